From an optimization exercise on the open Yosys and OpenROAD flow, aimed at small area and a short achievable clock period; shortcuts taken in it are not production practice. Where RTL was checked, it was by simulation tests only, not by an equivalence proof against the original. Runs are listed by start time; runs that overlapped did not see each other's results, and the first one shown may already differ from the original design. Some runs may be left out. An edit can pass the tests and still lose a function that they never use. The RTL of runs 1 to 3 and 6 to 11 was laid out without a check of its function. No activity file was given, so power comes from the tool's default toggle rates.

## design/flow/run.sh

```bash
#!/bin/bash
# synth_recipe.tcl (not shown) runs the flow's synth.tcl, then flattens the netlist and writes it again
# the make line also repeats each setting of config.mk as NAME=value (left out here)
make -C /OpenROAD-flow-scripts/flow DESIGN_CONFIG=/design/flow/config.mk WORK_HOME=/design/flow/orfs CLKGATE_MAP_FILE= SYNTH_SCRIPT=/design/flow/synth_recipe.tcl finish
```

## design/flow/config.mk

```make
export PLATFORM = sky130hd
export DESIGN_NAME = uw_phase_resolver
export DESIGN_NICKNAME = uw_phase_resolver
export VERILOG_FILES = /design/flow/design.v
export SDC_FILE = /design/flow/constraint.sdc
export NUM_CORES = 4
export LEC_CHECK = 0
export CAP_MARGIN = 20
export CORE_MARGIN = 2
export CORE_UTILIZATION = 40
export PLACE_DENSITY = 0.6
export SLEW_MARGIN = 20
```

## design/flow/constraint.sdc

```tcl
create_clock -name core_clock -period 28.0 [get_ports {clk}]
set_input_delay 5.6000 -clock core_clock [delete_from_list [all_inputs] [get_ports {clk}]]
set_output_delay 5.6000 -clock core_clock [all_outputs]
set_load 0.01 [all_outputs]
```

## design/flow/design.v

```verilog
`timescale 1ns / 1ps
module window_buffer (
    input clk,
    input rst,
    input in_en,
    input signed [15:0] in_i,
    input signed [15:0] in_q,
    output reg signed [15:0] out_i0, output reg signed [15:0] out_q0,
    output reg signed [15:0] out_i1, output reg signed [15:0] out_q1,
    output reg signed [15:0] out_i2, output reg signed [15:0] out_q2,
    output reg signed [15:0] out_i3, output reg signed [15:0] out_q3,
    output reg signed [15:0] out_i4, output reg signed [15:0] out_q4,
    output reg signed [15:0] out_i5, output reg signed [15:0] out_q5,
    output reg signed [15:0] out_i6, output reg signed [15:0] out_q6,
    output reg signed [15:0] out_i7, output reg signed [15:0] out_q7,
    output reg signed [15:0] out_i8, output reg signed [15:0] out_q8,
    output reg signed [15:0] out_i9, output reg signed [15:0] out_q9,
    output reg signed [15:0] out_i10, output reg signed [15:0] out_q10,
    output reg signed [15:0] out_i11, output reg signed [15:0] out_q11,
    output reg signed [15:0] out_i12, output reg signed [15:0] out_q12,
    output reg signed [15:0] out_i13, output reg signed [15:0] out_q13,
    output reg signed [15:0] out_i14, output reg signed [15:0] out_q14,
    output reg signed [15:0] out_i15, output reg signed [15:0] out_q15
);
    always @(posedge clk) begin
        if (rst) begin
            out_i0 <= 0;  out_q0 <= 0;
            out_i1 <= 0;  out_q1 <= 0;
            out_i2 <= 0;  out_q2 <= 0;
            out_i3 <= 0;  out_q3 <= 0;
            out_i4 <= 0;  out_q4 <= 0;
            out_i5 <= 0;  out_q5 <= 0;
            out_i6 <= 0;  out_q6 <= 0;
            out_i7 <= 0;  out_q7 <= 0;
            out_i8 <= 0;  out_q8 <= 0;
            out_i9 <= 0;  out_q9 <= 0;
            out_i10 <= 0; out_q10 <= 0;
            out_i11 <= 0; out_q11 <= 0;
            out_i12 <= 0; out_q12 <= 0;
            out_i13 <= 0; out_q13 <= 0;
            out_i14 <= 0; out_q14 <= 0;
            out_i15 <= 0; out_q15 <= 0;
        end else if (in_en) begin
            out_i0  <= out_i1;   out_q0  <= out_q1;
            out_i1  <= out_i2;   out_q1  <= out_q2;
            out_i2  <= out_i3;   out_q2  <= out_q3;
            out_i3  <= out_i4;   out_q3  <= out_q4;
            out_i4  <= out_i5;   out_q4  <= out_q5;
            out_i5  <= out_i6;   out_q5  <= out_q6;
            out_i6  <= out_i7;   out_q6  <= out_q7;
            out_i7  <= out_i8;   out_q7  <= out_q8;
            out_i8  <= out_i9;   out_q8  <= out_q9;
            out_i9  <= out_i10;  out_q9  <= out_q10;
            out_i10 <= out_i11;  out_q10 <= out_q11;
            out_i11 <= out_i12;  out_q11 <= out_q12;
            out_i12 <= out_i13;  out_q12 <= out_q13;
            out_i13 <= out_i14;  out_q13 <= out_q14;
            out_i14 <= out_i15;  out_q14 <= out_q15;
            out_i15 <= in_i;     out_q15 <= in_q;    
        end
    end
endmodule
`timescale 1ns / 1ps
module uw_match_score (
    input clk,
    input rst,
    input in_en,
    input [31:0] uw_pattern,   
    input signed [15:0] i0, input signed [15:0] q0,
    input signed [15:0] i1, input signed [15:0] q1,
    input signed [15:0] i2, input signed [15:0] q2,
    input signed [15:0] i3, input signed [15:0] q3,
    input signed [15:0] i4, input signed [15:0] q4,
    input signed [15:0] i5, input signed [15:0] q5,
    input signed [15:0] i6, input signed [15:0] q6,
    input signed [15:0] i7, input signed [15:0] q7,
    input signed [15:0] i8, input signed [15:0] q8,
    input signed [15:0] i9, input signed [15:0] q9,
    input signed [15:0] i10, input signed [15:0] q10,
    input signed [15:0] i11, input signed [15:0] q11,
    input signed [15:0] i12, input signed [15:0] q12,
    input signed [15:0] i13, input signed [15:0] q13,
    input signed [15:0] i14, input signed [15:0] q14,
    input signed [15:0] i15, input signed [15:0] q15,
    output reg [1:0] best_rot,
    output reg [5:0] score   
);
    reg [31:0] rot_sym[0:3];      
    reg [5:0]  rot_score[0:3];    
    reg signed [15:0] i_tmp, q_tmp;
    reg [1:0] sym;
    reg i_sign, q_sign;
    integer i, j;
    always @(posedge clk) begin
        if (rst) begin
            best_rot <= 2'd0;
            score    <= 5'd0;
        end else if (in_en) begin
            for (j = 0; j < 4; j = j + 1)
                rot_sym[j] = 32'd0;
            for (i = 0; i < 16; i = i + 1) begin
                case (i)
                    0:  begin i_tmp = i0;  q_tmp = q0;  end
                    1:  begin i_tmp = i1;  q_tmp = q1;  end
                    2:  begin i_tmp = i2;  q_tmp = q2;  end
                    3:  begin i_tmp = i3;  q_tmp = q3;  end
                    4:  begin i_tmp = i4;  q_tmp = q4;  end
                    5:  begin i_tmp = i5;  q_tmp = q5;  end
                    6:  begin i_tmp = i6;  q_tmp = q6;  end
                    7:  begin i_tmp = i7;  q_tmp = q7;  end
                    8:  begin i_tmp = i8;  q_tmp = q8;  end
                    9:  begin i_tmp = i9;  q_tmp = q9;  end
                    10: begin i_tmp = i10; q_tmp = q10; end
                    11: begin i_tmp = i11; q_tmp = q11; end
                    12: begin i_tmp = i12; q_tmp = q12; end
                    13: begin i_tmp = i13; q_tmp = q13; end
                    14: begin i_tmp = i14; q_tmp = q14; end
                    15: begin i_tmp = i15; q_tmp = q15; end
                endcase
                i_sign = ~i_tmp[15];
                q_sign = ~q_tmp[15];
                sym = {q_sign, i_sign};
                rot_sym[0][(31 - 2*i) -: 2] = sym;
                sym = {i_sign, ~q_sign};
                rot_sym[1][(31 - 2*i) -: 2] = sym;
                sym = {~q_sign, ~i_sign};
                rot_sym[2][(31 - 2*i) -: 2] = sym;
                sym = {~i_sign, q_sign};
                rot_sym[3][(31 - 2*i) -: 2] = sym;
            end
            for (j = 0; j < 4; j = j + 1) begin
                rot_score[j] = 0;
                for (i = 0; i < 32; i = i + 1)
                    if (rot_sym[j][i] == uw_pattern[i])
                        rot_score[j] = rot_score[j] + 1;
            end
            if (rot_score[0] >= rot_score[1] &&
                rot_score[0] >= rot_score[2] &&
                rot_score[0] >= rot_score[3]) begin
                best_rot <= 2'd0;
                score    <= rot_score[0];
            end else if (rot_score[1] >= rot_score[2] &&
                         rot_score[1] >= rot_score[3]) begin
                best_rot <= 2'd1;
                score    <= rot_score[1];
            end else if (rot_score[2] >= rot_score[3]) begin
                best_rot <= 2'd2;
                score    <= rot_score[2];
            end else begin
                best_rot <= 2'd3;
                score    <= rot_score[3];
            end
        end
    end
endmodule
`timescale 1ns / 1ps
module phase_corrector (
    input wire [1:0] best_rot,            
    input wire signed [15:0] i_in,        
    input wire signed [15:0] q_in,        
    output reg signed [15:0] i_out,       
    output reg signed [15:0] q_out        
);
    always @(*) begin
        case (best_rot)
            2'b00: begin
                i_out = i_in;
                q_out = q_in;
            end
            2'b01: begin
                i_out = -q_in;
                q_out = i_in;
            end
            2'b10: begin
                i_out = -i_in;
                q_out = -q_in;
            end
            2'b11: begin
                i_out = q_in;
                q_out = -i_in;
            end
            default: begin
                i_out = i_in;
                q_out = q_in;
            end
        endcase
    end
endmodule
`timescale 1ns / 1ps
module uw_phase_resolver (
    input clk,
    input rst,
    input [31:0] uw_pattern,                 
    output [13:0] mem_addr,                  
    input signed [15:0] rd_i,                
    input signed [15:0] rd_q,                
    output wr_en,
    output [13:0] wr_addr,
    output signed [15:0] wr_i,
    output signed [15:0] wr_q,
    output reg [1:0] best_rot,               
    output reg [13:0] match_index,           
    output reg valid                         
);
    parameter TOTAL_SAMPLES = 16384;
    parameter UW_LEN = 16;
    reg [1:0] state;
    localparam SCAN_UW = 2'd0,
               HOLD    = 2'd1,
               ROTATE  = 2'd2,
               DONE    = 2'd3;
    reg [14:0] bram_addr;
    wire signed [15:0] i_data = rd_i;
    wire signed [15:0] q_data = rd_q;
    reg window_en;
    reg rot_en;
    reg [5:0] max_score;
    reg [13:0] best_index;
    wire signed [15:0] i_rot, q_rot;
    assign mem_addr = bram_addr[13:0];
    assign wr_en    = rot_en;
    assign wr_addr  = bram_addr[13:0] - 14'd1;    
    assign wr_i     = i_rot;
    assign wr_q     = q_rot;
    wire signed [15:0] i_sym0, i_sym1, i_sym2, i_sym3;
    wire signed [15:0] i_sym4, i_sym5, i_sym6, i_sym7;
    wire signed [15:0] i_sym8, i_sym9, i_sym10, i_sym11;
    wire signed [15:0] i_sym12, i_sym13, i_sym14, i_sym15;
    wire signed [15:0] q_sym0, q_sym1, q_sym2, q_sym3;
    wire signed [15:0] q_sym4, q_sym5, q_sym6, q_sym7;
    wire signed [15:0] q_sym8, q_sym9, q_sym10, q_sym11;
    wire signed [15:0] q_sym12, q_sym13, q_sym14, q_sym15;
    window_buffer buffer_inst (
        .clk(clk),
        .rst(rst),
        .in_en(window_en),
        .in_i(i_data),
        .in_q(q_data),
        .out_i0(i_sym0), .out_q0(q_sym0),
        .out_i1(i_sym1), .out_q1(q_sym1),
        .out_i2(i_sym2), .out_q2(q_sym2),
        .out_i3(i_sym3), .out_q3(q_sym3),
        .out_i4(i_sym4), .out_q4(q_sym4),
        .out_i5(i_sym5), .out_q5(q_sym5),
        .out_i6(i_sym6), .out_q6(q_sym6),
        .out_i7(i_sym7), .out_q7(q_sym7),
        .out_i8(i_sym8), .out_q8(q_sym8),
        .out_i9(i_sym9), .out_q9(q_sym9),
        .out_i10(i_sym10), .out_q10(q_sym10),
        .out_i11(i_sym11), .out_q11(q_sym11),
        .out_i12(i_sym12), .out_q12(q_sym12),
        .out_i13(i_sym13), .out_q13(q_sym13),
        .out_i14(i_sym14), .out_q14(q_sym14),
        .out_i15(i_sym15), .out_q15(q_sym15)
    );
    wire [1:0] match_rot;
    wire [5:0] match_score;
    uw_match_score scorer (
        .clk(clk),
        .rst(rst),
        .in_en(window_en),
        .uw_pattern(uw_pattern),
        .i0(i_sym0),   .q0(q_sym0),
        .i1(i_sym1),   .q1(q_sym1),
        .i2(i_sym2),   .q2(q_sym2),
        .i3(i_sym3),   .q3(q_sym3),
        .i4(i_sym4),   .q4(q_sym4),
        .i5(i_sym5),   .q5(q_sym5),
        .i6(i_sym6),   .q6(q_sym6),
        .i7(i_sym7),   .q7(q_sym7),
        .i8(i_sym8),   .q8(q_sym8),
        .i9(i_sym9),   .q9(q_sym9),
        .i10(i_sym10), .q10(q_sym10),
        .i11(i_sym11), .q11(q_sym11),
        .i12(i_sym12), .q12(q_sym12),
        .i13(i_sym13), .q13(q_sym13),
        .i14(i_sym14), .q14(q_sym14),
        .i15(i_sym15), .q15(q_sym15),
        .best_rot(match_rot),
        .score(match_score)
    );
    phase_corrector pc_inst (
        .best_rot(best_rot),
        .i_in(i_data),
        .q_in(q_data),
        .i_out(i_rot),
        .q_out(q_rot)
    );
    always @(posedge clk) begin
        if (rst) begin
            state       <= SCAN_UW;
            bram_addr   <= 0;
            window_en   <= 0;
            rot_en      <= 0;
            valid       <= 0;
            best_rot    <= 0;
            max_score   <= 0;
            match_index <= 0;
            best_index  <= 0;
        end else begin
            case (state)
                SCAN_UW: begin
                    window_en <= 1;
                    if (bram_addr < TOTAL_SAMPLES) begin
                        bram_addr <= bram_addr + 1;
                        if (match_score > max_score) begin
                            max_score   <= match_score;
                            best_index  <= bram_addr - UW_LEN - 2;
                            best_rot    <= match_rot;
                        end
                    end else begin
                        window_en   <= 0;
                        match_index <= best_index;
                        valid       <= 1;
                        bram_addr   <= 0;
                        state       <= ROTATE;
                    end
                end
                ROTATE: begin
                    rot_en <= 1;
                    if (bram_addr < TOTAL_SAMPLES) begin
                        bram_addr <= bram_addr + 1;
                    end else begin
                        rot_en <= 0;
                        state  <= DONE;
                    end
                end
                DONE: begin
                    rot_en <= 0;
                end
            endcase
        end
    end
endmodule
```

==> results of run 1 <==
[worst max-delay path by stage]
stage / startpoint / end
final: uw_pattern[2] / scorer.score[2]$_SDFFE_PP0P_
after global routing: uw_pattern[2] / scorer.score[2]$_SDFFE_PP0P_
after CTS: uw_pattern[2] / scorer.score[2]$_SDFFE_PP0P_
after detailed placement: uw_pattern[2] / scorer.score[2]$_SDFFE_PP0P_
after global placement: uw_pattern[2] / scorer.score[2]$_SDFFE_PP0P_
after floorplan: uw_pattern[0] / scorer.score[2]$_SDFFE_PP0P_
[flip-flops by register name (all words and copies together), names as in the netlist, 2 cells and up]
register / flops
best_rot: 2
match_index: 14
best_index: 14
state: 2
max_score: 6
scorer.best_rot: 2
bram_addr: 15
scorer.score: 6
[critical path, delay by kind of cell]
kind / cells / cell delay, ns
muxes: 5 / 0.91
xor gates and xnor gates: 11 / 3.14
and+or+nand+nor: 30 / 5.04
AOI/OAI and AO/OA: 25 / 6.43
adders and majority gates: 14 / 4.20
buffers and inverters: 4 / 1.09
[layout make-up]
cell class / instances / share of cell area
multi-input combinational: 3383 / 0.8103
clock inverter: 6 / 0.002498
antenna: 2 / 0.0001665
timing repair buffer: 199 / 0.06154
inverter: 136 / 0.01699
tap: 882 / 0.03672
sequential: 96 / 0.06416
clock buffer: 10 / 0.007620
[cells by family after synthesis]
logic type,Yosys count
buf+inv,315
xor+xnor,705
mux,145
fa+ha+maj,174
flops,96
compound gates,914
simple gates,1445
[per-layer routing]
metal  share of wire  global-route usage
met1            0.48              0.2956
met2            0.47              0.3718
met3           0.035             0.01725
met4           0.016             0.04145
met5               0                   0
[stage by stage]
stage / cells / hold slack [ns] / util / worst slack (ns) / cell area, µm²
after global routing: 4712 / 0.4766 / 0.4396 / 0.04504 / 30050
after CTS: 4712 / 0.4542 / 0.4395 / 2.123 / 30040
final: 4714 / 0.4513 / 0.4397 / 1.830 / 30050
after detailed placement: 4696 / 0.4440 / 0.4350 / 1.812 / 29730
after global placement: 4696 / 0.4401 / 0.4350 / 2.247 / 29730
after floorplan: 3794 / 0.4312 / - / 4.972 / 27560
[layout by cell type (no fill, tap or decap), drive strengths merged, types with 34 or more instances in the layout]
cell,n
nand2,447
nand4,34
o21ai,177
or3,43
nand3,113
buf,57
mux2i,118
inv,140
clkdlybuf4s50,142
a211oi,67
ha,171
o211ai,46
nor2,445
xnor2,447
and2,39
xor2,188
a31oi,63
a21oi,238
dfxtp,96
nor3,131
xnor3,62
==> impl_metrics.json, run 1 <==
{
  "status": "timing/DRC/antenna clean",
  "hpwl_um": 63600,
  "tns_ns": 0,
  "synth_area_leaders": "xnor2_1, ha_1, dfxtp_1",
  "n_fill_cell": 7090,
  "routed_wl_um": 78920,
  "antenna_found_initial": 2,
  "cts_sinks": 96,
  "yosysSeqAreaShare": 0.06975,
  "drcViolationCount": 0,
  "slowest_stage": "xnor2_1",
  "wl_per_cell_um": 16.74,
  "synth_top_area_cell": "xnor2_1",
  "htree_levels": 3,
  "synthAdderAreaFrac": 0.07874,
  "overflow": 0,
  "postCtsSetupBuffers": 0,
  "synth-edff-count": 0,
  "fin_crit_ns": 26.17,
  "yosys_warnings": 6,
  "drive_gt1_frac": 0.06005,
  "required_ns": 28.27,
  "synth_common_cells": "nand2_1, nor2_1, xnor2_1",
  "finalHoldViolCount": 0,
  "hold_path_depth": 2,
  "rows": 96,
  "fin_nets": 4062,
  "cap_violations": 0,
  "io_pins": 144,
  "cts_tree": "done",
  "timing.final.setup_violations": 0,
  "hold_path_class": "reg -> reg",
  "cts.clk_slew.worst_paths_ns": 0.08,
  "critPathLaunchType": "input pin",
  "post_cts_resized": 0,
  "fmax_ghz": 0.03821,
  "yosysUniqueCellTypes": 111,
  "grt_max_degree": 100,
  "clk_path_buf_depth": 2,
  "rrSetupSlack_ns": 7.15,
  "drt_first_pass_iters": 6,
  "yosysMostFrequentCell": "nand2_1",
  "slew_viol_final": 0,
  "worstMarginPinSlew_ns": 1.039,
  "multi_input_area_mm2": 0.02435,
  "ys.flop_type": "dfxtp_1",
  "initial_core_util": 0.4032,
  "cts_hold_buf": 0,
  "port_buffers": 143,
  "cpPeakStageDelay_ns": 0.86,
  "rsz0062_at_grt": "false",
  "cts_buffers": 9,
  "synthesis.area_mm2": 0.02756,
  "clock_latency_ns": 0.38,
  "yosysTopAreaCellShare": 0.1294,
  "fin_crit_sh": 0.9347,
  "vias_per_cell": 5.694,
  "syn_area_per_cell_um2": 7.263,
  "setup.worst_path.end_class": "register",
  "timing.rr.start": "buffer_inst.out_q15[15]$_SDFFE_PP0P_",
  "grt_pass1_wl_um": 128200,
  "min_to": "match_index[6]$_SDFFE_PP0P_",
  "seqCellArea_mm2": 0.001928,
  "die_w_um": 266.5,
  "globalRouteTotalUtil": 0.2161,
  "root_buffer": "clkbuf_16",
  "drtAntennaViolNets": 0,
  "synthMuxAreaShare": 0.05798,
  "min_from": "best_index[6]$_SDFFE_PP0P_",
  "drt-initial-drc-count": 1974,
  "fin_skew_ns": 0.01311,
  "ff2ff_path_depth": 90,
  "async_reset_ff_frac": 0,
  "area_delta_synth_final_pct": 9.054,
  "synth_compound_area_frac": 0.2215,
  "synth_top_family_by_area": "XOR/XNOR gates",
  "path_class": "in -> reg",
  "syn_nets": 4031,
  "grt_pass1_vias": 24381,
  "coreArea_mm2": 0.06835,
  "arrival_ns": 26.44,
  "gp_congestion": 0.8977,
  "die_h_um": 266.5,
  "yosys.area_share.simple": 0.2430,
  "num_vias": 26842,
  "critPathMaxFanout": 12,
  "ys_seq_elements": 96,
  "worst_path_most_repeated_cell": "ha_1",
  "max_slew_margin": 0.3034,
  "syn_inst": 3794,
  "die_area_mm2": 0.07100,
  "rr_endpoint": "scorer.score[2]$_SDFFE_PP0P_",
  "synth-xor-area-share": 0.2815
}
Power of run 1 is not shown: default switching activity piles up to over one toggle a cycle in this logic, so the estimate is an artifact.
==> inputs of run 2 (changes only) <==
==> design/flow/design.v (replaced) <==
`timescale 1ns / 1ps
module window_buffer (
    input clk,
    input rst,
    input in_in,             
    input in_qn,             
    output [31:0] win
);
    reg [33:0] sr;
    always @(posedge clk) begin
        if (rst)
            sr <= 34'd0;
        else
            sr <= {sr[31:0], in_qn, in_in};
    end
    genvar k;
    generate
        for (k = 0; k < 16; k = k + 1) begin : g_win
            assign win[2*k+1] = sr[33-2*k];
            assign win[2*k]   = sr[32-2*k];
        end
    endgenerate
endmodule
`timescale 1ns / 1ps
module uw_match_score (
    input  [31:0] uw_pattern,
    input  [31:0] win,           
    output [1:0]  best_rot,
    output [4:0]  level          
);
    wire [15:0] alpha, beta;
    genvar k;
    generate
        for (k = 0; k < 16; k = k + 1) begin : g_sym
            wire in = win[2*k];
            wire qn = win[2*k+1];
            wire uq = uw_pattern[31-2*k];
            wire ui = uw_pattern[30-2*k];
            wire e  = ~(uq ^ ui);
            assign alpha[k] = (e ? in : qn) ^ uq;
            assign beta[k]  = (e ? qn : in) ^ ui;
        end
    endgenerate
    function [1:0] fa(input x, input y, input z);
        fa = {(x & y) | (x & z) | (y & z), x ^ y ^ z};
    endfunction
    function [1:0] ha(input x, input y);
        ha = {x & y, x ^ y};
    endfunction
    function [4:0] pop16(input [15:0] x);
        reg [1:0] a1, a2, a3, a4, a5, b1, b2, b3, c1, c2, c3, d1, d2, e1, e2, e3;
        begin
            a1 = fa(x[0], x[1], x[2]);
            a2 = fa(x[3], x[4], x[5]);
            a3 = fa(x[6], x[7], x[8]);
            a4 = fa(x[9], x[10], x[11]);
            a5 = fa(x[12], x[13], x[14]);
            b1 = fa(a1[0], a2[0], a3[0]);
            b2 = fa(a4[0], a5[0], x[15]);
            b3 = ha(b1[0], b2[0]);
            c1 = fa(a1[1], a2[1], a3[1]);
            c2 = fa(a4[1], a5[1], b1[1]);
            c3 = fa(c1[0], c2[0], b2[1]);
            d1 = ha(c3[0], b3[1]);
            e1 = fa(c1[1], c2[1], c3[1]);
            e2 = ha(e1[0], d1[1]);
            e3 = ha(e1[1], e2[1]);
            pop16 = {e3[1], e3[0], e2[0], d1[0], b3[0]};
        end
    endfunction
    wire [4:0] a = pop16(alpha);
    wire [4:0] b = pop16(beta);
    wire a_lo = ~(a[4] | a[3]);                  
    wire b_lo = ~(b[4] | b[3]);                  
    wire b_hi = b[4] | (b[3] & (|b[2:0]));        
    wire [4:0] a_mag = a_lo ? (5'd8 - a) : (a - 5'd8);
    wire [4:0] b_mag = b_lo ? (5'd8 - b) : (b - 5'd8);
    assign level    = a_mag + b_mag + 5'd1;
    assign best_rot = {a_lo, a_lo ? b_hi : b_lo};
endmodule
`timescale 1ns / 1ps
module phase_corrector (
    input  [1:0] best_rot,
    input  signed [15:0] i_in,
    input  signed [15:0] q_in,
    output signed [15:0] i_out,
    output signed [15:0] q_out
);
    wire swap  = best_rot[0];
    wire neg_i = best_rot[0] ^ best_rot[1];
    wire neg_q = best_rot[1];
    wire [15:0] a = swap ? q_in : i_in;
    wire [15:0] b = swap ? i_in : q_in;
    wire [15:0] a_low, b_low;    
    assign a_low[0] = 1'b0;
    assign b_low[0] = 1'b0;
    genvar k;
    generate
        for (k = 1; k < 16; k = k + 1) begin : g_or
            assign a_low[k] = |a[k-1:0];
            assign b_low[k] = |b[k-1:0];
        end
    endgenerate
    assign i_out = a ^ (a_low & {16{neg_i}});
    assign q_out = b ^ (b_low & {16{neg_q}});
endmodule
`timescale 1ns / 1ps
module uw_phase_resolver (
    input clk,
    input rst,
    input [31:0] uw_pattern,                 
    output [13:0] mem_addr,                  
    input signed [15:0] rd_i,                
    input signed [15:0] rd_q,                
    output reg wr_en,
    output [13:0] wr_addr,
    output signed [15:0] wr_i,
    output signed [15:0] wr_q,
    output reg [1:0] best_rot,               
    output [13:0] match_index,               
    output reg valid                         
);
    reg [13:0] pos;
    reg        started;
    reg [4:0]  max_level;
    reg [13:0] best_index;
    wire [14:0] next  = {1'b0, pos} + 15'd1;
    wire        last  = next[14];                
    wire        count = ~last | (~started & ~wr_en);
    assign mem_addr    = next[13:0];
    assign wr_addr     = pos;
    assign match_index = valid ? best_index : 14'd0;
    wire judge = started & ~valid & ~last & (|pos);
    wire [31:0] win;
    window_buffer buffer_inst (
        .clk(clk),
        .rst(rst),
        .in_in(rd_i[15] & started),              
        .in_qn(rd_q[15] & started),
        .win(win)
    );
    wire [1:0] match_rot;
    wire [4:0] match_level;
    uw_match_score scorer (
        .uw_pattern(uw_pattern),
        .win(win),
        .best_rot(match_rot),
        .level(match_level)
    );
    phase_corrector pc_inst (
        .best_rot(best_rot),
        .i_in(rd_i),
        .q_in(rd_q),
        .i_out(wr_i),
        .q_out(wr_q)
    );
    always @(posedge clk) begin
        if (rst) begin
            pos     <= 14'h3fff;
            started <= 1'b0;
            valid   <= 1'b0;
            wr_en   <= 1'b0;
        end else begin
            if (count)
                pos <= next[13:0];
            if (last) begin
                started <= ~(started ^ valid) | wr_en;
                valid   <= valid | started;
                wr_en   <= ~started & valid & ~wr_en;
            end
        end
    end
    wire better = judge && match_level > max_level;
    always @(posedge clk) begin
        if (rst) begin
            max_level <= 5'd0;
            best_rot  <= 2'd0;
        end else if (better) begin
            max_level <= match_level;
            best_rot  <= match_rot;
        end
    end
    always @(posedge clk) begin
        if (better)
            best_index <= pos - 14'd17;
    end
endmodule
==> impl_metrics.json, run 2 <==
{
  "p_clk_frac": 0.148,
  "yosysUniqueCellTypes": 65,
  "worstMarginPinSlew_ns": 0.9101,
  "synth_common_cells": "nand2_1, o21ai_0, dfxtp_1",
  "critPathLaunchType": "input pin",
  "initial_core_util": 0.4072,
  "synthAdderAreaFrac": 0.1319,
  "vdd_drop_max_v": 0.00009488,
  "synthesis.area_mm2": 0.006145,
  "drtAntennaViolNets": 0,
  "die_area_mm2": 0.01637,
  "antenna_found_initial": 0,
  "fin_crit_ns": 14.13,
  "combinationalPowerShare": 0.676,
  "drt-initial-drc-count": 244,
  "rr_endpoint": "max_level[0]$_SDFFE_PP0P_",
  "rsz0062_at_grt": "false",
  "io_pins": 144,
  "worst_path_most_repeated_cell": "clkdlybuf4s50_1",
  "fin_skew_ns": 0.006465,
  "globalRouteTotalUtil": 0.1868,
  "largest_reg_flops": 34,
  "synthMuxAreaShare": 0.07005,
  "overflow": 0,
  "synth-xor-area-share": 0.07127,
  "routed_wl_um": 15150,
  "synth_top_family_by_area": "simple AND/OR/NAND/NOR gates",
  "top_register": "buffer_inst.sr",
  "setup.worst_path.end_class": "primary output",
  "drt_first_pass_iters": 4,
  "reg.largest.list": "buffer_inst.sr (34), best_index (14), pos (14)",
  "power_switching_uw": 377.3,
  "cts_tree": "done",
  "drcViolationCount": 0,
  "finalHoldViolCount": 0,
  "fin_nets": 981,
  "syn_area_per_cell_um2": 8.337,
  "syn_nets": 854,
  "cts_sinks": 72,
  "status": "timing/DRC/antenna clean",
  "max_slew_margin": 0.3933,
  "cts_hold_buf": 0,
  "ys.flop_type": "dfxtp_1",
  "fmax_ghz": 0.07076,
  "yosysMostFrequentCell": "nand2_1",
  "cpPeakStageDelay_ns": 0.69,
  "post_cts_resized": 0,
  "die_w_um": 127.9,
  "grt_pass1_wl_um": 25130,
  "clock_latency_ns": 0.34,
  "multi_input_area_mm2": 0.004200,
  "coreArea_mm2": 0.01509,
  "p_sw_frac": 0.4165,
  "die_h_um": 127.9,
  "timing.rr.start": "buffer_inst.sr[32]$_SDFF_PP0_",
  "path_cells": "clkdlybuf4s50_1 -> nor3b_1 -> o211ai_1 -> or4b_1 -> o41ai_1 -> xor2_1 -> clkdlybuf4s50_1",
  "ys_seq_elements": 72,
  "drive_gt1_frac": 0.04488,
  "grt_max_degree": 98,
  "cp_top_family": "buffers and inverters",
  "yosysTopAreaCellShare": 0.1890,
  "gp_congestion": 0.8114,
  "async_reset_ff_frac": 0,
  "root_buffer": "clkbuf_16",
  "htree_levels": 3,
  "num_vias": 5567,
  "antenna_cells": 0,
  "layout_common_cells": "clkdlybuf4s50_1, nand2_1, o21ai_0",
  "vias_per_cell": 5.267,
  "port_buffers": 143,
  "power.leakage_nw": 2.957,
  "hold_path_class": "reg -> reg",
  "cap_violations": 0,
  "path_buf_inv": 2,
  "yosysSeqAreaShare": 0.2574,
  "area_delta_synth_final_pct": 30.73,
  "seqCellArea_mm2": 0.001584,
  "fin_crit_sh": 0.5047,
  "hold_path_depth": 1,
  "postCtsSetupBuffers": 0,
  "min_to": "buffer_inst.sr[2]$_SDFF_PP0_",
  "min_from": "buffer_inst.sr[0]$_SDFF_PP0_",
  "yosys_warnings": 3,
  "tns_ns": 0,
  "syn_inst": 737,
  "hpwl_um": 11580,
  "slew_viol_final": 0,
  "path_class": "in -> out",
  "synth_compound_area_frac": 0.1725,
  "cts.clk_slew.worst_paths_ns": 0.06,
  "pwr_density_cell_mw_per_mm2": 112.8,
  "grt_pass1_vias": 5376,
  "wl_per_cell_um": 14.33,
  "synth_top_area_cell": "dfxtp_1",
  "arrival_ns": 8.53,
  "synth-edff-count": 14,
  "pwr-share-seq": 0.177,
  "critPathMaxFanout": 8,
  "yosys.area_share.simple": 0.2378,
  "rrSetupSlack_ns": 20.80,
  "synth_area_leaders": "dfxtp_1, fa_1, edfxtp_1",
  "timing.final.setup_violations": 0,
  "design_area_mm2": 0.008033,
  "slowest_stage": "or4b_1",
  "clk_path_buf_depth": 2,
  "n_fill_cell": 1425,
  "final_common_cell": "clkdlybuf4s50_1",
  "cts_buffers": 9,
  "post_dp_cell_area_mm2": 0.007686,
  "rows": 45,
  "p_int_uw": 528.5,
  "required_ns": 22.40,
  "ff2ff_path_depth": 26
}
[run 2: changes by cell type in the layout (fill, tap and decap cells not counted), sizes merged, moves of 86 or more]
cell	before	now
xnor2	447	26
a21oi	238	31
xor2	188	24
nor3	131	15
nand3	113	20
o21ai	177	61
nand2	447	66
ha	171	28
nor2	445	28
inv	140	54
[run 2: logic make-up after synthesis]
kind of cell / count (synthesis)
AO/OA/AOI/OAI: 169
XOR/XNOR: 50
adder cells (fa/ha/maj): 51
buffers and inverters: 86
flip-flops: 72
multiplexers: 42
AND/OR/NAND/NOR: 267
[run 2: cell type report]
| type | instances | area share |
|---|---|---|
| multi-input cells | 579 | 0.5229 |
| flip-flops and latches | 72 | 0.1972 |
| repair buffers | 147 | 0.1819 |
| clock buffers | 10 | 0.02975 |
| well taps | 188 | 0.02928 |
| inverters | 55 | 0.02570 |
| clock inverters | 6 | 0.01324 |
[run 2: per-stage QoR]
| step | utilization | instances | setup slack, ns | hold WS (ns) | power [mW] |
|---|---|---|---|---|---|
| 2_1_floorplan | - | 737 | 15.08 | 0.4138 | 0.5636 |
| 3_3_place_gp | 0.5094 | 1041 | 13.91 | 0.4396 | 0.7511 |
| 3_5_place_dp | 0.5094 | 1041 | 13.90 | 0.4392 | 0.7699 |
| 4_1_cts | 0.5323 | 1057 | 13.86 | 0.4636 | 0.9110 |
| 5_1_grt | 0.5323 | 1057 | 13.69 | 0.4746 | 0.9901 |
| 6_report | 0.5323 | 1057 | 13.87 | 0.4600 | 0.9057 |
[run 2: how the worst max path moves through the flow]
| stage | cells past startpoint | end | from | slack [ns] |
|---|---|---|---|---|
| finish | 7 | wr_q[15] | rd_i[0] | 13.87 |
| global route | 7 | wr_q[15] | rd_i[0] | 13.69 |
| CTS | 7 | wr_q[15] | rd_i[0] | 13.86 |
| detailed placement | 7 | wr_q[15] | rd_i[0] | 13.90 |
| global placement | 7 | wr_q[15] | rd_i[0] | 13.91 |
| floorplan | 6 | wr_i[15] | rd_q[0] | 15.08 |
[run 2: power by group through the flow]
stage	Clock, mW	Combinational (mW)	Sequential [mW]
global route	0.140	0.686	0.164
detailed placement	0	0.608	0.162
floorplan	0	0.413	0.151
global placement	0	0.590	0.161
finish	0.134	0.612	0.160
CTS	0.136	0.615	0.160
[run 2: layer usage]
metal	GRT usage	routed length [µm]	vias up
li1	-	-	2842
met4	0.05495	218	0
met2	0.3177	7178	126
met5	0	0	-
met3	0.03339	656	19
met1	0.2430	7099	2580
==> inputs of run 3 (changes only) <==
==> design/flow/flow/run.sh (new file) <==
#!/bin/bash
# Own layout flow: the standard ORFS layout, with the port buffers that
# buffer_ports inserts on every input and output made of the smallest plain
# buffer (sky130_fd_sc_hd__buf_1) instead of ORFS's default choice.
set -euo pipefail
export BUFFER_PORTS_ARGS="-buffer_cell sky130_fd_sc_hd__buf_1"
bash standard.sh finish > standard_flow.log 2>&1
==> design/flow/standard.sh (new file) <==
#!/bin/bash
# synth_recipe.tcl (not shown) runs the flow's synth.tcl, then flattens the netlist and writes it again
# the make line also repeats each setting of config.mk as NAME=value (left out here)
make -C /OpenROAD-flow-scripts/flow DESIGN_CONFIG=/design/flow/config.mk WORK_HOME=/design/flow/orfs CLKGATE_MAP_FILE= SYNTH_SCRIPT=/design/flow/synth_recipe.tcl "${@:-finish}"
removed: design/flow/run.sh
==> impl_metrics.json, run 3 <==
{
  "status": "timing/DRC/antenna clean",
  "num_vias": 5409,
  "syn_inst": 737,
  "critPathMaxFanout": 8,
  "drtAntennaViolNets": 0,
  "finalHoldViolCount": 0,
  "final_core_util": 0.4716,
  "hold_path_class": "reg -> reg",
  "die_w_um": 127.9,
  "rr_endpoint": "max_level[0]$_SDFFE_PP0P_",
  "fin_crit_sh": 0.4771,
  "yosysTopAreaCellShare": 0.1890,
  "arrival_ns": 7.76,
  "min_to": "buffer_inst.sr[2]$_SDFF_PP0_",
  "top_register": "buffer_inst.sr",
  "fmax_ghz": 0.07485,
  "drcViolationCount": 0,
  "hold_path_depth": 1,
  "post_cts_resized": 0,
  "critPathLaunchType": "input pin",
  "synth_top_family_by_area": "simple AND/OR/NAND/NOR gates",
  "die_h_um": 127.9,
  "clk_path_buf_depth": 2,
  "n_fill_cell": 1488,
  "hpwl_um": 10200,
  "cts_hold_buf": 0,
  "synth_top_area_cell": "dfxtp_1",
  "p_sw_frac": 0.4514,
  "cts_tree": "done",
  "timing.rr.start": "buffer_inst.sr[27]$_SDFF_PP0_",
  "combinationalPowerShare": 0.646,
  "io_pins": 144,
  "htree_levels": 3,
  "grt_pass1_wl_um": 22420,
  "setup.worst_path.end_class": "primary output",
  "rrSetupSlack_ns": 20.83,
  "vias_per_cell": 5.117,
  "synth-edff-count": 14,
  "pre_cts_ws_ns": 14.68,
  "slew_viol_final": 0,
  "design_area_mm2": 0.007116,
  "root_buffer": "clkbuf_16",
  "synth_compound_area_frac": 0.1725,
  "yosys.area_share.simple": 0.2378,
  "vdd_drop_max_v": 0.00007564,
  "clock_latency_ns": 0.33,
  "path_class": "in -> out",
  "drt-initial-drc-count": 308,
  "synth-xor-area-share": 0.07127,
  "postCtsSetupBuffers": 0,
  "pwr_density_cell_mw_per_mm2": 112.3,
  "overflow": 0,
  "grt_pass1_vias": 4810,
  "final_common_cell": "buf_1",
  "syn_area_per_cell_um2": 8.337,
  "initial_core_util": 0.4072,
  "synthMuxAreaShare": 0.07005,
  "yosysMostFrequentCell": "nand2_1",
  "power_switching_uw": 360.6,
  "die_area_mm2": 0.01637,
  "cts_sinks": 72,
  "yosysUniqueCellTypes": 65,
  "instances_no_fill": 1057,
  "grt_max_degree": 97,
  "synth_area_leaders": "dfxtp_1, fa_1, edfxtp_1",
  "routed_wl_um": 13500,
  "area_delta_synth_final_pct": 15.80,
  "ff2ff_path_depth": 25,
  "post_dp_cell_area_mm2": 0.006793,
  "worstMarginPinSlew_ns": 0.9262,
  "yosysSeqAreaShare": 0.2574,
  "port_buffers": 143,
  "fin_skew_ns": 0.006984,
  "reg.largest.list": "buffer_inst.sr (34), best_index (14), pos (14)",
  "p_clk_frac": 0.153,
  "yosys_warnings": 3,
  "dp_cells": 1041,
  "drt_first_pass_iters": 4,
  "globalRouteTotalUtil": 0.1655,
  "min_from": "buffer_inst.sr[0]$_SDFF_PP0_",
  "synthAdderAreaFrac": 0.1319,
  "fin_crit_ns": 13.36,
  "timing.final.setup_violations": 0,
  "p_int_uw": 438.2,
  "ys.flop_type": "dfxtp_1",
  "largest_reg_flops": 34,
  "crit_start": "rd_i[0]",
  "gp_congestion": 0.7920,
  "antenna_cells": 0,
  "drive_gt1_frac": 0.04603,
  "required_ns": 22.40,
  "cap_violations": 0,
  "tns_ns": 0,
  "wl_per_cell_um": 12.77,
  "pwr-share-seq": 0.200,
  "antenna_found_initial": 0,
  "ys_seq_elements": 72,
  "syn_nets": 854,
  "synth_common_cells": "nand2_1, o21ai_0, dfxtp_1",
  "rows": 45,
  "max_slew_margin": 0.3825,
  "layout_common_cells": "buf_1, nand2_1, o21ai_0",
  "coreArea_mm2": 0.01509,
  "synthesis.area_mm2": 0.006145,
  "async_reset_ff_frac": 0,
  "worst_slack_ns": 14.64,
  "cts.clk_slew.worst_paths_ns": 0.06,
  "power.leakage_nw": 2.554,
  "fin_nets": 981,
  "cts_buffers": 9,
  "rsz0062_at_grt": "false"
}
==> run 3: cell types whose count changed in the layout (fill, tap and decap cells not counted) <==
cell / previous run / this run
buf_1: 0 / 142
bufinv_16: 3 / 2
clkbuf_2: 0 / 1
clkbuf_8: 1 / 0
clkdlybuf4s50_1: 143 / 0
clkinv_2: 1 / 0
clkinv_4: 0 / 2
clkinvlp_4: 1 / 2
==> run 3: layout make-up <==
cell class / instances / area (µm²) / share of cell area
Multi-Input combinational cell: 579 / 4200 / 0.5903
Tap cell: 188 / 235.2 / 0.03306
Clock buffer: 9 / 225.2 / 0.03165
Timing Repair Buffer: 147 / 568.0 / 0.07983
Inverter: 55 / 206.4 / 0.02901
Clock inverter: 7 / 96.34 / 0.01354
Sequential cell: 72 / 1584 / 0.2226
==> run 3: worst max-delay path by stage <==
stage / cells past startpoint / slack, ns / endpoint
after detailed placement: 7 / 14.68 / wr_q[15]
after CTS: 7 / 14.64 / wr_q[15]
after floorplan: 6 / 15.08 / wr_i[15]
after global placement: 7 / 14.69 / wr_q[15]
after global routing: 7 / 14.47 / wr_q[15]
final: 7 / 14.64 / wr_q[15]
==> run 3: power groups by stage <==
stage | sequential (mW) | combinational, mW | clock (mW)
final | 0.160 | 0.516 | 0.123
after global placement | 0.162 | 0.516 | 0
after global routing | 0.165 | 0.587 | 0.131
after detailed placement | 0.162 | 0.519 | 0
after floorplan | 0.151 | 0.413 | 0
after CTS | 0.160 | 0.523 | 0.127
==> run 3: cell families after synthesis <==
group | after synthesis
flops | 72
compound gates | 169
buf+inv | 86
mux | 42
xor+xnor | 50
simple gates | 267
fa+ha+maj | 51
==> run 3: per-layer routing <==
layer  vias up  track usage  wire, µm
met5         -            0         0
li1       2849            -         -
met3        10      0.03339       703
met2       128       0.2598      5926
met4         0      0.04202       134
met1      2422       0.2336      6735
==> run 3: per-stage QoR <==
step | hold slack [ns] | power [mW]
floorplan | 0.4138 | 0.5636
global placement | 0.4238 | 0.6781
detailed placement | 0.4223 | 0.6813
CTS | 0.4369 | 0.8097
global route | 0.4598 | 0.8829
finish | 0.4337 | 0.7988
==> run 3: critical path, cell delays in order <==
cell and delay (ns):
buf_1 0.16, nor3b_1 0.34, o211ai_1 0.27, or4b_1 0.70, o41ai_1 0.35, xor2_1 0.18, buf_1 0.16
==> inputs of run 4 (changes only) <==
--- a/design/flow/design.v
+++ b/design/flow/design.v
@@ -6,18 +6,20 @@
     input in_qn,             
     output [31:0] win
 );
+    localparam [33:0] INV = 34'h0_cccc_cccc;    
     reg [33:0] sr;
     always @(posedge clk) begin
         if (rst)
-            sr <= 34'd0;
+            sr <= INV;                      
         else
-            sr <= {sr[31:0], in_qn, in_in};
+            sr <= {~sr[31:0], in_qn, in_in};
     end
+    wire [33:0] flags = sr ^ INV;
     genvar k;
     generate
         for (k = 0; k < 16; k = k + 1) begin : g_win
-            assign win[2*k+1] = sr[33-2*k];
-            assign win[2*k]   = sr[32-2*k];
+            assign win[2*k+1] = flags[33-2*k];
+            assign win[2*k]   = flags[32-2*k];
         end
     endgenerate
 endmodule
@@ -123,13 +125,13 @@
     reg [13:0] pos;
     reg        started;
     reg [4:0]  max_level;
-    reg [13:0] best_index;
+    reg [13:0] best_index_n;                 
     wire [14:0] next  = {1'b0, pos} + 15'd1;
     wire        last  = next[14];                
     wire        count = ~last | (~started & ~wr_en);
     assign mem_addr    = next[13:0];
     assign wr_addr     = pos;
-    assign match_index = valid ? best_index : 14'd0;
+    assign match_index = ~(best_index_n | {14{~valid}});
     wire judge = started & ~valid & ~last & (|pos);
     wire [31:0] win;
     window_buffer buffer_inst (
@@ -182,6 +184,6 @@
     end
     always @(posedge clk) begin
         if (better)
-            best_index <= pos - 14'd17;
+            best_index_n <= ~(pos - 14'd17);
     end
 endmodule
==> design/flow/flow/run.sh (replaced) <==
#!/bin/bash
# Own layout flow: the standard ORFS layout (standard.sh) with two changes:
#  * ABC maps the logic with the area-oriented script in flow/abc_area.script
#    instead of ORFS's speed script (registers, their names and cells are
#    untouched: ABC only maps the combinational logic);
#  * the port buffers that buffer_ports puts on every input and output are
#    sky130_fd_sc_hd__buf_1.
set -euo pipefail
here=$(pwd)
export BUFFER_PORTS_ARGS="-buffer_cell sky130_fd_sc_hd__buf_1"
sed "s#@SCRIPT@#$here/flow/abc_area.script#" flow/abc_override.tcl > flow_abc_override.tcl
sed "s#^source \$::env(SCRIPTS_DIR)/synth.tcl#source $here/flow_abc_override.tcl\n&#" synth_recipe.tcl > flow_synth.tcl
grep -q flow_abc_override flow_synth.tcl
sed "s#SYNTH_SCRIPT=[^ ]*#SYNTH_SCRIPT=$here/flow_synth.tcl#" standard.sh > flow_standard.sh
grep -q "SYNTH_SCRIPT=$here/flow_synth.tcl" flow_standard.sh
bash flow_standard.sh finish > flow_make.log 2>&1
==> design/flow/flow/abc_area.script (new file) <==
&get -n
&st
&dch -f
&nf -a
&put
topo
==> design/flow/flow/abc_override.tcl (new file) <==
# Sourced before ORFS's synth.tcl: its "abc -script <ORFS script> ..." call
# runs with the area-oriented script instead (all other arguments kept).
proc abc {args} {
  set i [lsearch -exact $args -script]
  if { $i >= 0 } {
    set args [lreplace $args [expr {$i + 1}] [expr {$i + 1}] {@SCRIPT@}]
  }
  puts "abc (flow override): $args"
  yosys abc {*}$args
}
==> impl_metrics.json, run 4 <==
{
  "synth-edff-count": 14,
  "gp_congestion": 0.8669,
  "cpPeakStageDelay_ns": 0.49,
  "hold_path_class": "reg -> reg",
  "syn_inst": 562,
  "reg.largest.list": "buffer_inst.sr (34), best_index_n (14), pos (14)",
  "fin_total_pwr_uw": 721.6,
  "synth_top_area_cell": "dfxtp_1",
  "clock_latency_ns": 0.33,
  "ys_seq_elements": 72,
  "pwr_density_cell_mw_per_mm2": 113.4,
  "power.leakage_nw": 2.283,
  "worst_path_most_repeated_cell": "buf_1",
  "grt_max_degree": 38,
  "die_area_mm2": 0.01410,
  "fin_nets": 837,
  "ff2ff_path_depth": 26,
  "area_delta_synth_final_pct": 20.79,
  "root_buffer": "clkbuf_16",
  "grt_pass1_wl_um": 20090,
  "pre_cts_ws_ns": 14.97,
  "max_slew_margin": 0.3320,
  "post_dp_cell_area_mm2": 0.006050,
  "fin_crit_sh": 0.4659,
  "crit_start": "rd_i[1]",
  "cts_tree": "done",
  "htree_levels": 3,
  "cts.clk_slew.worst_paths_ns": 0.05,
  "finalHoldViolCount": 0,
  "n_fill_cell": 1244,
  "path_cells": "buf_1 -> mux2i_1 -> nand4_1 -> or3_1 -> o31ai_1 -> xor2_1 -> buf_1",
  "yosys_warnings": 3,
  "instances_no_fill": 897,
  "die_w_um": 118.7,
  "rows": 41,
  "timing.final.setup_violations": 0,
  "fin_crit_ns": 13.05,
  "syn_area_per_cell_um2": 9.371,
  "final_core_util": 0.5000,
  "design_area_mm2": 0.006361,
  "final_common_cell": "buf_1",
  "drcViolationCount": 0,
  "top_register": "buffer_inst.sr",
  "overflow": 0,
  "vias_per_cell": 4.909,
  "postCtsSetupBuffers": 0,
  "fmax_ghz": 0.07666,
  "setup.worst_path.end_class": "primary output",
  "drtAntennaViolNets": 0,
  "critPathLaunchType": "input pin",
  "initial_core_util": 0.4139,
  "worst_slack_ns": 14.95,
  "critPathMaxFanout": 8,
  "coreArea_mm2": 0.01272,
  "rr_endpoint": "best_rot[1]$_SDFFE_PP0P_",
  "timing.rr.start": "buffer_inst.sr[33]$_SDFF_PP0_",
  "yosysTopAreaCellShare": 0.2205,
  "routed_wl_um": 12000,
  "port_buffers": 143,
  "yosysMostFrequentCell": "xor2_1",
  "cts_hold_buf": 0,
  "vdd_drop_max_v": 0.00007858,
  "post_cts_resized": 0,
  "synth_area_leaders": "dfxtp_1, mux2i_1, xor2_1",
  "async_reset_ff_frac": 0,
  "hpwl_um": 9552,
  "ys.flop_type": "dfxtp_1",
  "rrSetupSlack_ns": 21.31,
  "num_vias": 4403,
  "wl_per_cell_um": 13.37,
  "syn_nets": 679,
  "grt_pass1_vias": 4418,
  "drt-initial-drc-count": 164,
  "slowest_stage": "or3_1",
  "required_ns": 22.40,
  "synth_common_cells": "xor2_1, mux2i_1, dfxtp_1",
  "yosysSeqAreaShare": 0.3003,
  "largest_reg_flops": 34,
  "arrival_ns": 7.45,
  "status": "timing/DRC/antenna clean",
  "fin_skew_ns": 0.006601,
  "drt_first_pass_iters": 4,
  "antenna_cells": 0,
  "slew_viol_final": 0,
  "dp_cells": 881,
  "io_pins": 144,
  "holdWs_ns": 0.3608,
  "cts_sinks": 72,
  "die_h_um": 118.7,
  "cap_violations": 0,
  "drive_gt1_frac": 0.02483,
  "yosysUniqueCellTypes": 34,
  "synthesis.area_mm2": 0.005266,
  "rsz0062_at_grt": "false",
  "endpoint": "wr_q[12]",
  "cts_buffers": 9,
  "clk_path_buf_depth": 2,
  "globalRouteTotalUtil": 0.1727,
  "path_class": "in -> out",
  "layout_common_cells": "buf_1, xor2_1, mux2i_1",
  "worstMarginPinSlew_ns": 1.002,
  "tns_ns": 0,
  "antenna_found_initial": 0
}
[run 4: cell families (layout without fill, tap and decap cells)]
| kind of cell | after synthesis | count (layout) | share of synthesized area |
|---|---|---|---|
| simple gates | 151 | 151 | 0.1326 |
| xor+xnor | 112 | 112 | 0.1863 |
| flops | 72 | 72 | 0.3003 |
| mux | 65 | 65 | 0.1247 |
| compound gates | 59 | 59 | 0.06510 |
| buf+inv | 52 | 215 | 0.03706 |
| fa+ha+maj | 51 | 51 | 0.1540 |
[run 4: layer usage]
metal | global-route usage | part of all wire | up-vias
met5 | 0 | 0 | -
met4 | 0.05506 | 0.015 | 0
met3 | 0.02992 | 0.037 | 19
met2 | 0.3014 | 0.51 | 90
met1 | 0.2158 | 0.44 | 2073
li1 | - | - | 2221
[run 4: cell type report]
cell class                      count  area (µm²)  share of cell area
Tap cell                          172       215.2             0.03383
Inverter                           52       195.2             0.03068
Sequential cell                    72        1583              0.2488
Clock buffer                        9       225.2             0.03541
Timing Repair Buffer              147       566.8             0.08910
Multi-Input combinational cell    438        3490              0.5486
Clock inverter                      7       86.33             0.01357
[run 4: power breakdown]
part           leakage [nW]  switching [mW]  internal (mW)  total, mW
combinational          1.54           0.267          0.177      0.444
clock                 0.144          0.0428         0.0770      0.120
sequential            0.600          0.0245          0.133      0.158
[run 4: worst min path at each step]
| stage | startpoint | end | slack (ns) | cells after the start |
|---|---|---|---|---|
| 3_3_place_gp | buffer_inst.sr[1]$_SDFF_PP0_ | buffer_inst.sr[3]$_SDFF_PP1_ | 0.35 | 1 |
| 2_1_floorplan | buffer_inst.sr[0]$_SDFF_PP0_ | buffer_inst.sr[2]$_SDFF_PP1_ | 0.34 | 1 |
| 3_5_place_dp | buffer_inst.sr[0]$_SDFF_PP0_ | buffer_inst.sr[2]$_SDFF_PP1_ | 0.35 | 1 |
| 6_report | buffer_inst.sr[1]$_SDFF_PP0_ | buffer_inst.sr[3]$_SDFF_PP1_ | 0.36 | 1 |
| 4_1_cts | buffer_inst.sr[0]$_SDFF_PP0_ | buffer_inst.sr[2]$_SDFF_PP1_ | 0.36 | 1 |
| 5_1_grt | buffer_inst.sr[0]$_SDFF_PP0_ | buffer_inst.sr[2]$_SDFF_PP1_ | 0.38 | 1 |
[run 4: worst max-delay path, delay by kind of cell]
| family | cells | cell delay, ns |
|---|---|---|
| AO/OA/AOI/OAI | 1 | 0.32 |
| multiplexers | 1 | 0.34 |
| AND/OR/NAND/NOR | 2 | 0.72 |
| XOR/XNOR | 1 | 0.19 |
| buffers and inverters | 2 | 0.26 |
==> inputs of run 5 (changes only) <==
--- a/design/flow/config.mk
+++ b/design/flow/config.mk
@@ -7,6 +7,6 @@
 export LEC_CHECK = 0
 export CAP_MARGIN = 20
 export CORE_MARGIN = 2
-export CORE_UTILIZATION = 40
-export PLACE_DENSITY = 0.6
+export CORE_UTILIZATION = 65
+export PLACE_DENSITY = 0.75
 export SLEW_MARGIN = 20
==> impl_metrics.json, run 5 <==
{
  "status": "timing/DRC/antenna clean",
  "hpwl_um": 9059,
  "wl_met1_um": 4772,
  "fin_crit_sh": 0.4654,
  "drt-initial-drc-count": 102,
  "port_buffers": 143,
  "slowest_stage": "or3_1",
  "drt_first_pass_iters": 4,
  "holdWs_ns": 0.3699,
  "grt_max_degree": 38,
  "finalHoldViolCount": 0,
  "wl_met2_um": 6243,
  "drive_gt1_frac": 0.02897,
  "worstMarginPinSlew_ns": 0.9911,
  "cts_hold_buf": 0,
  "die_area_mm2": 0.008838,
  "layout_common_cells": "buf_1, xor2_1, mux2i_1",
  "tns_ns": 0,
  "largest_reg_flops": 34,
  "root_buffer": "clkbuf_8",
  "synth_area_leaders": "dfxtp_1, mux2i_1, xor2_1",
  "worst_path_most_repeated_cell": "buf_1",
  "fin_crit_ns": 13.03,
  "coreArea_mm2": 0.007807,
  "ys_seq_elements": 72,
  "synthesis.area_mm2": 0.005266,
  "synth_top_area_cell": "dfxtp_1",
  "critPathMaxFanout": 8,
  "rsz0062_at_grt": "false",
  "drtAntennaViolNets": 0,
  "pwr_density_cell_mw_per_mm2": 115.2,
  "cp_top_family": "simple AND/OR/NAND/NOR gates",
  "die_w_um": 94.01,
  "antenna_cells": 0,
  "rrSetupSlack_ns": 21.17,
  "top_layer": "met4",
  "antenna_found_initial": 0,
  "fin_skew_ns": 0.01442,
  "vdd_drop_max_v": 0.0001057,
  "syn_area_per_cell_um2": 9.371,
  "yosysUniqueCellTypes": 34,
  "hold_path_class": "reg -> reg",
  "ys.flop_type": "dfxtp_1",
  "grt_pass1_vias": 4428,
  "cts.clk_slew.worst_paths_ns": 0.08,
  "ff2ff_path_depth": 26,
  "async_reset_ff_frac": 0,
  "wl_per_cell_um": 14.24,
  "path_class": "in -> out",
  "postCtsSetupBuffers": 0,
  "fin_nets": 837,
  "crit_start": "rd_i[0]",
  "worst_slack_ns": 14.97,
  "required_ns": 22.40,
  "die_h_um": 94.01,
  "top_register": "buffer_inst.sr",
  "post_cts_resized": 0,
  "routed_wl_um": 11770,
  "max_slew_margin": 0.3393,
  "endpoint": "wr_q[12]",
  "yosys_warnings": 3,
  "cap_violations": 0,
  "final_common_cell": "buf_1",
  "rows": 32,
  "cts_buffers": 9,
  "area_delta_synth_final_pct": 17.63,
  "htree_levels": 3,
  "hold_path_depth": 1,
  "path_cells": "buf_1 -> mux2i_1 -> nand4_1 -> or3_1 -> o31ai_1 -> xor2_1 -> buf_1",
  "synth-edff-count": 14,
  "syn_inst": 562,
  "initial_core_util": 0.6745,
  "yosysSeqAreaShare": 0.3003,
  "cpPeakStageDelay_ns": 0.49,
  "reg.largest.list": "buffer_inst.sr (34), best_index_n (14), pos (14)",
  "grt_pass1_wl_um": 19320,
  "syn_nets": 679,
  "num_vias": 4506,
  "critPathLaunchType": "input pin",
  "yosysTopAreaCellShare": 0.2205,
  "power.leakage_nw": 2.253,
  "timing.rr.start": "buffer_inst.sr[33]$_SDFF_PP0_",
  "rr_endpoint": "max_level[0]$_SDFFE_PP0P_",
  "vias_per_cell": 5.449,
  "timing.final.setup_violations": 0,
  "synth_common_cells": "xor2_1, mux2i_1, dfxtp_1",
  "io_pins": 144,
  "cp_num_cells": 7,
  "overflow": 0,
  "dr_wl_met3_um": 559,
  "clk_path_buf_depth": 2,
  "drcViolationCount": 0,
  "fmax_ghz": 0.07673,
  "path_buf_inv": 2,
  "slew_viol_final": 0,
  "cts_tree": "done",
  "setup.worst_path.end_class": "primary output",
  "pre_cts_ws_ns": 14.99,
  "clock_latency_ns": 0.37,
  "cts_sinks": 72,
  "arrival_ns": 7.43,
  "gp_congestion": 0.7848,
  "globalRouteTotalUtil": 0.2763,
  "yosysMostFrequentCell": "xor2_1"
}
==> run 5: metal layers <==
layer,global-route usage,vias up
li1,-,2230
met1,0.3268,2132
met2,0.4964,125
met3,0.04815,19
met4,0.1075,0
met5,0,-
==> run 5: layout make-up <==
| type | count | area [µm²] |
|---|---|---|
| Multi-Input combinational cell | 438 | 3491 |
| Fill cell | 577 | 1613 |
| Sequential cell | 72 | 1583 |
| Timing Repair Buffer | 147 | 566.8 |
| Inverter | 52 | 195.2 |
| Tap cell | 102 | 127.6 |
| Clock buffer | 9 | 123.9 |
| Clock inverter | 7 | 107.6 |
==> run 5: power by group <==
part / leakage (nW) / internal [mW] / total, mW / switching (mW)
registers: 0.600 / 0.133 / 0.158 / 0.0247
clock network: 0.114 / 0.0520 / 0.0969 / 0.0449
logic: 1.54 / 0.181 / 0.459 / 0.279
total: 2.25 / 0.366 / 0.714 / 0.348
==> run 5: worst register-to-register path, delay by kind of cell (launching register included) <==
family,cells,cell delay [ns]
AO/OA/AOI/OAI,4,1.47
XOR/XNOR,2,0.38
adder cells (fa/ha/maj),9,3.33
buffers and inverters,7,0.77
flip-flops,1,0.32
multiplexers,1,0.18
AND/OR/NAND/NOR,3,0.30
==> run 5: worst min path at each step <==
stage,start,endpoint,slack (ns)
after CTS,buffer_inst.sr[1]$_SDFF_PP0_,buffer_inst.sr[3]$_SDFF_PP1_,0.37
final,buffer_inst.sr[1]$_SDFF_PP0_,buffer_inst.sr[3]$_SDFF_PP1_,0.37
after detailed placement,buffer_inst.sr[1]$_SDFF_PP0_,buffer_inst.sr[3]$_SDFF_PP1_,0.35
after global placement,buffer_inst.sr[0]$_SDFF_PP0_,buffer_inst.sr[2]$_SDFF_PP1_,0.35
after global routing,buffer_inst.sr[1]$_SDFF_PP0_,buffer_inst.sr[3]$_SDFF_PP1_,0.38
after floorplan,buffer_inst.sr[0]$_SDFF_PP0_,buffer_inst.sr[2]$_SDFF_PP1_,0.34
==> run 5: cell families (layout without fill, tap and decap cells) <==
group	Yosys count	in the layout	synth area share
simple gates	151	151	0.1326
xor+xnor	112	112	0.1863
mux	65	65	0.1247
compound gates	59	59	0.06510
flops	72	72	0.3003
buf+inv	52	215	0.03706
fa+ha+maj	51	51	0.1540
==> run 5: stage by stage <==
step	instance area [µm²]	instances	power [mW]	util
6_report	6195	827	0.7138	0.7934
5_1_grt	6195	827	0.7842	0.7934
4_1_cts	6193	827	0.7072	0.7933
3_5_place_dp	5962	811	0.6021	0.7636
3_3_place_gp	5962	811	0.5853	0.7636
2_1_floorplan	5266	562	0.4881	-
==> inputs of run 6 (changes only) <==
--- a/design/flow/design.v
+++ b/design/flow/design.v
@@ -6,20 +6,20 @@
     input in_qn,             
     output [31:0] win
 );
-    localparam [33:0] INV = 34'h0_cccc_cccc;    
-    reg [33:0] sr;
+    localparam [31:0] INV = 32'hcccc_cccc;      
+    reg [31:0] sr;
     always @(posedge clk) begin
         if (rst)
-            sr <= INV;                      
+            sr <= INV;                           
         else
-            sr <= {~sr[31:0], in_qn, in_in};
+            sr <= {~sr[29:0], in_qn, in_in};
     end
-    wire [33:0] flags = sr ^ INV;
+    wire [31:0] flags = sr ^ INV;
     genvar k;
     generate
         for (k = 0; k < 16; k = k + 1) begin : g_win
-            assign win[2*k+1] = flags[33-2*k];
-            assign win[2*k]   = flags[32-2*k];
+            assign win[2*k+1] = flags[31-2*k];
+            assign win[2*k]   = flags[30-2*k];
         end
     endgenerate
 endmodule
@@ -75,9 +75,9 @@
     wire a_lo = ~(a[4] | a[3]);                  
     wire b_lo = ~(b[4] | b[3]);                  
     wire b_hi = b[4] | (b[3] & (|b[2:0]));        
-    wire [4:0] a_mag = a_lo ? (5'd8 - a) : (a - 5'd8);
-    wire [4:0] b_mag = b_lo ? (5'd8 - b) : (b - 5'd8);
-    assign level    = a_mag + b_mag + 5'd1;
+    wire [3:0] a_m = {a[4], a[2:0] ^ {3{a_lo}}};
+    wire [3:0] b_m = {b[4], b[2:0] ^ {3{b_lo}}};
+    assign level    = a_m + b_m + {a_lo | b_lo, ~(a_lo ^ b_lo)};
     assign best_rot = {a_lo, a_lo ? b_hi : b_lo};
 endmodule
 `timescale 1ns / 1ps
@@ -125,6 +125,7 @@
     reg [13:0] pos;
     reg        started;
     reg [4:0]  max_level;
+    reg [1:0]  rot_found;                    
     reg [13:0] best_index_n;                 
     wire [14:0] next  = {1'b0, pos} + 15'd1;
     wire        last  = next[14];                
@@ -132,7 +133,7 @@
     assign mem_addr    = next[13:0];
     assign wr_addr     = pos;
     assign match_index = ~(best_index_n | {14{~valid}});
-    wire judge = started & ~valid & ~last & (|pos);
+    wire judge = started & ~valid & ~(&pos[13:1]);
     wire [31:0] win;
     window_buffer buffer_inst (
         .clk(clk),
@@ -176,14 +177,18 @@
     always @(posedge clk) begin
         if (rst) begin
             max_level <= 5'd0;
+            rot_found <= 2'd0;
             best_rot  <= 2'd0;
-        end else if (better) begin
-            max_level <= match_level;
-            best_rot  <= match_rot;
+        end else begin
+            if (better) begin
+                max_level <= match_level;
+                rot_found <= match_rot;
+            end
+            best_rot <= rot_found;
         end
     end
     always @(posedge clk) begin
         if (better)
-            best_index_n <= ~(pos - 14'd17);
+            best_index_n <= ~{pos[13:4] - 10'd1, pos[3:0]};
     end
 endmodule
--- a/design/flow/flow/run.sh
+++ b/design/flow/flow/run.sh
@@ -8,6 +8,8 @@
 set -euo pipefail
 here=$(pwd)
 export BUFFER_PORTS_ARGS="-buffer_cell sky130_fd_sc_hd__buf_1"
+# Clock tree without the dummy loads CTS adds for balance.
+export CTS_ARGS="-sink_clustering_enable -repair_clock_nets -dont_use_dummy_load -buf_list sky130_fd_sc_hd__clkbuf_8"
 sed "s#@SCRIPT@#$here/flow/abc_area.script#" flow/abc_override.tcl > flow_abc_override.tcl
 sed "s#^source \$::env(SCRIPTS_DIR)/synth.tcl#source $here/flow_abc_override.tcl\n&#" synth_recipe.tcl > flow_synth.tcl
 grep -q flow_abc_override flow_synth.tcl
==> impl_metrics.json, run 6 <==
{
  "arrival_ns": 7.54,
  "instances_no_fill": 790,
  "slew_viol_final": 0,
  "wl_per_cell_um": 14.01,
  "postCtsSetupBuffers": 0,
  "synth_common_cells": "xor2_1, dfxtp_1, mux2i_1",
  "yosysUniqueCellTypes": 34,
  "initial_core_util": 0.6729,
  "area_delta_synth_final_pct": 15.33,
  "drcViolationCount": 0,
  "worst_path_most_repeated_cell": "buf_1",
  "antenna_cells": 0,
  "die_h_um": 93.44,
  "cts_sinks": 72,
  "ff2ff_path_depth": 24,
  "hold_path_class": "reg -> reg",
  "drt_first_pass_iters": 4,
  "cts_hold_buf": 0,
  "max_slew_margin": 0.3001,
  "synth_compound_area_frac": 0.06569,
  "rsz0062_at_grt": "false",
  "endpoint": "wr_i[15]",
  "syn_nets": 652,
  "cpPeakStageDelay_ns": 0.54,
  "syn_area_per_cell_um2": 9.701,
  "vdd_drop_max_v": 0.0001198,
  "fmax_ghz": 0.07609,
  "power.leakage_nw": 2.173,
  "rows": 32,
  "drive_gt1_frac": 0.01744,
  "yosysSeqAreaShare": 0.3041,
  "hold_path_depth": 1,
  "finalHoldViolCount": 0,
  "power_switching_uw": 365.3,
  "n_fill_cell": 569,
  "p_int_uw": 369.7,
  "ys.flop_type": "dfxtp_1",
  "gp_congestion": 0.8033,
  "yosys_warnings": 3,
  "slowest_stage": "or3b_1",
  "grt_pass1_vias": 4251,
  "post_cts_resized": 0,
  "rrSetupSlack_ns": 20.35,
  "min_from": "buffer_inst.sr[5]$_SDFF_PP0_",
  "fin_crit_ns": 13.14,
  "top_register": "buffer_inst.sr",
  "synth-edff-count": 14,
  "synth_top_family_by_area": "XOR/XNOR gates",
  "final_common_cell": "buf_1",
  "cts.clk_slew.worst_paths_ns": 0.08,
  "num_vias": 4262,
  "yosysTopAreaCellShare": 0.2233,
  "drtAntennaViolNets": 0,
  "overflow": 0,
  "ys_seq_elements": 72,
  "root_buffer": "clkbuf_8",
  "layout_common_cells": "buf_1, xor2_1, dfxtp_1",
  "port_buffers": 143,
  "antenna_found_initial": 0,
  "globalRouteTotalUtil": 0.2629,
  "crit_start": "rd_q[0]",
  "combinationalPowerShare": 0.694,
  "fin_skew_ns": 0.02282,
  "io_pins": 144,
  "dp_cells": 781,
  "critPathMaxFanout": 8,
  "htree_levels": 3,
  "required_ns": 22.40,
  "cts_buffers": 9,
  "tns_ns": 0,
  "synthesis.area_mm2": 0.005200,
  "synth-xor-area-share": 0.1836,
  "die_w_um": 93.44,
  "status": "timing/DRC/antenna clean",
  "hpwl_um": 8698,
  "synth_top_area_cell": "dfxtp_1",
  "synthMuxAreaShare": 0.1251,
  "yosys.area_share.simple": 0.1304,
  "async_reset_ff_frac": 0,
  "clock_latency_ns": 0.35,
  "clk_path_buf_depth": 2,
  "coreArea_mm2": 0.007727,
  "synth_area_leaders": "dfxtp_1, mux2i_1, xor2_1",
  "critPathLaunchType": "input pin",
  "pwr-share-seq": 0.222,
  "p_sw_frac": 0.4970,
  "rr_endpoint": "max_level[0]$_SDFFE_PP0P_",
  "setup.worst_path.end_class": "primary output",
  "routed_wl_um": 11070,
  "timing.rr.start": "buffer_inst.sr[31]$_SDFF_PP1_",
  "timing.final.setup_violations": 0,
  "cap_violations": 0,
  "grt_max_degree": 59,
  "path_cells": "buf_1 -> mux2_1 -> nand4b_1 -> or3b_1 -> o31ai_1 -> xor2_1 -> buf_1",
  "fin_crit_sh": 0.4694,
  "multi_input_area_mm2": 0.003445,
  "reg.largest.list": "buffer_inst.sr (32), best_index_n (14), pos (14)",
  "path_class": "in -> out",
  "vias_per_cell": 5.395,
  "syn_inst": 536,
  "largest_reg_flops": 32,
  "synthAdderAreaFrac": 0.1564,
  "grt_pass1_wl_um": 18300,
  "seqCellArea_mm2": 0.001583,
  "worstMarginPinSlew_ns": 1.050,
  "cts_tree": "done",
  "yosysMostFrequentCell": "xor2_1",
  "pwr_density_cell_mw_per_mm2": 122.6,
  "die_area_mm2": 0.008731,
  "fin_nets": 806,
  "drt-initial-drc-count": 136,
  "p_clk_frac": 0.084
}
[run 6: cell count changes in the layout (fill, tap and decap cells not counted), moves of 4 or more]
cell,previous run,this run
nand2_1,48,24
nand2b_1,2,19
o21ai_0,26,18
a21o_1,0,5
buf_4,4,0
clkinv_1,52,48
mux2i_1,60,56
nor2_1,46,42
nor4_1,5,1
xor2_1,63,59
[run 6: worst max-delay path: cells and delay by family]
kind,cells,cell delay [ns]
and+or+nand+nor,2,0.80
AOI/OAI and AO/OA,1,0.36
xor gates and xnor gates,1,0.17
muxes,1,0.35
buffers and inverters,2,0.25
[run 6: layout make-up]
class | count | area share
clock buffer | 9 | 0.02066
timing repair buffer | 143 | 0.08971
sequential | 72 | 0.2639
inverter | 48 | 0.03004
multi-input combinational | 416 | 0.5744
tap | 102 | 0.02128
[run 6: per-stage QoR]
stage	cell area, µm²	utilization	worst slack (ns)	total power, mW	hold slack [ns]
floorplan	5200	-	15.17	0.5341	0.3816
global placement	5867	0.7592	14.72	0.6391	0.3928
detailed placement	5867	0.7592	14.44	0.6631	0.3935
CTS	5991	0.7753	14.70	0.7338	0.3987
global route	5997	0.7761	14.45	0.8144	0.4140
finish	5997	0.7761	14.86	0.7350	0.3989
[run 6: worst min path at each step]
stage / end
final: buffer_inst.sr[7]$_SDFF_PP1_
after global routing: buffer_inst.sr[14]$_SDFF_PP1_
after CTS: buffer_inst.sr[14]$_SDFF_PP1_
after detailed placement: buffer_inst.sr[11]$_SDFF_PP1_
after global placement: buffer_inst.sr[18]$_SDFF_PP1_
after floorplan: buffer_inst.sr[10]$_SDFF_PP1_
[run 6: cells by family (layout without fill, tap and decap cells)]
kind of cell,after synthesis,in the layout
and+or+nand+nor,136,136
xor gates and xnor gates,109,109
DFF,72,72
muxes,64,64
buffers and inverters,48,200
AOI/OAI and AO/OA,57,57
adders and majority gates,50,50
[run 6: per-layer routing]
layer  GRT usage  part of all wire  wire length, µm  vias up
met1      0.3077              0.41             4544     2012
met3     0.06527             0.066              733       21
met2      0.4760              0.51             5626      114
met5           0                 0                0        -
li1            -                 -                -     2115
met4     0.07353             0.014              160        0
[run 6: power groups by stage]
stage                     clock network (mW)  registers (mW)  logic, mW
final                                 0.0617           0.163      0.510
after global placement                     0           0.163      0.476
after floorplan                            0           0.163      0.371
after CTS                             0.0630           0.163      0.508
after global routing                  0.0672           0.167      0.580
after detailed placement                   0           0.165      0.498
==> inputs of run 7 (changes only) <==
--- a/design/flow/design.v
+++ b/design/flow/design.v
@@ -158,20 +158,10 @@
         .q_out(wr_q)
     );
     always @(posedge clk) begin
-        if (rst) begin
-            pos     <= 14'h3fff;
-            started <= 1'b0;
-            valid   <= 1'b0;
-            wr_en   <= 1'b0;
-        end else begin
-            if (count)
-                pos <= next[13:0];
-            if (last) begin
-                started <= ~(started ^ valid) | wr_en;
-                valid   <= valid | started;
-                wr_en   <= ~started & valid & ~wr_en;
-            end
-        end
+        pos     <= next[13:0] | {14{rst | ~count}};
+        started <= ~rst & (last ? ~(started ^ valid) | wr_en : started);
+        valid   <= ~rst & (valid | (last & started));
+        wr_en   <= ~rst & (last ? ~started & valid & ~wr_en : wr_en);
     end
     wire better = judge && match_level > max_level;
     always @(posedge clk) begin
==> impl_metrics.json, run 7 <==
{
  "hold_path_class": "reg -> reg",
  "hold_path_depth": 1,
  "finalHoldViolCount": 0,
  "critPathLaunchType": "input pin",
  "dp_cells": 770,
  "yosysTopAreaCellShare": 0.2267,
  "layout_common_cells": "buf_1, xnor2_1, mux2i_1",
  "synthesis.area_mm2": 0.005122,
  "fmax_ghz": 0.07674,
  "initial_core_util": 0.6663,
  "cap_violations": 0,
  "vias_per_cell": 5.241,
  "num_vias": 4083,
  "setup.worst_path.end_class": "primary output",
  "post_cts_resized": 0,
  "path_cells": "buf_1 -> mux2i_1 -> nand4_1 -> or3_1 -> o31ai_1 -> xor2_1 -> buf_1",
  "fin_crit_sh": 0.4654,
  "yosys_warnings": 3,
  "antenna_found_initial": 0,
  "timing.final.setup_violations": 0,
  "die_w_um": 92.77,
  "async_reset_ff_frac": 0,
  "synth-edff-count": 14,
  "yosysUniqueCellTypes": 34,
  "yosysSeqAreaShare": 0.3087,
  "synth_common_cells": "xnor2_1, mux2i_1, dfxtp_1",
  "power.leakage_nw": 2.136,
  "hpwl_um": 8468,
  "fin_nets": 794,
  "clk_path_buf_depth": 2,
  "worst_path_most_repeated_cell": "buf_1",
  "drcViolationCount": 0,
  "syn_nets": 639,
  "root_buffer": "clkbuf_8",
  "fin_skew_ns": 0.02325,
  "instances_no_fill": 779,
  "required_ns": 22.40,
  "antenna_cells": 0,
  "die_h_um": 92.77,
  "drtAntennaViolNets": 0,
  "die_area_mm2": 0.008606,
  "cts_tree": "done",
  "overflow": 0,
  "tns_ns": 0,
  "synth_area_leaders": "dfxtp_1, mux2i_1, xnor2_1",
  "globalRouteTotalUtil": 0.2505,
  "max_slew_margin": 0.3338,
  "port_buffers": 143,
  "grt_pass1_vias": 4049,
  "slew_viol_final": 0,
  "critPathMaxFanout": 8,
  "vdd_drop_max_v": 0.0001002,
  "post_dp_cell_area_mm2": 0.005796,
  "rows": 32,
  "coreArea_mm2": 0.007687,
  "gp_congestion": 0.8795,
  "cpPeakStageDelay_ns": 0.49,
  "reg.largest.list": "buffer_inst.sr (32), best_index_n (14), pos (14)",
  "drive_gt1_frac": 0.01773,
  "syn_area_per_cell_um2": 9.776,
  "worstMarginPinSlew_ns": 0.9993,
  "largest_reg_flops": 32,
  "top_register": "buffer_inst.sr",
  "cts_buffers": 9,
  "final_common_cell": "buf_1",
  "io_pins": 144,
  "cts_sinks": 72,
  "wl_per_cell_um": 13.62,
  "fin_crit_ns": 13.03,
  "postCtsSetupBuffers": 0,
  "yosysMostFrequentCell": "xnor2_1",
  "cts.clk_slew.worst_paths_ns": 0.07,
  "rsz0062_at_grt": "false",
  "status": "timing/DRC/antenna clean",
  "cts_hold_buf": 0,
  "drt-initial-drc-count": 135,
  "clock_latency_ns": 0.36,
  "ff2ff_path_depth": 25,
  "pwr_density_cell_mw_per_mm2": 111.8,
  "routed_wl_um": 10610,
  "drt_first_pass_iters": 4,
  "ys.flop_type": "dfxtp_1",
  "area_delta_synth_final_pct": 15.63,
  "ys_seq_elements": 72,
  "path_class": "in -> out",
  "slowest_stage": "or3_1",
  "design_area_mm2": 0.005923,
  "htree_levels": 3,
  "synth_top_area_cell": "dfxtp_1",
  "grt_pass1_wl_um": 17220,
  "arrival_ns": 7.43,
  "syn_inst": 524,
  "grt_max_degree": 46
}
[run 7: cell types whose count changed after synthesis, moves of 6 or more]
cell      delta
nand2b_1    +11
xnor2_1     +10
xor2_1      -11
o21ai_0      -8
or3_1       -11
nor2_1       +6
[run 7: layer usage]
layer / track usage / vias to the layer above / wire length [µm]
li1: - / 2064 / -
met1: 0.2972 / 1886 / 4657
met2: 0.4372 / 113 / 5077
met3: 0.06265 / 20 / 677
met4: 0.09314 / 0 / 195
met5: 0 / - / 0
[run 7: final timing paths]
kind,from,slack [ns],to
min,buffer_inst.sr[5]$_SDFF_PP0_,0.40,buffer_inst.sr[7]$_SDFF_PP1_
max,rd_i[0],14.97,wr_q[12]
max reg2reg,buffer_inst.sr[25]$_SDFF_PP0_,20.51,best_index_n[12]$_DFFE_PP_
min reg2reg,buffer_inst.sr[5]$_SDFF_PP0_,0.40,buffer_inst.sr[7]$_SDFF_PP1_
[run 7: area by class of cell]
type                    count  area (µm²)
clock buffers               9       123.9
fillers                   580        1764
inverters                  44       165.2
multi-input cells         408        3379
flip-flops and latches     72        1583
well taps                 102       127.6
repair buffers            144       544.3
[run 7: worst max-delay path, delay by kind of cell]
family          cells  cell delay, ns
simple gates        2            0.73
buf+inv             2            0.25
compound gates      1            0.32
mux                 1            0.36
xor+xnor            1            0.17
[run 7: where the power goes]
part | switching, mW | internal, mW
clock network | 0.0336 | 0.0286
registers | 0.0201 | 0.136
logic | 0.250 | 0.194
total | 0.304 | 0.358
[run 7: cell families (layout without fill, tap and decap cells)]
group	after synthesis	in the layout	share of synthesized area
xor gates and xnor gates	108	108	0.1847
DFF	72	72	0.3087
muxes	65	65	0.1285
AOI/OAI and AO/OA	46	46	0.05447
adders and majority gates	49	49	0.1563
and+or+nand+nor	140	140	0.1351
buffers and inverters	44	197	0.03224
[run 7: stage by stage]
step           power, mW  worst slack, ns  utilization  hold slack [ns]
6_report          0.6621            14.97       0.7705           0.4025
5_1_grt           0.7328            14.60       0.7705           0.4241
4_1_cts           0.6642            14.99       0.7700           0.4133
3_5_place_dp      0.5981            14.74       0.7539           0.3971
3_3_place_gp      0.5816            14.87       0.7539           0.3928
2_1_floorplan     0.4890            15.38            -           0.3816
==> inputs of run 8 (changes only) <==
--- a/design/flow/flow/run.sh
+++ b/design/flow/flow/run.sh
@@ -9,7 +9,7 @@
 here=$(pwd)
 export BUFFER_PORTS_ARGS="-buffer_cell sky130_fd_sc_hd__buf_1"
 # Clock tree without the dummy loads CTS adds for balance.
-export CTS_ARGS="-sink_clustering_enable -repair_clock_nets -dont_use_dummy_load -buf_list sky130_fd_sc_hd__clkbuf_8"
+export CTS_ARGS="-sink_clustering_enable -repair_clock_nets -dont_use_dummy_load -buf_list {sky130_fd_sc_hd__clkbuf_4 sky130_fd_sc_hd__clkbuf_8} -sink_clustering_size 30 -sink_clustering_max_diameter 80"
 sed "s#@SCRIPT@#$here/flow/abc_area.script#" flow/abc_override.tcl > flow_abc_override.tcl
 sed "s#^source \$::env(SCRIPTS_DIR)/synth.tcl#source $here/flow_abc_override.tcl\n&#" synth_recipe.tcl > flow_synth.tcl
 grep -q flow_abc_override flow_synth.tcl
==> impl_metrics.json, run 8 <==
{
  "status": "timing/DRC/antenna clean",
  "top_register": "buffer_inst.sr",
  "grt_max_degree": 46,
  "cts_sinks": 72,
  "required_ns": 22.40,
  "vias_per_cell": 5.241,
  "min_to": "buffer_inst.sr[7]$_SDFF_PP1_",
  "synth_common_cells": "xnor2_1, mux2i_1, dfxtp_1",
  "cts.clk_slew.worst_paths_ns": 0.07,
  "postCtsSetupBuffers": 0,
  "hold_path_class": "reg -> reg",
  "pwr_density_cell_mw_per_mm2": 111.8,
  "async_reset_ff_frac": 0,
  "fin_crit_ns": 13.03,
  "critPathMaxFanout": 8,
  "fin_total_pwr_uw": 662.1,
  "yosysUniqueCellTypes": 34,
  "power.leakage_nw": 2.136,
  "max_slew_margin": 0.3338,
  "timing.final.setup_violations": 0,
  "die_area_mm2": 0.008606,
  "timing.rr.start": "buffer_inst.sr[25]$_SDFF_PP0_",
  "overflow": 0,
  "fin_nets": 794,
  "synthesis.area_mm2": 0.005122,
  "die_w_um": 92.77,
  "final_common_cell": "buf_1",
  "drive_gt1_frac": 0.01773,
  "wl_per_cell_um": 13.62,
  "critPathLaunchType": "input pin",
  "drcViolationCount": 0,
  "cts_hold_buf": 0,
  "clk_path_buf_depth": 2,
  "ys.flop_type": "dfxtp_1",
  "cts_tree": "done",
  "worstMarginPinSlew_ns": 0.9993,
  "finalHoldViolCount": 0,
  "yosysTopAreaCellShare": 0.2267,
  "fmax_ghz": 0.07674,
  "drt-initial-drc-count": 135,
  "grt_pass1_wl_um": 17220,
  "min_from": "buffer_inst.sr[5]$_SDFF_PP0_",
  "antenna_cells": 0,
  "syn_nets": 639,
  "synth_top_area_cell": "dfxtp_1",
  "die_h_um": 92.77,
  "globalRouteTotalUtil": 0.2505,
  "cap_violations": 0,
  "root_buffer": "clkbuf_8",
  "area_delta_synth_final_pct": 15.63,
  "setup.worst_path.end_class": "primary output",
  "ys_seq_elements": 72,
  "gp_congestion": 0.8795,
  "vdd_drop_max_v": 0.0001002,
  "slew_viol_final": 0,
  "clock_latency_ns": 0.36,
  "drt_first_pass_iters": 4,
  "yosys_warnings": 3,
  "post_cts_resized": 0,
  "hpwl_um": 8468,
  "drtAntennaViolNets": 0,
  "arrival_ns": 7.43,
  "io_pins": 144,
  "num_vias": 4083,
  "yosysMostFrequentCell": "xnor2_1",
  "rows": 32,
  "tns_ns": 0,
  "grt_pass1_vias": 4049,
  "ff2ff_path_depth": 25,
  "hold_path_depth": 1,
  "htree_levels": 3,
  "cts_buffers": 9,
  "syn_area_per_cell_um2": 9.776,
  "fin_crit_sh": 0.4654,
  "synth_area_leaders": "dfxtp_1, mux2i_1, xnor2_1",
  "port_buffers": 143,
  "path_class": "in -> out",
  "synth-edff-count": 14,
  "largest_reg_flops": 32,
  "antenna_found_initial": 0,
  "syn_inst": 524,
  "reg.largest.list": "buffer_inst.sr (32), best_index_n (14), pos (14)",
  "coreArea_mm2": 0.007687,
  "rsz0062_at_grt": "false",
  "rr_endpoint": "best_index_n[12]$_DFFE_PP_",
  "routed_wl_um": 10610,
  "rrSetupSlack_ns": 20.51,
  "initial_core_util": 0.6663,
  "fin_skew_ns": 0.02325,
  "yosysSeqAreaShare": 0.3087,
  "layout_common_cells": "buf_1, xnor2_1, mux2i_1"
}
-- run 8: power by group --
group / switching [mW] / internal [mW] / leakage, nW / total (mW)
registers: 0.0201 / 0.136 / 0.601 / 0.156
logic: 0.250 / 0.194 / 1.47 / 0.444
clock network: 0.0336 / 0.0286 / 0.0647 / 0.0622
total: 0.304 / 0.358 / 2.14 / 0.662
-- run 8: critical path, stage by stage --
cell,delay (ns)
buf_1,0.08
mux2i_1,0.36
nand4_1,0.24
or3_1,0.49
o31ai_1,0.32
xor2_1,0.17
buf_1,0.17
-- run 8: per-stage QoR --
stage / util / setup WS (ns) / instance area (µm²) / hold WS (ns) / std cells
2_1_floorplan: - / 15.38 / 5122 / 0.3816 / 524
3_3_place_gp: 0.7539 / 14.87 / 5796 / 0.3928 / 770
3_5_place_dp: 0.7539 / 14.74 / 5796 / 0.3971 / 770
4_1_cts: 0.7700 / 14.99 / 5919 / 0.4133 / 779
5_1_grt: 0.7705 / 14.60 / 5923 / 0.4241 / 779
6_report: 0.7705 / 14.97 / 5923 / 0.4025 / 779
-- run 8: how the worst max path moves through the flow --
| stage | start | endpoint | slack [ns] | depth (start not counted) |
|---|---|---|---|---|
| after CTS | rd_i[0] | wr_q[12] | 14.99 | 7 |
| after global routing | uw_pattern[24] | rot_found[0]$_SDFFE_PP0P_ | 14.60 | 28 |
| after floorplan | rd_i[0] | wr_q[10] | 15.38 | 5 |
| final | rd_i[0] | wr_q[12] | 14.97 | 7 |
| after detailed placement | uw_pattern[24] | best_index_n[11]$_DFFE_PP_ | 14.74 | 27 |
| after global placement | uw_pattern[31] | best_index_n[1]$_DFFE_PP_ | 14.87 | 28 |
-- run 8: cells by family (layout without fill, tap and decap cells) --
kind of cell / after synthesis / in the layout / share of synthesized area
simple gates: 140 / 140 / 0.1351
xor+xnor: 108 / 108 / 0.1847
flops: 72 / 72 / 0.3087
mux: 65 / 65 / 0.1285
fa+ha+maj: 49 / 49 / 0.1563
compound gates: 46 / 46 / 0.05447
buf+inv: 44 / 197 / 0.03224
-- run 8: area by class of cell --
class	instances	area [µm²]
sequential	72	1583
multi-input combinational	408	3379
fill	580	1764
clock buffer	9	123.9
inverter	44	165.2
timing repair buffer	144	544.3
tap	102	127.6
-- run 8: metal layers --
metal / up-vias / global-route usage / wire length (µm)
met1: 1886 / 0.2972 / 4657
met4: 0 / 0.09314 / 195
li1: 2064 / - / -
met2: 113 / 0.4372 / 5077
met5: - / 0 / 0
met3: 20 / 0.06265 / 677
==> inputs of run 9 (changes only) <==
==> design/flow/flow/run.sh (replaced) <==
#!/bin/bash
# Own layout flow: the standard ORFS layout (standard.sh) with these changes:
#  * ABC maps the logic with the area-oriented script in flow/abc_area.script
#    instead of ORFS's speed script, and only full adders are extracted as
#    adder cells (flow/abc_override.tcl; registers, their names and cells are
#    untouched: both only change how the combinational logic is mapped);
#  * the port buffers that buffer_ports puts on every input and output are
#    sky130_fd_sc_hd__buf_1.
set -euo pipefail
here=$(pwd)
export BUFFER_PORTS_ARGS="-buffer_cell sky130_fd_sc_hd__buf_1"
# Clock tree without the dummy loads CTS adds for balance.
export CTS_ARGS="-sink_clustering_enable -repair_clock_nets -dont_use_dummy_load -buf_list sky130_fd_sc_hd__clkbuf_8"
sed "s#@SCRIPT@#$here/flow/abc_area.script#" flow/abc_override.tcl > flow_abc_override.tcl
sed "s#^source \$::env(SCRIPTS_DIR)/synth.tcl#source $here/flow_abc_override.tcl\n&#" synth_recipe.tcl > flow_synth.tcl
grep -q flow_abc_override flow_synth.tcl
sed "s#SYNTH_SCRIPT=[^ ]*#SYNTH_SCRIPT=$here/flow_synth.tcl#" standard.sh > flow_standard.sh
grep -q "SYNTH_SCRIPT=$here/flow_synth.tcl" flow_standard.sh
bash flow_standard.sh finish > flow_make.log 2>&1
--- a/design/flow/flow/abc_override.tcl
+++ b/design/flow/flow/abc_override.tcl
@@ -8,3 +8,10 @@
   puts "abc (flow override): $args"
   yosys abc {*}$args
 }
+
+# ORFS's "extract_fa" call extracts only full adders: half adders stay plain
+# gates, which ABC maps without the inverters a half-adder cell often needs.
+proc extract_fa {args} {
+  puts "extract_fa (flow override): -fa"
+  yosys extract_fa -fa
+}
--- a/design/flow/config.mk
+++ b/design/flow/config.mk
@@ -7,6 +7,6 @@
 export LEC_CHECK = 0
 export CAP_MARGIN = 20
 export CORE_MARGIN = 2
-export CORE_UTILIZATION = 65
-export PLACE_DENSITY = 0.75
+export CORE_UTILIZATION = 80
+export PLACE_DENSITY = 0.88
 export SLEW_MARGIN = 20
==> impl_metrics.json, run 9 <==
{
  "status": "timing/DRC/antenna clean",
  "cts_hold_buf": 0,
  "multi_input_area_mm2": 0.003237,
  "min_from": "buffer_inst.sr[21]$_SDFF_PP0_",
  "ys_seq_elements": 72,
  "finalHoldViolCount": 0,
  "rrSetupSlack_ns": 19.70,
  "largest_reg_flops": 32,
  "synth_common_cells": "xnor2_1, mux2i_1, dfxtp_1",
  "ys.flop_type": "dfxtp_1",
  "vias_per_cell": 6.941,
  "required_ns": 28.05,
  "drtAntennaViolNets": 0,
  "pre_cts_ws_ns": 14.68,
  "clock_latency_ns": 0.38,
  "rsz0062_at_grt": "false",
  "drt_first_pass_iters": 7,
  "gp_congestion": 0.8390,
  "antenna_found_initial": 0,
  "syn_nets": 592,
  "setup.worst_path.end_class": "register",
  "rows": 28,
  "top_register": "buffer_inst.sr",
  "area_delta_synth_final_pct": 15.73,
  "max_slew_margin": 0.2676,
  "yosysMostFrequentCell": "xnor2_1",
  "slew_viol_final": 0,
  "final_common_cell": "buf_1",
  "die_h_um": 82.33,
  "cts_buffers": 9,
  "vdd_drop_max_v": 0.0001023,
  "slowest_stage": "nor4bb_1",
  "initial_core_util": 0.8290,
  "syn_inst": 501,
  "cpPeakStageDelay_ns": 0.70,
  "wl_per_cell_um": 24.16,
  "cts.clk_slew.worst_paths_ns": 0.07,
  "crit_start": "uw_pattern[20]",
  "routed_wl_um": 17640,
  "async_reset_ff_frac": 0,
  "root_buffer": "clkbuf_8",
  "grt_pass1_wl_um": 26680,
  "tns_ns": 0,
  "fin_crit_ns": 13.73,
  "reg.largest.list": "buffer_inst.sr (32), best_index_n (14), pos (14)",
  "htree_levels": 3,
  "yosysSeqAreaShare": 0.3222,
  "synth_top_area_cell": "dfxtp_1",
  "final_core_util": 0.9594,
  "critPathLaunchType": "input pin",
  "layout_common_cells": "buf_1, xnor2_1, mux2i_1",
  "coreArea_mm2": 0.005921,
  "synth-edff-count": 14,
  "yosys_warnings": 3,
  "synth_area_leaders": "dfxtp_1, mux2i_1, xnor2_1",
  "n_fill_cell": 150,
  "grt_max_degree": 57,
  "drcViolationCount": 0,
  "die_w_um": 82.33,
  "fin_total_pwr_uw": 717.5,
  "fin_nets": 748,
  "yosysTopAreaCellShare": 0.2366,
  "grt_pass1_vias": 5180,
  "cap_violations": 0,
  "fin_skew_ns": 0.02473,
  "hpwl_um": 10220,
  "synthesis.area_mm2": 0.004908,
  "cts_tree": "done",
  "overflow": 0,
  "post_cts_resized": 0,
  "clk_path_buf_depth": 2,
  "path_cells": "buf_1 -> xnor2_1 -> mux2i_1 -> xnor2_1 -> fa_1 -> clkinv_1 -> fa_1 -> clkinv_1 -> fa_1 -> fa_1 -> fa_1 -> nor4bb_1 -> nor2_1 -> xnor2_1 -> fa_1 -> nor2b_1 -> fa_1 -> clkinv_1 -> maj3_1 -> maj3_1 -> o21a_1 -> nor2_1 -> buf_4",
  "fin_crit_sh": 0.4903,
  "critPathMaxFanout": 11,
  "timing.rr.start": "buffer_inst.sr[24]$_SDFF_PP0_",
  "drt-initial-drc-count": 781,
  "worstMarginPinSlew_ns": 1.099,
  "yosysUniqueCellTypes": 37,
  "syn_area_per_cell_um2": 9.797,
  "arrival_ns": 13.78,
  "die_area_mm2": 0.006778,
  "num_vias": 5067,
  "path_class": "in -> reg",
  "fmax_ghz": 0.07285,
  "power.leakage_nw": 1.984,
  "worst_slack_ns": 14.27,
  "postCtsSetupBuffers": 0,
  "pwr_density_cell_mw_per_mm2": 126.3,
  "drive_gt1_frac": 0.01985,
  "worst_path_most_repeated_cell": "fa_1",
  "hold_path_class": "reg -> reg",
  "port_buffers": 143,
  "globalRouteTotalUtil": 0.5469,
  "antenna_cells": 0,
  "seqCellArea_mm2": 0.001583,
  "cts_sinks": 72,
  "io_pins": 144,
  "timing.final.setup_violations": 0
}
-- run 9: cell types whose count changed in the layout (fill, tap and decap cells not counted), sizes merged, moves of 6 or more --
cell,previous run,this run
or3,1,10
nor2b,2,20
ha,24,0
clkinv,44,24
o21a,0,6
nand2b,30,19
-- run 9: critical path: cells and delay by family --
kind / cells / cell delay, ns
xor gates and xnor gates: 3 / 0.79
buffers and inverters: 5 / 0.83
adders and majority gates: 9 / 4.22
and+or+nand+nor: 4 / 1.92
muxes: 1 / 0.27
AOI/OAI and AO/OA: 1 / 0.15
-- run 9: layout make-up --
| class | instances | area share |
|---|---|---|
| multi-input combinational | 405 | 0.5698 |
| clock buffer | 9 | 0.02181 |
| tap | 75 | 0.01652 |
| inverter | 24 | 0.01586 |
| sequential | 72 | 0.2786 |
| timing repair buffer | 145 | 0.09736 |
-- run 9: power breakdown --
part	switching (mW)	internal (mW)	total, mW
clock	0.0377	0.0287	0.0665
combinational	0.309	0.176	0.485
sequential	0.0335	0.132	0.166
total	0.380	0.337	0.717
-- run 9: cells by family (layout without fill, tap and decap cells) --
kind of cell	count (synthesis)	in the layout	share of synthesized area
simple gates	146	146	0.1529
xor+xnor	112	112	0.1998
flops	72	72	0.3222
mux	65	65	0.1338
compound gates	55	55	0.06679
fa+ha+maj	27	27	0.1060
buf+inv	24	178	0.01835
-- run 9: worst paths after layout --
check                                  endpoint  cells after the start
setup reg to reg     best_index_n[11]$_DFFE_PP_                     21
hold reg to reg   buffer_inst.sr[23]$_SDFF_PP1_                      1
hold / removal    buffer_inst.sr[23]$_SDFF_PP1_                      1
setup / recovery     best_index_n[11]$_DFFE_PP_                     23
-- run 9: through the flow --
step / instance area [µm²] / std cells / hold slack [ns]
floorplan: 4908 / 501 / 0.3816
global placement: 5557 / 721 / 0.3904
detailed placement: 5557 / 721 / 0.3937
CTS: 5680 / 730 / 0.4129
global route: 5680 / 730 / 0.4348
finish: 5680 / 730 / 0.4157
-- run 9: routing by layer --
layer  wire length [µm]  vias to the layer above  track usage
li1                   -                     2005            -
met1               5394                     2245       0.5361
met2               8100                      595       0.8492
met3               2114                      222       0.2370
met4               2027                        0       0.5317
met5                  0                        -            0
==> inputs of run 10 (changes only) <==
--- a/design/flow/config.mk
+++ b/design/flow/config.mk
@@ -7,6 +7,6 @@
 export LEC_CHECK = 0
 export CAP_MARGIN = 20
 export CORE_MARGIN = 2
-export CORE_UTILIZATION = 80
-export PLACE_DENSITY = 0.88
+export CORE_UTILIZATION = 65
+export PLACE_DENSITY = 0.75
 export SLEW_MARGIN = 20
==> impl_metrics.json, run 10 <==
{
  "critPathLaunchType": "input pin",
  "arrival_ns": 7.67,
  "rsz0062_at_grt": "false",
  "worst_slack_ns": 14.73,
  "layout_common_cells": "buf_1, xnor2_1, mux2i_1",
  "gr-usage-met3": 0.05092,
  "instances_no_fill": 754,
  "synth-edff-count": 14,
  "routed_wl_um": 10590,
  "cap_violations": 0,
  "vias_per_cell": 5.329,
  "setup.worst_path.end_class": "primary output",
  "reg.largest.list": "buffer_inst.sr (32), best_index_n (14), pos (14)",
  "die_w_um": 90.90,
  "slowest_stage": "and4_1",
  "async_reset_ff_frac": 0,
  "cts_hold_buf": 0,
  "coreArea_mm2": 0.007292,
  "post_cts_resized": 0,
  "synth_top_area_cell": "dfxtp_1",
  "cts_sinks": 72,
  "worstMarginPinSlew_ns": 0.9747,
  "globalRouteTotalUtil": 0.2679,
  "port_buffers": 143,
  "root_buffer": "clkbuf_8",
  "drive_gt1_frac": 0.01985,
  "fmax_ghz": 0.07537,
  "gp_congestion": 0.8187,
  "cts.clk_slew.worst_paths_ns": 0.07,
  "ys.flop_type": "dfxtp_1",
  "drtAntennaViolNets": 0,
  "worst_path_most_repeated_cell": "buf_1",
  "critPathMaxFanout": 4,
  "dp_cells": 744,
  "holdWs_ns": 0.4011,
  "final_core_util": 0.7828,
  "timing.final.setup_violations": 0,
  "pwr_density_cell_mw_per_mm2": 109.7,
  "syn_nets": 592,
  "cpPeakStageDelay_ns": 0.29,
  "final_common_cell": "buf_1",
  "io_pins": 144,
  "top_register": "buffer_inst.sr",
  "fin_total_pwr_uw": 625.9,
  "vdd_drop_max_v": 0.00007342,
  "drt-initial-drc-count": 138,
  "die_area_mm2": 0.008263,
  "fin_crit_ns": 13.27,
  "htree_levels": 3,
  "antenna_cells": 0,
  "grt_max_degree": 57,
  "yosysSeqAreaShare": 0.3222,
  "rows": 31,
  "initial_core_util": 0.6731,
  "cts_buffers": 9,
  "synthesis.area_mm2": 0.004908,
  "yosys_warnings": 3,
  "yosysUniqueCellTypes": 37,
  "grt_pass1_vias": 4072,
  "path_cells": "buf_1 -> mux2i_1 -> and4_1 -> and3_1 -> nand3_1 -> nor3_1 -> a21oi_1 -> nor2_1 -> o21ai_0 -> xnor2_1 -> buf_1",
  "grt_pass1_wl_um": 18040,
  "clk_path_buf_depth": 2,
  "path_class": "in -> out",
  "wl_per_cell_um": 14.05,
  "design_area_mm2": 0.005708,
  "cts_tree": "done",
  "post_dp_cell_area_mm2": 0.005579,
  "finalHoldViolCount": 0,
  "status": "timing/DRC/antenna clean",
  "yosysMostFrequentCell": "xnor2_1",
  "die_h_um": 90.90,
  "yosysTopAreaCellShare": 0.2366,
  "synth_area_leaders": "dfxtp_1, mux2i_1, xnor2_1",
  "top_usage_layer": "met2",
  "largest_reg_flops": 32,
  "drcViolationCount": 0,
  "synth_common_cells": "xnor2_1, mux2i_1, dfxtp_1",
  "use_met1": 0.3279,
  "ys_seq_elements": 72,
  "required_ns": 22.40,
  "grt_use_met2": 0.4745,
  "syn_area_per_cell_um2": 9.797,
  "tns_ns": 0,
  "hpwl_um": 8343,
  "postCtsSetupBuffers": 0,
  "num_vias": 4018,
  "overflow": 0,
  "fin_nets": 748,
  "antenna_found_initial": 0,
  "drt_first_pass_iters": 5,
  "hold_path_class": "reg -> reg",
  "fin_crit_sh": 0.4738,
  "syn_inst": 501,
  "power.leakage_nw": 1.982,
  "clock_latency_ns": 0.35,
  "fin_skew_ns": 0.01940,
  "pre_cts_ws_ns": 14.65,
  "slew_viol_final": 0,
  "max_slew_margin": 0.3502,
  "area_delta_synth_final_pct": 16.29
}
run 10: layout make-up:
cell class / instances / area [µm²]
Multi-Input combinational cell: 405 / 3237
Sequential cell: 72 / 1583
Timing Repair Buffer: 145 / 550.5
Fill cell: 544 / 1584
Clock buffer: 9 / 123.9
Inverter: 24 / 90.09
Tap cell: 99 / 123.9
run 10: layer usage:
metal,up-vias,wire [µm]
met1,1883,4501
met4,0,182
li1,1999,-
met3,19,611
met5,-,0
met2,117,5298
run 10: critical path, delay by kind of cell:
kind	cells	cell delay [ns]
simple gates	5	1.09
compound gates	2	0.29
mux	1	0.27
buf+inv	2	0.25
xor+xnor	1	0.16
run 10: final timing paths:
check,start,to,slack [ns],cells after the start
setup / recovery,rd_q[0],wr_i[15],14.73,11
hold reg to reg,buffer_inst.sr[5]$_SDFF_PP0_,buffer_inst.sr[7]$_SDFF_PP1_,0.40,1
setup reg to reg,buffer_inst.sr[28]$_SDFF_PP0_,max_level[2]$_SDFFE_PP0P_,21.04,21
hold / removal,buffer_inst.sr[5]$_SDFF_PP0_,buffer_inst.sr[7]$_SDFF_PP1_,0.40,1
run 10: kinds of logic after synthesis:
| kind of cell | after synthesis | synth area share |
|---|---|---|
| AO/OA/AOI/OAI | 55 | 0.06679 |
| XOR/XNOR | 112 | 0.1998 |
| multiplexers | 65 | 0.1338 |
| adder cells (fa/ha/maj) | 27 | 0.1060 |
| flip-flops | 72 | 0.3222 |
| AND/OR/NAND/NOR | 146 | 0.1529 |
| buffers and inverters | 24 | 0.01835 |
run 10: power breakdown:
part | internal (mW) | switching, mW | total (mW)
clock | 0.0287 | 0.0335 | 0.0621
combinational | 0.171 | 0.234 | 0.405
sequential | 0.132 | 0.0269 | 0.159
==> inputs of run 11 (changes only) <==
==> design/flow/flow/run.sh (replaced) <==
#!/bin/bash
# Own layout flow: the standard ORFS layout (standard.sh) with these changes:
#  * ABC maps the logic with scripts of its own instead of ORFS's speed
#    script (delay-oriented for the wr_i/wr_q cone, area-oriented for the
#    rest), and only full adders are extracted as adder cells (see
#    flow/abc_override.tcl; registers, their names and cells are untouched:
#    both only change how the combinational logic is mapped);
#  * the port buffers that buffer_ports puts on every input and output are
#    sky130_fd_sc_hd__buf_1.
set -euo pipefail
here=$(pwd)
export BUFFER_PORTS_ARGS="-buffer_cell sky130_fd_sc_hd__buf_1"
# Clock tree without the dummy loads CTS adds for balance.
export CTS_ARGS="-sink_clustering_enable -repair_clock_nets -dont_use_dummy_load -buf_list sky130_fd_sc_hd__clkbuf_8"
sed "s#@DIR@#$here/flow#g" flow/abc_override.tcl > flow_abc_override.tcl
sed "s#^source \$::env(SCRIPTS_DIR)/synth.tcl#source $here/flow_abc_override.tcl\n&#" synth_recipe.tcl > flow_synth.tcl
grep -q flow_abc_override flow_synth.tcl
sed "s#SYNTH_SCRIPT=[^ ]*#SYNTH_SCRIPT=$here/flow_synth.tcl#" standard.sh > flow_standard.sh
grep -q "SYNTH_SCRIPT=$here/flow_synth.tcl" flow_standard.sh
bash flow_standard.sh finish > flow_make.log 2>&1
==> design/flow/flow/abc_delay.script (new file) <==
&get -n
&st
&dch -f
&if -g -K 6
&synch2
&nf
&put
topo
==> design/flow/flow/abc_override.tcl (replaced) <==
# Sourced before ORFS's synth.tcl (flow/run.sh fills in @DIR@).
#
# ORFS's "abc -script <ORFS speed script> ..." call maps the logic in two
# runs, all other arguments kept:
#  * first the combinational cone of the wr_i/wr_q outputs (the phase
#    corrector, from the rd_i/rd_q inputs and the registers) with the
#    delay-oriented script flow/abc_delay.script, as it lies on the
#    input-to-output path;
#  * then all the rest with the area-oriented script flow/abc_area.script.
# Registers are already mapped by then and are not touched.
proc abc {args} {
  set i [lsearch -exact $args -script]
  set delay_args [lreplace $args [expr {$i + 1}] [expr {$i + 1}] {@DIR@/abc_delay.script}]
  set area_args [lreplace $args [expr {$i + 1}] [expr {$i + 1}] {@DIR@/abc_area.script}]
  yosys select -set corrector o:wr_i o:wr_q %u %ci*:-sky130_fd_sc_hd__dfxtp_1,sky130_fd_sc_hd__edfxtp_1
  puts "abc (flow override, wr_i/wr_q cone): $delay_args"
  yosys abc {*}$delay_args @corrector
  yosys select -clear
  puts "abc (flow override, the rest): $area_args"
  yosys abc {*}$area_args
}

# ORFS's "extract_fa" call extracts only full adders: half adders stay plain
# gates, which ABC maps without the inverters a half-adder cell often needs.
proc extract_fa {args} {
  puts "extract_fa (flow override): -fa"
  yosys extract_fa -fa
}
==> impl_metrics.json, run 11 <==
{
  "tns_ns": 0,
  "htree_levels": 3,
  "vias_per_cell": 5.309,
  "cp_top_family": "adder cells",
  "overflow": 0,
  "globalRouteTotalUtil": 0.2563,
  "postCtsSetupBuffers": 0,
  "die_area_mm2": 0.008375,
  "yosysMostFrequentCell": "mux2i_1",
  "worstMarginPinSlew_ns": 0.9641,
  "fin_skew_ns": 0.03669,
  "pwr_density_cell_mw_per_mm2": 105.4,
  "fin_crit_sh": 0.4825,
  "hold_path_class": "reg -> reg",
  "cap_violations": 0,
  "slew_viol_final": 0,
  "num_vias": 4035,
  "syn_nets": 600,
  "cts.clk_slew.worst_paths_ns": 0.07,
  "cts_sinks": 72,
  "area_delta_synth_final_pct": 15.81,
  "status": "timing/DRC/antenna clean",
  "cts_hold_buf": 0,
  "setup.worst_path.end_class": "register",
  "p_clk_frac": 0.101,
  "coreArea_mm2": 0.007331,
  "yosysSeqAreaShare": 0.3177,
  "combinationalPowerShare": 0.650,
  "pwr-share-seq": 0.249,
  "fmax_ghz": 0.07403,
  "top_register": "buffer_inst.sr",
  "cts_tree": "done",
  "drt_first_pass_iters": 4,
  "clock_latency_ns": 0.36,
  "port_buffers": 143,
  "die_h_um": 91.52,
  "routed_wl_um": 10370,
  "grt_max_degree": 55,
  "synth_top_area_cell": "dfxtp_1",
  "critPathMaxFanout": 15,
  "initial_core_util": 0.6791,
  "fin_nets": 754,
  "ys.flop_type": "dfxtp_1",
  "cpPeakStageDelay_ns": 0.71,
  "largest_reg_flops": 32,
  "yosys_warnings": 3,
  "rsz0062_at_grt": "false",
  "rows": 31,
  "p_sw_frac": 0.4436,
  "final_core_util": 0.7865,
  "layout_common_cells": "buf_1, mux2i_1, xnor2_1",
  "yosysUniqueCellTypes": 36,
  "power.leakage_nw": 2.023,
  "path_class": "in -> reg",
  "drtAntennaViolNets": 0,
  "reg.largest.list": "buffer_inst.sr (32), best_index_n (14), pos (14)",
  "required_ns": 28.24,
  "synthesis.area_mm2": 0.004979,
  "final_common_cell": "buf_1",
  "drcViolationCount": 0,
  "cts_buffers": 9,
  "vdd_drop_max_v": 0.00009119,
  "die_w_um": 91.52,
  "synth_area_leaders": "dfxtp_1, mux2i_1, xnor2_1",
  "max_slew_margin": 0.3572,
  "holdWs_ns": 0.4064,
  "yosysTopAreaCellShare": 0.2332,
  "antenna_cells": 0,
  "drive_gt1_frac": 0.01664,
  "timing.final.setup_violations": 0,
  "synth_common_cells": "mux2i_1, xnor2_1, dfxtp_1",
  "worst_path_most_repeated_cell": "fa_1",
  "drt-initial-drc-count": 102,
  "clk_path_buf_depth": 2,
  "path_buf_inv": 4,
  "p_int_uw": 338.0,
  "path_cells": "buf_1 -> xor2_1 -> mux2i_1 -> xnor2_1 -> fa_1 -> clkinv_1 -> fa_1 -> clkinv_1 -> fa_1 -> fa_1 -> fa_1 -> nor4bb_1 -> nor2_1 -> xnor2_1 -> fa_1 -> nor2b_1 -> fa_1 -> maj3_1 -> maj3_1 -> o211ai_1 -> clkinv_1 -> a211oi_1",
  "syn_area_per_cell_um2": 9.781,
  "grt_pass1_vias": 3984,
  "finalHoldViolCount": 0,
  "arrival_ns": 13.75,
  "gp_congestion": 0.8559,
  "root_buffer": "clkbuf_8",
  "io_pins": 144,
  "synth-edff-count": 14,
  "power_switching_uw": 269.4,
  "syn_inst": 509,
  "slowest_stage": "clkinv_1",
  "post_cts_resized": 0,
  "fin_crit_ns": 13.51,
  "antenna_found_initial": 0,
  "grt_pass1_wl_um": 17440,
  "ys_seq_elements": 72,
  "critPathLaunchType": "input pin",
  "hpwl_um": 8357,
  "wl_per_cell_um": 13.64,
  "async_reset_ff_frac": 0
}
[run 11: cell count changes after synthesis, moves of 5 or more]
| cell | before | now |
|---|---|---|
| mux2i_1 | 60 | 67 |
| xor2_1 | 48 | 55 |
| nand2_1 | 25 | 20 |
| xnor2_1 | 64 | 59 |
| clkinv_1 | 24 | 32 |
| nand4_1 | 4 | 11 |
[run 11: per-layer routing]
metal / vias to the layer above / share of wire / GRT usage
li1: 2026 / - / -
met1: 1881 / 0.41 / 0.2980
met2: 108 / 0.52 / 0.4700
met3: 20 / 0.050 / 0.04896
met4: 0 / 0.020 / 0.08333
met5: - / 0 / 0
[run 11: through the flow]
step / worst slack (ns) / cells / instance area, µm² / power, mW
after floorplan: 15.11 / 509 / 4979 / 0.4583
after CTS: 14.46 / 760 / 5766 / 0.6110
after global routing: 13.82 / 760 / 5766 / 0.6627
final: 14.49 / 760 / 5766 / 0.6074
after detailed placement: 14.14 / 751 / 5642 / 0.5483
after global placement: 14.54 / 751 / 5642 / 0.5332
[run 11: final timing paths]
kind,from,to,slack (ns),cells after the start
worst min-delay path,buffer_inst.sr[0]$_SDFF_PP0_,buffer_inst.sr[2]$_SDFF_PP1_,0.41,1
worst max-delay path,uw_pattern[24],max_level[0]$_SDFFE_PP0P_,14.49,22
worst min register to register,buffer_inst.sr[0]$_SDFF_PP0_,buffer_inst.sr[2]$_SDFF_PP1_,0.41,1
worst max register to register,buffer_inst.sr[28]$_SDFF_PP0_,max_level[0]$_SDFFE_PP0P_,19.92,20
[run 11: power by group through the flow]
stage	Sequential, mW	Clock [mW]	Combinational [mW]
3_3_place_gp	0.152	0	0.381
4_1_cts	0.151	0.0626	0.398
5_1_grt	0.155	0.0669	0.441
6_report	0.151	0.0612	0.395
3_5_place_dp	0.153	0	0.395
2_1_floorplan	0.152	0	0.307
[run 11: cells by family after synthesis]
kind of cell / count (synthesis) / synth area share
buf+inv: 32 / 0.02413
flops: 72 / 0.3177
mux: 68 / 0.1370
simple gates: 148 / 0.1531
xor+xnor: 115 / 0.2051
fa+ha+maj: 28 / 0.1066
compound gates: 46 / 0.05655
[run 11: layout make-up]
| cell class | instances | area [µm²] |
|---|---|---|
| multi-input combinational | 405 | 3277 |
| sequential | 72 | 1583 |
| fill | 553 | 1565 |
| timing repair buffer | 143 | 538.0 |
| clock buffer | 9 | 123.9 |
| tap | 99 | 123.9 |
| inverter | 32 | 120.1 |
==> inputs of run 12 (changes only) <==
--- a/design/flow/design.v
+++ b/design/flow/design.v
@@ -123,23 +123,24 @@
     output reg valid                         
 );
     reg [13:0] pos;
-    reg        started;
+    reg        held;
     reg [4:0]  max_level;
-    reg [1:0]  rot_found;                    
+    reg        better_d;                     
+    reg [1:0]  rot_d;                        
     reg [13:0] best_index_n;                 
     wire [14:0] next  = {1'b0, pos} + 15'd1;
     wire        last  = next[14];                
-    wire        count = ~last | (~started & ~wr_en);
+    wire        hold  = last & held;
     assign mem_addr    = next[13:0];
     assign wr_addr     = pos;
     assign match_index = ~(best_index_n | {14{~valid}});
-    wire judge = started & ~valid & ~(&pos[13:1]);
+    wire judge = ~valid & ~(&pos[13:1]);
     wire [31:0] win;
     window_buffer buffer_inst (
         .clk(clk),
         .rst(rst),
-        .in_in(rd_i[15] & started),              
-        .in_qn(rd_q[15] & started),
+        .in_in(rd_i[15] & ~last),                
+        .in_qn(rd_q[15] & ~last),
         .win(win)
     );
     wire [1:0] match_rot;
@@ -158,27 +159,28 @@
         .q_out(wr_q)
     );
     always @(posedge clk) begin
-        pos     <= next[13:0] | {14{rst | ~count}};
-        started <= ~rst & (last ? ~(started ^ valid) | wr_en : started);
-        valid   <= ~rst & (valid | (last & started));
-        wr_en   <= ~rst & (last ? ~started & valid & ~wr_en : wr_en);
+        pos   <= next[13:0] | {14{rst | hold}};
+        held  <= ~rst & (last ? valid | ~held : held);
+        valid <= ~rst & (valid | (last & held));
+        wr_en <= ~rst & (last ? valid & ~wr_en & ~held : wr_en);
     end
     wire better = judge && match_level > max_level;
     always @(posedge clk) begin
-        if (rst) begin
+        if (rst)
             max_level <= 5'd0;
-            rot_found <= 2'd0;
-            best_rot  <= 2'd0;
-        end else begin
-            if (better) begin
-                max_level <= match_level;
-                rot_found <= match_rot;
-            end
-            best_rot <= rot_found;
-        end
+        else if (better)
+            max_level <= match_level;
+        better_d <= ~rst & better;
+        rot_d    <= match_rot;
     end
     always @(posedge clk) begin
-        if (better)
-            best_index_n <= ~{pos[13:4] - 10'd1, pos[3:0]};
+        if (rst)
+            best_rot <= 2'd0;
+        else if (better_d)
+            best_rot <= rot_d;
+    end
+    always @(posedge clk) begin
+        if (better_d)
+            best_index_n <= ~(pos - 14'd17);
     end
 endmodule
--- a/design/flow/flow/run.sh
+++ b/design/flow/flow/run.sh
@@ -10,6 +10,7 @@
 set -euo pipefail
 here=$(pwd)
 export BUFFER_PORTS_ARGS="-buffer_cell sky130_fd_sc_hd__buf_1"
+export SETUP_SLACK_MARGIN=15.35
 # Clock tree without the dummy loads CTS adds for balance.
 export CTS_ARGS="-sink_clustering_enable -repair_clock_nets -dont_use_dummy_load -buf_list sky130_fd_sc_hd__clkbuf_8"
 sed "s#@DIR@#$here/flow#g" flow/abc_override.tcl > flow_abc_override.tcl
==> impl_metrics.json, run 12 <==
{
  "synth_top_family_by_area": "XOR/XNOR gates",
  "clock_latency_ns": 0.35,
  "required_ns": 22.40,
  "rrSetupSlack_ns": 21.14,
  "syn_nets": 601,
  "synth_area_leaders": "dfxtp_1, mux2i_1, xnor2_1",
  "rsz0062_at_grt": "true",
  "root_buffer": "clkbuf_8",
  "cts_sinks": 73,
  "yosys.area_share.simple": 0.1584,
  "grt_pass1_vias": 3985,
  "die_h_um": 91.93,
  "htree_levels": 3,
  "timing.final.setup_violations": 0,
  "synth-edff-count": 14,
  "port_buffers": 143,
  "status": "timing/DRC/antenna clean",
  "die_w_um": 91.93,
  "yosysSeqAreaShare": 0.3187,
  "drcViolationCount": 0,
  "fin_nets": 764,
  "min_to": "buffer_inst.sr[2]$_SDFF_PP1_",
  "critPathLaunchType": "input pin",
  "initial_core_util": 0.6605,
  "wl_per_cell_um": 14.14,
  "largest_reg_flops": 32,
  "rr_endpoint": "max_level[3]$_SDFFE_PP0P_",
  "fin_crit_ns": 12.72,
  "cts_tree": "done",
  "grt_max_degree": 45,
  "synth_top_area_cell": "dfxtp_1",
  "fin_skew_ns": 0.02892,
  "synthesis.area_mm2": 0.005025,
  "tns_ns": 0,
  "yosysTopAreaCellShare": 0.2351,
  "vias_per_cell": 5.307,
  "yosysUniqueCellTypes": 37,
  "path_class": "in -> out",
  "die_area_mm2": 0.008450,
  "n_fill_cell": 544,
  "overflow": 0,
  "syn_inst": 510,
  "synthMuxAreaShare": 0.1357,
  "slew_viol_final": 0,
  "finalHoldViolCount": 0,
  "hold_path_depth": 1,
  "synth_compound_area_frac": 0.05304,
  "reg.largest.list": "buffer_inst.sr (32), best_index_n (14), pos (14)",
  "cap_violations": 0,
  "drtAntennaViolNets": 0,
  "arrival_ns": 7.12,
  "max_slew_margin": 0.2464,
  "top_register": "buffer_inst.sr",
  "drt-initial-drc-count": 88,
  "min_from": "buffer_inst.sr[0]$_SDFF_PP0_",
  "crit_start": "rd_q[1]",
  "coreArea_mm2": 0.007607,
  "num_vias": 4102,
  "antenna_cells": 0,
  "hold_path_class": "reg -> reg",
  "routed_wl_um": 10930,
  "async_reset_ff_frac": 0,
  "yosysMostFrequentCell": "mux2i_1",
  "critPathMaxFanout": 8,
  "synth_common_cells": "mux2i_1, xnor2_1, dfxtp_1",
  "worstMarginPinSlew_ns": 1.130,
  "cts.clk_slew.worst_paths_ns": 0.05,
  "ff2ff_path_depth": 21,
  "timing.rr.start": "buffer_inst.sr[24]$_SDFF_PP0_",
  "globalRouteTotalUtil": 0.2570,
  "cts_buffers": 9,
  "io_pins": 144,
  "ys.flop_type": "dfxtp_1",
  "hpwl_um": 8142,
  "gp_congestion": 0.8596,
  "clk_path_buf_depth": 2,
  "fin_crit_sh": 0.4542,
  "drt_first_pass_iters": 4,
  "setup.worst_path.end_class": "primary output",
  "antenna_found_initial": 0,
  "syn_area_per_cell_um2": 9.853,
  "rows": 32,
  "final_common_cell": "buf_1",
  "drive_gt1_frac": 0.08644,
  "layout_common_cells": "buf_1, xnor2_1, dfxtp_1",
  "synthAdderAreaFrac": 0.1056,
  "ys_seq_elements": 73,
  "grt_pass1_wl_um": 17500,
  "area_delta_synth_final_pct": 20.59,
  "yosys_warnings": 3,
  "fmax_ghz": 0.07863,
  "synth-xor-area-share": 0.2084
}
[run 12: changes by cell type in the layout (fill, tap and decap cells not counted), moves of 4 or more]
| cell | previous run | this run |
|---|---|---|
| buf_1 | 142 | 129 |
| mux2i_1 | 67 | 57 |
| nand2b_1 | 21 | 31 |
| buf_4 | 0 | 9 |
| or3_1 | 9 | 0 |
| buf_2 | 0 | 8 |
| mux2i_2 | 0 | 8 |
| a21oi_1 | 15 | 8 |
| a21oi_2 | 0 | 6 |
| clkinv_1 | 32 | 27 |
| nand3_1 | 7 | 11 |
[run 12: worst max-delay path by stage]
stage / slack, ns / cells past startpoint / end
floorplan: 15.60 / 5 / wr_i[10]
global placement: 15.18 / 7 / wr_q[15]
detailed placement: 15.10 / 22 / max_level[4]$_SDFFE_PP0P_
CTS: 15.31 / 7 / wr_q[14]
global route: 15.21 / 7 / wr_i[9]
finish: 15.28 / 7 / wr_q[12]
[run 12: metrics by stage]
step / util / instance area, µm² / hold slack [ns] / worst slack, ns / cells
finish: 0.7965 / 6060 / 0.4093 / 15.28 / 773
CTS: 0.7711 / 5866 / 0.4133 / 15.31 / 767
floorplan: - / 5025 / 0.3816 / 15.60 / 510
global route: 0.7965 / 6060 / 0.4238 / 15.21 / 773
detailed placement: 0.7490 / 5698 / 0.3975 / 15.10 / 756
global placement: 0.7490 / 5698 / 0.3885 / 15.18 / 756
[run 12: worst max-delay path, cell delays in order]
cell	delay (ns)
clkbuf_2	0.13
mux2i_4	0.18
nand4_1	0.21
o31a_4	0.46
a21oi_1	0.17
xor2_1	0.20
buf_2	0.17
[run 12: kinds of logic (layout without fill, tap and decap cells)]
group           Yosys count  after routing
flops                    73             73
compound gates           44             44
buf+inv                  27            188
fa+ha+maj                28             28
xor+xnor                118            118
mux                      68             68
simple gates            152            152
[run 12: routing by layer]
layer | share of wire | wire length [µm] | vias to the layer above | GRT usage
met5 | 0 | 0 | - | 0
met4 | 0.014 | 156 | 0 | 0.06841
met1 | 0.42 | 4550 | 1925 | 0.3149
met3 | 0.062 | 678 | 17 | 0.07724
li1 | - | - | 2044 | -
met2 | 0.51 | 5545 | 116 | 0.4424
[run 12: timing repair]
item                       CTS  global route
hold buffers                 0             0
setup endpoints to repair   13            23
pin swaps                    2             4
gates cloned                 0             0
setup buffers                2             6
resized for setup            8            46
[run 12: area by class of cell]
type,instances,area [µm²],area share
tap,102,127.6,0.02106
sequential,73,1603,0.2645
timing repair buffer,152,634.4,0.1047
clock buffer,9,123.9,0.02044
inverter,27,101.3,0.01673
multi-input combinational,410,3470,0.5726
Power of run 12 is not shown: the default activity estimate is doubtful for this run.
==> inputs of run 13 (changes only) <==
--- a/design/flow/flow/run.sh
+++ b/design/flow/flow/run.sh
@@ -10,7 +10,6 @@
 set -euo pipefail
 here=$(pwd)
 export BUFFER_PORTS_ARGS="-buffer_cell sky130_fd_sc_hd__buf_1"
-export SETUP_SLACK_MARGIN=15.35
 # Clock tree without the dummy loads CTS adds for balance.
 export CTS_ARGS="-sink_clustering_enable -repair_clock_nets -dont_use_dummy_load -buf_list sky130_fd_sc_hd__clkbuf_8"
 sed "s#@DIR@#$here/flow#g" flow/abc_override.tcl > flow_abc_override.tcl
==> impl_metrics.json, run 13 <==
{
  "rows": 32,
  "die_w_um": 91.93,
  "synth-xor-area-share": 0.2084,
  "grt_pass1_vias": 3961,
  "setup.worst_path.end_class": "primary output",
  "fin_skew_ns": 0.02841,
  "async_reset_ff_frac": 0,
  "wl_per_cell_um": 13.57,
  "pwr_density_cell_mw_per_mm2": 133.6,
  "cts.clk_slew.worst_paths_ns": 0.05,
  "wl_met1_um": 4539,
  "hpwl_um": 8142,
  "hold_path_depth": 1,
  "combinationalPowerShare": 0.699,
  "antenna_found_initial": 0,
  "dr_wl_met3_um": 583,
  "top_layer": "met4",
  "die_area_mm2": 0.008450,
  "layout_common_cells": "buf_1, mux2i_1, xnor2_1",
  "synth_top_area_cell": "dfxtp_1",
  "worst_slack_ns": 15.09,
  "top_register": "buffer_inst.sr",
  "cts_tree": "done",
  "coreArea_mm2": 0.007607,
  "yosys.area_share.simple": 0.1584,
  "drive_gt1_frac": 0.01961,
  "syn_inst": 510,
  "routed_wl_um": 10380,
  "rsz0062_at_grt": "false",
  "drcViolationCount": 0,
  "syn_nets": 601,
  "yosysTopAreaCellShare": 0.2351,
  "globalRouteTotalUtil": 0.2553,
  "die_h_um": 91.93,
  "postCtsSetupBuffers": 0,
  "ys.flop_type": "dfxtp_1",
  "wl_met2_um": 5085,
  "crit_start": "rd_i[1]",
  "critPathLaunchType": "input pin",
  "rrSetupSlack_ns": 20.86,
  "fin_crit_ns": 12.91,
  "fin_nets": 756,
  "p_clk_frac": 0.080,
  "yosysMostFrequentCell": "mux2i_1",
  "cts_hold_buf": 0,
  "vias_per_cell": 5.224,
  "slew_viol_final": 0,
  "p_sw_frac": 0.4674,
  "rr_endpoint": "max_level[4]$_SDFFE_PP0P_",
  "path_class": "in -> out",
  "post_cts_resized": 0,
  "grt_max_degree": 45,
  "timing.rr.start": "buffer_inst.sr[24]$_SDFF_PP0_",
  "synthAdderAreaFrac": 0.1056,
  "ff2ff_path_depth": 20,
  "critPathMaxFanout": 8,
  "cts_buffers": 9,
  "hold_path_class": "reg -> reg",
  "reg.largest.list": "buffer_inst.sr (32), best_index_n (14), pos (14)",
  "yosys_warnings": 3,
  "largest_reg_flops": 32,
  "synthMuxAreaShare": 0.1357,
  "yosysSeqAreaShare": 0.3187,
  "pre_cts_ws_ns": 15.10,
  "ys_seq_elements": 73,
  "synth_compound_area_frac": 0.05304,
  "num_vias": 3996,
  "grt_pass1_wl_um": 17390,
  "initial_core_util": 0.6605,
  "antenna_cells": 0,
  "cts_sinks": 73,
  "final_common_cell": "buf_1",
  "finalHoldViolCount": 0,
  "tns_ns": 0,
  "drt_first_pass_iters": 5,
  "vdd_drop_max_v": 0.00008548,
  "overflow": 0,
  "synthesis.area_mm2": 0.005025,
  "gp_congestion": 0.8596,
  "pwr-share-seq": 0.222,
  "endpoint": "wr_q[14]",
  "required_ns": 22.40,
  "io_pins": 144,
  "root_buffer": "clkbuf_8",
  "htree_levels": 3,
  "drt-initial-drc-count": 100,
  "synth_area_leaders": "dfxtp_1, mux2i_1, xnor2_1",
  "arrival_ns": 7.31,
  "p_int_uw": 415.1,
  "synth-edff-count": 14,
  "drtAntennaViolNets": 0,
  "area_delta_synth_final_pct": 16.06,
  "fmax_ghz": 0.07745,
  "synth_top_family_by_area": "XOR/XNOR gates",
  "status": "timing/DRC/antenna clean",
  "power.leakage_nw": 2.078,
  "fin_crit_sh": 0.4611,
  "clock_latency_ns": 0.35,
  "syn_area_per_cell_um2": 9.853,
  "clk_path_buf_depth": 2,
  "synth_common_cells": "mux2i_1, xnor2_1, dfxtp_1",
  "cap_violations": 0,
  "yosysUniqueCellTypes": 37,
  "timing.final.setup_violations": 0,
  "max_slew_margin": 0.3444,
  "worstMarginPinSlew_ns": 0.9835,
  "power_switching_uw": 364.2,
  "port_buffers": 143
}
run 13: logic make-up after synthesis:
group / count (synthesis)
AND/OR/NAND/NOR: 152
XOR/XNOR: 118
flip-flops: 73
multiplexers: 68
AO/OA/AOI/OAI: 44
adder cells (fa/ha/maj): 28
buffers and inverters: 27
run 13: worst min path at each step:
stage	from	endpoint	slack (ns)
finish	buffer_inst.sr[0]$_SDFF_PP0_	buffer_inst.sr[2]$_SDFF_PP1_	0.41
global route	buffer_inst.sr[1]$_SDFF_PP0_	buffer_inst.sr[3]$_SDFF_PP1_	0.42
CTS	buffer_inst.sr[0]$_SDFF_PP0_	buffer_inst.sr[2]$_SDFF_PP1_	0.41
detailed placement	buffer_inst.sr[13]$_SDFF_PP0_	buffer_inst.sr[15]$_SDFF_PP1_	0.40
global placement	buffer_inst.sr[28]$_SDFF_PP0_	buffer_inst.sr[30]$_SDFF_PP1_	0.39
floorplan	buffer_inst.sr[8]$_SDFF_PP0_	buffer_inst.sr[10]$_SDFF_PP1_	0.38
run 13: power by group through the flow:
stage	clock (mW)	sequential, mW	combinational (mW)
2_1_floorplan	0	0.171	0.424
3_3_place_gp	0	0.173	0.524
3_5_place_dp	0	0.175	0.543
4_1_cts	0.0636	0.173	0.547
5_1_grt	0.0669	0.177	0.602
6_report	0.0621	0.173	0.545
run 13: cell type report:
cell class,instances,area (µm²)
Sequential cell,73,1603
Inverter,27,101.3
Fill cell,592,1775
Clock buffer,9,123.9
Tap cell,102,127.6
Multi-Input combinational cell,410,3332
Timing Repair Buffer,144,544.3
run 13: layer usage:
layer / vias up / track usage
met1: 1852 / 0.3101
li1: 2030 / -
met5: - / 0
met2: 97 / 0.4406
met4: 0 / 0.07214
met3: 17 / 0.07642
run 13: per-stage QoR:
step | cell area [µm²] | util | total power [mW] | hold WS, ns | std cells
after global placement | 5698 | 0.7490 | 0.6976 | 0.3885 | 756
final | 5832 | 0.7666 | 0.7793 | 0.4093 | 765
after global routing | 5832 | 0.7666 | 0.8467 | 0.4238 | 765
after detailed placement | 5698 | 0.7490 | 0.7181 | 0.3975 | 756
after floorplan | 5025 | - | 0.5949 | 0.3816 | 510
after CTS | 5822 | 0.7653 | 0.7831 | 0.4133 | 765
run 13: worst max-delay path, stage by stage:
cell and delay [ns]:
buf_1 0.08, mux2i_1 0.27, nand4_1 0.27, o31a_1 0.48, a21oi_1 0.19, xor2_1 0.24, buf_1 0.18
==> inputs of run 14 (changes only) <==
--- a/design/flow/flow/run.sh
+++ b/design/flow/flow/run.sh
@@ -10,6 +10,8 @@
 set -euo pipefail
 here=$(pwd)
 export BUFFER_PORTS_ARGS="-buffer_cell sky130_fd_sc_hd__buf_1"
+export SETUP_SLACK_MARGIN=15.25
+export SETUP_MOVE_SEQUENCE=sizeup
 # Clock tree without the dummy loads CTS adds for balance.
 export CTS_ARGS="-sink_clustering_enable -repair_clock_nets -dont_use_dummy_load -buf_list sky130_fd_sc_hd__clkbuf_8"
 sed "s#@DIR@#$here/flow#g" flow/abc_override.tcl > flow_abc_override.tcl
==> design/flow/flow/abc_area.script (replaced) <==
&get -n
&st
&dc2
&dch
&nf -a -R 1000
&put
topo
==> impl_metrics.json, run 14 <==
{
  "timing.final.setup_violations": 0,
  "io_pins": 144,
  "synth_top_area_cell": "dfxtp_1",
  "min_to": "buffer_inst.sr[11]$_SDFF_PP1_",
  "grt_max_degree": 45,
  "vias_per_cell": 5.339,
  "dp_cells": 749,
  "overflow": 0,
  "critPathMaxFanout": 8,
  "rows": 31,
  "globalRouteTotalUtil": 0.2564,
  "synth_common_cells": "mux2i_1, dfxtp_1, nor2_1, xor2_1, xnor2_1",
  "async_reset_ff_frac": 0,
  "setup.worst_path.end_class": "primary output",
  "pwr_density_cell_mw_per_mm2": 120.2,
  "hold_path_class": "reg -> reg",
  "slew_viol_final": 0,
  "p_clk_frac": 0.088,
  "antenna_cells": 0,
  "synth_area_leaders": "dfxtp_1, mux2i_1, fa_1",
  "initial_core_util": 0.6723,
  "path_class": "in -> out",
  "syn_area_per_cell_um2": 9.688,
  "hold_path_depth": 1,
  "cts_buffers": 9,
  "worstMarginPinSlew_ns": 1.168,
  "pwr-share-seq": 0.251,
  "arrival_ns": 7.12,
  "required_ns": 22.40,
  "yosysTopAreaCellShare": 0.2409,
  "rr_endpoint": "max_level[1]$_SDFFE_PP0P_",
  "largest_reg_flops": 32,
  "ff2ff_path_depth": 22,
  "yosysUniqueCellTypes": 34,
  "area_delta_synth_final_pct": 18.84,
  "layout_common_cells": "buf_1, dfxtp_1, xor2_1, nor2_1, mux2i_1",
  "holdWs_ns": 0.3999,
  "combinationalPowerShare": 0.662,
  "cts_tree": "done",
  "yosysSeqAreaShare": 0.3267,
  "yosys_warnings": 3,
  "top_register": "buffer_inst.sr",
  "drt-initial-drc-count": 99,
  "ys.flop_type": "dfxtp_1",
  "antenna_found_initial": 0,
  "rsz0062_at_grt": "true",
  "port_buffers": 143,
  "fin_crit_ns": 12.72,
  "yosysMostFrequentCell": "mux2i_1",
  "fin_skew_ns": 0.03753,
  "synthesis.area_mm2": 0.004902,
  "drcViolationCount": 0,
  "drive_gt1_frac": 0.05758,
  "power_switching_uw": 331.4,
  "finalHoldViolCount": 0,
  "instances_no_fill": 759,
  "cts_sinks": 73,
  "fin_total_pwr_uw": 700.1,
  "tns_ns": 0,
  "wl_per_cell_um": 13.91,
  "hpwl_um": 8163,
  "status": "timing/DRC/antenna clean",
  "syn_inst": 506,
  "synth-edff-count": 14,
  "n_fill_cell": 526,
  "htree_levels": 3,
  "final_common_cell": "buf_1",
  "die_w_um": 90.85,
  "min_from": "buffer_inst.sr[9]$_SDFF_PP0_",
  "grt_pass1_vias": 3973,
  "p_sw_frac": 0.4733,
  "critPathLaunchType": "input pin",
  "max_slew_margin": 0.2214,
  "reg.largest.list": "buffer_inst.sr (32), best_index_n (14), pos (14)",
  "pre_cts_ws_ns": 15.22,
  "fmax_ghz": 0.07860,
  "cap_violations": 0,
  "fin_crit_sh": 0.4544,
  "root_buffer": "clkbuf_8",
  "drt_first_pass_iters": 4,
  "ys_seq_elements": 73,
  "vdd_drop_max_v": 0.00009265,
  "clock_latency_ns": 0.35,
  "grt_pass1_wl_um": 17310,
  "power.leakage_nw": 2.121,
  "rrSetupSlack_ns": 21.52,
  "die_area_mm2": 0.008253,
  "die_h_um": 90.85,
  "routed_wl_um": 10560,
  "gp_congestion": 0.9263,
  "num_vias": 4052,
  "clk_path_buf_depth": 2,
  "fin_nets": 753,
  "p_int_uw": 368.7,
  "timing.rr.start": "buffer_inst.sr[31]$_SDFF_PP1_",
  "worst_slack_ns": 15.28,
  "syn_nets": 597,
  "cts.clk_slew.worst_paths_ns": 0.07,
  "drtAntennaViolNets": 0,
  "coreArea_mm2": 0.007292
}
run 14: timing repair:
action                                  CTS  global route
gates resized for setup                   2            30
hold buffers                              0             0
endpoints found under the setup margin    3            13
hold endpoints to repair                  0             0
setup buffers                             0             0
run 14: critical path, stage by stage:
cell	delay [ns]
buf_1	0.11
mux2i_4	0.19
nand4_1	0.21
o31a_4	0.46
a21oi_2	0.15
xor2_1	0.20
buf_1	0.20
run 14: through the flow:
| step | util | cell area [µm²] |
|---|---|---|
| 2_1_floorplan | - | 4902 |
| 3_3_place_gp | 0.7641 | 5572 |
| 3_5_place_dp | 0.7641 | 5572 |
| 4_1_cts | 0.7821 | 5703 |
| 5_1_grt | 0.7989 | 5826 |
| 6_report | 0.7989 | 5826 |
run 14: final cells by class:
| type | instances | area [µm²] | share of cell area |
|---|---|---|---|
| repair buffers | 145 | 560.5 | 0.09622 |
| flip-flops and latches | 73 | 1603 | 0.2751 |
| multi-input cells | 408 | 3321 | 0.5700 |
| well taps | 99 | 123.9 | 0.02126 |
| clock buffers | 9 | 123.9 | 0.02126 |
| inverters | 25 | 93.84 | 0.01611 |
run 14: how the worst max path moves through the flow:
stage          startpoint        to  slack, ns  cells after the start
2_1_floorplan     rd_q[0]  wr_i[10]      15.60                      5
3_3_place_gp      rd_i[1]  wr_q[11]      15.31                      7
3_5_place_dp      rd_q[0]  wr_i[14]      15.22                      7
4_1_cts           rd_i[1]  wr_q[10]      15.30                      7
5_1_grt           rd_q[0]  wr_q[10]      15.18                      7
6_report          rd_q[1]  wr_q[10]      15.28                      7
run 14: power by group through the flow:
stage | combinational [mW] | sequential, mW | clock [mW]
final | 0.463 | 0.175 | 0.0614
after global routing | 0.512 | 0.181 | 0.0668
after CTS | 0.455 | 0.173 | 0.0622
after detailed placement | 0.447 | 0.175 | 0
after global placement | 0.436 | 0.174 | 0
after floorplan | 0.341 | 0.172 | 0
run 14: kinds of logic after synthesis:
logic type / after synthesis / synth area share
compound gates: 57 / 0.07045
xor+xnor: 108 / 0.1930
fa+ha+maj: 27 / 0.1062
buf+inv: 25 / 0.01914
flops: 73 / 0.3267
mux: 67 / 0.1376
simple gates: 149 / 0.1470
run 14: per-layer routing:
layer	GRT usage	vias to the layer above	routed length, µm
met5	0	-	0
met4	0.08081	0	168
met3	0.06177	14	560
met2	0.4571	102	5412
met1	0.3047	1918	4413
li1	-	2018	-
==> inputs of run 15 (changes only) <==
--- a/design/flow/flow/run.sh
+++ b/design/flow/flow/run.sh
@@ -10,8 +10,6 @@
 set -euo pipefail
 here=$(pwd)
 export BUFFER_PORTS_ARGS="-buffer_cell sky130_fd_sc_hd__buf_1"
-export SETUP_SLACK_MARGIN=15.25
-export SETUP_MOVE_SEQUENCE=sizeup
 # Clock tree without the dummy loads CTS adds for balance.
 export CTS_ARGS="-sink_clustering_enable -repair_clock_nets -dont_use_dummy_load -buf_list sky130_fd_sc_hd__clkbuf_8"
 sed "s#@DIR@#$here/flow#g" flow/abc_override.tcl > flow_abc_override.tcl
==> impl_metrics.json, run 15 <==
{
  "status": "timing/DRC/antenna clean",
  "setup.worst_path.end_class": "primary output",
  "post_dp_cell_area_mm2": 0.005572,
  "cts_hold_buf": 0,
  "timing.final.setup_violations": 0,
  "design_area_mm2": 0.005703,
  "reg.largest.list": "buffer_inst.sr (32), best_index_n (14), pos (14)",
  "grt_pass1_vias": 3959,
  "die_w_um": 90.85,
  "async_reset_ff_frac": 0,
  "drtAntennaViolNets": 0,
  "synthesis.area_mm2": 0.004902,
  "syn_nets": 597,
  "fin_crit_ns": 12.82,
  "vdd_drop_max_v": 0.00009275,
  "layout_common_cells": "buf_1, mux2i_1, dfxtp_1",
  "rrSetupSlack_ns": 21.53,
  "tns_ns": 0,
  "wl_per_cell_um": 13.59,
  "root_buffer": "clkbuf_8",
  "syn_area_per_cell_um2": 9.688,
  "fin_crit_sh": 0.4580,
  "drcViolationCount": 0,
  "fmax_ghz": 0.07798,
  "area_delta_synth_final_pct": 16.33,
  "hold_path_class": "reg -> reg",
  "n_fill_cell": 553,
  "synth_top_area_cell": "dfxtp_1",
  "cts_sinks": 73,
  "coreArea_mm2": 0.007292,
  "drt-initial-drc-count": 115,
  "num_vias": 4035,
  "pre_cts_ws_ns": 15.22,
  "ys.flop_type": "dfxtp_1",
  "grt_max_degree": 45,
  "worstMarginPinSlew_ns": 0.9934,
  "fin_skew_ns": 0.03747,
  "finalHoldViolCount": 0,
  "yosysSeqAreaShare": 0.3267,
  "synth_common_cells": "mux2i_1, dfxtp_1, nor2_1, xor2_1, xnor2_1",
  "worst_slack_ns": 15.18,
  "synth-edff-count": 14,
  "crit_start": "rd_q[0]",
  "postCtsSetupBuffers": 0,
  "cap_violations": 0,
  "clock_latency_ns": 0.35,
  "initial_core_util": 0.6723,
  "required_ns": 22.40,
  "vias_per_cell": 5.316,
  "die_h_um": 90.85,
  "largest_reg_flops": 32,
  "htree_levels": 3,
  "cts.clk_slew.worst_paths_ns": 0.07,
  "drive_gt1_frac": 0.01818,
  "grt_pass1_wl_um": 17290,
  "yosysTopAreaCellShare": 0.2409,
  "yosysUniqueCellTypes": 34,
  "io_pins": 144,
  "max_slew_margin": 0.3377,
  "syn_inst": 506,
  "critPathLaunchType": "input pin",
  "yosys_warnings": 3,
  "hold_path_depth": 1,
  "ys_seq_elements": 73,
  "top_register": "buffer_inst.sr",
  "die_area_mm2": 0.008253,
  "arrival_ns": 7.22,
  "pwr_density_cell_mw_per_mm2": 120.4,
  "port_buffers": 143,
  "rows": 31,
  "fin_total_pwr_uw": 686.4,
  "synth_area_leaders": "dfxtp_1, mux2i_1, fa_1",
  "antenna_found_initial": 0,
  "rsz0062_at_grt": "false",
  "gp_congestion": 0.9263,
  "critPathMaxFanout": 6,
  "rr_endpoint": "max_level[1]$_SDFFE_PP0P_",
  "min_from": "buffer_inst.sr[9]$_SDFF_PP0_",
  "timing.rr.start": "buffer_inst.sr[31]$_SDFF_PP1_",
  "seqCellArea_mm2": 0.001603,
  "final_common_cell": "buf_1",
  "hpwl_um": 8163,
  "overflow": 0,
  "drt_first_pass_iters": 4,
  "globalRouteTotalUtil": 0.2561,
  "post_cts_resized": 0,
  "fin_nets": 753,
  "path_class": "in -> out",
  "routed_wl_um": 10310,
  "clk_path_buf_depth": 2,
  "ff2ff_path_depth": 22,
  "cts_tree": "done",
  "antenna_cells": 0,
  "slew_viol_final": 0,
  "cts_buffers": 9,
  "multi_input_area_mm2": 0.003207,
  "min_to": "buffer_inst.sr[11]$_SDFF_PP1_",
  "power.leakage_nw": 2.077,
  "yosysMostFrequentCell": "mux2i_1"
}
-- run 15: worst max-delay path by stage --
stage                     endpoint  slack (ns)
after global placement    wr_q[11]       15.31
final                      wr_i[9]       15.18
after floorplan           wr_i[10]       15.60
after detailed placement  wr_i[14]       15.22
after CTS                 wr_i[14]       15.23
after global routing       wr_i[9]       15.01
-- run 15: critical path, cell delays in order --
cell,delay (ns)
buf_1,0.08
mux2i_1,0.30
a41oi_1,0.26
a21oi_1,0.40
o21ai_0,0.21
xnor2_1,0.20
buf_1,0.17
-- run 15: power breakdown --
group	internal (mW)	switching (mW)
Clock	0.0286	0.0327
Combinational	0.195	0.257
Sequential	0.138	0.0350
-- run 15: area by class of cell --
| type | count | share of cell area |
|---|---|---|
| Sequential cell | 73 | 0.2810 |
| Inverter | 25 | 0.01645 |
| Clock buffer | 9 | 0.02172 |
| Timing Repair Buffer | 145 | 0.09675 |
| Tap cell | 99 | 0.02172 |
| Multi-Input combinational cell | 408 | 0.5623 |
-- run 15: cells by family after synthesis --
group,count (synthesis),share of synthesized area
AOI/OAI and AO/OA,57,0.07045
xor gates and xnor gates,108,0.1930
adders and majority gates,27,0.1062
buffers and inverters,25,0.01914
DFF,73,0.3267
muxes,67,0.1376
and+or+nand+nor,149,0.1470
-- run 15: routing by layer --
| metal | GRT usage | routed length [µm] | part of all wire | up-vias |
|---|---|---|---|---|
| met2 | 0.4546 | 5292 | 0.51 | 109 |
| li1 | - | - | - | 2018 |
| met1 | 0.3055 | 4303 | 0.42 | 1896 |
| met4 | 0.08207 | 154 | 0.015 | 0 |
| met3 | 0.06177 | 563 | 0.055 | 12 |
| met5 | 0 | 0 | 0 | - |
-- run 15: through the flow --
step,util,hold WS [ns],std cells
2_1_floorplan,-,0.3816,506
3_3_place_gp,0.7641,0.3925,749
3_5_place_dp,0.7641,0.3958,749
4_1_cts,0.7811,0.4015,758
5_1_grt,0.7821,0.4180,759
6_report,0.7821,0.4000,759
==> inputs of run 16 (changes only) <==
--- a/design/flow/config.mk
+++ b/design/flow/config.mk
@@ -7,6 +7,6 @@
 export LEC_CHECK = 0
 export CAP_MARGIN = 20
 export CORE_MARGIN = 2
-export CORE_UTILIZATION = 65
-export PLACE_DENSITY = 0.75
+export CORE_UTILIZATION = 55
+export PLACE_DENSITY = 0.65
 export SLEW_MARGIN = 20
==> impl_metrics.json, run 16 <==
{
  "power.leakage_nw": 2.072,
  "syn_area_per_cell_um2": 9.688,
  "fin_skew_ns": 0.04113,
  "final_core_util": 0.6580,
  "ys.flop_type": "dfxtp_1",
  "clock_latency_ns": 0.35,
  "drtAntennaViolNets": 0,
  "slew_viol_final": 0,
  "drt-initial-drc-count": 100,
  "required_ns": 22.40,
  "grt_max_degree": 45,
  "root_buffer": "clkbuf_8",
  "cts_hold_buf": 0,
  "postCtsSetupBuffers": 0,
  "cts.clk_slew.worst_paths_ns": 0.05,
  "async_reset_ff_frac": 0,
  "yosysMostFrequentCell": "mux2i_1",
  "num_vias": 4016,
  "overflow": 0,
  "fin_crit_sh": 0.4575,
  "drive_gt1_frac": 0.01821,
  "final_common_cell": "buf_1",
  "grt_pass1_wl_um": 17340,
  "crit_start": "rd_q[0]",
  "synth-edff-count": 14,
  "grt_pass1_vias": 3923,
  "arrival_ns": 7.21,
  "setup.worst_path.end_class": "primary output",
  "hold_path_class": "reg -> reg",
  "holdWs_ns": 0.4039,
  "reg.largest.list": "buffer_inst.sr (32), best_index_n (14), pos (14)",
  "vias_per_cell": 5.236,
  "fin_total_pwr_uw": 690.6,
  "yosys_warnings": 3,
  "cts_tree": "done",
  "top_register": "buffer_inst.sr",
  "fmax_ghz": 0.07806,
  "synth_top_area_cell": "dfxtp_1",
  "cap_violations": 0,
  "yosysSeqAreaShare": 0.3267,
  "synthesis.area_mm2": 0.004902,
  "globalRouteTotalUtil": 0.2184,
  "wl_per_cell_um": 13.77,
  "rsz0062_at_grt": "false",
  "antenna_cells": 0,
  "gp_congestion": 0.9192,
  "cts_sinks": 73,
  "critPathLaunchType": "input pin",
  "pre_cts_ws_ns": 15.19,
  "synth_area_leaders": "dfxtp_1, mux2i_1, fa_1",
  "die_area_mm2": 0.009685,
  "antenna_found_initial": 0,
  "rows": 34,
  "port_buffers": 143,
  "die_h_um": 98.41,
  "area_delta_synth_final_pct": 16.49,
  "cts_buffers": 9,
  "initial_core_util": 0.5649,
  "finalHoldViolCount": 0,
  "timing.final.setup_violations": 0,
  "drcViolationCount": 0,
  "critPathMaxFanout": 6,
  "fin_nets": 752,
  "synth_common_cells": "mux2i_1, dfxtp_1, nor2_1, xor2_1, xnor2_1",
  "largest_reg_flops": 32,
  "timing.rr.start": "buffer_inst.sr[29]$_SDFF_PP0_",
  "coreArea_mm2": 0.008678,
  "layout_common_cells": "buf_1, mux2i_1, dfxtp_1",
  "htree_levels": 3,
  "pwr_density_cell_mw_per_mm2": 120.9,
  "drt_first_pass_iters": 4,
  "worstMarginPinSlew_ns": 0.9969,
  "syn_inst": 506,
  "die_w_um": 98.41,
  "post_cts_resized": 0,
  "routed_wl_um": 10560,
  "tns_ns": 0,
  "hpwl_um": 8363,
  "clk_path_buf_depth": 2,
  "io_pins": 144,
  "min_from": "buffer_inst.sr[1]$_SDFF_PP0_",
  "ys_seq_elements": 73,
  "status": "timing/DRC/antenna clean",
  "max_slew_margin": 0.3354,
  "syn_nets": 597,
  "yosysUniqueCellTypes": 34,
  "vdd_drop_max_v": 0.00007180,
  "path_class": "in -> out",
  "fin_crit_ns": 12.81,
  "n_fill_cell": 767,
  "yosysTopAreaCellShare": 0.2409,
  "worst_slack_ns": 15.19
}
-- run 16: changes by cell type in the layout (fill, tap and decap cells not counted), sizes merged --
| cell | previous run | this run |
|---|---|---|
| buf | 145 | 144 |
-- run 16: cell families (layout without fill, tap and decap cells) --
| group | after synthesis | in the layout | synth area share |
|---|---|---|---|
| buf+inv | 25 | 178 | 0.01914 |
| xor+xnor | 108 | 108 | 0.1930 |
| flops | 73 | 73 | 0.3267 |
| fa+ha+maj | 27 | 27 | 0.1062 |
| compound gates | 57 | 57 | 0.07045 |
| simple gates | 149 | 149 | 0.1470 |
| mux | 67 | 67 | 0.1376 |
-- run 16: worst paths after layout --
check	cells after the start	to	slack [ns]
max	7	wr_i[10]	15.19
min	1	buffer_inst.sr[3]$_SDFF_PP1_	0.40
max reg2reg	22	max_level[2]$_SDFFE_PP0P_	21.35
min reg2reg	1	buffer_inst.sr[3]$_SDFF_PP1_	0.40
-- run 16: per-layer routing --
layer / vias to the layer above / share of wire / global-route usage / wire [µm]
met5: - / 0 / 0 / 0
met3: 15 / 0.045 / 0.04539 / 470
met4: 0 / 0.013 / 0.06533 / 134
met1: 1887 / 0.45 / 0.2731 / 4773
met2: 94 / 0.49 / 0.3815 / 5182
li1: 2020 / - / - / -
-- run 16: worst max-delay path: stages --
cell and delay (ns):
buf_1 0.08, mux2i_1 0.28, a41oi_1 0.26, a21oi_1 0.40, o21ai_0 0.20, xnor2_1 0.21
buf_1 0.17
-- run 16: stage by stage --
stage / cells / cell area (µm²)
finish: 767 / 5710
global route: 767 / 5710
CTS: 767 / 5707
detailed placement: 758 / 5583
global placement: 758 / 5583
floorplan: 506 / 4902
-- run 16: power breakdown --
group | switching [mW] | internal [mW] | total (mW)
sequential | 0.0351 | 0.138 | 0.173
clock | 0.0341 | 0.0287 | 0.0628
combinational | 0.260 | 0.195 | 0.455
total | 0.329 | 0.362 | 0.691
-- run 16: cell type report --
| type | instances | area [µm²] | share of cell area |
|---|---|---|---|
| clock buffer | 9 | 123.9 | 0.02169 |
| inverter | 25 | 93.84 | 0.01643 |
| multi-input combinational | 408 | 3211 | 0.5622 |
| sequential | 73 | 1603 | 0.2807 |
| tap | 108 | 135.1 | 0.02366 |
| timing repair buffer | 144 | 544.3 | 0.09531 |
==> inputs of run 17 (changes only) <==
--- a/design/flow/config.mk
+++ b/design/flow/config.mk
@@ -7,6 +7,6 @@
 export LEC_CHECK = 0
 export CAP_MARGIN = 20
 export CORE_MARGIN = 2
-export CORE_UTILIZATION = 55
-export PLACE_DENSITY = 0.65
+export CORE_UTILIZATION = 72
+export PLACE_DENSITY = 0.8
 export SLEW_MARGIN = 20
==> impl_metrics.json, run 17 <==
{
  "status": "timing/DRC/antenna clean",
  "ff2ff_path_depth": 22,
  "cts_tree": "done",
  "drtAntennaViolNets": 0,
  "cts_buffers": 9,
  "tns_ns": 0,
  "critPathMaxFanout": 8,
  "synth_area_leaders": "dfxtp_1, mux2i_1, fa_1",
  "syn_area_per_cell_um2": 9.688,
  "synth-edff-count": 14,
  "cts_hold_buf": 0,
  "top_register": "buffer_inst.sr",
  "rsz0062_at_grt": "false",
  "grt_pass1_wl_um": 17440,
  "rrSetupSlack_ns": 21.46,
  "min_from": "buffer_inst.sr[1]$_SDFF_PP0_",
  "final_core_util": 0.8489,
  "multi_input_area_mm2": 0.003207,
  "hold_path_class": "reg -> reg",
  "vdd_drop_max_v": 0.00009315,
  "syn_inst": 506,
  "root_buffer": "clkbuf_8",
  "cts_sinks": 73,
  "synthesis.area_mm2": 0.004902,
  "reg.largest.list": "buffer_inst.sr (32), best_index_n (14), pos (14)",
  "post_dp_cell_area_mm2": 0.005548,
  "path_class": "in -> out",
  "overflow": 0,
  "drt-initial-drc-count": 138,
  "path_buf_inv": 2,
  "arrival_ns": 7.25,
  "die_w_um": 86.52,
  "rr_endpoint": "max_level[1]$_SDFFE_PP0P_",
  "fin_skew_ns": 0.02763,
  "largest_reg_flops": 32,
  "yosysTopAreaCellShare": 0.2409,
  "wl_per_cell_um": 14.50,
  "yosysSeqAreaShare": 0.3267,
  "initial_core_util": 0.7337,
  "htree_levels": 3,
  "pwr_density_cell_mw_per_mm2": 121.9,
  "fmax_ghz": 0.07782,
  "postCtsSetupBuffers": 0,
  "fin_nets": 752,
  "slowest_stage": "o31a_1",
  "antenna_cells": 0,
  "hold_path_depth": 1,
  "required_ns": 22.40,
  "timing.rr.start": "buffer_inst.sr[24]$_SDFF_PP0_",
  "die_area_mm2": 0.007485,
  "syn_nets": 597,
  "fin_crit_sh": 0.4589,
  "grt_pass1_vias": 4038,
  "cts.clk_slew.worst_paths_ns": 0.07,
  "post_cts_resized": 0,
  "setup.worst_path.end_class": "primary output",
  "holdWs_ns": 0.3880,
  "vias_per_cell": 5.571,
  "die_h_um": 86.52,
  "critPathLaunchType": "input pin",
  "cap_violations": 0,
  "timing.final.setup_violations": 0,
  "globalRouteTotalUtil": 0.2962,
  "async_reset_ff_frac": 0,
  "cpPeakStageDelay_ns": 0.44,
  "ys_seq_elements": 73,
  "num_vias": 4117,
  "gp_congestion": 0.8948,
  "coreArea_mm2": 0.006681,
  "area_delta_synth_final_pct": 15.70,
  "ys.flop_type": "dfxtp_1",
  "drcViolationCount": 0,
  "final_common_cell": "buf_1",
  "rows": 30,
  "clock_latency_ns": 0.35,
  "synth_top_area_cell": "dfxtp_1",
  "routed_wl_um": 10720,
  "yosysMostFrequentCell": "mux2i_1",
  "hpwl_um": 8458,
  "antenna_found_initial": 0,
  "layout_common_cells": "buf_1, mux2i_1, dfxtp_1",
  "io_pins": 144,
  "cp_top_family": "compound AO/OA/AOI/OAI gates",
  "seqCellArea_mm2": 0.001603,
  "path_cells": "buf_1 -> mux2i_1 -> nand4_1 -> o31a_1 -> a21oi_1 -> xor2_1 -> buf_1",
  "drive_gt1_frac": 0.01669,
  "port_buffers": 143,
  "finalHoldViolCount": 0,
  "worst_path_most_repeated_cell": "buf_1",
  "drt_first_pass_iters": 4,
  "slew_viol_final": 0,
  "fin_crit_ns": 12.85,
  "yosysUniqueCellTypes": 34,
  "grt_max_degree": 45,
  "max_slew_margin": 0.2968,
  "yosys_warnings": 3,
  "power.leakage_nw": 2.072,
  "clk_path_buf_depth": 2,
  "worstMarginPinSlew_ns": 1.055,
  "design_area_mm2": 0.005672,
  "n_fill_cell": 416,
  "synth_common_cells": "mux2i_1, dfxtp_1, nor2_1, xor2_1, xnor2_1",
  "min_to": "buffer_inst.sr[3]$_SDFF_PP1_"
}
[run 17: cells by family (layout without fill, tap and decap cells)]
kind of cell,after synthesis,in the layout,synth area share
buffers and inverters,25,178,0.01914
AND/OR/NAND/NOR,149,149,0.1470
AO/OA/AOI/OAI,57,57,0.07045
multiplexers,67,67,0.1376
XOR/XNOR,108,108,0.1930
adder cells (fa/ha/maj),27,27,0.1062
flip-flops,73,73,0.3267
[run 17: worst max-delay path by stage]
stage / from / end / slack (ns) / depth (start not counted)
floorplan: rd_q[0] / wr_i[10] / 15.60 / 5
global placement: rd_i[1] / wr_q[13] / 15.30 / 7
detailed placement: rd_i[1] / wr_q[14] / 15.16 / 7
CTS: rd_i[1] / wr_q[10] / 15.16 / 7
global route: rd_q[0] / wr_i[9] / 14.90 / 7
finish: rd_i[1] / wr_q[10] / 15.15 / 7
[run 17: worst reg2reg max path, cell delays in order (launching register included)]
cell and delay, ns:
dfxtp_1 0.38, mux2i_1 0.11, xnor2_1 0.16, fa_1 0.55, clkinv_1 0.09, fa_1 0.43
clkinv_1 0.07, fa_1 0.42, fa_1 0.42, fa_1 0.51, and3_1 0.23, nor2_1 0.11
mux2_1 0.34, fa_1 0.50, nor2b_1 0.19, fa_1 0.49, clkinv_1 0.08, maj3_1 0.35
maj3_1 0.34, o21ai_0 0.08, and3_1 0.32, nor2_1 0.08, a211oi_1 0.22
[run 17: final cells by class]
| cell class | count | share of cell area |
|---|---|---|
| multi-input combinational | 408 | 0.5654 |
| sequential | 73 | 0.2826 |
| timing repair buffer | 144 | 0.09596 |
| clock buffer | 9 | 0.02184 |
| tap | 80 | 0.01765 |
| inverter | 25 | 0.01655 |
[run 17: report_power, final]
part           internal (mW)  switching (mW)
clock network         0.0287          0.0340
logic                  0.194           0.261
registers              0.138          0.0353
[run 17: per-layer routing]
metal	wire [µm]	share of wire	track usage
met1	4238	0.40	0.3368
met3	606	0.057	0.05905
met2	5611	0.52	0.5399
met4	261	0.024	0.1222
met5	0	0	0
[run 17: stage by stage]
stage	worst slack, ns	power, mW	cells
2_1_floorplan	15.60	0.5126	506
3_3_place_gp	15.30	0.6068	730
3_5_place_dp	15.16	0.6239	730
4_1_cts	15.16	0.6900	739
5_1_grt	14.90	0.7519	739
6_report	15.15	0.6912	739

what the ideal ports hide:
In the flow no input, the clock included, has a driving cell. The finished layouts below were timed again as built, in two steps. Step 1, drivers: a clkbuf_16 drives clk and a buf_2 each remaining input, both assumed. Step 2 also shifts input and output timing later by t, the mid clock arrival at the registers, as if the neighbouring blocks saw the same clock. a / b / c = ideal / step 1 / step 2; a / b = the first two.
run | t, ns | setup WS [ns] | pins driven straight from the clock port
run 1 | 0.425 | 1.830 / 1.859 / 1.434 | 1
run 2 | 0.374 | 13.868 / 13.846 / 13.846 | 1
run 3 | 0.363 | 14.641 / 14.616 / 14.616 | 1
run 4 | 0.360 | 14.955 / 14.930 / 14.930 | 1
run 5 | 0.392 | 14.968 / 14.945 / 14.945 | 1
run 6 | 0.367 | 14.858 / 14.837 / 14.567 | 1
run 7 | 0.383 | 14.970 / 14.945 / 14.711 | 1
run 8 | 0.383 | 14.970 / 14.945 / 14.711 | 1
run 9 | 0.394 | 14.272 / 14.281 / 13.887 | 1
run 10 | 0.370 | 14.732 / 14.711 / 14.711 | 1
run 11 | 0.369 | 14.491 / 14.499 / 14.129 | 1
run 12 | 0.363 | 15.283 / 15.261 / 15.261 | 1
run 13 | 0.364 | 15.089 / 15.066 / 15.066 | 1
run 14 | 0.366 | 15.278 / 15.252 / 15.252 | 1
run 15 | 0.364 | 15.175 / 15.153 / 15.153 | 1
run 16 | 0.365 | 15.189 / 15.170 / 15.170 | 1
run 17 | 0.364 | 15.150 / 15.124 / 15.124 | 1
After both steps every run listed still meets setup and hold. The setup slack of run 1, which loses most, moves by +0.029 ns with the drivers and by -0.396 ns with both steps.
